This design comes from an exercise in tuning for small area on the open sky130 flow, not from production work. RTL that was checked went through simulation tests only; none was proved equivalent to the original. Runs are listed by start time; runs that overlapped did not see each other's results, and the first one shown may already differ from the original design. Not every run is shown, and edits may drop behaviour that the tests do not exercise. The RTL of runs 1, 2, 4, 5 and 15 was laid out without a check of its function. Power is estimated from default activity; no workload was simulated.

$ cat flow/design.v
`timescale 1ns / 1ps
module  uart_rx (
    input wire          clk,
    input wire          rst,
    input wire          din,
    output reg [7:0]    data_out,
    output reg          valid
);
parameter START_BIT  = 3'b000;
parameter RX_BITS   = 3'b001;
parameter STOP_BIT   = 3'b010;
reg [2:0]   state;
reg [9:0]   etu_cnt;
reg [2:0]   bit_index;
wire etu_full, etu_half;
assign etu_full = (etu_cnt == (100_000_000/115200));
assign etu_half = (etu_cnt == ((100_000_000/115200)/2));
always  @ (posedge clk)
begin
  if (rst)
    begin
      state <= START_BIT;
      etu_cnt <= 10'd0;
      bit_index <= 3'd0;
      data_out <= 8'd0;
      valid <= 1'b0;
    end
  else
    begin
      valid <= 1'b0;
      etu_cnt <= (etu_cnt + 1'b1);
      state <= state;
      data_out <= data_out;
    case(state)
      START_BIT:
        begin
           if(din == 1'b0)
           begin
             if(etu_half)
              begin
               state <= RX_BITS;
               etu_cnt <= 10'd0;
               data_out <= 8'd0;
              end
             end
               else
                etu_cnt <= 10'd0;
              end
     RX_BITS:
       if(etu_full)
       begin
         etu_cnt <= 0;
         data_out[bit_index] <= din;
         if (bit_index < 7)
           begin
             bit_index <= bit_index + 1;
             state <= RX_BITS;
           end
         else
           begin
             bit_index <= 0;
             state<= STOP_BIT;
           end
         end
     STOP_BIT:
      if(etu_full)
       begin
        etu_cnt <= 10'd0;
        state <= START_BIT;
        valid <= din;
      end
    default:
         $display ("UART RX: Invalid state 0x%X", state);
    endcase
  end
end
endmodule
`timescale 1ns / 1ps
module  uart_tx (
  input wire       clk,
  input wire       rst,
  output reg       dout,
  input wire [7:0] data_in,
  input wire       en,
  output reg       rdy
);
parameter UART_START  = 3'b000;
parameter UART_DATA   = 3'b001;
parameter UART_STOP   = 3'b010;
parameter UART_IDLE   = 3'b011;
reg [2:0] state;
reg [9:0] etu_cnt;
reg [2:0] bit_index;
wire etu_full;
assign etu_full = (etu_cnt == (100_000_000/115200));
always  @ (posedge clk)
  if (rst)
    begin
      state <= UART_START;
      dout <= 1'b1;
      rdy <= 1'b1;
      etu_cnt <= 10'd0;
      bit_index <= 3'd0;
    end
  else
    begin
      etu_cnt <= (etu_cnt + 1'b1);
      dout <= dout;
      rdy <= rdy;
      state <= state;
      case(state)
        UART_START:
          begin
            if(en)
              begin
                dout <= 1'b0;
                state <= UART_DATA;
                etu_cnt <= 9'd0;
                rdy <= 1'b0;
              end
            end
        UART_DATA:
          if(etu_full)
            begin
              dout  <= data_in[bit_index];
              etu_cnt <= 0;    
              if (bit_index < 7)
                begin
                  bit_index <= bit_index + 1;
                  state <= UART_DATA;
                end
              else
                begin
                  bit_index <= 0;
                  state <= UART_STOP;
                end
            end
       UART_STOP:
        if(etu_full)
          begin
            etu_cnt <= 9'd0;
            dout <= 1'b1;
            state <= UART_IDLE;
          end
       UART_IDLE:
        if(etu_full)
          begin
            rdy <= 1'b1;
            state <= UART_START;
          end
       default:
        $display ("UART TX: Invalid state 0x%X", state);
     endcase
   end
endmodule
module uint32_receiver(
    input clk,
   input reset,
   input enable,
   input [7:0] uart_data,
   input uart_valid,
   output reg [31:0] data,
   output reg data_valid
   );
parameter STATE_IDLE = 4'd0;
parameter STATE_RECEIVING = 4'd1;
reg [3:0] state;
reg [3:0] received_bytes;
always @(posedge clk)
begin
   if(reset)
   begin
       received_bytes <= 4'd0;
       state <= STATE_IDLE;
       data <= 32'd0;
       data_valid <= 1'b0;
   end
   else
   begin
      received_bytes <= received_bytes;
      state <= state;
      data_valid <= 1'b0;
      data <= data;
       case(state)
           STATE_IDLE:
           begin
               if(enable)
               begin
                   received_bytes <= 4'd0;
                   data_valid <= 4'd0;
                   state <= STATE_RECEIVING;
               end
           end
           STATE_RECEIVING:
           begin
               if(uart_valid)
               begin
                   data <= {data[23:0], uart_data};
                   received_bytes <= received_bytes + 1;
                   if(received_bytes == 3)
                   begin
                       state <= STATE_IDLE;
                       data_valid <= 1'b1;
                   end
               end
           end
       endcase        
   end
end
endmodule
`timescale 1ns / 1ps
module pwm(
 input clk,
 input rst,
 input [7:0] duty,
 input  signal,
 output reg state
 );
 reg [7:0] counter;
 always @ (posedge clk)
  begin
    state <= 1'b0;
    if(rst)
      begin
        counter <= 8'd0;
      end
    else if(counter == duty)
      begin
        state <= signal;
        counter <= 8'd0;
      end
    else
      begin
        counter <= counter + 1;
      end
  end
endmodule
`timescale 1ns / 1ps
module glitch(
  input clk,
  input rst,
  input enable,
  input wire [31:0] glitch_delay,
  input wire [31:0] glitch_width,
  input wire [31:0] glitch_count,
  input wire [31:0] glitch_gap,
  input wire [31:0] glitch_max,
  input wire [31:0] reset_target,
  output reg glitched,
  input wire vstart,
  output reg vout,
  output wire finished,
  output wire reset_out
    );
parameter DELAY = 3'b000;
parameter GLITCH = 3'b001;
parameter GAP = 3'b010;
  reg [31:0] width_cnt;
  reg [31:0] cnt;
  reg [31:0] cycles;
  reg [31:0] reset_cnt;
  reg [2:0] state;
  assign finished = (glitch_max && cycles == glitch_max);
  assign reset_out = !enable || !reset_target || state != DELAY || (enable && reset_target && state == DELAY && reset_cnt == reset_target);
  always @(posedge clk)
  begin
    if(!enable)
      begin
         state <= DELAY;
         if(!glitched)
           begin
             vout <= vstart;
           end
         width_cnt <= 32'd0;
         cnt <= 32'd0;
      end
    if(rst)
      begin
        state <= DELAY;
        vout <= vstart;
        width_cnt <= 32'd0;
        cnt <= 32'd0;
        glitched <= 1'b0;
        cycles <= 32'b0;
        reset_cnt <= 32'b0;
      end
    if(enable)
    begin
      glitched <= 1'b1;
      case(state)
        DELAY:
          begin
            vout <= 1'b1;
            if(reset_target && reset_cnt < reset_target)
              begin
                reset_cnt <= reset_cnt + 32'b1;
              end
            if(width_cnt == glitch_delay)
              begin
                state <= GLITCH;
                vout <= 1'b0;
                width_cnt <= 32'd0;
                reset_cnt <= 32'd0;
              end
            else
              begin
                width_cnt <= width_cnt + 32'b1;
              end
          end
        GLITCH:
          begin
              if(width_cnt == glitch_width - 1 || glitch_width == 0)
                begin
                  width_cnt <= 32'd0;             
                  state <= GAP;
                  vout <= 1'b1;
                  cnt <= cnt + 32'b1;
                  if(cnt == glitch_count - 1)
                    begin
                      cnt <= 32'd0;
                      state <= DELAY;
                      vout <= 1'b1;
                      cycles <= cycles + 32'b1;
                    end
              end
            else
              begin
                width_cnt <= width_cnt + 32'b1;
              end
          end
        GAP:
          begin
            if(width_cnt == glitch_gap - 1 || glitch_gap == 0)
              begin
                width_cnt <= 32'd0;
                state <= GLITCH;
                vout <= 1'b0;
            end
          else
            begin
              width_cnt <= width_cnt + 32'b1;
            end
          end
        default:
          begin
          end
      endcase
    end
  end
endmodule
`timescale 1ns / 1ps
module cmd(
  input clk,
  input din,
  input trigger_in,
  input rst,
  input finished,
  input glitched,
  input glitch_out,
  input gpio_in1,
  input gpio_in2,
  output reg gpio_out,
  output wire dout,
  output reg [1:0] force_state,
  output reg [31:0] glitch_delay,
  output reg [31:0] glitch_width,
  output reg [31:0] glitch_count,
  output reg [31:0] glitch_gap,
  output reg [31:0] glitch_max,
  output reg armed,
  output reg reset_glitcher,
  output reg vstart,
  output reg invert_trigger,
  output reg [31:0] reset_target
  );
reg fpga_rst;
parameter AUTO = 2'd2;
parameter CMD_RST_GLITCHER = 8'd65;
parameter CMD_FORCE_GLITCH_OUT_STATE = 8'd66;
parameter CMD_FLAG_STATUS = 8'd68;
parameter CMD_GLITCH_DELAY = 8'd69;
parameter CMD_GLITCH_WIDTH = 8'd70;
parameter CMD_GLITCH_COUNT = 8'd71;
parameter CMD_ARM = 8'd72;
parameter CMD_GLITCH_GAP = 8'd73;
parameter CMD_RST = 8'd74;
parameter CMD_VSTART = 8'd75;
parameter CMD_GLITCH_MAX = 8'd76;
parameter CMD_BUILDTIME = 8'd77;
parameter CMD_INVERT = 8'd78;
parameter CMD_RESET_TARGET = 8'd79;
parameter CMD_GPIO_OUT = 8'd80;
parameter BUILDTIME_WORD = 32'h20200914;
parameter IDLE = 5'b00000;
parameter ACK_4BYTE_CMD = 5'b00001;
parameter GLITCH_WIDTH = 5'b00011;
parameter GLITCH_DELAY_LENGTH = 5'b00100;
parameter GLITCH_COUNT = 5'b01000;
parameter ARM = 5'b01001;
parameter GLITCH_GAP = 5'b01100;
parameter FORCE_GLITCH_OUT_STATE = 5'b01110;
parameter RST_GLITCHER = 5'b10000;
parameter GPIO_OUT = 5'b10001;
parameter RST = 5'b10010;
parameter VSTART = 5'b10100;
parameter GLITCH_MAX = 5'b10110;
parameter BUILDTIME = 5'b11000;
parameter FLAG_STATUS = 5'b11010;
parameter INVERT = 5'b11100;
parameter RESET_TARGET = 5'b11110;
reg [4:0] state;
wire bit_out;
wire [7:0] rx_data;
wire rx_valid;
uart_rx rxi (
  .clk(clk),
  .rst(rst),
  .din(din),
  .data_out(rx_data),
  .valid(rx_valid)
  );
reg  tx_en;
reg [7:0] tx_data;
wire tx_rdy;
wire [8:0] flags; 
assign flags[0]= armed;        
assign flags[1]= glitched;     
assign flags[2]= finished;     
assign flags[3]= glitch_out;   
assign flags[4]= trigger_in;   
assign flags[5] = gpio_in1;  
assign flags[6] = gpio_out;  
assign flags[7] = gpio_in2;  
uart_tx txi (
  .clk(clk),
  .rst(rst),
  .dout(dout),
  .data_in(tx_data),
  .en(tx_en),
  .rdy(tx_rdy)
  );
reg u32_rec_enable;
wire u32_rec_valid;
wire [31:0] u32_rec_data;
uint32_receiver u32_rec(
  .clk(clk),
  .reset(rst),
  .uart_data(rx_data),
  .uart_valid(rx_valid),
  .data(u32_rec_data),
  .data_valid(u32_rec_valid),
  .enable(u32_rec_enable)
);
wire [31:0] buildtime;     
reg [2:0] count;
always @(posedge clk)
  begin
    if(rst)
      begin
        state <= IDLE;
        force_state <= AUTO;
        glitch_delay <= 32'd0;
        glitch_width <= 32'd0;
        glitch_count <= 32'd0;
        glitch_gap <= 32'd0;
        glitch_max <= 32'd0;
        reset_target <= 32'd0;
        armed <= 1'b0;
        reset_glitcher <= 1'b0;
        vstart <= 1'b0;
        invert_trigger <= 1'b0;
        gpio_out <= 1'b0;
        fpga_rst <= 1'b0;
        tx_en <= 1'b0;
        tx_data <= 8'd0;
        u32_rec_enable <= 1'b0;
        count <= 3'd0;
      end
    else if(reset_glitcher)
      begin
        reset_glitcher <= 0;
      end
  else
  begin
    u32_rec_enable <= 1'b0;
    glitch_delay <= glitch_delay;
    glitch_count <= glitch_count;
    glitch_width <= glitch_width;
    glitch_max <= glitch_max;
    glitch_gap <= glitch_gap;
    state <= state;
    if(state == BUILDTIME || state == ACK_4BYTE_CMD)
      begin
        tx_en <= 1'b1;
      end
    else
      begin
        tx_en <= 1'b0;
      end
    case(state)
      IDLE:
        begin
          if(rx_valid)
            begin
              case(rx_data)
                CMD_FORCE_GLITCH_OUT_STATE:
                  begin
                    tx_data <= rx_data;
                    tx_en <= 1'b1; 
                    state <= FORCE_GLITCH_OUT_STATE;
                  end
                CMD_RST_GLITCHER:
                  begin
                    tx_data <= rx_data;
                    tx_en <= 1'b1; 
                    state <= RST_GLITCHER;
                  end
                CMD_RST:
                  begin
                    tx_data <= rx_data;
                    tx_en <= 1'b1; 
                    state <= RST;
                  end
                CMD_FLAG_STATUS:
                  begin
                    tx_en <= 1'b1;
                    state <= FLAG_STATUS;
                  end
                CMD_GLITCH_DELAY:
                  begin
                    tx_data <= rx_data;
                    tx_en <= 1'b1;
                    u32_rec_enable <= 1'b1;
                    state <= GLITCH_DELAY_LENGTH;
                  end
                CMD_GLITCH_WIDTH:
                  begin
                    tx_data <= rx_data;
                    tx_en <= 1'b1;
                    u32_rec_enable <= 1'b1;
                    state <= GLITCH_WIDTH;
                  end
                CMD_GLITCH_COUNT:
                  begin
                    tx_data <= rx_data;
                    tx_en <= 1'b1;
                    u32_rec_enable <= 1'b1;
                    state <= GLITCH_COUNT;
                  end
                CMD_GLITCH_GAP:
                  begin
                    tx_data <= rx_data;
                    tx_en <= 1'b1;
                    u32_rec_enable <= 1'b1;
                    state <= GLITCH_GAP;
                  end
                CMD_GLITCH_MAX:
                  begin
                    tx_data <= rx_data;
                    tx_en <= 1'b1;
                    u32_rec_enable <= 1'b1;
                    state <= GLITCH_MAX;
                  end
                CMD_RESET_TARGET:
                  begin
                    tx_data <= rx_data;
                    tx_en <= 1'b1;
                    u32_rec_enable <= 1'b1;
                    state <= RESET_TARGET;
                  end
                CMD_ARM:
                  begin
                    tx_data <= rx_data;
                    tx_en <= 1'b1;    
                    state <= ARM;
                  end
                CMD_VSTART:  
                  begin
                    tx_data <= rx_data;
                    tx_en <= 1'b1;    
                    state <= VSTART;
                  end
                CMD_INVERT:  
                  begin
                    tx_data <= rx_data;
                    tx_en <= 1'b1;    
                    state <= INVERT;
                  end
                  CMD_GPIO_OUT:  
                    begin
                      tx_data <= rx_data;
                      tx_en <= 1'b1;    
                      state <= GPIO_OUT;
                     end
                CMD_BUILDTIME:
                  begin
                    tx_en <= 1'b1;    
                    state <= BUILDTIME;
                  end
              endcase     
            end
        end
     FORCE_GLITCH_OUT_STATE:
      begin
        if(rx_valid)
          begin
            force_state <= rx_data;
            tx_data <= rx_data;
            tx_en <= 1'b1;  
            state <= IDLE;
          end
        end
     RST_GLITCHER:
      begin
        if(rx_valid)
          begin
            reset_glitcher <= rx_data != 32'b0;
            tx_data <= rx_data;
            tx_en <= 1'b1;
            state <= IDLE;
          end
      end
     RST:
      begin
        if(rx_valid)
          begin
            fpga_rst <= rx_data != 32'b0;
            tx_data <= rx_data;
            tx_en <= 1'b1;
          end
      end
      GLITCH_DELAY_LENGTH:
        begin
          if(u32_rec_valid)
            begin
              glitch_delay <= u32_rec_data;
              state <= ACK_4BYTE_CMD;
              count <= count -1;
            end
        end
      RESET_TARGET:
        begin
          if(u32_rec_valid)
            begin
              reset_target <= u32_rec_data;
              state <= ACK_4BYTE_CMD;
              count <= count -1;
            end
        end
      ACK_4BYTE_CMD:
        begin
          if(tx_rdy)
            begin
              tx_data <= u32_rec_data[(count *8 ) +:8]; 
              count <= count +1;
              if(count == 3)
                begin
                  state <= IDLE;
                  count <= 0;
               end
             end   
         end       
      GLITCH_WIDTH:
        begin
          if(u32_rec_valid)
            begin
              glitch_width <= u32_rec_data;
              state <= ACK_4BYTE_CMD;
              count <= count -1;
            end
        end
      GLITCH_COUNT:
       begin
        if(u32_rec_valid)
          begin
            glitch_count <= u32_rec_data;
            state <= ACK_4BYTE_CMD;
            count <= count -1;
          end
       end
      GLITCH_GAP:
        begin
          if(u32_rec_valid)
            begin
              glitch_gap <= u32_rec_data;
              state <= ACK_4BYTE_CMD;
              count <= count -1;
            end
        end
      GLITCH_MAX:
        begin
          if(u32_rec_valid)
            begin
              glitch_max <= u32_rec_data;
              state <= ACK_4BYTE_CMD;
              count <= count -1;
            end
        end
      ARM:
        begin
         if(rx_valid)
           begin
             armed <= rx_data != 8'b0;
             tx_data <= rx_data;
             tx_en <= 1'b1;    
             state <= IDLE;
           end
       end
      VSTART:
        begin
          if(rx_valid)
            begin
              vstart <= rx_data != 8'b0;
              tx_data <= rx_data;
              tx_en <= 1'b1;    
              state <= IDLE;
            end
        end
      INVERT:
        begin
          if(rx_valid)
            begin
              invert_trigger <= rx_data != 8'b0;
              tx_data <= rx_data;
              tx_en <= 1'b1;    
              state <= IDLE;
            end
        end
      GPIO_OUT:
        begin
         if(rx_valid)
           begin
            gpio_out <= rx_data != 8'b0;
            tx_data <= rx_data;
            tx_en <= 1'b1;    
            state <= IDLE;
           end
         end
      FLAG_STATUS:
        begin
          if(tx_rdy)
            begin
             tx_data <= flags;
             state <= IDLE;
            end
        end
      BUILDTIME:
        begin
          if(tx_rdy)
            begin
              tx_data <= buildtime[(count *8 ) +:8]; 
                count <= count +1;
                if(count == 3)
                  begin
                    state <= IDLE;
                    count <= 0;
                  end  
              end
          end
    endcase
   end
 end
    assign buildtime = BUILDTIME_WORD;
 endmodule
`timescale 1ns / 1ps
module top(
  input clk,
  input rst,
  input ftdi_rx,
  input trigger_in,
  input gpio_in1,
  input gpio_in2,
  output gpio_out,
  output ftdi_tx,
  output led0_g,
  output led0_r,
  output led0_b,
  output led2_g,
  output led2_r,
  output led2_b,
  output led_blink,
  output led5_debug,
  output led6_debug,
  output debug_io0_14_p30,
  output led_glitch_out,
  output wire glitch_out,
  output invert_glitch_out,
  output wire reset_out
    );
parameter AUTO = 2'd2;
wire bit_out;
wire active;
wire [31:0] glitch_delay;
wire [31:0] glitch_width;
wire [31:0] glitch_count;
wire [31:0] glitch_gap;
wire [31:0] glitch_max;
wire [31:0] reset_target;
wire armed;
wire glitched;
wire finished;
wire vstart;  
wire invert_trigger;
wire [1:0] force_state;
wire reset_glitcher;
reg [31:0] counter;
cmd cmd_inst
(
  .clk(clk),
  .rst(rst),
  .din(ftdi_rx),
  .dout(bit_out),
  .trigger_in(trigger_in),
  .glitch_delay(glitch_delay),
  .glitch_width(glitch_width),
  .glitch_count(glitch_count),
  .glitch_gap(glitch_gap),
  .glitch_max(glitch_max),
  .armed(armed),
  .finished(finished),
  .glitched(glitched),
  .glitch_out(glitch_out),
  .force_state(force_state),
  .reset_glitcher(reset_glitcher),
  .vstart(vstart),
  .invert_trigger(invert_trigger),
  .reset_target(reset_target),
  .gpio_in1(gpio_in1),
  .gpio_in2(gpio_in2),
  .gpio_out(gpio_out)
  );   
  assign ftdi_tx =  bit_out;
wire glitch;
wire trigger;
assign trigger = invert_trigger ^ trigger_in;
assign glitch_out = force_state != AUTO ? force_state : glitch;
assign invert_glitch_out = !glitch_out;
wire enable =  (force_state == AUTO && (((armed && !finished) && trigger) || (glitch_max && glitched && !finished)));
 glitch glitchi
 (
  .clk(clk),
  .rst(rst || reset_glitcher),
  .enable(enable),
  .vout(glitch),
  .glitch_delay(glitch_delay),
  .glitch_width(glitch_width),
  .glitch_count(glitch_count),
  .glitch_gap(glitch_gap),
  .glitch_max(glitch_max),
  .glitched(glitched),
  .vstart(vstart),
  .finished(finished),
  .reset_target(reset_target),
  .reset_out(reset_out)
 );
   pwm pwm_led0_r (
    .clk(clk),
    .rst(rst),
    .duty(64),
    .signal(finished),
    .state(led0_r)
   );
   pwm pwm_led0_g (
    .clk(clk),
    .rst(rst),
    .duty(16),
    .signal(glitched && !finished),
    .state(led0_g)
   );
   pwm pwm_led0_b (
    .clk(clk),
    .rst(rst),
    .duty(64),
    .signal(!glitched && armed),
    .state(led0_b)
   );
   pwm pwm_led2_r (
    .clk(clk),
    .rst(rst),
    .duty(32),
    .signal(trigger_in),
    .state(led2_r)
   );
   pwm pwm_led2_g (
    .clk(clk),
    .rst(rst),
    .duty(4),
    .signal(trigger_in),
    .state(led2_g)
   );
   pwm pwm_led2_b (
    .clk(clk),
    .rst(rst),
    .duty(48),
    .signal(trigger_in),
    .state(led2_b)
   );
  assign debug_io0_14_p30 = glitch_out;
  assign led5_debug = reset_out;
  assign led6_debug = reset_target;
  assign led_blink = counter[22];
  assign led_glitch_out = glitch_out;
  always @(posedge clk)
  begin
    if(rst)
      counter <= 32'd0;
    else
      counter <= counter + 1;
  end
endmodule
$ cat flow/run.sh
#!/bin/bash
# synth_recipe.tcl (not shown) runs the flow's synth.tcl, then flattens the netlist and writes it again
# the make line also repeats each setting of config.mk as NAME=value (left out here)
make -C /OpenROAD-flow-scripts/flow DESIGN_CONFIG=/design/flow/config.mk WORK_HOME=/design/flow/orfs CLKGATE_MAP_FILE= SYNTH_SCRIPT=/design/flow/synth_recipe.tcl finish
$ cat flow/constraint.sdc
create_clock -name core_clock -period 10.0 [get_ports {clk}]
set_input_delay 2.0000 -clock core_clock [delete_from_list [all_inputs] [get_ports {clk}]]
set_output_delay 2.0000 -clock core_clock [all_outputs]
set_load 0.01 [all_outputs]
$ cat flow/config.mk
export PLATFORM = sky130hd
export DESIGN_NAME = top
export DESIGN_NICKNAME = top
export VERILOG_FILES = /design/flow/design.v
export SDC_FILE = /design/flow/constraint.sdc
export NUM_CORES = 4
export LEC_CHECK = 0
export CAP_MARGIN = 20
export CORE_MARGIN = 2
export CORE_UTILIZATION = 40
export SLEW_MARGIN = 20
==> out/qor_table.md, run 1 <==
| Group | Metric | Reported |
| --- | --- | --- |
| worst setup path | Critical Path Start Type | primary input |
| timing | Number of slew-limit violations in the final report | 0 |
| timing | Slew headroom | 26.7% |
| global route | Global-route wire length before repair | 125 mm |
| floorplanning | Total Die Area | 71,700 um2 |
| worst setup path | Required time reported for the critical path endpoint | 8.00 ns |
| power and ir drop | Worst IR drop on VDD | 0.142 mV |
| routing | Initial DRT Pass Iterations | 5 |
| layout | Ratio of cells with drive above 1 in the final layout | 5.16% |
| global route | Sum of overflow across all layers after global routing | 0 |
| floorplanning | I/O pin cnt | 22 |
| clock network | Buffer cell driving the clock tree root | clkbuf_16 |
| clock network | Clock-pin transition on the worst setup and hold timing paths | 0.06 ns |
| routing | Detailed-route via count | 24,755 |
| global route | Antenna violations before repair | 1 |
| global route | Pin count of the biggest net entering global routing | 209 |
| layout | Area grow syn2layout | 8.89% |
| worst setup path | Highest cell delay on the worst timing path | 0.64 ns |
| synth | Count of unique library cells instantiated by Yosys | 90 |
| synth | Synth Cell Area | 27,800 um2 |
| synth | Dominant synthesized flop cell | dfxtp_1 |
| layout | Most common library cell in the layout ignoring fill and taps | nand2_1 |
| synth | Biggest area consumer among synthesized cells | dfxtp_1 |
| clock network | Clk Latency, worst-skew pair | 0.64 ns |
| worst setup path | CP bufs+invs | 2 |
| clock network | H-Tree Level Count | 2 |
| layout | Fin nets | 3,553 |
| placed design | RD Place Congestion | 0.910 |
| synth | Top post-synthesis cells by area | dfxtp_1 36%, nand2_1 8.8%, a21oi_1 6.6% |
| floorplanning | Number of cell rows | 96 |
| outcome | Status | timing/DRC/antenna clean |
| placed design | Count of input and output buffers | 21 |
| worst setup path | Critical path capture point type | output port |
| floorplanning | Area of the core | 68,700 um2 |
| floorplanning | Die W | 268 um |
| synth | Synthesized net count | 3,702 |
| worst setup path | Cell type with the highest occurrence count on the critical path | clkdlybuf4s50_1 |
| layout | Commonest cells after routing, fill and taps aside | 652 x nand2_1, 506 x dfxtp_1, 366 x a21oi_1, 222 x nor2_1, 152 x xor2_1 |
| timing | Final setup violation count | 0 |
| timing | Actual transition at the worst max-transition pin | 1.10 ns |
| clock network | Post-CTS resize count | 0 |
| worst setup path | Critical-path maximum fanout | 9 |
| global route | Global Route Usage Sum | 21.8% |
| synth | Post-synth ARST share | 0% |
| clock network | # Post-CTS Setup Buffers | 0 |
| synth | Total number of yosys warnings | 13 |
| timing | Peak clock frequency supported by timing | 145 MHz |
| routing | Initial DRC count | 2,043 |
| timing | Final worst-path cycle share | 69.0% |
| clock network | Post-cts hold buffer count | 0 |
| min path | Hold Path Class | reg -> reg |
| synth | Synth Instances | 3,621 |
| synth | Share of Yosys cell area claimed by the top area cell type | 36.4% |
| timing | Final sum of negative setup slack | 0 ns |
| synth | Post-synth EDFFs | 0 |
| clock network | Total clock buffers created by CTS | 54 |
| routing | Post-DRT Antenna Nets | 0 |
| routing | Overall routed net length | 79.0 mm |
| layout | Final antenna diode count | 0 |
| worst setup path | Critical Path, Cell by Cell | clkdlybuf4s50_1 > xor2_1 > nand2_1 > o21ai_0 > nand4b_1 > nand2b_1 > or4_1 > clkdlybuf4s50_1 |
| routing | Routed length per instance | 17.8 um |
| floorplanning | Die boundary height | 268 um |
| timing | Hold Vio Cnt, Final | 0 |
| timing | Setup clock skew after layout | 0.0272 ns |
| layout | Post-layout util | 44.1% |
| clock network | Sink Count | 506 |
| run | Maximum Capacitance Violations | 0 |
| timing | Tmin final | 6.90 ns |
| synth | Synthesized area divided by synthesized cell count | 7.68 um2 |
| worst setup path | Data arrival, critical path | 4.90 ns |
| placed design | Detailed Place HPWL | 53.4 mm |
| worst setup path | Cell at the slowest stage of the critical path | clkdlybuf4s50_1 |
| routing | Total DRC errors in the routed layout | 0 |
| worst setup path | Critical path class | in -> out |
| timing | Setup repair after global routing missed its margin | no |
| global route | Vias in the first global route | 22,282 |
| routing | Via density per instance | 5.58 |
| synth | Portion of the post-synthesis area used by sequential elements | 36.4% |
| floorplanning | Effective utilization at floorplan | 40.5% |
| power and ir drop | Total power divided by cell area | 145 nW/um2 |
| worst setup path | Kind of cell adding the most delay to the critical path | simple AND/OR/NAND/NOR gates |
| synth | Number of register bits inferred by synthesis | 506 |
| clock network | Largest buffer count on any clock path | 3 |
| power and ir drop | Leakage power | 11.4 nW |
| layout | Fillers | 7,023 |
| clock network | CTS tree | built |
## sequential cells by signal, indices dropped and copies added, names as in the netlist, 10 cells and up, named ones only
register,cells
cmd_inst.glitch_count,32
cmd_inst.glitch_delay,32
cmd_inst.glitch_gap,32
cmd_inst.glitch_max,32
cmd_inst.glitch_width,32
cmd_inst.reset_target,32
cmd_inst.u32_rec.data,32
glitchi.cnt,32
glitchi.cycles,32
glitchi.reset_cnt,32
glitchi.width_cnt,32
counter,23
cmd_inst.rxi.etu_cnt,10
cmd_inst.txi.etu_cnt,10
## kinds of logic after synthesis
| kind of cell | Yosys count | share of synthesized area, % |
|---|---|---|
| simple gates | 1587 | 27.8 |
| compound gates | 748 | 16.1 |
| flops | 506 | 36.4 |
| buf+inv | 368 | 5.20 |
| xor+xnor | 298 | 9.44 |
| fa+ha+maj | 75 | 3.37 |
| mux | 39 | 1.66 |
## per-stage QoR
step / cells / setup slack [ns] / power [mW] / instance area, um2 / hold slack [ns]
floorplan: 3621 / 4.54 / 2.32 / 27800 / 0.398
global placement: 4346 / 3.15 / 2.38 / 28500 / 0.428
detailed placement: 4346 / 3.12 / 2.38 / 28500 / 0.431
CTS: 4439 / 3.11 / 4.44 / 30300 / 0.444
global route: 4440 / 3.04 / 4.55 / 30300 / 0.471
finish: 4440 / 3.10 / 4.39 / 30300 / 0.444
## power by group
group | switching [mW] | internal [mW] | leakage (nW)
Clock | 0.859 | 1.19 | 0.886
Combinational | 0.146 | 0.0914 | 6.43
Sequential | 0.0559 | 2.04 | 4.08
Total | 1.06 | 3.33 | 11.4
## final cells by class
| cell class | count | area, um2 | share of cell area (%) |
|---|---|---|---|
| multi-input combinational | 2747 | 16300 | 53.8 |
| sequential | 506 | 10100 | 33.4 |
| clock buffer | 78 | 1570 | 5.19 |
| tap | 931 | 1160 | 3.85 |
| timing repair buffer | 55 | 490 | 1.62 |
| inverter | 108 | 405 | 1.34 |
| clock inverter | 15 | 239 | 0.789 |
## layer usage
layer	wire length [um]	vias up	track usage, %
met2	35400	680	34.3
li1	-	12258	-
met5	0	-	0
met3	4980	141	3.35
met1	36100	11676	30.3
met4	2600	0	7.66
## synth_stat cells (7+ instances only)
cell type	instances
nand2_1	653
dfxtp_1	506
a21oi_1	367
clkbuf_1	233
nor2_1	224
xor2_1	152
xnor2_1	145
nand3_1	143
o21ai_0	122
inv_1	107
nor3_1	84
and3_1	76
ha_1	75
nor4_1	73
nand4_1	69
a21o_1	66
nor3b_1	36
a31oi_1	35
or3_1	35
nand2b_1	28
mux2i_1	26
nor2b_1	25
and2_1	24
or4_1	23
or2_2	18
nor4b_1	17
o211ai_1	14
o21bai_1	14
and4_1	13
a211oi_1	12
a211o_1	11
a22oi_1	9
nand3b_1	9
nand4b_1	9
o22ai_1	9
buf_2	8
mux2_2	8
o31ai_1	8
a2111oi_0	7
buf_1	7
## worst reg2reg max path: cells and delay by family (launching register included)
family	cells	cell delay [ns]
simple gates	7	2.88
compound gates	3	0.73
flops	1	0.39
buf+inv	2	0.38
fa+ha+maj	1	0.26
## worst paths after layout
kind,startpoint,to,slack (ns),depth (start not counted)
min reg2reg,counter[0]$_SDFF_PP0_,counter[0]$_SDFF_PP0_,0.44,1
max,trigger_in,led5_debug,3.10,8
max reg2reg,cmd_inst.glitch_width[0]$_SDFFE_PP0P_,glitchi.cycles[2]$_DFF_P_,5.26,13
min,counter[0]$_SDFF_PP0_,counter[0]$_SDFF_PP0_,0.44,1
==> run 2, diff against run 1 <==
--- a/flow/config.mk
+++ b/flow/config.mk
@@ -5,6 +5,7 @@
 export SDC_FILE = /design/flow/constraint.sdc
 export NUM_CORES = 4
 export LEC_CHECK = 0
+export ABC_AREA = 1
 export CAP_MARGIN = 20
 export CORE_MARGIN = 2
 export CORE_UTILIZATION = 40
==> run 2 against run 1 <==
Net effect:
- sequential share of layout area down 4.0 points
- largest cell class unchanged
- critical path depth up 2
- still clean on timing, DRC and antenna
- register-to-register slack better by 0.57 ns
- core utilization up 0.15 points
- via count up 27%
- wire length up 31%
- global-route usage up 2.9 points
- maximum frequency up 7.1%
- highest routed layer unchanged
- hold slack worse by 0.0033 ns
- first-iteration DRC count up 56%
- largest power group is now clock
- synthesized cell count up 36%
==> out/qor_table.md, run 2 <==
| Group | Metric | Reported | Change |
| --- | --- | --- | --- |
| min path | Worst hold path stage count | 1 | unchanged |
| timing | Final sum of negative setup slack | 0 ns | unchanged |
| placed design | Detailed Place HPWL | 72.5 mm | +36% |
| synth | Synthesized area divided by synthesized cell count | 6.40 um2 | -17% |
| layout | Most common library cell in the layout ignoring fill and taps | nand2_1 |  |
| synth | Dominant synthesized flop cell | dfxtp_1 |  |
| global route | Vias in the first global route | 28,235 | +27% |
| clock network | H-Tree Level Count | 2 | unchanged |
| worst setup path | Critical Path, Cell by Cell | clkdlybuf4s50_1 > a21oi_1 > o21ai_0 > nand2_1 > nand3_1 > nor2_4 > nand2_1 > inv_1 > nand3_1 > clkdlybuf4s50_1 |  |
| timing | Worst hold slack after final layout | 0.440 ns | -0.00335 ns |
| power and ir drop | Worst IR drop on VDD | 0.154 mV | +8.3% |
| routing | Overall routed net length | 103 mm | +31% |
| layout | Non-filler instance count after layout | 5,908 | +33% |
| worst setup path | Reg2Reg Depth | 21 | +8 |
| timing | Peak clock frequency supported by timing | 155 MHz | +7.1% |
| power and ir drop | Leakage power | 15.2 nW | +33% |
| synth | Synth Instances | 4,921 | +36% |
| synth | Synth Cell Area | 31,500 um2 | +13% |
| synth | Count of unique library cells instantiated by Yosys | 58 | -36% |
| floorplanning | Total Die Area | 81,000 um2 | +13% |
| routing | Routed length per instance | 17.5 um | -1.9% |
| power and ir drop | Design Power | 4.60 mW | +4.8% |
| synth | Biggest area consumer among synthesized cells | dfxtp_1 |  |
| synth | Number of register bits inferred by synthesis | 506 | unchanged |
| timing | Tmin final | 6.44 ns | -0.457 ns |
| placed design | Inst Count DP | 5,803 | +34% |
| timing | Slew headroom | 25.6% | -1.1 points |
| clock network | Post-cts hold buffer count | 0 | unchanged |
| routing | Initial DRT Pass Iterations | 5 | unchanged |
| worst setup path | Critical Path Start Type | primary input |  |
| worst setup path | Highest cell delay on the worst timing path | 0.52 ns | -0.12 ns |
| routing | Via density per instance | 5.32 | -4.7% |
| worst setup path | Critical path class | in -> out |  |
| power and ir drop | Switching power | 1.19 mW | +12% |
| timing | Final setup violation count | 0 | unchanged |
| min path | Worst min-delay path endpoint | pwm_led0_b.counter[0]$_SDFF_PP0_ |  |
| min path | Hold path start | pwm_led0_b.counter[0]$_SDFF_PP0_ |  |
| floorplanning | Die boundary height | 285 um | +6.3% |
| placed design | Count of input and output buffers | 21 | unchanged |
| timing | Worst path setup slack after routing | 3.56 ns | +0.457 ns |
| clock network | Clk Latency, worst-skew pair | 0.65 ns | about the same |
| synth | Post-synth ARST share | 0% | unchanged |
| floorplanning | Number of cell rows | 102 | +6.3% |
| floorplanning | Area of the core | 77,700 um2 | +13% |
| floorplanning | Effective utilization at floorplan | 40.5% | about the same |
| run | Maximum Capacitance Violations | 0 | unchanged |
| timing | Final worst-path cycle share | 64.4% | -4.6 points |
| layout | Ratio of cells with drive above 1 in the final layout | 4.77% | -0.39 points |
| synth | Total number of yosys warnings | 13 | unchanged |
| timing | Hold Vio Cnt, Final | 0 | unchanged |
| synth | Most frequently used cell type in the post-synthesis netlist | nand2_1 |  |
| global route | Antenna violations before repair | 2 | +1 |
| floorplanning | I/O pin cnt | 22 | unchanged |
| worst setup path | Reg2Reg Launch Point | cmd_inst.glitch_count[0]$_SDFFE_PP0P_ |  |
| routing | Total DRC errors in the routed layout | 0 | unchanged |
| routing | Initial DRC count | 3,191 | +56% |
| routing | Post-DRT Antenna Nets | 0 | unchanged |
| floorplanning | Die W | 285 um | +6.3% |
| clock network | # Post-CTS Setup Buffers | 0 | unchanged |
| global route | Global Route Usage Sum | 24.7% | +2.9 points |
| worst setup path | Register-to-register path setup slack | 5.83 ns | +0.57 ns |
| global route | Pin count of the biggest net entering global routing | 106 | -49% |
| layout | Area grow syn2layout | 9.17% |  |
| power and ir drop | Fraction of power spent switching nets | 25.9% | +1.7 points |
| timing | Actual transition at the worst max-transition pin | 1.11 ns | +0.0151 ns |
| layout | Commonest cells after routing, fill and taps aside | 1,019 x nand2_1, 743 x nor2_1, 575 x inv_1, 506 x dfxtp_1, 368 x o21ai_0 |  |
| synth | Post-synth EDFFs | 0 | unchanged |
| worst setup path | Data arrival, critical path | 4.44 ns | -0.46 ns |
| power and ir drop | Part of the total power dissipated in combinational logic | 7.1% | +1.7 points |
| timing | Setup repair after global routing missed its margin | no |  |
| clock network | Sink Count | 506 | unchanged |
| placed design | Post-place setup slack | 3.58 ns | +0.460 ns |
| worst setup path | Required time reported for the critical path endpoint | 8.00 ns | about the same |
| power and ir drop | Sequential fraction of design power | 45.6% | -2.2 points |
| routing | Detailed-route via count | 31,405 | +27% |
| timing | Setup clock skew after layout | 0.0489 ns | +0.0218 ns |
| clock network | CTS tree | built |  |
| clock network | Largest buffer count on any clock path | 3 | unchanged |
| min path | Hold Path Class | reg -> reg |  |
| global route | Global-route wire length before repair | 160 mm | +28% |
| worst setup path | Critical Path Start | trigger_in |  |
| synth | Portion of the post-synthesis area used by sequential elements | 32.2% | -4.2 points |
| placed design | RD Place Congestion | 0.953 | +4.7% |
| clock network | Post-CTS resize count | 0 | unchanged |
| layout | Fin nets | 4,904 | +38% |
| power and ir drop | Clock network power share | 47.2% | +0.4 points |
| synth | Synthesized net count | 5,002 | +35% |
| power and ir drop | Total power divided by cell area | 134 nW/um2 | -7.7% |
| clock network | Clock-pin transition on the worst setup and hold timing paths | 0.06 ns | about the same |
| global route | Sum of overflow across all layers after global routing | 0 | unchanged |
| synth | Share of Yosys cell area claimed by the top area cell type | 32.2% | -4.2 points |
| worst setup path | Critical path capture point type | output port |  |
| synth | Top post-synthesis cells by area | dfxtp_1 32%, nand2_1 12%, nor2_1 8.9% |  |
| power and ir drop | Pint | 3.41 mW | +2.4% |
| worst setup path | Capture instance of the worst register-to-register path | glitchi.cycles[21]$_DFF_P_ |  |
| timing | Number of slew-limit violations in the final report | 0 | unchanged |
| worst setup path | Cell at the slowest stage of the critical path | clkdlybuf4s50_1 |  |
| outcome | Status | timing/DRC/antenna clean |  |
| clock network | Buffer cell driving the clock tree root | clkbuf_16 |  |
| synth | Synth cell count leaders | 1,020 x nand2_1, 747 x nor2_1, 577 x inv_1, 506 x dfxtp_1, 368 x o21ai_0 |  |
| worst setup path | Critical-path maximum fanout | 14 | +5 |
| clock network | Total clock buffers created by CTS | 57 | +5.6% |
[run 2: changes by cell type after synthesis, moves of 73 or more]
cell and delta:
o21ai_0 +246, clkbuf_1 -83, xnor2_1 -76, and3_1 -73
inv_1 +470, nand4_1 +136, nand2_1 +367, a21oi_1 -106
nand3_1 +158, nor2_1 +523
[run 2: worst max path at each step]
stage / endpoint / slack [ns] / depth (start not counted)
floorplan: reset_out / 4.72 / 10
global placement: reset_out / 3.58 / 10
detailed placement: reset_out / 3.58 / 10
CTS: reset_out / 3.56 / 10
global route: led5_debug / 3.39 / 10
finish: reset_out / 3.56 / 10
[run 2: cell families (layout without fill, tap and decap cells)]
family	Yosys count	in the layout	synth area share (%)
AO/OA/AOI/OAI	733	733	12.4
XOR/XNOR	264	264	7.41
adder cells (fa/ha/maj)	75	75	2.98
buffers and inverters	809	755	9.92
flip-flops	506	506	32.2
other	0	1	0
AND/OR/NAND/NOR	2534	2534	35.1
[run 2: routing by layer]
| metal | wire length, um | vias to the layer above | track usage, % |
|---|---|---|---|
| met5 | 0 | - | 0 |
| met4 | 3540 | 0 | 8.96 |
| met3 | 7600 | 195 | 3.61 |
| met2 | 45000 | 1088 | 38.6 |
| met1 | 47100 | 14353 | 34.4 |
| li1 | - | 15769 | - |
[run 2: worst max-delay path: cells and delay by family]
kind,cells,cell delay [ns]
simple gates,5,0.88
compound gates,2,0.30
buf+inv,3,1.26
[run 2: cell type report]
type / count / area, um2
antenna: 1 / 2.50
clock buffer: 75 / 1620
clock inverter: 28 / 318
fill: 8179 / 43300
inverter: 599 / 2250
multi-input combinational: 3606 / 18300
sequential: 506 / 10100
tap: 1040 / 1300
timing repair buffer: 53 / 465
[run 2: power groups by stage]
stage                     sequential [mW]  combinational, mW  clock [mW]
after floorplan                      2.13              0.242           0
after global placement               2.14              0.322           0
after detailed placement             2.14              0.324           0
after CTS                            2.10              0.325        2.21
after global routing                 2.10              0.383        2.30
final                                2.10              0.328        2.17
[run 2: metrics by stage]
step / instance area (um2) / utilization [%]
4_1_cts: 34300 / 44.2
6_report: 34400 / 44.2
3_5_place_dp: 32400 / 41.7
2_1_floorplan: 31500 / -
5_1_grt: 34400 / 44.2
3_3_place_gp: 32400 / 41.7
==> run 3, diff against run 2 <==
==> flow/design.v (replaced) <==
module uart_rx (
    input  wire       clk,
    input  wire       rst,
    input  wire       din,
    output reg  [7:0] data_out,
    output reg        valid
);
reg [3:0] ph;
reg [9:0] etu;
wire [9:0] etu_nx = {etu[8:0], ~(etu[9] ^ etu[6])};
wire etu_half = ~etu[0] & etu[1] & ~etu[2] & ~etu[5] & ~etu[6] & ~etu[7] & ~etu[9];
wire etu_full = ~etu[0] & ~etu[1] & etu[3] & ~etu[4] & ~etu[5] & etu[6] & etu[7] & ~etu[8] & etu[9];
wire start = (ph == 4'b0001);
always @(posedge clk) begin
  if (rst) begin
    ph <= 4'b0001;
    etu <= 10'd0;
    valid <= 1'b0;
  end else begin
    valid <= 1'b0;
    etu <= etu_nx;
    if (start) begin
      if (din)
        etu <= 10'd0;
      else if (etu_half) begin
        ph <= 4'b1000;
        etu <= 10'd0;
      end
    end else if (etu_full) begin
      etu <= 10'd0;
      if (ph[3]) begin
        data_out <= {din, data_out[7:1]};
        ph <= ph + 4'd1;
      end else begin
        ph <= 4'b0001;
        valid <= din;
      end
    end
  end
end
endmodule
module uart_tx (
  input  wire       clk,
  input  wire       rst,
  output reg        dout,
  input  wire [7:0] data_in,
  input  wire       en,
  output wire       rdy
);
reg [3:0] ph;
reg [9:0] etu;
wire [9:0] etu_nx = {etu[8:0], ~(etu[9] ^ etu[6])};
wire etu_full = ~etu[0] & ~etu[1] & etu[3] & ~etu[4] & ~etu[5] & etu[6] & etu[7] & ~etu[8] & etu[9];
assign rdy = (ph == 4'b0010);
always @(posedge clk) begin
  if (rst) begin
    ph <= 4'b0010;
    dout <= 1'b1;
    etu <= 10'd0;
  end else begin
    etu <= etu_nx;
    if (rdy) begin
      etu <= 10'd0;
      if (en) begin
        dout <= 1'b0;
        ph <= 4'b1000;
      end
    end else if (etu_full) begin
      etu <= 10'd0;
      dout <= ph[3] ? data_in[ph[2:0]] : 1'b1;
      ph <= ph + 4'd1;
    end
  end
end
endmodule
module uint32_receiver(
  input             clk,
  input             shift,
  input      [7:0]  uart_data,
  output reg [23:0] data
);
always @(posedge clk)
  if (shift)
    data <= {data[15:0], uart_data};
endmodule
module pwm #(parameter W = 3, parameter [W-1:0] TERM = 4) (
  input  clk,
  input  rst,
  output term
);
reg [W-1:0] counter;
assign term = &(counter | ~TERM);
always @(posedge clk)
  if (rst || term)
    counter <= {W{1'b0}};
  else
    counter <= counter + 1'b1;
endmodule
module glitch(
  input clk,
  input rst,
  input enable,
  input wire [31:0] glitch_delay,
  input wire [31:0] glitch_width,
  input wire [31:0] glitch_count,
  input wire [31:0] glitch_gap,
  input wire [31:0] glitch_max,
  input wire [31:0] reset_target,
  output reg glitched,
  input wire vstart,
  output reg vout,
  output wire finished,
  output wire reset_out
    );
reg [31:0] width_cnt;
reg [31:0] cnt;
reg [31:0] cycles;
reg [31:0] reset_cnt;
reg [1:0] state;    
wire s_delay = !state[0] && !state[1];
wire s_glitch = state[0];
wire s_gap = state[1];
wire [31:0] width_nx = width_cnt + 32'd1;
wire [31:0] cnt_nx = cnt + 32'd1;
wire delay_done = width_cnt == glitch_delay;
wire width_done = width_nx == glitch_width || glitch_width == 32'd0;
wire gap_done = width_nx == glitch_gap || glitch_gap == 32'd0;
wire count_done = cnt_nx == glitch_count;
wire target_nz = reset_target != 32'd0;
wire target_eq = reset_cnt == reset_target;
wire target_lt = reset_cnt < reset_target;
assign finished = glitch_max != 32'd0 && cycles == glitch_max;
assign reset_out = !enable || !target_nz || !s_delay || target_eq;
wire phase_done = s_glitch ? width_done : s_gap ? gap_done : delay_done;
wire pulse_end = enable && s_glitch && width_done;       
wire train_end = pulse_end && count_done;                
wire rst_inc = enable && s_delay && !delay_done && target_lt;
wire rst_clr = (enable && s_delay && delay_done) || (rst && !rst_inc);
wire cnt_clr = !enable || train_end || (rst && !pulse_end);
always @(posedge clk)
  begin
    width_cnt <= (enable && !phase_done) ? width_nx : 32'd0;
    cnt <= cnt_clr ? 32'd0 : pulse_end ? cnt_nx : cnt;
    cycles <= (rst && !train_end) ? 32'd0 : cycles + {31'd0, train_end};
    reset_cnt <= rst_clr ? 32'd0 : reset_cnt + {31'd0, rst_inc};
    glitched <= enable || (glitched && !rst);
    if (enable)
      begin
        if (s_glitch)
          state <= width_done ? (count_done ? 2'd0 : 2'd2) : (rst ? 2'd0 : 2'd1);
        else if (s_gap)
          state <= gap_done ? 2'd1 : (rst ? 2'd0 : 2'd2);
        else
          state <= {1'b0, delay_done};
      end
    else
      state <= 2'd0;
    if (enable)
      begin
        if (s_glitch)
          vout <= width_done ? 1'b1 : rst ? vstart : vout;
        else if (s_gap)
          vout <= gap_done ? 1'b0 : rst ? vstart : vout;
        else
          vout <= !delay_done;
      end
    else if (rst || !glitched)
      vout <= vstart;
  end
endmodule
module cmd(
  input clk,
  input din,
  input trigger_in,
  input rst,
  input finished,
  input glitched,
  input glitch_out,
  input gpio_in1,
  input gpio_in2,
  output reg gpio_out,
  output wire dout,
  output reg [1:0] force_state,
  output reg [31:0] glitch_delay,
  output reg [31:0] glitch_width,
  output reg [31:0] glitch_count,
  output reg [31:0] glitch_gap,
  output reg [31:0] glitch_max,
  output reg armed,
  output reg reset_glitcher,
  output reg vstart,
  output reg invert_trigger,
  output reg [31:0] reset_target
  );
localparam [3:0] N_GPIO = 4'h0, N_RSTG = 4'h1, N_FORCE = 4'h2, N_ACK = 4'h3,
                 N_FLAG = 4'h4, N_DELAY = 4'h5, N_WIDTH = 4'h6, N_COUNT = 4'h7,
                 N_ARM = 4'h8, N_GAP = 4'h9, N_RST = 4'hA, N_VSTART = 4'hB,
                 N_MAX = 4'hC, N_BUILD = 4'hD, N_INVERT = 4'hE, N_RTGT = 4'hF;
reg busy;
reg [3:0] nib;
reg [1:0] count;
reg tx_en;
reg [7:0] tx_data;
reg u32_valid;
wire [7:0] rx_data;
wire rx_valid;
wire tx_rdy;
uart_rx rxi (
  .clk(clk),
  .rst(rst),
  .din(din),
  .data_out(rx_data),
  .valid(rx_valid)
  );
uart_tx txi (
  .clk(clk),
  .rst(rst),
  .dout(dout),
  .data_in(tx_data),
  .en(tx_en),
  .rdy(tx_rdy)
  );
wire is_four = (nib == N_DELAY) || (nib == N_WIDTH) || (nib == N_COUNT) ||
               (nib == N_GAP) || (nib == N_MAX) || (nib == N_RTGT);
wire is_reply = (nib == N_ACK) || (nib == N_BUILD);
wire [23:0] u32_hi;
uint32_receiver u32_rec(
  .clk(clk),
  .shift(busy && is_four && rx_valid && count != 2'd3),
  .uart_data(rx_data),
  .data(u32_hi)
);
wire [31:0] u32_data = {u32_hi, rx_data};
wire is_cmd = (rx_data[7:4] == 4'h4 && rx_data[3:0] != 4'h0 && rx_data[3:0] != 4'h3) ||
              rx_data == 8'h50;
wire [7:0] flags = {gpio_in2, gpio_out, gpio_in1, trigger_in, glitch_out, finished, glitched, armed};
reg [7:0] reply_byte;
always @(*)
  if (nib[3])    
    case (count)
      2'd0: reply_byte = 8'h14;
      2'd1: reply_byte = 8'h09;
      default: reply_byte = 8'h20;
    endcase
  else
    case (count)
      2'd0: reply_byte = u32_data[7:0];
      2'd1: reply_byte = u32_data[15:8];
      2'd2: reply_byte = u32_data[23:16];
      default: reply_byte = u32_data[31:24];
    endcase
wire [31:0] wdata = rst ? 32'd0 : u32_data;
always @(posedge clk) begin
  if (rst || (u32_valid && nib == N_DELAY)) glitch_delay <= wdata;
  if (rst || (u32_valid && nib == N_WIDTH)) glitch_width <= wdata;
  if (rst || (u32_valid && nib == N_COUNT)) glitch_count <= wdata;
  if (rst || (u32_valid && nib == N_GAP))   glitch_gap <= wdata;
  if (rst || (u32_valid && nib == N_MAX))   glitch_max <= wdata;
  if (rst || (u32_valid && nib == N_RTGT))  reset_target <= wdata;
end
wire rx_nz = rx_data != 8'd0;
always @(posedge clk)
  begin
    if (rst)
      begin
        busy <= 1'b0;
        count <= 2'd0;
        tx_en <= 1'b0;
        u32_valid <= 1'b0;
        force_state <= 2'd2;
        armed <= 1'b0;
        reset_glitcher <= 1'b0;
        vstart <= 1'b0;
        invert_trigger <= 1'b0;
        gpio_out <= 1'b0;
      end
    else if (reset_glitcher)
      reset_glitcher <= 1'b0;
    else
      begin
        u32_valid <= 1'b0;
        tx_en <= busy && is_reply;
        if (!busy)
          begin
            if (rx_valid && is_cmd)
              begin
                busy <= 1'b1;
                nib <= rx_data[3:0];
                tx_en <= 1'b1;
                if (rx_data != 8'd68 && rx_data != 8'd77)
                  tx_data <= rx_data;
              end
          end
        else if (is_four)
          begin
            if (rx_valid)
              begin
                count <= count + 2'd1;
                if (count == 2'd3)
                  u32_valid <= 1'b1;
              end
            if (u32_valid)
              nib <= N_ACK;
          end
        else if (is_reply)
          begin
            if (tx_rdy && tx_en)
              begin
                tx_data <= reply_byte;
                count <= count + 2'd1;
                if (count == 2'd3)
                  busy <= 1'b0;
              end
          end
        else if (nib == N_FLAG)
          begin
            if (tx_rdy)
              begin
                tx_data <= flags;
                busy <= 1'b0;
              end
          end
        else if (rx_valid)    
          begin
            tx_data <= rx_data;
            tx_en <= 1'b1;
            if (nib != N_RST)
              busy <= 1'b0;
            case (nib)
              N_FORCE:  force_state <= rx_data[1:0];
              N_RSTG:   reset_glitcher <= rx_nz;
              N_ARM:    armed <= rx_nz;
              N_VSTART: vstart <= rx_nz;
              N_INVERT: invert_trigger <= rx_nz;
              N_GPIO:   gpio_out <= rx_nz;
              default: ;
            endcase
          end
      end
  end
endmodule
module top(
  input clk,
  input rst,
  input ftdi_rx,
  input trigger_in,
  input gpio_in1,
  input gpio_in2,
  output gpio_out,
  output ftdi_tx,
  output led0_g,
  output led0_r,
  output led0_b,
  output led2_g,
  output led2_r,
  output led2_b,
  output led_blink,
  output led5_debug,
  output led6_debug,
  output debug_io0_14_p30,
  output led_glitch_out,
  output wire glitch_out,
  output invert_glitch_out,
  output wire reset_out
    );
wire [31:0] glitch_delay;
wire [31:0] glitch_width;
wire [31:0] glitch_count;
wire [31:0] glitch_gap;
wire [31:0] glitch_max;
wire [31:0] reset_target;
wire armed;
wire glitched;
wire finished;
wire vstart;
wire invert_trigger;
wire [1:0] force_state;
wire reset_glitcher;
wire glitch;
cmd cmd_inst
(
  .clk(clk),
  .rst(rst),
  .din(ftdi_rx),
  .dout(ftdi_tx),
  .trigger_in(trigger_in),
  .glitch_delay(glitch_delay),
  .glitch_width(glitch_width),
  .glitch_count(glitch_count),
  .glitch_gap(glitch_gap),
  .glitch_max(glitch_max),
  .armed(armed),
  .finished(finished),
  .glitched(glitched),
  .glitch_out(glitch_out),
  .force_state(force_state),
  .reset_glitcher(reset_glitcher),
  .vstart(vstart),
  .invert_trigger(invert_trigger),
  .reset_target(reset_target),
  .gpio_in1(gpio_in1),
  .gpio_in2(gpio_in2),
  .gpio_out(gpio_out)
  );
wire automatic_out = force_state == 2'd2;
wire trigger = invert_trigger ^ trigger_in;
assign glitch_out = automatic_out ? glitch : force_state[0];
assign invert_glitch_out = !glitch_out;
wire enable = automatic_out && !finished &&
              ((armed && trigger) || (glitch_max != 32'd0 && glitched));
glitch glitchi
(
  .clk(clk),
  .rst(rst || reset_glitcher),
  .enable(enable),
  .vout(glitch),
  .glitch_delay(glitch_delay),
  .glitch_width(glitch_width),
  .glitch_count(glitch_count),
  .glitch_gap(glitch_gap),
  .glitch_max(glitch_max),
  .glitched(glitched),
  .vstart(vstart),
  .finished(finished),
  .reset_target(reset_target),
  .reset_out(reset_out)
);
wire t5, t13, t17, t33, t49;
pwm #(.W(3), .TERM(3'd4))   p5  (.clk(clk), .rst(rst), .term(t5));
pwm #(.W(4), .TERM(4'd12))  p13 (.clk(clk), .rst(rst), .term(t13));
pwm #(.W(5), .TERM(5'd16))  p17 (.clk(clk), .rst(rst), .term(t17));
pwm #(.W(6), .TERM(6'd32))  p33 (.clk(clk), .rst(rst), .term(t33));
pwm #(.W(6), .TERM(6'd48))  p49 (.clk(clk), .rst(rst), .term(t49));
wire t65 = t5 && t13;
reg r_led0_r, r_led0_g, r_led0_b, r_led2_r, r_led2_g, r_led2_b;
always @(posedge clk) begin
  r_led0_r <= !rst && t65 && finished;
  r_led0_g <= !rst && t17 && glitched && !finished;
  r_led0_b <= !rst && t65 && !glitched && armed;
  r_led2_r <= !rst && t33 && trigger_in;
  r_led2_g <= !rst && t5 && trigger_in;
  r_led2_b <= !rst && t49 && trigger_in;
end
assign led0_r = r_led0_r;
assign led0_g = r_led0_g;
assign led0_b = r_led0_b;
assign led2_r = r_led2_r;
assign led2_g = r_led2_g;
assign led2_b = r_led2_b;
assign debug_io0_14_p30 = glitch_out;
assign led5_debug = reset_out;
assign led6_debug = reset_target[0];
assign led_glitch_out = glitch_out;
reg [21:0] hb;
reg blink;
wire hb_low_zero = hb[20:0] == 21'd0;
wire hb_last = hb[21] && hb_low_zero;
always @(posedge clk) begin
  if (rst) begin
    hb <= 22'd0;
    blink <= 1'b0;
  end else begin
    hb <= {hb[20:0], hb[21] ^ hb[20] ^ hb_low_zero};
    blink <= blink ^ hb_last;
  end
end
assign led_blink = blink;
endmodule
--- a/flow/config.mk
+++ b/flow/config.mk
@@ -5,7 +5,6 @@
 export SDC_FILE = /design/flow/constraint.sdc
 export NUM_CORES = 4
 export LEC_CHECK = 0
-export ABC_AREA = 1
 export CAP_MARGIN = 20
 export CORE_MARGIN = 2
 export CORE_UTILIZATION = 40
==> run 3 against run 2 <==
Net effect:
- worst setup slack lost 0.28 ns
- sequential power rose by 3%
- cell count down 51%
- combinational power up 8.8%
- maximum frequency shrank 4.1%
- global-route usage down 3.6 points
- first-iteration DRC count is 48% lower
- critical path depth decreased by 2
- core utilization increased by 1.0 points
- via count decreased by 48%
- non-clock buffer count down 1
- clock skew shrank 0.0033 ns
- largest cell class is now sequential cells
==> out/qor_table.md, run 3 <==
| Group | Metric | Reported | Change |
| --- | --- | --- | --- |
| clock network | Sink Count | 463 | -8.5% |
| global route | Global-route wire length before repair | 92.4 mm | -42% |
| worst setup path | Register-to-register path setup slack | 3.80 ns | -2.03 ns |
| placed design | Count of input and output buffers | 21 | unchanged |
| floorplanning | Area of the core | 55,100 um2 | -29% |
| timing | Final setup violation count | 0 | unchanged |
| global route | Vias in the first global route | 15,706 | -44% |
| routing | Detail Route met3 WL | 4.55 mm | -40% |
| synth | Synthesized area divided by synthesized cell count | 10.5 um2 | +65% |
| layout | Fin nets | 2,167 | -56% |
| run | Maximum Capacitance Violations | 0 | unchanged |
| worst setup path | Data arrival, critical path | 4.72 ns | +0.28 ns |
| routing | Overall routed net length | 60.4 mm | -41% |
| outcome | Status | timing/DRC/antenna clean |  |
| routing | Via density per instance | 5.64 | +6.1% |
| synth | Synth cell count leaders | 237 x edfxtp_1, 226 x dfxtp_1, 220 x nor2_1, 141 x xor2_1, 115 x xnor2_1 |  |
| routing | Post-DRT Antenna Nets | 0 | unchanged |
| synth | Portion of the post-synthesis area used by sequential elements | 52.3% | +20 points |
| worst setup path | Critical path class | in -> out |  |
| clock network | Clk Latency, worst-skew pair | 0.61 ns | -0.04 ns |
| worst setup path | Reg2Reg Depth | 18 | -14% |
| power and ir drop | Total power divided by cell area | 175 nW/um2 | +31% |
| synth | Count of unique library cells instantiated by Yosys | 91 | +57% |
| global route | Sum of overflow across all layers after global routing | 0 | unchanged |
| clock network | Buffer cell driving the clock tree root | clkbuf_16 |  |
| synth | Dominant synthesized flop cell | edfxtp_1 |  |
| placed design | Post-place setup slack | 3.25 ns | -0.328 ns |
| timing | Setup repair after global routing missed its margin | no |  |
| routing | Detailed-route via count | 16,360 | -48% |
| worst setup path | Critical Path Start Type | primary input |  |
| layout | Fillers | 5,191 | -37% |
| timing | Number of slew-limit violations in the final report | 0 | unchanged |
| timing | Slew headroom | 26.9% | +1.3 points |
| timing | Final sum of negative setup slack | 0 ns | unchanged |
| placed design | Detailed Place HPWL | 43.3 mm | -40% |
| timing | Worst path setup slack after routing | 3.28 ns | -0.277 ns |
| clock network | Post-CTS resize count | 0 | unchanged |
| floorplanning | Total Die Area | 57,600 um2 | -29% |
| placed design | RD Place Congestion | 0.983 | +3.2% |
| clock network | Clock-pin transition on the worst setup and hold timing paths | 0.06 ns | about the same |
| worst setup path | Critical Path Start | trigger_in |  |
| timing | Tmin final | 6.72 ns | +0.277 ns |
| synth | Number of register bits inferred by synthesis | 463 | -8.5% |
| synth | Total number of yosys warnings | 11 | -2 |
| synth | Top post-synthesis cells by area | edfxtp_1 32%, dfxtp_1 20%, xor2_1 5.5% |  |
| floorplanning | Die boundary height | 240 um | -16% |
| layout | Ratio of cells with drive above 1 in the final layout | 6.88% | +2.1 points |
| global route | Pin count of the biggest net entering global routing | 61 | -42% |
| worst setup path | Critical Path End | reset_out |  |
| floorplanning | Die W | 240 um | -16% |
| synth | Post-synth EDFFs | 237 | +237 |
| timing | Setup clock skew after layout | 0.0456 ns | -0.00331 ns |
| clock network | H-Tree Level Count | 2 | unchanged |
| floorplanning | Effective utilization at floorplan | 40.4% | -0.10 points |
| routing | Total DRC errors in the routed layout | 0 | unchanged |
| clock network | Total clock buffers created by CTS | 50 | -12% |
| clock network | # Post-CTS Setup Buffers | 0 | unchanged |
| clock network | Largest buffer count on any clock path | 3 | unchanged |
| worst setup path | Required time reported for the critical path endpoint | 8.00 ns | about the same |
| synth | Synthesized net count | 2,169 | -57% |
| clock network | CTS tree | built |  |
| routing | Routed wire length on met2 | 27.3 mm | -39% |
| power and ir drop | Leakage power | 9.11 nW | -40% |
| routing | Initial DRC count | 1,659 | -48% |
| layout | Commonest cells after routing, fill and taps aside | 237 x edfxtp_1, 226 x dfxtp_1, 220 x nor2_1, 141 x xor2_1, 115 x xnor2_1 |  |
| routing | Routed length per instance | 20.8 um | +19% |
| floorplanning | I/O pin cnt | 22 | unchanged |
| worst setup path | Critical-path maximum fanout | 10 | -4 |
| global route | Antenna violations before repair | 11 | +9 |
| synth | Post-synth ARST share | 0% | unchanged |
| synth | Synth Instances | 2,113 | -57% |
| min path | Hold path start | p5.counter[0]$_SDFF_PP0_ |  |
| floorplanning | Number of cell rows | 86 | -16% |
| routing | Top layer in use | met4 |  |
| routing | Wire length the detailed router placed on met1 | 26.7 mm | -43% |
| worst setup path | Capture instance of the worst register-to-register path | glitchi.cycles[31]$_SDFF_PP0_ |  |
| synth | Share of Yosys cell area claimed by the top area cell type | 32.0% | -0.20 points |
| worst setup path | Critical path capture point type | output port |  |
| synth | Most frequently used cell type in the post-synthesis netlist | edfxtp_1 |  |
| routing | Initial DRT Pass Iterations | 7 | +2 |
| timing | Peak clock frequency supported by timing | 149 MHz | -4.1% |
| worst setup path | Reg2Reg Launch Point | glitchi.width_cnt[8]$_SDFF_PN0_ |  |
| power and ir drop | Worst IR drop on VDD | 0.120 mV | -22% |
| synth | Biggest area consumer among synthesized cells | edfxtp_1 |  |
| layout | Most common library cell in the layout ignoring fill and taps | edfxtp_1 |  |
| global route | Global Route Usage Sum | 21.0% | -3.6 points |
| timing | Final worst-path cycle share | 67.2% | +2.8 points |
| timing | Hold Vio Cnt, Final | 0 | unchanged |
| synth | Synth Cell Area | 22,300 um2 | -29% |
| timing | Actual transition at the worst max-transition pin | 1.09 ns | -0.0182 ns |
| power and ir drop | Design Power | 4.37 mW | -4.9% |
| clock network | Post-cts hold buffer count | 0 | unchanged |
| layout | Area grow syn2layout | 11.9% |  |
| min path | Hold Path Class | reg -> reg |  |
run 3: cell types whose count changed in the layout (fill, tap and decap cells not counted), sizes merged, moves of 69 or more:
cell,before,now
nand2,1031,87
nor2,775,220
inv,591,92
o21ai,384,62
dfxtp,506,226
edfxtp,0,237
nand3,306,84
a21oi,265,57
nand4,206,60
nor2b,1,70
run 3: area by class of cell:
cell class / instances / area, um2 / area share, %
timing repair buffer: 52 / 440 / 1.77
multi-input combinational: 1453 / 9890 / 39.7
tap: 748 / 936 / 3.76
antenna: 1 / 2.50 / 0.0100
inverter: 91 / 342 / 1.37
clock inverter: 20 / 215 / 0.864
sequential: 463 / 11600 / 46.7
clock buffer: 73 / 1450 / 5.81
run 3: worst max-delay path, stage by stage:
cell             delay, ns
clkdlybuf4s50_1       0.61
xor2_1                0.18
nand2_1               0.07
o21ai_0               0.07
and4b_1               0.51
nor3b_1               0.52
nand2_1               0.21
clkdlybuf4s50_1       0.53
run 3: worst min path at each step:
stage | endpoint | slack [ns] | cells past startpoint
final | p5.counter[0]$_SDFF_PP0_ | 0.43 | 1
after global routing | p5.counter[0]$_SDFF_PP0_ | 0.45 | 1
after CTS | p5.counter[0]$_SDFF_PP0_ | 0.43 | 1
after detailed placement | p5.counter[0]$_SDFF_PP0_ | 0.43 | 1
after global placement | p5.counter[0]$_SDFF_PP0_ | 0.41 | 1
after floorplan | p5.counter[0]$_SDFF_PP0_ | 0.40 | 1
run 3: metrics by stage:
step | utilization (%) | hold slack, ns | area [um2] | std cells
4_1_cts | 45.2 | 0.434 | 24900 | 2900
3_3_place_gp | 42.2 | 0.412 | 23200 | 2807
6_report | 45.2 | 0.429 | 24900 | 2901
3_5_place_dp | 42.2 | 0.425 | 23200 | 2807
2_1_floorplan | - | 0.404 | 22300 | 2113
5_1_grt | 45.2 | 0.453 | 24900 | 2900
run 3: routing by layer:
metal	up-vias	GRT usage [%]
met4	0	7.81
met5	-	0
met2	630	32.9
met1	7964	29.4
li1	7662	-
met3	104	3.41
run 3: power breakdown:
| group | leakage (nW) | internal [mW] | switching [mW] |
|---|---|---|---|
| logic | 4.10 | 0.156 | 0.201 |
| clock network | 0.808 | 1.09 | 0.768 |
| registers | 4.20 | 2.07 | 0.0916 |
| total | 9.11 | 3.31 | 1.06 |
run 3: logic make-up (layout without fill, tap and decap cells):
kind of cell    after synthesis  count (layout)  share of synthesized area, %
simple gates                814             814                          19.4
flops                       463             463                          52.3
compound gates              300             300                          9.40
xor+xnor                    271             271                          11.6
buf+inv                     197             236                          3.55
fa+ha+maj                    50              50                          2.81
mux                          18              18                         0.938
other cells                   0               1                             0
==> run 4, diff against run 3 <==
--- a/flow/design.v
+++ b/flow/design.v
@@ -120,8 +120,19 @@
 wire s_delay = !state[0] && !state[1];
 wire s_glitch = state[0];
 wire s_gap = state[1];
-wire [31:0] width_nx = width_cnt + 32'd1;
-wire [31:0] cnt_nx = cnt + 32'd1;
+function [31:0] inc32(input [31:0] x, input ci);
+  integer i;
+  reg c;
+  begin
+    c = ci;
+    for (i = 0; i < 32; i = i + 1) begin
+      inc32[i] = x[i] ^ c;
+      c = x[i] & c;
+    end
+  end
+endfunction
+wire [31:0] width_nx = inc32(width_cnt, 1'b1);
+wire [31:0] cnt_nx = inc32(cnt, 1'b1);
 wire delay_done = width_cnt == glitch_delay;
 wire width_done = width_nx == glitch_width || glitch_width == 32'd0;
 wire gap_done = width_nx == glitch_gap || glitch_gap == 32'd0;
@@ -141,8 +152,8 @@
   begin
     width_cnt <= (enable && !phase_done) ? width_nx : 32'd0;
     cnt <= cnt_clr ? 32'd0 : pulse_end ? cnt_nx : cnt;
-    cycles <= (rst && !train_end) ? 32'd0 : cycles + {31'd0, train_end};
-    reset_cnt <= rst_clr ? 32'd0 : reset_cnt + {31'd0, rst_inc};
+    cycles <= (rst && !train_end) ? 32'd0 : inc32(cycles, train_end);
+    reset_cnt <= rst_clr ? 32'd0 : inc32(reset_cnt, rst_inc);
     glitched <= enable || (glitched && !rst);
     if (enable)
       begin
==> run 4 against run 3 <==
Net effect:
- now fails the layout checks on setup timing
- total power fell by 2.2%
- global-route usage fell by 1.9 points
- cell count fell by 17%
- register-to-register slack got worse by 4.7 ns
- synthesized cell count fell by 22%
==> out/qor_table.md, run 4 <==
| Group | Metric | Reported | Change |
| --- | --- | --- | --- |
| outcome | Status | complete, but fails checks |  |
| outcome | Reasons for failing layout checks | setup timing |  |
| layout | Final antenna diode count | 0 | -1 |
| worst setup path | Critical path capture point type | flop |  |
| clock network | Clock-pin transition on the worst setup and hold timing paths | 0.06 ns | about the same |
| routing | Post-DRT Antenna Nets | 0 | unchanged |
| synth | Portion of the post-synthesis area used by sequential elements | 57.9% | +5.6 points |
| synth | Top post-synthesis cells by area | edfxtp_1 35%, dfxtp_1 22%, ha_1 10% |  |
| synth | Post-synth EDFFs | 237 | unchanged |
| global route | Global Route Usage Sum | 19.1% | -1.9 points |
| worst setup path | Cell type with the highest occurrence count on the critical path | ha_4 |  |
| synth | Synthesized area divided by synthesized cell count | 12.2 um2 | +16% |
| floorplanning | Number of cell rows | 82 | -4.7% |
| worst setup path | Critical path class | reg -> reg |  |
| timing | Setup clock skew after layout | 0.0152 ns | -0.0304 ns |
| layout | Non-filler instance count after layout | 2,421 | -17% |
| synth | Dominant synthesized flop cell | edfxtp_1 |  |
| synth | Most frequently used cell type in the post-synthesis netlist | edfxtp_1 |  |
| worst setup path | Required time reported for the critical path endpoint | 10.47 ns | +2.47 ns |
| routing | Initial DRT Pass Iterations | 8 | +1 |
| floorplanning | Die boundary height | 228 um | -4.9% |
| routing | Initial DRC count | 1,141 | -31% |
| routing | Detailed-route via count | 12,675 | -23% |
| synth | Number of register bits inferred by synthesis | 463 | unchanged |
| timing | Peak clock frequency supported by timing | 91.9 MHz | -38% |
| global route | Sum of overflow across all layers after global routing | 0 | unchanged |
| worst setup path | Data arrival, critical path | 11.35 ns | +6.63 ns |
| timing | Worst path setup slack after routing | -0.879 ns | -4.16 ns |
| worst setup path | Critical-path maximum fanout | 2 | -8 |
| synth | Total number of yosys warnings | 11 | unchanged |
| routing | Via density per instance | 5.24 | -7.2% |
| clock network | Largest buffer count on any clock path | 3 | unchanged |
| timing | Number of slew-limit violations in the final report | 0 | unchanged |
| worst setup path | Cell at the slowest stage of the critical path | dfxtp_4 |  |
| power and ir drop | Worst IR drop on VDD | 0.104 mV | -14% |
| synth | Post-synth ARST share | 0% | unchanged |
| timing | Final setup violation count | 7 | +7 |
| synth | Synth cell count leaders | 237 x edfxtp_1, 226 x dfxtp_1, 166 x ha_1, 137 x nor2_1, 95 x xnor2_1 |  |
| clock network | Sink Count | 463 | unchanged |
| worst setup path | Critical Path Start Type | flop |  |
| floorplanning | Area of the core | 49,900 um2 | -9.5% |
| floorplanning | I/O pin cnt | 22 | unchanged |
| timing | Final worst-path cycle share | 109% | +42 points |
| routing | Total DRC errors in the routed layout | 0 | unchanged |
| clock network | Clk Latency, worst-skew pair | 0.58 ns | -0.03 ns |
| timing | Final sum of negative setup slack | -3.23 ns | -3.23 ns |
| power and ir drop | Leakage power | 9.27 nW | +1.7% |
| placed design | Count of input and output buffers | 21 | unchanged |
| timing | Worst hold slack after final layout | 0.430 ns | +0.00186 ns |
| synth | Biggest area consumer among synthesized cells | edfxtp_1 |  |
| clock network | H-Tree Level Count | 2 | unchanged |
| layout | Fin nets | 1,880 | -13% |
| power and ir drop | Total power divided by cell area | 178 nW/um2 | +1.2% |
| placed design | Inst Count DP | 2,328 | -17% |
| layout | Area grow syn2layout | 19.7% |  |
| floorplanning | Die W | 228 um | -4.9% |
| layout | Most common library cell in the layout ignoring fill and taps | edfxtp_1 |  |
| global route | Vias in the first global route | 12,614 | -20% |
| global route | Global-route wire length before repair | 75.5 mm | -18% |
| timing | Actual transition at the worst max-transition pin | 1.13 ns | +0.0379 ns |
| placed design | Detailed Place HPWL | 35.5 mm | -18% |
| timing | Tmin final | 10.88 ns | +4.16 ns |
| worst setup path | Highest cell delay on the worst timing path | 0.35 ns | -0.26 ns |
| clock network | CTS tree | built |  |
| run | Maximum Capacitance Violations | 0 | unchanged |
| routing | Routed length per instance | 20.5 um | -1.4% |
| synth | Share of Yosys cell area claimed by the top area cell type | 35.4% | +3.4 points |
| synth | Synth Cell Area | 20,100 um2 | -9.7% |
| clock network | Buffer cell driving the clock tree root | clkbuf_16 |  |
| routing | Overall routed net length | 49.7 mm | -18% |
| floorplanning | Total Die Area | 52,100 um2 | -9.5% |
| layout | Commonest cells after routing, fill and taps aside | 237 x edfxtp_1, 223 x dfxtp_1, 136 x nor2_1, 94 x xnor2_1, 90 x ha_4 |  |
| synth | Count of unique library cells instantiated by Yosys | 69 | -24% |
| global route | Antenna violations before repair | 4 | -7 |
| synth | Synthesized net count | 1,816 | -16% |
| min path | Hold Path Class | reg -> reg |  |
| placed design | RD Place Congestion | 0.869 | -12% |
| timing | Hold Vio Cnt, Final | 0 | unchanged |
| power and ir drop | Design Power | 4.27 mW | -2.2% |
| clock network | Post-cts hold buffer count | 0 | unchanged |
| floorplanning | Effective utilization at floorplan | 40.3% | -0.074 points |
| global route | Pin count of the biggest net entering global routing | 61 | unchanged |
| layout | Ratio of cells with drive above 1 in the final layout | 14.1% | +7.2 points |
| clock network | Total clock buffers created by CTS | 49 | -2.0% |
| timing | Setup repair after global routing missed its margin | yes |  |
| timing | Slew headroom | 24.4% | -2.5 points |
| synth | Synth Instances | 1,644 | -22% |
-- run 4: path summary, 6_finish.rpt --
kind / startpoint / to / slack [ns] / cells after the start
min reg2reg: cmd_inst.txi.etu[2]$_SDFF_PP0_ / cmd_inst.txi.etu[3]$_SDFF_PP0_ / 0.43 / 1
max reg2reg: glitchi.width_cnt[0]$_SDFF_PN0_ / glitchi.cycles[31]$_SDFF_PP0_ / -0.88 / 69
min: cmd_inst.txi.etu[2]$_SDFF_PP0_ / cmd_inst.txi.etu[3]$_SDFF_PP0_ / 0.43 / 1
max: glitchi.width_cnt[0]$_SDFF_PN0_ / glitchi.cycles[31]$_SDFF_PP0_ / -0.88 / 69
-- run 4: worst max-delay path, delay by kind of cell, from the launching register on --
family                   cells  cell delay [ns]
flip-flops                   1             0.35
adder cells (fa/ha/maj)     61             9.46
XOR/XNOR                     2             0.29
AO/OA/AOI/OAI                1             0.11
AND/OR/NAND/NOR              5             0.46
-- run 4: logic make-up (layout without fill, tap and decap cells) --
| logic type | Yosys count | in the layout | synth area share (%) |
|---|---|---|---|
| xor gates and xnor gates | 182 | 182 | 7.96 |
| AOI/OAI and AO/OA | 128 | 128 | 4.53 |
| muxes | 39 | 39 | 2.10 |
| and+or+nand+nor | 567 | 567 | 15.2 |
| buffers and inverters | 99 | 204 | 2.05 |
| adders and majority gates | 166 | 166 | 10.3 |
| DFF | 463 | 463 | 57.9 |
-- run 4: power breakdown --
| part | internal (mW) | leakage (nW) | total, mW | switching (mW) |
|---|---|---|---|---|
| Clock | 1.04 | 0.762 | 1.77 | 0.730 |
| Sequential | 2.07 | 4.17 | 2.13 | 0.0544 |
| Combinational | 0.171 | 4.33 | 0.380 | 0.209 |
| Total | 3.28 | 9.27 | 4.27 | 0.993 |
-- run 4: metal layers --
metal / up-vias / GRT usage (%) / share of wire (%) / routed length, um
li1: 6052 / - / - / -
met1: 6157 / 25.7 / 44 / 22100
met2: 374 / 31.2 / 47 / 23200
met3: 92 / 2.99 / 5.7 / 2830
met4: 0 / 7.27 / 3.4 / 1670
met5: - / 0 / 0 / 0
-- run 4: what timing repair did --
item                       in CTS  in global routing
pin swaps                       4                 10
hold endpoints to repair        0                  0
resized for setup               4                  5
setup buffers                   0                  1
setup endpoints to repair       7                  8
-- run 4: stage by stage --
step | worst slack [ns] | utilization, % | cell area [um2]
final | -0.879 | 48.3 | 24100
after global routing | -1.11 | 48.3 | 24100
after CTS | -0.927 | 48.2 | 24000
after detailed placement | -0.947 | 45.0 | 22400
after global placement | -0.837 | 44.9 | 22400
after floorplan | -0.619 | - | 21200
-- run 4: layout make-up --
| class | count | area (um2) |
|---|---|---|
| clock buffer | 76 | 1430 |
| clock inverter | 16 | 134 |
| fill | 4436 | 25800 |
| inverter | 47 | 176 |
| multi-input combinational | 1082 | 9300 |
| sequential | 463 | 11600 |
| tap | 672 | 841 |
| timing repair buffer | 65 | 551 |
==> run 5, diff against run 4 <==
==> flow/config.mk (replaced) <==
export PLATFORM = sky130hd
export DESIGN_NAME = top
export DESIGN_NICKNAME = top
export VERILOG_FILES = /design/flow/design.v
export SDC_FILE = /design/flow/constraint.sdc
export NUM_CORES = 4
export LEC_CHECK = 0
export CAP_MARGIN = 0
export CORE_MARGIN = 2
export CORE_UTILIZATION = 60
export CTS_BUF_LIST = sky130_fd_sc_hd__clkbuf_4
export SLEW_MARGIN = 0
==> run 5 against run 4 <==
Net effect:
- the layout still fails its checks (setup timing)
- total power down 4.7%
- worst setup slack worse by 0.035 ns
- maximum frequency down 0.32%
- sequential power about the same
- core utilization up 23 points
- critical endpoint unchanged
- largest power group unchanged
==> out/qor_table.md, run 5 <==
| Group | Metric | Reported | Change |
| --- | --- | --- | --- |
| routing | Detailed-route via count | 13,158 | +3.8% |
| layout | Commonest cells after routing, fill and taps aside | 237 x edfxtp_1, 223 x dfxtp_1, 177 x clkbuf_4, 136 x nor2_1, 94 x xnor2_1 |  |
| floorplanning | Number of cell rows | 67 | -18% |
| worst setup path | Data arrival, critical path | 11.59 ns | +0.24 ns |
| synth | Count of unique library cells instantiated by Yosys | 69 | unchanged |
| timing | Setup clock skew after layout | 0.0670 ns | +0.0518 ns |
| layout | Fillers | 2,387 | -46% |
| clock network | Clock-pin transition on the worst setup and hold timing paths | 0.07 ns | about the same |
| timing | Actual transition at the worst max-transition pin | 1.20 ns | +0.0709 ns |
| synth | Post-synth EDFFs | 237 | unchanged |
| synth | Biggest area consumer among synthesized cells | edfxtp_1 |  |
| floorplanning | Die W | 187 um | -18% |
| power and ir drop | Worst IR drop on VDD | 0.126 mV | +21% |
| global route | Vias in the first global route | 13,285 | +5.3% |
| timing | Number of slew-limit violations in the final report | 0 | unchanged |
| synth | Top post-synthesis cells by area | edfxtp_1 35%, dfxtp_1 22%, ha_1 10% |  |
| clock network | Post-cts hold buffer count | 0 | unchanged |
| global route | Pin count of the biggest net entering global routing | 89 | +46% |
| timing | Hold Vio Cnt, Final | 0 | unchanged |
| layout | Ratio of cells with drive above 1 in the final layout | 18.9% | +4.7 points |
| synth | Dominant synthesized flop cell | edfxtp_1 |  |
| worst setup path | Cell at the slowest stage of the critical path | dfxtp_4 |  |
| timing | Worst path setup slack after routing | -0.915 ns | -0.0351 ns |
| power and ir drop | Total power divided by cell area | 172 nW/um2 | -3.0% |
| timing | Final setup violation count | 7 | unchanged |
| timing | Setup repair after global routing missed its margin | yes |  |
| global route | Antenna violations before repair | 2 | -2 |
| floorplanning | Effective utilization at floorplan | 60.4% | +20 points |
| layout | Sequential standard cell area | 11,600 um2 | unchanged |
| layout | Post-layout util | 71.1% | +23 points |
| synth | Post-synth ARST share | 0% | unchanged |
| placed design | Count of input and output buffers | 21 | unchanged |
| min path | Hold Path Class | reg -> reg |  |
| clock network | Largest buffer count on any clock path | 3 | unchanged |
| global route | Global Route Usage Sum | 28.5% | +9.3 points |
| routing | Initial DRT Pass Iterations | 5 | -3 |
| synth | Portion of the post-synthesis area used by sequential elements | 57.9% | unchanged |
| routing | Total DRC errors in the routed layout | 0 | unchanged |
| floorplanning | Die boundary height | 187 um | -18% |
| floorplanning | Area of the core | 33,300 um2 | -33% |
| worst setup path | Cell type with the highest occurrence count on the critical path | ha_4 |  |
| synth | Synth cell count leaders | 237 x edfxtp_1, 226 x dfxtp_1, 166 x ha_1, 137 x nor2_1, 95 x xnor2_1 |  |
| worst setup path | Required time reported for the critical path endpoint | 10.68 ns | +0.21 ns |
| layout | Area grow syn2layout | 17.7% |  |
| placed design | RD Place Congestion | 0.938 | +7.9% |
| synth | Synthesized area divided by synthesized cell count | 12.2 um2 | unchanged |
| synth | Synth Instances | 1,644 | unchanged |
| placed design | Detailed Place HPWL | 34.3 mm | -3.3% |
| power and ir drop | Design Power | 4.08 mW | -4.7% |
| worst setup path | Highest cell delay on the worst timing path | 0.35 ns | about the same |
| layout | Fin nets | 1,939 | +3.1% |
| floorplanning | I/O pin cnt | 22 | unchanged |
| synth | Synth Cell Area | 20,100 um2 | unchanged |
| synth | Synthesized net count | 1,816 | unchanged |
| synth | Share of Yosys cell area claimed by the top area cell type | 35.4% | unchanged |
| routing | Routed length per instance | 21.1 um | +2.6% |
| timing | Peak clock frequency supported by timing | 91.6 MHz | -0.32% |
| synth | Number of register bits inferred by synthesis | 463 | unchanged |
| routing | Via density per instance | 5.68 | +8.4% |
| outcome | Status | complete, but fails checks |  |
| synth | Most frequently used cell type in the post-synthesis netlist | edfxtp_1 |  |
| timing | Tmin final | 10.91 ns | +0.0351 ns |
| clock network | Total clock buffers created by CTS | 115 | +130% |
| power and ir drop | Leakage power | 9.36 nW | +1.0% |
| run | Maximum Capacitance Violations | 0 | unchanged |
| clock network | Buffer cell driving the clock tree root | clkbuf_4 |  |
| clock network | Clk Latency, worst-skew pair | 0.83 ns | +0.25 ns |
| outcome | Reasons for failing layout checks | setup timing |  |
| global route | Global-route wire length before repair | 75.2 mm | -0.29% |
| routing | Post-DRT Antenna Nets | 0 | unchanged |
| worst setup path | Critical Path Start Type | flop |  |
| clock network | Sink Count | 463 | unchanged |
| worst setup path | Critical path capture point type | flop |  |
| worst setup path | Critical path class | reg -> reg |  |
| routing | Initial DRC count | 978 | -14% |
| floorplanning | Total Die Area | 35,000 um2 | -33% |
| timing | Final worst-path cycle share | 109% | +0.35 points |
| clock network | CTS tree | built |  |
| clock network | H-Tree Level Count | 3 | +1 |
| synth | Total number of yosys warnings | 11 | unchanged |
| global route | Sum of overflow across all layers after global routing | 0 | unchanged |
| layout | Area used by multi-input combinational logic | 9280 um2 | -0.27% |
| timing | Slew headroom | 19.7% | -4.7 points |
| worst setup path | Critical-path maximum fanout | 2 | unchanged |
| layout | Most common library cell in the layout ignoring fill and taps | edfxtp_1 |  |
| routing | Overall routed net length | 48.8 mm | -1.8% |
run 5: cell counts after synthesis:
No cell type changed its count.
run 5: where the power goes:
group | leakage (nW) | internal, mW | switching, mW
Sequential | 4.17 | 2.07 | 0.0579
Combinational | 4.28 | 0.166 | 0.194
Clock | 0.906 | 0.833 | 0.752
run 5: logic make-up after synthesis:
| kind of cell | share of synthesized area [%] |
|---|---|
| DFF | 57.9 |
| muxes | 2.10 |
| AOI/OAI and AO/OA | 4.53 |
| xor gates and xnor gates | 7.96 |
| and+or+nand+nor | 15.2 |
| adders and majority gates | 10.3 |
| buffers and inverters | 2.05 |
run 5: final timing paths:
check                                        from                             to  depth (start not counted)  slack, ns
setup reg to reg  glitchi.width_cnt[0]$_SDFF_PN0_  glitchi.cycles[31]$_SDFF_PP0_                         69      -0.91
setup / recovery  glitchi.width_cnt[0]$_SDFF_PN0_  glitchi.cycles[31]$_SDFF_PP0_                         69      -0.91
hold reg to reg          p5.counter[0]$_SDFF_PP0_       p5.counter[0]$_SDFF_PP0_                          1       0.43
hold / removal           p5.counter[0]$_SDFF_PP0_       p5.counter[0]$_SDFF_PP0_                          1       0.43
run 5: worst max-delay path: cells and delay by family, from the launching register on:
family          cells  cell delay (ns)
simple gates        5             0.50
compound gates      1             0.08
fa+ha+maj          61             9.45
flops               1             0.35
xor+xnor            2             0.30
run 5: repair_timing:
item / CTS / global route
buffers inserted: 2 / 1
endpoints found under the setup margin: 7 / 8
resized for setup: 7 / 3
pin swaps: 6 / 9
run 5: cell type report:
type / count / share of cell area (%)
clock inverter: 39 / 0.772
multi-input combinational: 1082 / 39.2
antenna: 4 / 0.0423
tap: 448 / 2.37
timing repair buffer: 58 / 2.05
inverter: 47 / 0.745
sequential: 463 / 49.2
clock buffer: 177 / 5.61
run 5: metrics by stage:
step           instances  hold slack, ns  cell area, um2  setup TNS (ns)  worst slack [ns]
4_1_cts             2313           0.425           23600           -3.79            -0.962
3_3_place_gp        2095           0.409           22100           -3.10            -0.857
2_1_floorplan       1644           0.398           21200           -1.81            -0.619
3_5_place_dp        2095           0.412           22100           -4.04             -1.00
6_report            2318           0.427           23700           -3.46            -0.915
5_1_grt             2317           0.459           23700           -5.12             -1.15
run 5: layer usage:
metal	global-route usage [%]	wire (um)	vias up
met5	0	0	-
met4	12.7	1870	0
met3	5.89	3320	107
met2	46.4	23300	493
met1	37.0	20300	6309
li1	-	-	6249
==> run 6, diff against run 5 <==
--- a/flow/design.v
+++ b/flow/design.v
@@ -112,8 +112,8 @@
   output wire finished,
   output wire reset_out
     );
-reg [31:0] width_cnt;
-reg [31:0] cnt;
+reg [31:0] phase_cnt;
+reg [31:0] pulse_no;
 reg [31:0] cycles;
 reg [31:0] reset_cnt;
 reg [1:0] state;    
@@ -131,49 +131,59 @@
     end
   end
 endfunction
-wire [31:0] width_nx = inc32(width_cnt, 1'b1);
-wire [31:0] cnt_nx = inc32(cnt, 1'b1);
-wire delay_done = width_cnt == glitch_delay;
-wire width_done = width_nx == glitch_width || glitch_width == 32'd0;
-wire gap_done = width_nx == glitch_gap || glitch_gap == 32'd0;
-wire count_done = cnt_nx == glitch_count;
+wire [31:0] phase_nx = inc32(phase_cnt, !(rst && !s_delay));
+wire [31:0] phase_len = ({32{s_delay}} & glitch_delay) |
+                        ({32{s_glitch}} & glitch_width) |
+                        ({32{s_gap}} & glitch_gap);
+wire phase_hit = phase_cnt == phase_len;
+wire width_zero = glitch_width == 32'd0;
+wire gap_zero = glitch_gap == 32'd0;
+wire phase_done = phase_hit || (s_glitch && width_zero) || (s_gap && gap_zero);
+wire count_done = pulse_no == glitch_count;
 wire target_nz = reset_target != 32'd0;
-wire target_eq = reset_cnt == reset_target;
-wire target_lt = reset_cnt < reset_target;
+wire [31:0] rt_diff = reset_cnt ^ reset_target;
+wire target_eq = rt_diff == 32'd0;
+reg target_lt;
+integer k;
+always @(*) begin
+  target_lt = 1'b0;
+  for (k = 0; k < 32; k = k + 1)
+    target_lt = rt_diff[k] ? reset_target[k] : target_lt;
+end
 assign finished = glitch_max != 32'd0 && cycles == glitch_max;
 assign reset_out = !enable || !target_nz || !s_delay || target_eq;
-wire phase_done = s_glitch ? width_done : s_gap ? gap_done : delay_done;
-wire pulse_end = enable && s_glitch && width_done;       
+wire pulse_end = enable && s_glitch && phase_done;       
 wire train_end = pulse_end && count_done;                
-wire rst_inc = enable && s_delay && !delay_done && target_lt;
-wire rst_clr = (enable && s_delay && delay_done) || (rst && !rst_inc);
-wire cnt_clr = !enable || train_end || (rst && !pulse_end);
+wire rst_inc = enable && s_delay && !phase_done && target_lt;
+wire rst_clr = (enable && s_delay && phase_done) || (rst && !rst_inc);
+wire pulse_clr = !enable || train_end || (rst && !pulse_end);
 always @(posedge clk)
   begin
-    width_cnt <= (enable && !phase_done) ? width_nx : 32'd0;
-    cnt <= cnt_clr ? 32'd0 : pulse_end ? cnt_nx : cnt;
+    phase_cnt[31:1] <= (enable && !phase_done) ? phase_nx[31:1] : 31'd0;
+    phase_cnt[0] <= enable && (phase_done ? !train_end : phase_nx[0]);
+    pulse_no <= pulse_clr ? 32'd1 : inc32(pulse_no, pulse_end);
     cycles <= (rst && !train_end) ? 32'd0 : inc32(cycles, train_end);
     reset_cnt <= rst_clr ? 32'd0 : inc32(reset_cnt, rst_inc);
     glitched <= enable || (glitched && !rst);
     if (enable)
       begin
         if (s_glitch)
-          state <= width_done ? (count_done ? 2'd0 : 2'd2) : (rst ? 2'd0 : 2'd1);
+          state <= phase_done ? (count_done ? 2'd0 : 2'd2) : (rst ? 2'd0 : 2'd1);
         else if (s_gap)
-          state <= gap_done ? 2'd1 : (rst ? 2'd0 : 2'd2);
+          state <= phase_done ? 2'd1 : (rst ? 2'd0 : 2'd2);
         else
-          state <= {1'b0, delay_done};
+          state <= {1'b0, phase_done};
       end
     else
       state <= 2'd0;
     if (enable)
       begin
         if (s_glitch)
-          vout <= width_done ? 1'b1 : rst ? vstart : vout;
+          vout <= phase_done ? 1'b1 : rst ? vstart : vout;
         else if (s_gap)
-          vout <= gap_done ? 1'b0 : rst ? vstart : vout;
+          vout <= phase_done ? 1'b0 : rst ? vstart : vout;
         else
-          vout <= !delay_done;
+          vout <= !phase_done;
       end
     else if (rst || !glitched)
       vout <= vstart;
==> flow/config.mk (replaced) <==
export PLATFORM = sky130hd
export DESIGN_NAME = top
export DESIGN_NICKNAME = top
export VERILOG_FILES = /design/flow/design.v
export SDC_FILE = /design/flow/constraint.sdc
export NUM_CORES = 4
export LEC_CHECK = 0
export CAP_MARGIN = 20
export CORE_MARGIN = 2
export CORE_UTILIZATION = 55
export CTS_BUF_LIST = sky130_fd_sc_hd__clkbuf_4 sky130_fd_sc_hd__clkbuf_8
export CTS_CLUSTER_DIAMETER = 60
export CTS_CLUSTER_SIZE = 20
export SLEW_MARGIN = 20
==> run 6 against run 5 <==
Net effect:
- sequential cell count unchanged
- synthesized area down 2.5%
- hold slack better by 0.0044 ns
- wire length down 7.6%
- worst setup slack better by 1.6 ns
- synthesized cell count down 3.0%
- largest cell class unchanged
- clock skew down 0.041 ns
- the run now finishes clean
- largest power group unchanged
- sequential power about the same
==> out/qor_table.md, run 6 <==
| Group | Metric | Reported | Change |
| --- | --- | --- | --- |
| layout | Ratio of cells with drive above 1 in the final layout | 7.13% | -12 points |
| timing | Hold Vio Cnt, Final | 0 | unchanged |
| synth | Synth Cell Area | 19,600 um2 | -2.5% |
| clock network | CTS tree | built |  |
| timing | Setup repair after global routing missed its margin | no |  |
| routing | Post-DRT Antenna Nets | 0 | unchanged |
| global route | Antenna violations before repair | 2 | unchanged |
| clock network | Buffer cell driving the clock tree root | clkbuf_8 |  |
| clock network | Largest buffer count on any clock path | 3 | unchanged |
| power and ir drop | Leakage power | 8.57 nW | -8.4% |
| worst setup path | Capture instance of the worst register-to-register path | glitchi.reset_cnt[31]$_SDFF_PP0_ |  |
| layout | Layout Cell Area excl Fill | 21,100 um2 | -11% |
| worst setup path | Highest cell delay on the worst timing path | 0.49 ns | +0.14 ns |
| floorplanning | Number of cell rows | 69 | +3.0% |
| min path | Hold Path Class | reg -> reg |  |
| timing | Final worst-path cycle share | 93.0% | -16 points |
| clock network | # Post-CTS Setup Buffers | 0 | -2 |
| worst setup path | Critical Path Start Type | primary input |  |
| power and ir drop | Design Power | 3.43 mW | -16% |
| synth | Biggest area consumer among synthesized cells | edfxtp_1 |  |
| routing | Initial DRC count | 809 | -17% |
| layout | Commonest cells after routing, fill and taps aside | 237 x edfxtp_1, 224 x dfxtp_1, 137 x ha_1, 90 x and3_1 |  |
| timing | Number of slew-limit violations in the final report | 0 | unchanged |
| synth | Count of unique library cells instantiated by Yosys | 72 | +4.3% |
| routing | Routed length per instance | 21.5 um | +2.0% |
| outcome | Status | timing/DRC/antenna clean |  |
| timing | Slew headroom | 21.7% | +2.0 points |
| clock network | Total clock buffers created by CTS | 36 | -69% |
| min path | Hold path start | p5.counter[0]$_SDFF_PP0_ |  |
| clock network | Post-CTS resize count | 0 | -7 |
| worst setup path | Critical path class | in -> reg |  |
| layout | Area grow syn2layout | 7.77% |  |
| worst setup path | Cell type with the highest occurrence count on the critical path | ha_1 |  |
| timing | Tmin final | 9.30 ns | -1.61 ns |
| timing | Worst path setup slack after routing | 0.696 ns | +1.61 ns |
| synth | Portion of the post-synthesis area used by sequential elements | 59.4% | +1.5 points |
| layout | Post-layout util | 59.9% | -11 points |
| layout | Final antenna diode count | 0 | -4 |
| global route | Sum of overflow across all layers after global routing | 0 | unchanged |
| timing | Worst hold slack after final layout | 0.431 ns | +0.00435 ns |
| placed design | Placed Instance Area | 20,400 um2 | -7.7% |
| synth | Share of Yosys cell area claimed by the top area cell type | 36.3% | +0.91 points |
| run | Maximum Capacitance Violations | 0 | unchanged |
| worst setup path | Data arrival, critical path | 9.77 ns | -1.82 ns |
| clock network | Clock-pin transition on the worst setup and hold timing paths | 0.11 ns | +0.04 ns |
| power and ir drop | Worst IR drop on VDD | 0.137 mV | +9.3% |
| synth | Synthesized net count | 1,737 | -4.4% |
| timing | Final setup violation count | 0 | -7 |
| worst setup path | Cell at the slowest stage of the critical path | clkdlybuf4s50_1 |  |
| placed design | Detailed Place HPWL | 30.9 mm | -9.9% |
| layout | Fillers | 2,927 | +23% |
| placed design | Count of input and output buffers | 21 | unchanged |
| floorplanning | I/O pin cnt | 22 | unchanged |
| worst setup path | Required time reported for the critical path endpoint | 10.47 ns | -0.21 ns |
| clock network | Post-cts hold buffer count | 0 | unchanged |
| synth | Post-synth ARST share | 0% | unchanged |
| synth | Most frequently used cell type in the post-synthesis netlist | edfxtp_1 |  |
| worst setup path | Reg2Reg Launch Point | glitchi.state[1]$_SDFF_PN0_ |  |
| global route | Pin count of the biggest net entering global routing | 58 | -35% |
| synth | Number of register bits inferred by synthesis | 463 | unchanged |
| synth | Synth Instances | 1,594 | -3.0% |
| timing | Final sum of negative setup slack | 0 ns | +3.46 ns |
| layout | Non-filler instance count after layout | 2,101 | -9.4% |
| routing | Initial DRT Pass Iterations | 7 | +2 |
| floorplanning | Effective utilization at floorplan | 55.5% | -4.9 points |
| worst setup path | Critical-path maximum fanout | 9 | +7 |
| routing | Overall routed net length | 45.1 mm | -7.6% |
| clock network | H-Tree Level Count | 2 | -1 |
| global route | Global-route wire length before repair | 68.7 mm | -8.7% |
| placed design | Inst Count DP | 2,036 | -2.8% |
| floorplanning | Die boundary height | 193 um | +3.1% |
| global route | Global Route Usage Sum | 24.8% | -3.7 points |
| global route | Vias in the first global route | 12,018 | -9.5% |
| clock network | Sink Count | 463 | unchanged |
| layout | Fin nets | 1,757 | -9.4% |
| floorplanning | Die W | 193 um | +3.1% |
| power and ir drop | Total power divided by cell area | 162 nW/um2 | -5.9% |
| min path | Worst min-delay path endpoint | p5.counter[0]$_SDFF_PP0_ |  |
| routing | Total DRC errors in the routed layout | 0 | unchanged |
| placed design | Post-place setup slack | 0.0733 ns | +1.07 ns |
| synth | Synth cell count leaders | 237 x edfxtp_1, 226 x dfxtp_1, 137 x ha_1, 90 x and3_1, 76 x nor2b_1 |  |
| routing | Detailed-route via count | 12,279 | -6.7% |
| min path | Worst hold path stage count | 1 | unchanged |
| routing | Via density per instance | 5.84 | +3.0% |
| placed design | RD Place Congestion | 0.874 | -6.9% |
| floorplanning | Area of the core | 35,300 um2 | +6.1% |
| timing | Peak clock frequency supported by timing | 107 MHz | +17% |
| worst setup path | Register-to-register path setup slack | 0.74 ns | +1.65 ns |
| floorplanning | Total Die Area | 37,200 um2 | +6.2% |
| synth | Total number of yosys warnings | 11 | unchanged |
| synth | Synthesized area divided by synthesized cell count | 12.3 um2 | +0.55% |
| worst setup path | Critical path capture point type | flop |  |
| synth | Post-synth EDFFs | 237 | unchanged |
| synth | Dominant synthesized flop cell | edfxtp_1 |  |
| synth | Top post-synthesis cells by area | edfxtp_1 36%, dfxtp_1 23%, ha_1 8.7% |  |
| clock network | Clk Latency, worst-skew pair | 0.58 ns | -0.25 ns |
| timing | Setup clock skew after layout | 0.0264 ns | -0.0406 ns |
| timing | Actual transition at the worst max-transition pin | 1.17 ns | -0.0304 ns |
| worst setup path | Reg2Reg Depth | 41 | -41% |
| layout | Most common library cell in the layout ignoring fill and taps | edfxtp_1 |  |
## run 6: cell count changes after synthesis, sizes merged, moves of 29 or more
cell / before / now
xnor2: 96 / 52
mux2i: 34 / 4
a21oi: 34 / 64
and2: 86 / 53
nor2: 137 / 75
xor2: 86 / 43
nor3b: 7 / 39
ha: 166 / 137
and3: 2 / 90
## run 6: how the worst max path moves through the flow
stage / start / end
2_1_floorplan: trigger_in / glitchi.pulse_no[30]$_SDFF_PP0_
3_3_place_gp: trigger_in / glitchi.reset_cnt[31]$_SDFF_PP0_
3_5_place_dp: trigger_in / glitchi.reset_cnt[31]$_SDFF_PP0_
4_1_cts: glitchi.state[1]$_SDFF_PN0_ / glitchi.reset_cnt[31]$_SDFF_PP0_
5_1_grt: glitchi.state[1]$_SDFF_PN0_ / glitchi.reset_cnt[31]$_SDFF_PP0_
6_report: trigger_in / glitchi.reset_cnt[31]$_SDFF_PP0_
## run 6: cell families (layout without fill, tap and decap cells)
| logic type | after synthesis | in the layout | share of synthesized area, % |
|---|---|---|---|
| buf+inv | 108 | 154 | 2.35 |
| fa+ha+maj | 139 | 139 | 8.84 |
| simple gates | 582 | 582 | 17.6 |
| compound gates | 200 | 200 | 7.11 |
| flops | 463 | 463 | 59.4 |
| mux | 7 | 7 | 0.491 |
| xor+xnor | 95 | 95 | 4.24 |
## run 6: power breakdown
group	switching, mW	internal (mW)
logic	0.119	0.0915
clock network	0.668	0.427
registers	0.0503	2.07
total	0.837	2.59
## run 6: cell type report
class	instances	area (um2)	area share (%)
clock inverter	23	224	1.06
multi-input combinational	1023	7550	35.7
timing repair buffer	50	448	2.12
inverter	40	150	0.710
clock buffer	41	546	2.58
tap	461	577	2.73
sequential	463	11600	55.1
## run 6: worst max-delay path, delay by kind of cell
kind	cells	cell delay, ns
AO/OA/AOI/OAI	2	0.17
XOR/XNOR	2	0.28
buffers and inverters	2	0.70
adder cells (fa/ha/maj)	31	6.15
AND/OR/NAND/NOR	3	0.50
## run 6: layer usage
metal	part of all wire (%)	up-vias	track usage (%)
li1	-	5931	-
met1	45	5989	34.3
met2	46	286	39.9
met3	5.1	73	3.69
met4	3.5	0	8.81
met5	0	-	0
==> run 7, diff against run 6 <==
==> flow/config.mk (replaced) <==
export PLATFORM = sky130hd
export DESIGN_NAME = top
export DESIGN_NICKNAME = top
export VERILOG_FILES = /design/flow/design.v
export SDC_FILE = /design/flow/constraint.sdc
export NUM_CORES = 4
export LEC_CHECK = 0
export CAP_MARGIN = 20
export CORE_MARGIN = 2
export CORE_UTILIZATION = 40
export SLEW_MARGIN = 20
==> run 7 against run 6 <==
Net effect:
- non-clock buffer count decreased by 4
- global-route usage decreased by 6.2 points
- worst setup slack got worse by 0.11 ns
- via count increased by 1.8%
- cell count increased by 8.9%
- wire length increased by 2.2%
- critical path type is now reg -> reg
- largest cell class unchanged
- largest power group unchanged
- highest routed layer unchanged
==> out/qor_table.md, run 7 <==
| Group | Metric | Reported | Change |
| --- | --- | --- | --- |
| outcome | Status | timing/DRC/antenna clean |  |
| synth | Count of unique library cells instantiated by Yosys | 72 | unchanged |
| routing | Total DRC errors in the routed layout | 0 | unchanged |
| routing | Detailed-route via count | 12,500 | +1.8% |
| layout | Area grow syn2layout | 12.8% |  |
| layout | Fin nets | 1,767 | +0.57% |
| layout | Final antenna diode count | 0 | unchanged |
| synth | Number of register bits inferred by synthesis | 463 | unchanged |
| synth | Share of Yosys cell area claimed by the top area cell type | 36.3% | unchanged |
| clock network | # Post-CTS Setup Buffers | 0 | unchanged |
| global route | Global-route wire length before repair | 72.2 mm | +5.1% |
| synth | Biggest area consumer among synthesized cells | edfxtp_1 |  |
| clock network | Largest buffer count on any clock path | 3 | unchanged |
| timing | Final sum of negative setup slack | 0 ns | unchanged |
| timing | Actual transition at the worst max-transition pin | 1.14 ns | -0.0305 ns |
| synth | Synth Instances | 1,594 | unchanged |
| synth | Post-synth EDFFs | 237 | unchanged |
| power and ir drop | Worst IR drop on VDD | 0.108 mV | -21% |
| global route | Busiest grt layer | met2 |  |
| synth | Synth cell count leaders | 237 x edfxtp_1, 226 x dfxtp_1, 137 x ha_1, 90 x and3_1, 76 x nor2b_1 |  |
| worst setup path | Reg2Reg Depth | 41 | unchanged |
| clock network | Total clock buffers created by CTS | 50 | +39% |
| clock network | Post-cts hold buffer count | 0 | unchanged |
| synth | Top post-synthesis cells by area | edfxtp_1 36%, dfxtp_1 23%, ha_1 8.7% |  |
| worst setup path | Reg2Reg Launch Point | glitchi.state[0]$_SDFF_PN0_ |  |
| routing | Initial DRT Pass Iterations | 5 | -2 |
| worst setup path | Cell at the slowest stage of the critical path | dfxtp_2 |  |
| power and ir drop | Clock network power share | 43.5% | +12 points |
| worst setup path | Critical Path Start Type | flop |  |
| global route | Pin count of the biggest net entering global routing | 60 | +3.4% |
| synth | Synthesized net count | 1,737 | unchanged |
| power and ir drop | Design Power | 4.13 mW | +21% |
| worst setup path | Required time reported for the critical path endpoint | 10.48 ns | about the same |
| routing | Post-DRT Antenna Nets | 0 | unchanged |
| layout | Layout Cell Area excl Fill | 22,100 um2 | +4.7% |
| power and ir drop | Leakage power | 8.93 nW | +4.1% |
| global route | Met2 routing resource usage after global routing | 29.1% | -11 points |
| routing | Via density per instance | 5.46 | -6.5% |
| floorplanning | I/O pin cnt | 22 | unchanged |
| synth | Post-synth ARST share | 0% | unchanged |
| layout | Area used by multi-input combinational logic | 7550 um2 | about the same |
| floorplanning | Number of cell rows | 81 | +17% |
| global route | Sum of overflow across all layers after global routing | 0 | unchanged |
| layout | Fillers | 4,439 | +52% |
| layout | Non-filler instance count after layout | 2,288 | +8.9% |
| timing | Slew headroom | 23.7% | +2.0 points |
| timing | Peak clock frequency supported by timing | 106 MHz | -1.2% |
| global route | Global Route Usage Sum | 18.6% | -6.2 points |
| clock network | Post-CTS resize count | 0 | unchanged |
| min path | Hold Path Class | reg -> reg |  |
| floorplanning | Die boundary height | 225 um | +17% |
| layout | Sequential standard cell area | 11,600 um2 | unchanged |
| timing | Setup repair after global routing missed its margin | no |  |
| worst setup path | Highest cell delay on the worst timing path | 0.77 ns | +0.28 ns |
| power and ir drop | Total power divided by cell area | 187 nW/um2 | +15% |
| global route | GR Util met3 | 2.82% | -0.88 points |
| worst setup path | Critical Path Start | glitchi.state[0]$_SDFF_PN0_ |  |
| timing | Number of slew-limit violations in the final report | 0 | unchanged |
| placed design | Count of input and output buffers | 21 | unchanged |
| layout | Ratio of cells with drive above 1 in the final layout | 7.20% | +0.069 points |
| clock network | H-Tree Level Count | 2 | unchanged |
| clock network | Clk Latency, worst-skew pair | 0.59 ns | about the same |
| clock network | Sink Count | 463 | unchanged |
| synth | Most frequently used cell type in the post-synthesis netlist | edfxtp_1 |  |
| power and ir drop | Switching power | 0.900 mW | +7.5% |
| synth | Dominant synthesized flop cell | edfxtp_1 |  |
| global route | Met1 track utilization from global routing | 26.0% | -8.3 points |
| timing | Final worst-path cycle share | 94.2% | +1.1 points |
| floorplanning | Effective utilization at floorplan | 40.3% | -15 points |
| worst setup path | Critical path capture point type | flop |  |
| routing | Initial DRC count | 1,085 | +34% |
| placed design | Placed Instance Area | 20,500 um2 | +0.72% |
| global route | Vias in the first global route | 12,474 | +3.8% |
| timing | Hold Vio Cnt, Final | 0 | unchanged |
| clock network | CTS tree | built |  |
| synth | Total number of yosys warnings | 11 | unchanged |
| worst setup path | Critical Path End | glitchi.reset_cnt[31]$_SDFF_PP0_ |  |
| floorplanning | Area of the core | 48,600 um2 | +38% |
| power and ir drop | Part of the total power dissipated in combinational logic | 5.0% | -1.2 points |
| power and ir drop | Sequential fraction of design power | 51.4% | -10 points |
| floorplanning | Total Die Area | 50,800 um2 | +37% |
| synth | Portion of the post-synthesis area used by sequential elements | 59.4% | unchanged |
| timing | Setup clock skew after layout | 0.0190 ns | -0.00741 ns |
| layout | Commonest cells after routing, fill and taps aside | 237 x edfxtp_1, 224 x dfxtp_1, 137 x ha_1, 90 x and3_1 |  |
| clock network | Buffer cell driving the clock tree root | clkbuf_16 |  |
| worst setup path | Register-to-register path setup slack | 0.58 ns | -0.16 ns |
| synth | Synthesized area divided by synthesized cell count | 12.3 um2 | unchanged |
| run | Maximum Capacitance Violations | 0 | unchanged |
| worst setup path | Critical-path maximum fanout | 34 | +25 |
| global route | Antenna violations before repair | 1 | -1 |
| routing | Routed length per instance | 20.2 um | -6.2% |
| worst setup path | Critical path class | reg -> reg |  |
| timing | Final setup violation count | 0 | unchanged |
| synth | Synth Cell Area | 19,600 um2 | unchanged |
| placed design | Inst Count DP | 2,194 | +7.8% |
| timing | Tmin final | 9.42 ns | +0.112 ns |
| worst setup path | Capture instance of the worst register-to-register path | glitchi.reset_cnt[31]$_SDFF_PP0_ |  |
| placed design | Detailed Place HPWL | 31.6 mm | +2.2% |
| worst setup path | Data arrival, critical path | 9.89 ns | +0.12 ns |
| power and ir drop | Pint | 3.23 mW | +25% |
| clock network | Clock-pin transition on the worst setup and hold timing paths | 0.06 ns | -0.05 ns |
| layout | Most common library cell in the layout ignoring fill and taps | edfxtp_1 |  |
| worst setup path | Cell type with the highest occurrence count on the critical path | ha_1 |  |
| routing | Overall routed net length | 46.1 mm | +2.2% |
| floorplanning | Die W | 225 um | +17% |
| placed design | RD Place Congestion | 0.836 | -4.2% |
| power and ir drop | Fraction of power spent switching nets | 21.8% | -2.7 points |
-- run 7: cell types whose count changed in the layout (fill, tap and decap cells not counted), sizes merged --
cell	delta
buf	-3
clkbuf	+43
clkinv	-2
inv	-12
-- run 7: layout make-up --
class | instances | area share (%)
Tap cell | 622 | 3.52
Multi-Input combinational cell | 1023 | 34.1
Sequential cell | 463 | 52.6
Clock buffer | 85 | 6.95
Inverter | 40 | 0.679
Timing Repair Buffer | 46 | 1.79
Clock inverter | 9 | 0.328
-- run 7: how the worst min path moves through the flow --
| stage | from | endpoint | slack (ns) | cells after the start |
|---|---|---|---|---|
| 6_report | p5.counter[0]$_SDFF_PP0_ | p5.counter[0]$_SDFF_PP0_ | 0.42 | 1 |
| 5_1_grt | p5.counter[0]$_SDFF_PP0_ | p5.counter[0]$_SDFF_PP0_ | 0.46 | 1 |
| 4_1_cts | p5.counter[0]$_SDFF_PP0_ | p5.counter[0]$_SDFF_PP0_ | 0.42 | 1 |
| 3_5_place_dp | p5.counter[0]$_SDFF_PP0_ | p5.counter[0]$_SDFF_PP0_ | 0.42 | 1 |
| 3_3_place_gp | p5.counter[0]$_SDFF_PP0_ | p5.counter[0]$_SDFF_PP0_ | 0.41 | 1 |
| 2_1_floorplan | p5.counter[0]$_SDFF_PP0_ | p5.counter[0]$_SDFF_PP0_ | 0.40 | 1 |
-- run 7: metal layers --
metal | up-vias | share of wire (%)
li1 | 5975 | -
met3 | 78 | 5.6
met1 | 6098 | 46
met4 | 0 | 3.3
met5 | - | 0
met2 | 349 | 45
-- run 7: power groups by stage --
stage | combinational (mW) | clock [mW] | sequential [mW]
after floorplan | 0.149 | 0 | 2.15
after global placement | 0.199 | 0 | 2.16
after detailed placement | 0.206 | 0 | 2.17
after CTS | 0.208 | 1.85 | 2.12
after global routing | 0.239 | 1.92 | 2.13
final | 0.207 | 1.80 | 2.12
-- run 7: kinds of logic after synthesis --
kind of cell,count (synthesis),share of synthesized area (%)
AO/OA/AOI/OAI,200,7.11
XOR/XNOR,95,4.24
adder cells (fa/ha/maj),139,8.84
buffers and inverters,108,2.35
flip-flops,463,59.4
multiplexers,7,0.491
AND/OR/NAND/NOR,582,17.6
-- run 7: critical path, delay by kind of cell (launching register included) --
kind / cells / cell delay (ns)
AND/OR/NAND/NOR: 6 / 1.58
XOR/XNOR: 1 / 0.14
adder cells (fa/ha/maj): 31 / 6.04
flip-flops: 1 / 0.77
AO/OA/AOI/OAI: 2 / 0.37
buffers and inverters: 1 / 0.37
-- run 7: metrics by stage --
step                setup WS [ns]  util (%)  hold WS [ns]
floorplan                   0.677         -         0.398
global placement            0.160      42.1         0.407
detailed placement          0.118      42.1         0.415
CTS                         0.451      45.5         0.425
global route              0.00759      45.5         0.463
finish                      0.583      45.5         0.424
==> run 8, diff against run 7 <==
==> flow/config.mk (replaced) <==
export PLATFORM = sky130hd
export DESIGN_NAME = top
export DESIGN_NICKNAME = top
export VERILOG_FILES = /design/flow/design.v
export SDC_FILE = /design/flow/constraint.sdc
export NUM_CORES = 4
export LEC_CHECK = 0
export CAP_MARGIN = 10
export CORE_MARGIN = 2
export CORE_UTILIZATION = 65
export CTS_BUF_LIST = sky130_fd_sc_hd__clkbuf_8
export CTS_CLUSTER_DIAMETER = 50
export CTS_CLUSTER_SIZE = 16
export SLEW_MARGIN = 10
==> run 8 against run 7 <==
Net effect:
- critical path depth unchanged
- global-route usage up 9.3 points
- sequential cell count unchanged
- register-to-register slack lost 0.02 ns
- total power decreased by 17%
- largest power group unchanged
- non-clock buffer count fell by 2
- still clean
- critical endpoint unchanged
- sequential share of layout area rose by 2.8 points
- sequential power about the same
- via count is 0.45% lower
- first-iteration DRC count grew 10%
- core utilization increased by 25 points
- synthesized cell count stayed put
==> out/qor_table.md, run 8 <==
| Group | Metric | Reported | Change |
| --- | --- | --- | --- |
| outcome | Status | timing/DRC/antenna clean |  |
| clock network | Total clock buffers created by CTS | 39 | -22% |
| routing | Detailed-route via count | 12,444 | -0.45% |
| clock network | Post-cts hold buffer count | 0 | unchanged |
| timing | Peak clock frequency supported by timing | 106 MHz | -0.19% |
| placed design | Placed Instance Area | 20,200 um2 | -1.4% |
| routing | Post-DRT Antenna Nets | 0 | unchanged |
| global route | Vias in the first global route | 12,163 | -2.5% |
| power and ir drop | Leakage power | 8.60 nW | -3.7% |
| routing | Initial DRC count | 1,194 | +10% |
| clock network | CTS tree | built |  |
| worst setup path | Critical path class | reg -> reg |  |
| run | Maximum Capacitance Violations | 0 | unchanged |
| routing | Total DRC errors in the routed layout | 0 | unchanged |
| clock network | # Post-CTS Setup Buffers | 0 | unchanged |
| layout | Area grow syn2layout | 7.09% |  |
| clock network | Clk Latency, worst-skew pair | 0.58 ns | about the same |
| clock network | Sink Count | 463 | unchanged |
| clock network | Largest buffer count on any clock path | 3 | unchanged |
| worst setup path | Data arrival, critical path | 9.88 ns | about the same |
| clock network | Post-CTS resize count | 0 | unchanged |
| synth | Synth Instances | 1,594 | unchanged |
| global route | Sum of overflow across all layers after global routing | 0 | unchanged |
| synth | Synthesized net count | 1,737 | unchanged |
| timing | Hold Vio Cnt, Final | 0 | unchanged |
| global route | Global Route Usage Sum | 27.9% | +9.3 points |
| placed design | Inst Count DP | 1,960 | -11% |
| clock network | Buffer cell driving the clock tree root | clkbuf_8 |  |
| placed design | Post-place setup slack | 0.0754 ns | -0.0423 ns |
| placed design | Detailed Place HPWL | 29.8 mm | -5.8% |
| power and ir drop | Worst IR drop on VDD | 0.138 mV | +28% |
| timing | Setup clock skew after layout | 0.0337 ns | +0.0147 ns |
| synth | Top post-synthesis cells by area | edfxtp_1 36%, dfxtp_1 23%, ha_1 8.7% |  |
| floorplanning | Die boundary height | 178 um | -21% |
| timing | Number of slew-limit violations in the final report | 0 | unchanged |
| layout | Final antenna diode count | 0 | unchanged |
| floorplanning | Effective utilization at floorplan | 66.2% | +26 points |
| layout | Most common library cell in the layout ignoring fill and taps | edfxtp_1 |  |
| timing | Setup repair after global routing missed its margin | no |  |
| floorplanning | Die W | 178 um | -21% |
| layout | Fin nets | 1,754 | -0.74% |
| clock network | H-Tree Level Count | 2 | unchanged |
| synth | Count of unique library cells instantiated by Yosys | 72 | unchanged |
| timing | Slew headroom | 20.5% | -3.2 points |
| global route | Antenna violations before repair | 1 | unchanged |
| placed design | RD Place Congestion | 0.904 | +8.0% |
| worst setup path | Critical-path maximum fanout | 30 | -12% |
| floorplanning | I/O pin cnt | 22 | unchanged |
| timing | Final setup violation count | 0 | unchanged |
| placed design | Count of input and output buffers | 21 | unchanged |
| synth | Post-synth ARST share | 0% | unchanged |
| routing | Initial DRT Pass Iterations | 6 | +1 |
| floorplanning | Area of the core | 29,600 um2 | -39% |
| floorplanning | Total Die Area | 31,600 um2 | -38% |
| layout | Ratio of cells with drive above 1 in the final layout | 6.22% | -0.99 points |
| synth | Post-synth EDFFs | 237 | unchanged |
| timing | Final sum of negative setup slack | 0 ns | unchanged |
| synth | Most frequently used cell type in the post-synthesis netlist | edfxtp_1 |  |
| synth | Portion of the post-synthesis area used by sequential elements | 59.4% | unchanged |
| global route | Global-route wire length before repair | 66.8 mm | -7.4% |
| synth | Synth cell count leaders | 237 x edfxtp_1, 226 x dfxtp_1, 137 x ha_1, 90 x and3_1, 76 x nor2b_1 |  |
| power and ir drop | Total power divided by cell area | 163 nW/um2 | -13% |
| worst setup path | Critical Path Start Type | flop |  |
| worst setup path | Cell at the slowest stage of the critical path | dfxtp_2 |  |
| routing | Routed length per instance | 21.2 um | +5.3% |
| worst setup path | Cell type with the highest occurrence count on the critical path | ha_1 |  |
| floorplanning | Number of cell rows | 63 | -22% |
| timing | Tmin final | 9.43 ns | +0.0179 ns |
| synth | Synthesized area divided by synthesized cell count | 12.3 um2 | unchanged |
| min path | Hold Path Class | reg -> reg |  |
| timing | Final worst-path cycle share | 94.3% | +0.18 points |
| synth | Biggest area consumer among synthesized cells | edfxtp_1 |  |
| worst setup path | Critical path capture point type | flop |  |
| synth | Dominant synthesized flop cell | edfxtp_1 |  |
| layout | Layout Cell Area excl Fill | 21,000 um2 | -5.1% |
| layout | Non-filler instance count after layout | 2,031 | -11% |
| routing | Overall routed net length | 43.1 mm | -6.5% |
| worst setup path | Required time reported for the critical path endpoint | 10.45 ns | -0.03 ns |
| worst setup path | Highest cell delay on the worst timing path | 0.51 ns | -0.26 ns |
| synth | Synth Cell Area | 19,600 um2 | unchanged |
| synth | Share of Yosys cell area claimed by the top area cell type | 36.3% | unchanged |
| routing | Via density per instance | 6.13 | +12% |
| synth | Number of register bits inferred by synthesis | 463 | unchanged |
| synth | Total number of yosys warnings | 11 | unchanged |
| clock network | Clock-pin transition on the worst setup and hold timing paths | 0.10 ns | +0.04 ns |
| layout | Commonest cells after routing, fill and taps aside | 237 x edfxtp_1, 224 x dfxtp_1, 137 x ha_1, 90 x and3_1, 76 x nor2b_1 |  |
| timing | Worst path setup slack after routing | 0.566 ns | -0.0179 ns |
| layout | Fillers | 2,150 | -52% |
| timing | Actual transition at the worst max-transition pin | 1.19 ns | +0.0477 ns |
| global route | Pin count of the biggest net entering global routing | 56 | -6.7% |
run 8: layout make-up:
type / instances / area (um2) / area share [%]
sequential: 463 / 11600 / 55.4
timing repair buffer: 44 / 393 / 1.87
tap: 390 / 488 / 2.32
inverter: 40 / 150 / 0.715
clock inverter: 28 / 203 / 0.965
clock buffer: 43 / 592 / 2.82
multi-input combinational: 1023 / 7530 / 35.9
run 8: final timing paths:
| path | startpoint | to | slack [ns] | depth (start not counted) |
|---|---|---|---|---|
| worst max-delay path | glitchi.state[1]$_SDFF_PN0_ | glitchi.reset_cnt[31]$_SDFF_PP0_ | 0.57 | 41 |
| worst min-delay path | p5.counter[0]$_SDFF_PP0_ | p5.counter[0]$_SDFF_PP0_ | 0.44 | 1 |
| worst max register to register | glitchi.state[1]$_SDFF_PN0_ | glitchi.reset_cnt[31]$_SDFF_PP0_ | 0.57 | 41 |
| worst min register to register | p5.counter[0]$_SDFF_PP0_ | p5.counter[0]$_SDFF_PP0_ | 0.44 | 1 |
run 8: cell families after synthesis:
group,synth area share (%)
AO/OA/AOI/OAI,7.11
buffers and inverters,2.35
XOR/XNOR,4.24
AND/OR/NAND/NOR,17.6
flip-flops,59.4
adder cells (fa/ha/maj),8.84
multiplexers,0.491
run 8: report_power, final:
group          switching, mW  internal [mW]  total [mW]
clock                  0.628          0.465        1.09
combinational          0.114         0.0903       0.204
sequential            0.0508           2.07        2.12
total                  0.793           2.62        3.42
run 8: metal layers:
metal	share of wire, %	up-vias	track usage (%)
met4	2.8	0	8.37
met1	43	6037	38.6
li1	-	5925	-
met2	47	416	46.3
met5	0	-	0
met3	6.9	66	3.77
run 8: through the flow:
step / utilization (%) / hold slack, ns / power (mW)
global placement: 68.2 / 0.407 / 2.36
CTS: 70.9 / 0.440 / 3.44
detailed placement: 68.2 / 0.425 / 2.37
floorplan: - / 0.398 / 2.30
global route: 70.9 / 0.459 / 3.55
finish: 70.9 / 0.440 / 3.42
run 8: worst max-delay path: cells and delay by family (launching register included):
kind	cells	cell delay, ns
AOI/OAI and AO/OA	1	0.21
xor gates and xnor gates	1	0.14
adders and majority gates	31	6.15
buffers and inverters	1	0.29
DFF	1	0.51
and+or+nand+nor	7	2.05
==> run 9, diff against run 8 <==
--- a/flow/design.v
+++ b/flow/design.v
@@ -106,6 +106,10 @@
   input wire [31:0] glitch_gap,
   input wire [31:0] glitch_max,
   input wire [31:0] reset_target,
+  input wire width_zero,
+  input wire gap_zero,
+  input wire max_zero,
+  input wire target_zero,
   output reg glitched,
   input wire vstart,
   output reg vout,
@@ -136,11 +140,8 @@
                         ({32{s_glitch}} & glitch_width) |
                         ({32{s_gap}} & glitch_gap);
 wire phase_hit = phase_cnt == phase_len;
-wire width_zero = glitch_width == 32'd0;
-wire gap_zero = glitch_gap == 32'd0;
 wire phase_done = phase_hit || (s_glitch && width_zero) || (s_gap && gap_zero);
 wire count_done = pulse_no == glitch_count;
-wire target_nz = reset_target != 32'd0;
 wire [31:0] rt_diff = reset_cnt ^ reset_target;
 wire target_eq = rt_diff == 32'd0;
 reg target_lt;
@@ -150,8 +151,8 @@
   for (k = 0; k < 32; k = k + 1)
     target_lt = rt_diff[k] ? reset_target[k] : target_lt;
 end
-assign finished = glitch_max != 32'd0 && cycles == glitch_max;
-assign reset_out = !enable || !target_nz || !s_delay || target_eq;
+assign finished = !max_zero && cycles == glitch_max;
+assign reset_out = !enable || target_zero || !s_delay || target_eq;
 wire pulse_end = enable && s_glitch && phase_done;       
 wire train_end = pulse_end && count_done;                
 wire rst_inc = enable && s_delay && !phase_done && target_lt;
@@ -211,7 +212,11 @@
   output reg reset_glitcher,
   output reg vstart,
   output reg invert_trigger,
-  output reg [31:0] reset_target
+  output reg [31:0] reset_target,
+  output reg width_zero,
+  output reg gap_zero,
+  output reg max_zero,
+  output reg target_zero
   );
 localparam [3:0] N_GPIO = 4'h0, N_RSTG = 4'h1, N_FORCE = 4'h2, N_ACK = 4'h3,
                  N_FLAG = 4'h4, N_DELAY = 4'h5, N_WIDTH = 4'h6, N_COUNT = 4'h7,
@@ -271,6 +276,7 @@
       default: reply_byte = u32_data[31:24];
     endcase
 wire [31:0] wdata = rst ? 32'd0 : u32_data;
+wire wzero = rst || u32_data == 32'd0;
 always @(posedge clk) begin
   if (rst || (u32_valid && nib == N_DELAY)) glitch_delay <= wdata;
   if (rst || (u32_valid && nib == N_WIDTH)) glitch_width <= wdata;
@@ -278,6 +284,10 @@
   if (rst || (u32_valid && nib == N_GAP))   glitch_gap <= wdata;
   if (rst || (u32_valid && nib == N_MAX))   glitch_max <= wdata;
   if (rst || (u32_valid && nib == N_RTGT))  reset_target <= wdata;
+  if (rst || (u32_valid && nib == N_WIDTH)) width_zero <= wzero;
+  if (rst || (u32_valid && nib == N_GAP))   gap_zero <= wzero;
+  if (rst || (u32_valid && nib == N_MAX))   max_zero <= wzero;
+  if (rst || (u32_valid && nib == N_RTGT))  target_zero <= wzero;
 end
 wire rx_nz = rx_data != 8'd0;
 always @(posedge clk)
@@ -398,6 +408,7 @@
 wire [1:0] force_state;
 wire reset_glitcher;
 wire glitch;
+wire width_zero, gap_zero, max_zero, target_zero;
 cmd cmd_inst
 (
   .clk(clk),
@@ -421,14 +432,18 @@
   .reset_target(reset_target),
   .gpio_in1(gpio_in1),
   .gpio_in2(gpio_in2),
-  .gpio_out(gpio_out)
+  .gpio_out(gpio_out),
+  .width_zero(width_zero),
+  .gap_zero(gap_zero),
+  .max_zero(max_zero),
+  .target_zero(target_zero)
   );
 wire automatic_out = force_state == 2'd2;
 wire trigger = invert_trigger ^ trigger_in;
 assign glitch_out = automatic_out ? glitch : force_state[0];
 assign invert_glitch_out = !glitch_out;
 wire enable = automatic_out && !finished &&
-              ((armed && trigger) || (glitch_max != 32'd0 && glitched));
+              ((armed && trigger) || (!max_zero && glitched));
 glitch glitchi
 (
   .clk(clk),
@@ -444,7 +459,11 @@
   .vstart(vstart),
   .finished(finished),
   .reset_target(reset_target),
-  .reset_out(reset_out)
+  .reset_out(reset_out),
+  .width_zero(width_zero),
+  .gap_zero(gap_zero),
+  .max_zero(max_zero),
+  .target_zero(target_zero)
 );
 wire t5, t13, t17, t33, t49;
 pwm #(.W(3), .TERM(3'd4))   p5  (.clk(clk), .rst(rst), .term(t5));
--- a/flow/config.mk
+++ b/flow/config.mk
@@ -8,7 +8,7 @@
 export CAP_MARGIN = 10
 export CORE_MARGIN = 2
 export CORE_UTILIZATION = 65
-export CTS_BUF_LIST = sky130_fd_sc_hd__clkbuf_8
-export CTS_CLUSTER_DIAMETER = 50
-export CTS_CLUSTER_SIZE = 16
+export CTS_BUF_LIST = sky130_fd_sc_hd__clkbuf_16
+export CTS_CLUSTER_DIAMETER = 60
+export CTS_CLUSTER_SIZE = 30
 export SLEW_MARGIN = 10
==> run 9 against run 8 <==
Net effect:
- cell count fell by 2.2%
- worst setup slack improved by 0.058 ns
- sequential cell count rose by 4
- wire length fell by 2.6%
- highest routed layer unchanged
- cell area rose by 0.42%
- global-route usage barely moved
- non-clock buffer count fell by 1
==> out/qor_table.md, run 9 <==
| Group | Metric | Reported | Change |
| --- | --- | --- | --- |
| timing | Tmin final | 9.38 ns | -0.0581 ns |
| synth | Synth cell count leaders | 241 x edfxtp_1, 226 x dfxtp_1, 137 x ha_1, 79 x xor2_1, 77 x nand2_1 |  |
| power and ir drop | Part of the total power dissipated in combinational logic | 3.7% | -2.3 points |
| layout | Fin nets | 1,715 | -2.2% |
| placed design | Count of input and output buffers | 21 | unchanged |
| timing | Setup clock skew after layout | 0.0165 ns | -0.0172 ns |
| timing | Hold Vio Cnt, Final | 0 | unchanged |
| worst setup path | Critical path class | in -> reg |  |
| global route | Antenna violations before repair | 0 | -1 |
| clock network | Buffer cell driving the clock tree root | clkbuf_16 |  |
| timing | Final worst-path cycle share | 93.8% | -0.58 points |
| power and ir drop | Pint | 2.79 mW | +6.3% |
| power and ir drop | Leakage power | 8.72 nW | +1.3% |
| routing | Detailed-route via count | 12,016 | -3.4% |
| placed design | RD Place Congestion | 0.912 | +0.91% |
| global route | Pin count of the biggest net entering global routing | 66 | +18% |
| global route | Sum of overflow across all layers after global routing | 0 | unchanged |
| worst setup path | Required time reported for the critical path endpoint | 10.40 ns | -0.05 ns |
| timing | Setup repair after global routing missed its margin | no |  |
| synth | Count of unique library cells instantiated by Yosys | 64 | -11% |
| outcome | Status | timing/DRC/antenna clean |  |
| power and ir drop | Clock network power share | 38.4% | +6.4 points |
| synth | Post-synth EDFFs | 241 | +1.7% |
| layout | Sequential standard cell area | 11,800 um2 | +1.0% |
| power and ir drop | Fraction of power spent switching nets | 22.5% | -0.67 points |
| synth | Synthesized area divided by synthesized cell count | 12.4 um2 | +0.84% |
| power and ir drop | Total power divided by cell area | 171 nW/um2 | +5.0% |
| clock network | Largest buffer count on any clock path | 3 | unchanged |
| timing | Final sum of negative setup slack | 0 ns | unchanged |
| worst setup path | Critical Path Start Type | primary input |  |
| floorplanning | Number of cell rows | 63 | unchanged |
| worst setup path | Kind of cell adding the most delay to the critical path | adder cells |  |
| power and ir drop | Design Power | 3.60 mW | +5.4% |
| floorplanning | Die W | 177 um | -0.58% |
| synth | Share of Yosys cell area claimed by the top area cell type | 37.3% | +1.1 points |
| routing | Initial DRT Pass Iterations | 8 | +2 |
| power and ir drop | Worst IR drop on VDD | 0.152 mV | +10% |
| layout | Final antenna diode count | 0 | unchanged |
| clock network | Sink Count | 467 | +0.86% |
| clock network | Total clock buffers created by CTS | 34 | -13% |
| timing | Peak clock frequency supported by timing | 107 MHz | +0.62% |
| synth | Post-synth ARST share | 0% | unchanged |
| worst setup path | Critical-path maximum fanout | 2 | -93% |
| synth | Biggest area consumer among synthesized cells | edfxtp_1 |  |
| synth | Top post-synthesis cells by area | edfxtp_1 37%, dfxtp_1 23%, ha_1 8.8% |  |
| worst setup path | CP bufs+invs | 1 | unchanged |
| global route | Global Route Usage Sum | 27.9% | about the same |
| global route | Global-route wire length before repair | 66.2 mm | -0.90% |
| layout | Area grow syn2layout | 8.83% |  |
| layout | Commonest cells after routing, fill and taps aside | 241 x edfxtp_1, 226 x dfxtp_1, 137 x ha_1, 79 x xor2_1, 77 x nand2_1 |  |
| timing | Slew headroom | 19.5% | -1.1 points |
| worst setup path | Critical path capture point type | flop |  |
| layout | Layout Cell Area excl Fill | 21,100 um2 | +0.42% |
| placed design | Detailed Place HPWL | 28.3 mm | -4.8% |
| worst setup path | Data arrival, critical path | 9.78 ns | -0.10 ns |
| routing | Total DRC errors in the routed layout | 0 | unchanged |
| floorplanning | Effective utilization at floorplan | 65.7% | -0.44 points |
| placed design | Placed Instance Area | 20,000 um2 | -1.2% |
| layout | Fillers | 2,124 | -1.2% |
| routing | Overall routed net length | 42.0 mm | -2.6% |
| timing | Number of slew-limit violations in the final report | 0 | unchanged |
| floorplanning | Total Die Area | 31,200 um2 | -1.2% |
| layout | Most common library cell in the layout ignoring fill and taps | edfxtp_1 |  |
| synth | Dominant synthesized flop cell | edfxtp_1 |  |
| routing | Routed length per instance | 21.1 um | -0.42% |
| power and ir drop | Sequential fraction of design power | 57.8% | -4.2 points |
| clock network | # Post-CTS Setup Buffers | 0 | unchanged |
| worst setup path | Register-to-register path setup slack | 0.88 ns | +0.31 ns |
| routing | Via density per instance | 6.05 | -1.3% |
| layout | Ratio of cells with drive above 1 in the final layout | 6.45% | +0.23 points |
| worst setup path | Highest cell delay on the worst timing path | 0.46 ns | -0.05 ns |
| worst setup path | Cell at the slowest stage of the critical path | clkdlybuf4s50_1 |  |
| global route | Vias in the first global route | 11,811 | -2.9% |
| synth | Total number of yosys warnings | 11 | unchanged |
| floorplanning | Die boundary height | 177 um | -0.58% |
| clock network | Clk Latency, worst-skew pair | 0.53 ns | -0.05 ns |
| synth | Synthesized net count | 1,705 | -1.8% |
| layout | Area used by multi-input combinational logic | 7190 um2 | -4.6% |
| timing | Final setup violation count | 0 | unchanged |
| synth | Synth Instances | 1,562 | -2.0% |
| synth | Number of register bits inferred by synthesis | 467 | +0.86% |
| clock network | Post-CTS resize count | 0 | unchanged |
| timing | Actual transition at the worst max-transition pin | 1.21 ns | +0.0162 ns |
| min path | Hold Path Class | reg -> reg |  |
| floorplanning | Area of the core | 29,500 um2 | -0.53% |
| synth | Synth Cell Area | 19,400 um2 | -1.2% |
| clock network | Post-cts hold buffer count | 0 | unchanged |
| clock network | Clock-pin transition on the worst setup and hold timing paths | 0.08 ns | -0.02 ns |
| clock network | H-Tree Level Count | 2 | unchanged |
| run | Maximum Capacitance Violations | 0 | unchanged |
| routing | Initial DRC count | 1,176 | -1.5% |
| floorplanning | I/O pin cnt | 22 | unchanged |
| synth | Portion of the post-synthesis area used by sequential elements | 60.7% | +1.3 points |
| power and ir drop | Switching power | 0.811 mW | +2.4% |
| clock network | CTS tree | built |  |
| worst setup path | Cell type with the highest occurrence count on the critical path | ha_1 |  |
| routing | Post-DRT Antenna Nets | 0 | unchanged |
| synth | Most frequently used cell type in the post-synthesis netlist | edfxtp_1 |  |
## run 9: per-layer routing
layer	global-route usage, %	vias up	share of wire (%)
met3	3.74	84	6.4
met2	45.1	420	46
met4	10.8	0	3.8
li1	-	5706	-
met5	0	-	0
met1	38.8	5806	43
## run 9: cell families (layout without fill, tap and decap cells)
kind of cell	after synthesis	after routing	share of synthesized area [%]
compound gates	197	197	7.23
flops	467	467	60.7
xor+xnor	121	121	5.47
buf+inv	110	145	2.58
mux	7	7	0.497
simple gates	520	520	14.5
fa+ha+maj	140	140	9.00
## run 9: worst paths after layout
kind,start,to,cells past startpoint
max,trigger_in,glitchi.reset_cnt[31]$_SDFF_PP0_,39
min,p5.counter[0]$_SDFF_PP0_,p5.counter[0]$_SDFF_PP0_,1
max reg2reg,glitchi.state[1]$_SDFF_PN0_,glitchi.reset_cnt[31]$_SDFF_PP0_,41
min reg2reg,p5.counter[0]$_SDFF_PP0_,p5.counter[0]$_SDFF_PP0_,1
## run 9: power groups by stage
stage | registers, mW | clock network [mW] | logic, mW
finish | 2.08 | 1.38 | 0.135
detailed placement | 2.13 | 0 | 0.133
CTS | 2.08 | 1.41 | 0.134
floorplan | 2.12 | 0 | 0.0853
global route | 2.09 | 1.49 | 0.147
global placement | 2.13 | 0 | 0.132
## run 9: layout make-up
class | instances | share of cell area, %
clock buffer | 36 | 4.27
clock inverter | 25 | 1.06
inverter | 41 | 0.730
multi-input combinational | 985 | 34.1
sequential | 467 | 55.8
tap | 390 | 2.31
timing repair buffer | 43 | 1.77
## run 9: through the flow
step	hold slack [ns]	utilization (%)	setup slack, ns	cells
6_report	0.422	71.5	0.624	1987
5_1_grt	0.439	71.5	0.303	1987
4_1_cts	0.428	71.5	0.643	1987
3_5_place_dp	0.410	67.7	0.0989	1926
3_3_place_gp	0.410	67.7	0.285	1926
2_1_floorplan	0.398	-	1.05	1562
==> run 10, diff against run 9 <==
==> flow/flow/run.sh (new file) <==
#!/bin/bash
# The standard layout, except that synthesis maps the logic with the ABC
# script in flow/abc_map.script (an area-leaning mapping) in place of
# ORFS's abc_speed.script. Everything else, registers included, is as the
# standard synthesis makes it. Logs: synth.log and layout.log here, and
# ORFS's own logs under orfs/logs.
set -euo pipefail
WORK=$PWD
rm -rf "$WORK/alt_scripts"
cp -r "$FLOW_HOME/scripts" "$WORK/alt_scripts"
cp "$WORK/flow/abc_map.script" "$WORK/alt_scripts/abc_speed.script"
bash "$WORK/standard.sh" SCRIPTS_DIR="$WORK/alt_scripts" synth > "$WORK/synth.log" 2>&1
bash "$WORK/standard.sh" > "$WORK/layout.log" 2>&1
==> flow/flow/abc_map.script (new file) <==
strash
ifraig
scorr
dc2
dretime
strash
&get -n
&dch -f
&nf
&put
strash
&get -n
&dch -f
&nf
&put
==> flow/standard.sh (new file) <==
#!/bin/bash
# synth_recipe.tcl (not shown) runs the flow's synth.tcl, then flattens the netlist and writes it again
# the make line also repeats each setting of config.mk as NAME=value (left out here)
make -C /OpenROAD-flow-scripts/flow DESIGN_CONFIG=/design/flow/config.mk WORK_HOME=/design/flow/orfs CLKGATE_MAP_FILE= SYNTH_SCRIPT=/design/flow/synth_recipe.tcl "${@:-finish}"
--- a/flow/config.mk
+++ b/flow/config.mk
@@ -8,7 +8,7 @@
 export CAP_MARGIN = 10
 export CORE_MARGIN = 2
 export CORE_UTILIZATION = 65
-export CTS_BUF_LIST = sky130_fd_sc_hd__clkbuf_16
-export CTS_CLUSTER_DIAMETER = 60
-export CTS_CLUSTER_SIZE = 30
+export CTS_BUF_LIST = sky130_fd_sc_hd__clkbuf_8
+export CTS_CLUSTER_DIAMETER = 50
+export CTS_CLUSTER_SIZE = 16
 export SLEW_MARGIN = 10
removed: flow/run.sh
==> run 10 against run 9 <==
Net effect:
- core utilization grew 1.1 points
- hold slack gained 0.0098 ns
- cell area shrank 1.1%
- register-to-register slack lost 0.45 ns
- critical path depth grew 10
- synthesized cell count shrank 4.8%
- worst setup slack lost 0.19 ns
- sequential cell count is the same
- clock power shrank 14%
- largest power group unchanged
==> out/qor_table.md, run 10 <==
| Group | Metric | Reported | Change |
| --- | --- | --- | --- |
| floorplanning | Area of the core | 28,700 um2 | -2.6% |
| synth | Number of register bits inferred by synthesis | 467 | unchanged |
| synth | Synthesized area divided by synthesized cell count | 12.8 um2 | +2.8% |
| layout | Final antenna diode count | 0 | unchanged |
| synth | Total number of yosys warnings | 11 | unchanged |
| power and ir drop | Switching power | 0.751 mW | -7.5% |
| synth | Count of unique library cells instantiated by Yosys | 57 | -11% |
| timing | Slew headroom | 15.5% | -4.0 points |
| worst setup path | Critical-path maximum fanout | 2 | unchanged |
| worst setup path | Critical path class | reg -> reg |  |
| synth | Most frequently used cell type in the post-synthesis netlist | edfxtp_1 |  |
| global route | Sum of overflow across all layers after global routing | 0 | unchanged |
| worst setup path | Critical Path Start Type | flop |  |
| synth | Synth Cell Area | 19,000 um2 | -2.1% |
| power and ir drop | Leakage power | 8.31 nW | -4.7% |
| clock network | Largest buffer count on any clock path | 3 | unchanged |
| floorplanning | Die boundary height | 175 um | -1.1% |
| timing | Final worst-path cycle share | 95.7% | +1.9 points |
| layout | Sequential standard cell area | 11,800 um2 | about the same |
| global route | Global Route Usage Sum | 28.2% | +0.28 points |
| timing | Actual transition at the worst max-transition pin | 1.26 ns | +0.0592 ns |
| timing | Hold Vio Cnt, Final | 0 | unchanged |
| power and ir drop | Part of the total power dissipated in combinational logic | 3.8% | about the same |
| synth | Portion of the post-synthesis area used by sequential elements | 62.0% | +1.3 points |
| timing | Peak clock frequency supported by timing | 105 MHz | -2.0% |
| power and ir drop | Total power divided by cell area | 162 nW/um2 | -4.9% |
| clock network | Clk Latency, worst-skew pair | 0.59 ns | +0.06 ns |
| clock network | Sink Count | 467 | unchanged |
| synth | Biggest area consumer among synthesized cells | edfxtp_1 |  |
| timing | Tmin final | 9.57 ns | +0.190 ns |
| synth | Top post-synthesis cells by area | edfxtp_1 38%, dfxtp_1 24%, ha_1 9.0% |  |
| worst setup path | Highest cell delay on the worst timing path | 0.41 ns | -0.05 ns |
| timing | Final setup violation count | 0 | unchanged |
| worst setup path | Data arrival, critical path | 10.03 ns | +0.25 ns |
| placed design | RD Place Congestion | 0.907 | -0.56% |
| outcome | Status | timing/DRC/antenna clean |  |
| synth | Share of Yosys cell area claimed by the top area cell type | 38.2% | +0.82 points |
| layout | Layout Cell Area excl Fill | 20,900 um2 | -1.1% |
| power and ir drop | Clock network power share | 34.9% | -3.5 points |
| synth | Post-synth EDFFs | 241 | unchanged |
| routing | Initial DRT Pass Iterations | 8 | unchanged |
| synth | Synthesized net count | 1,630 | -4.4% |
| layout | Ratio of cells with drive above 1 in the final layout | 7.47% | +1.0 points |
| floorplanning | Die W | 175 um | -1.1% |
| global route | Global-route wire length before repair | 65.8 mm | -0.73% |
| routing | Via density per instance | 6.05 | about the same |
| global route | Antenna violations before repair | 0 | unchanged |
| clock network | Clock-pin transition on the worst setup and hold timing paths | 0.10 ns | +0.02 ns |
| power and ir drop | Worst IR drop on VDD | 0.150 mV | -1.5% |
| layout | Area used by multi-input combinational logic | 7080 um2 | -1.5% |
| clock network | CTS tree | built |  |
| synth | Dominant synthesized flop cell | edfxtp_1 |  |
| placed design | Placed Instance Area | 19,900 um2 | -0.41% |
| placed design | Count of input and output buffers | 21 | unchanged |
| routing | Total DRC errors in the routed layout | 0 | unchanged |
| power and ir drop | Pint | 2.64 mW | -5.6% |
| routing | Routed length per instance | 21.2 um | +0.26% |
| routing | Overall routed net length | 42.2 mm | +0.47% |
| floorplanning | Effective utilization at floorplan | 66.1% | +0.33 points |
| floorplanning | I/O pin cnt | 22 | unchanged |
| routing | Post-DRT Antenna Nets | 0 | unchanged |
| min path | Hold Path Class | reg -> reg |  |
| worst setup path | Critical path capture point type | flop |  |
| worst setup path | Cell type with the highest occurrence count on the critical path | ha_1 |  |
| layout | Area grow syn2layout | 9.96% |  |
| global route | Pin count of the biggest net entering global routing | 59 | -11% |
| floorplanning | Number of cell rows | 62 | -1.6% |
| layout | Most common library cell in the layout ignoring fill and taps | edfxtp_1 |  |
| worst setup path | Cell at the slowest stage of the critical path | edfxtp_1 |  |
| synth | Post-synth ARST share | 0% | unchanged |
| power and ir drop | Design Power | 3.39 mW | -6.0% |
| synth | Synth Instances | 1,487 | -4.8% |
| routing | Detailed-route via count | 12,038 | +0.18% |
| worst setup path | Required time reported for the critical path endpoint | 10.47 ns | +0.07 ns |
| power and ir drop | Sequential fraction of design power | 61.3% | +3.5 points |
| placed design | Detailed Place HPWL | 29.1 mm | +2.7% |
| clock network | Buffer cell driving the clock tree root | clkbuf_8 |  |
| synth | Synth cell count leaders | 241 x edfxtp_1, 226 x dfxtp_1, 137 x ha_1, 115 x nor2b_1, 71 x a21oi_1 |  |
| clock network | H-Tree Level Count | 2 | unchanged |
| run | Maximum Capacitance Violations | 0 | unchanged |
| floorplanning | Total Die Area | 30,600 um2 | -2.1% |
| global route | Vias in the first global route | 11,684 | -1.1% |
| layout | Fin nets | 1,718 | +0.17% |
| layout | Commonest cells after routing, fill and taps aside | 241 x edfxtp_1, 225 x dfxtp_1, 124 x ha_1, 114 x nor2b_1, 70 x a21oi_1 |  |
| clock network | Total clock buffers created by CTS | 41 | +21% |
| timing | Number of slew-limit violations in the final report | 0 | unchanged |
| timing | Setup clock skew after layout | 0.0308 ns | +0.0142 ns |
| routing | Initial DRC count | 1,295 | +10% |
| layout | Fillers | 2,061 | -3.0% |
| power and ir drop | Fraction of power spent switching nets | 22.2% | -0.36 points |
[run 10: changes by cell type in the layout (fill, tap and decap cells not counted), moves of 26 or more]
cell	before	now
inv_1	41	10
clkbuf_8	0	45
xor2_1	79	35
nor2b_1	71	114
and2_1	52	1
clkinv_1	1	54
and2_0	0	48
clkbuf_16	36	0
nor3b_1	9	35
[run 10: worst paths after layout]
| kind | from | to | slack, ns | cells past startpoint |
|---|---|---|---|---|
| worst max-delay path | cmd_inst.reset_target[1]$_DFFE_PP_ | glitchi.reset_cnt[30]$_SDFF_PP0_ | 0.43 | 49 |
| worst max register to register | cmd_inst.reset_target[1]$_DFFE_PP_ | glitchi.reset_cnt[30]$_SDFF_PP0_ | 0.43 | 49 |
| worst min-delay path | p5.counter[0]$_SDFF_PP0_ | p5.counter[0]$_SDFF_PP0_ | 0.43 | 1 |
| worst min register to register | p5.counter[0]$_SDFF_PP0_ | p5.counter[0]$_SDFF_PP0_ | 0.43 | 1 |
[run 10: what timing repair did]
| item | CTS | global route |
|---|---|---|
| resized for setup | 0 | 24 |
| hold buffers | 0 | 0 |
| setup endpoints to repair | 0 | 4 |
| setup buffers | 0 | 1 |
[run 10: area by class of cell]
| type | count | share of cell area (%) |
|---|---|---|
| timing repair buffer | 48 | 2.09 |
| tap | 384 | 2.30 |
| clock inverter | 30 | 1.33 |
| clock buffer | 45 | 2.97 |
| multi-input combinational | 964 | 33.9 |
| inverter | 53 | 0.954 |
| sequential | 467 | 56.4 |
[run 10: logic make-up after synthesis]
family                     after synthesis  synth area share, %
and+or+nand+nor                        502                 14.9
DFF                                    467                 62.0
AOI/OAI and AO/OA                      242                 8.83
adders and majority gates              137                 9.04
xor gates and xnor gates                79                 3.65
buffers and inverters                   56                 1.17
muxes                                    4                0.343
[run 10: power by group through the flow]
stage               Sequential [mW]  Combinational (mW)  Clock (mW)
global placement               2.12               0.125           0
detailed placement             2.12               0.127           0
floorplan                      2.11              0.0710           0
finish                         2.08               0.129        1.18
global route                   2.08               0.140        1.28
CTS                            2.08               0.128        1.21
[run 10: worst max-delay path: cells and delay by family (launching register included)]
kind	cells	cell delay [ns]
AO/OA/AOI/OAI	15	2.54
adder cells (fa/ha/maj)	31	6.00
flip-flops	1	0.41
AND/OR/NAND/NOR	3	0.50
[run 10: per-layer routing]
| layer | up-vias | global-route usage [%] | share of wire (%) |
|---|---|---|---|
| li1 | 5714 | - | - |
| met1 | 5764 | 39.4 | 42 |
| met2 | 465 | 44.0 | 45 |
| met3 | 95 | 5.22 | 8.2 |
| met4 | 0 | 11.7 | 4.7 |
| met5 | - | 0 | 0 |
[run 10: through the flow]
step	hold slack (ns)	instances	TNS (ns)	worst slack, ns	utilization [%]
5_1_grt	0.450	1991	-0.00375	-0.00375	72.6
3_3_place_gp	0.407	1915	0	0.0409	69.3
4_1_cts	0.433	1990	0	0.0987	72.4
6_report	0.432	1991	0	0.434	72.6
3_5_place_dp	0.410	1915	-0.310	-0.168	69.3
2_1_floorplan	0.398	1487	0	0.252	-
==> run 11, diff against run 10 <==
==> flow/run.sh (new file) <==
#!/bin/bash
# synth_recipe.tcl (not shown) runs the flow's synth.tcl, then flattens the netlist and writes it again
# the make line also repeats each setting of config.mk as NAME=value (left out here)
make -C /OpenROAD-flow-scripts/flow DESIGN_CONFIG=/design/flow/config.mk WORK_HOME=/design/flow/orfs CLKGATE_MAP_FILE= SYNTH_SCRIPT=/design/flow/synth_recipe.tcl finish
removed: flow/flow/run.sh
removed: flow/flow/abc_map.script
removed: flow/standard.sh
==> run 11 against run 10 <==
Net effect:
- worst setup slack better by 0.24 ns
- non-clock buffer count down 5
- total power down 0.68%
- cell count up 0.25%
- register-to-register slack better by 0.35 ns
- sequential cell count unchanged
- core utilization down 2.1 points
- global-route usage down 0.41 points
- clock skew up 0.0011 ns
- critical path type is now in -> reg
- critical endpoint is now glitchi.reset_cnt[31]$_SDFF_PP0_
- largest cell class unchanged
- highest routed layer unchanged
==> out/qor_table.md, run 11 <==
| Group | Metric | Reported | Change |
| --- | --- | --- | --- |
| synth | Share of Yosys cell area claimed by the top area cell type | 37.3% | -0.82 points |
| timing | Slew headroom | 20.7% | +5.2 points |
| timing | Final worst-path cycle share | 93.3% | -2.4 points |
| worst setup path | Cell at the slowest stage of the critical path | clkdlybuf4s50_1 |  |
| placed design | RD Place Congestion | 0.912 | +0.56% |
| synth | Count of unique library cells instantiated by Yosys | 64 | +12% |
| timing | Setup clock skew after layout | 0.0319 ns | +0.00114 ns |
| synth | Dominant synthesized flop cell | edfxtp_1 |  |
| worst setup path | Critical path capture point type | flop |  |
| synth | Synth Cell Area | 19,400 um2 | +2.2% |
| layout | Post-layout util | 70.6% | -2.1 points |
| timing | Hold Vio Cnt, Final | 0 | unchanged |
| worst setup path | Critical-path maximum fanout | 2 | unchanged |
| timing | Actual transition at the worst max-transition pin | 1.19 ns | -0.0781 ns |
| synth | Post-synth ARST share | 0% | unchanged |
| worst setup path | Highest cell delay on the worst timing path | 0.46 ns | +0.05 ns |
| synth | Combinational family with the most area after synthesis | simple AND/OR/NAND/NOR gates |  |
| layout | Ratio of cells with drive above 1 in the final layout | 6.41% | -1.1 points |
| run | Maximum Capacitance Violations | 0 | unchanged |
| routing | Total DRC errors in the routed layout | 0 | unchanged |
| clock network | Buffer cell driving the clock tree root | clkbuf_8 |  |
| floorplanning | Die W | 177 um | +1.1% |
| outcome | Status | timing/DRC/antenna clean |  |
| clock network | # Post-CTS Setup Buffers | 0 | unchanged |
| clock network | Clock-pin transition on the worst setup and hold timing paths | 0.09 ns | about the same |
| timing | Number of slew-limit violations in the final report | 0 | unchanged |
| floorplanning | I/O pin cnt | 22 | unchanged |
| layout | Final antenna diode count | 0 | unchanged |
| layout | Most common library cell in the layout ignoring fill and taps | edfxtp_1 |  |
| clock network | H-Tree Level Count | 2 | unchanged |
| synth | Area share of xor/xnor cells in the synthesized design | 5.47% | +1.8 points |
| routing | Initial DRT Pass Iterations | 6 | -2 |
| clock network | Clk Latency, worst-skew pair | 0.57 ns | -0.02 ns |
| worst setup path | Critical path class | in -> reg |  |
| synth | Synthesized area divided by synthesized cell count | 12.4 um2 | -2.7% |
| clock network | CTS tree | built |  |
| routing | Overall routed net length | 41.9 mm | -0.66% |
| clock network | Total clock buffers created by CTS | 40 | -2.4% |
| synth | Synth Instances | 1,562 | +5.0% |
| global route | Global Route Usage Sum | 27.8% | -0.41 points |
| worst setup path | Critical Path Start Type | primary input |  |
| clock network | Post-cts hold buffer count | 0 | unchanged |
| routing | Detailed-route via count | 11,995 | -0.36% |
| synth | Synthesized net count | 1,705 | +4.6% |
| power and ir drop | Worst IR drop on VDD | 0.119 mV | -20% |
| timing | Setup repair after global routing missed its margin | no |  |
| timing | Worst hold slack after final layout | 0.421 ns | -0.0101 ns |
| global route | Pin count of the biggest net entering global routing | 66 | +12% |
| timing | Final setup violation count | 0 | unchanged |
| floorplanning | Total Die Area | 31,200 um2 | +2.1% |
| floorplanning | Number of cell rows | 63 | +1.6% |
| synth | Area fraction in compound gates after synthesis | 7.23% | -1.6 points |
| synth | Total number of yosys warnings | 11 | unchanged |
| worst setup path | Required time reported for the critical path endpoint | 10.46 ns | about the same |
| synth | Number of register bits inferred by synthesis | 467 | unchanged |
| routing | Post-DRT Antenna Nets | 0 | unchanged |
| power and ir drop | Leakage power | 8.61 nW | +3.6% |
| layout | Fillers | 2,171 | +5.3% |
| routing | Routed length per instance | 21.0 um | -0.91% |
| synth | Top post-synthesis cells by area | edfxtp_1 37%, dfxtp_1 23%, ha_1 8.8% |  |
| global route | Global-route wire length before repair | 65.7 mm | -0.10% |
| timing | Peak clock frequency supported by timing | 107 MHz | +2.5% |
| synth | Post-synth EDFFs | 241 | unchanged |
| routing | Initial DRC count | 1,151 | -11% |
| worst setup path | Cell type with the highest occurrence count on the critical path | ha_1 |  |
| placed design | Post-place setup slack | 0.0989 ns | +0.267 ns |
| clock network | Post-CTS resize count | 0 | unchanged |
| synth | Biggest area consumer among synthesized cells | edfxtp_1 |  |
| synth | Mux share of post-synthesis cell area | 0.497% | +0.15 points |
| floorplanning | Effective utilization at floorplan | 65.7% | -0.33 points |
| timing | Final sum of negative setup slack | 0 ns | unchanged |
| layout | Area grow syn2layout | 7.39% |  |
| min path | Hold Path Class | reg -> reg |  |
| layout | Layout Cell Area excl Fill | 20,800 um2 | -0.20% |
| clock network | Sink Count | 467 | unchanged |
| floorplanning | Area of the core | 29,500 um2 | +2.7% |
| synth | Most frequently used cell type in the post-synthesis netlist | edfxtp_1 |  |
| global route | Vias in the first global route | 11,761 | +0.66% |
| layout | Commonest cells after routing, fill and taps aside | 241 x edfxtp_1, 226 x dfxtp_1, 137 x ha_1, 79 x xor2_1, 77 x nand2_1 |  |
| synth | Share of synthesized cell area in full adder, half adder and majority cells | 9.00% | -0.039 points |
| placed design | Placed Instance Area | 20,000 um2 | +0.41% |
| worst setup path | Data arrival, critical path | 9.79 ns | -0.24 ns |
| synth | Synth cell count leaders | 241 x edfxtp_1, 226 x dfxtp_1, 137 x ha_1, 79 x xor2_1, 77 x nand2_1 |  |
| layout | Fin nets | 1,721 | +0.17% |
| global route | Antenna violations before repair | 0 | unchanged |
| placed design | Detailed Place HPWL | 28.3 mm | -2.6% |
| placed design | Count of input and output buffers | 21 | unchanged |
| timing | Tmin final | 9.33 ns | -0.236 ns |
| synth | Portion of the post-synthesis area used by sequential elements | 60.7% | -1.3 points |
| routing | Via density per instance | 6.01 | -0.61% |
| timing | Worst path setup slack after routing | 0.670 ns | +0.236 ns |
| power and ir drop | Total power divided by cell area | 162 nW/um2 | -0.48% |
| clock network | Largest buffer count on any clock path | 3 | unchanged |
| floorplanning | Die boundary height | 177 um | +1.1% |
| synth | Area fraction in and, or, nand and nor cells after synthesis | 14.5% | -0.41 points |
| global route | Sum of overflow across all layers after global routing | 0 | unchanged |
## run 11: changes by cell type after synthesis, sizes merged, moves of 26 or more
| cell | before | now |
|---|---|---|
| clkbuf | 0 | 43 |
| clkinv | 53 | 0 |
| inv | 0 | 41 |
| nor2b | 115 | 71 |
| nor3 | 33 | 59 |
| nor3b | 36 | 9 |
| xor2 | 35 | 79 |
## run 11: through the flow
stage	total power, mW	instances
final	3.36	1996
after CTS	3.39	1996
after global placement	2.26	1926
after global routing	3.48	1996
after floorplan	2.21	1562
after detailed placement	2.26	1926
## run 11: area by class of cell
| cell class | count | area [um2] | share of cell area [%] |
|---|---|---|---|
| sequential | 467 | 11800 | 56.5 |
| multi-input combinational | 985 | 7190 | 34.5 |
| clock buffer | 41 | 564 | 2.71 |
| tap | 390 | 488 | 2.35 |
| timing repair buffer | 43 | 373 | 1.79 |
| clock inverter | 29 | 280 | 1.35 |
| inverter | 41 | 154 | 0.740 |
## run 11: critical path, delay by kind of cell
kind / cells / cell delay, ns
fa+ha+maj: 31 / 6.16
buf+inv: 1 / 0.46
compound gates: 2 / 0.37
simple gates: 3 / 0.48
xor+xnor: 2 / 0.30
## run 11: path summary, 6_finish.rpt
| kind | startpoint | end | slack, ns | cells past startpoint |
|---|---|---|---|---|
| worst min register to register | p5.counter[0]$_SDFF_PP0_ | p5.counter[0]$_SDFF_PP0_ | 0.42 | 1 |
| worst min-delay path | p5.counter[0]$_SDFF_PP0_ | p5.counter[0]$_SDFF_PP0_ | 0.42 | 1 |
| worst max-delay path | trigger_in | glitchi.reset_cnt[31]$_SDFF_PP0_ | 0.67 | 39 |
| worst max register to register | glitchi.state[1]$_SDFF_PN0_ | glitchi.reset_cnt[31]$_SDFF_PP0_ | 0.78 | 41 |
## run 11: logic make-up (layout without fill, tap and decap cells)
| logic type | count (synthesis) | in the layout |
|---|---|---|
| buffers and inverters | 110 | 154 |
| and+or+nand+nor | 520 | 520 |
| DFF | 467 | 467 |
| AOI/OAI and AO/OA | 197 | 197 |
| xor gates and xnor gates | 121 | 121 |
| muxes | 7 | 7 |
| adders and majority gates | 140 | 140 |
## run 11: report_power, final
part	switching, mW	internal [mW]	leakage, nW	total [mW]
logic	0.0910	0.0433	3.94	0.134
registers	0.0240	2.06	4.21	2.08
clock network	0.621	0.525	0.460	1.15
total	0.736	2.63	8.61	3.36
## run 11: per-layer routing
metal	up-vias	wire length [um]	track usage, %
li1	5702	-	-
met1	5818	18300	38.8
met2	392	19500	44.6
met3	83	2430	3.63
met4	0	1730	11.0
met5	-	0	0
==> run 12, diff against run 11 <==
--- a/flow/config.mk
+++ b/flow/config.mk
@@ -8,7 +8,7 @@
 export CAP_MARGIN = 10
 export CORE_MARGIN = 2
 export CORE_UTILIZATION = 65
-export CTS_BUF_LIST = sky130_fd_sc_hd__clkbuf_8
-export CTS_CLUSTER_DIAMETER = 50
-export CTS_CLUSTER_SIZE = 16
+export CTS_BUF_LIST = sky130_fd_sc_hd__clkbuf_4
+export CTS_CLUSTER_DIAMETER = 30
+export CTS_CLUSTER_SIZE = 8
 export SLEW_MARGIN = 10
==> run 12 against run 11 <==
Net effect:
- still clean on timing, DRC and antenna
- worst setup slack gained 0.16 ns
- sequential power is essentially flat
- die area stayed put
- largest cell class unchanged
- largest power group unchanged
- highest routed layer unchanged
==> out/qor_table.md, run 12 <==
| Group | Metric | Reported | Change |
| --- | --- | --- | --- |
| timing | Tmin final | 9.17 ns | -0.161 ns |
| global route | Global Route Usage Sum | 28.3% | +0.47 points |
| layout | Non-filler instance count after layout | 2,084 | +4.4% |
| worst setup path | Data arrival, critical path | 9.79 ns | about the same |
| global route | Pin count of the biggest net entering global routing | 66 | unchanged |
| placed design | Inst Count DP | 1,926 | unchanged |
| layout | Ratio of cells with drive above 1 in the final layout | 11.1% | +4.6 points |
| routing | Routed length per instance | 20.3 um | -3.2% |
| global route | Sum of overflow across all layers after global routing | 0 | unchanged |
| global route | Global-route wire length before repair | 66.6 mm | +1.5% |
| clock network | CTS tree | built |  |
| worst setup path | Critical-path maximum fanout | 2 | unchanged |
| run | Maximum Capacitance Violations | 0 | unchanged |
| synth | Total number of yosys warnings | 11 | unchanged |
| floorplanning | Area of the core | 29,500 um2 | unchanged |
| global route | Antenna violations before repair | 2 | +2 |
| timing | Actual transition at the worst max-transition pin | 1.25 ns | +0.0670 ns |
| routing | Post-DRT Antenna Nets | 0 | unchanged |
| layout | Layout Cell Area excl Fill | 21,400 um2 | +2.9% |
| layout | Sequential standard cell area | 11,800 um2 | unchanged |
| floorplanning | Die boundary height | 177 um | unchanged |
| floorplanning | I/O pin cnt | 22 | unchanged |
| worst setup path | Reg2Reg Depth | 41 | unchanged |
| timing | Final setup violation count | 0 | unchanged |
| clock network | # Post-CTS Setup Buffers | 0 | unchanged |
| routing | Initial DRT Pass Iterations | 7 | +1 |
| synth | Synth Cell Area | 19,400 um2 | unchanged |
| worst setup path | Capture instance of the worst register-to-register path | glitchi.reset_cnt[31]$_SDFF_PP0_ |  |
| clock network | Total clock buffers created by CTS | 85 | +110% |
| synth | Post-synth EDFFs | 241 | unchanged |
| routing | Initial DRC count | 1,127 | -2.1% |
| worst setup path | Critical Path End | glitchi.reset_cnt[31]$_SDFF_PP0_ |  |
| timing | Worst hold slack after final layout | 0.422 ns | +0.0000790 ns |
| global route | Vias in the first global route | 12,200 | +3.7% |
| routing | Via density per instance | 5.91 | -1.6% |
| worst setup path | Critical Path Start Type | primary input |  |
| routing | Overall routed net length | 42.4 mm | +1.1% |
| clock network | Clock-pin transition on the worst setup and hold timing paths | 0.08 ns | about the same |
| routing | Detailed-route via count | 12,323 | +2.7% |
| timing | Number of slew-limit violations in the final report | 0 | unchanged |
| synth | Dominant synthesized flop cell | edfxtp_1 |  |
| clock network | H-Tree Level Count | 3 | +1 |
| synth | Synthesized area divided by synthesized cell count | 12.4 um2 | unchanged |
| placed design | Count of input and output buffers | 21 | unchanged |
| synth | Portion of the post-synthesis area used by sequential elements | 60.7% | unchanged |
| power and ir drop | Leakage power | 8.96 nW | +4.1% |
| placed design | Post-place setup slack | 0.0989 ns | unchanged |
| placed design | Detailed Place HPWL | 28.3 mm | unchanged |
| outcome | Status | timing/DRC/antenna clean |  |
| worst setup path | Critical path capture point type | flop |  |
| placed design | Placed Instance Area | 20,000 um2 | unchanged |
| timing | Worst path setup slack after routing | 0.831 ns | +0.161 ns |
| floorplanning | Effective utilization at floorplan | 65.7% | unchanged |
| synth | Most frequently used cell type in the post-synthesis netlist | edfxtp_1 |  |
| worst setup path | Cell type with the highest occurrence count on the critical path | ha_1 |  |
| power and ir drop | Total power divided by cell area | 181 nW/um2 | +12% |
| power and ir drop | Design Power | 3.87 mW | +15% |
| clock network | Largest buffer count on any clock path | 3 | unchanged |
| timing | Peak clock frequency supported by timing | 109 MHz | +1.8% |
| worst setup path | Register-to-register path setup slack | 0.91 ns | +0.13 ns |
| worst setup path | Critical Path Start | trigger_in |  |
| layout | Area grow syn2layout | 10.6% |  |
| layout | Fillers | 2,135 | -1.7% |
| worst setup path | Reg2Reg Launch Point | glitchi.state[1]$_SDFF_PN0_ |  |
| synth | Post-synth ARST share | 0% | unchanged |
| synth | Synth cell count leaders | 241 x edfxtp_1, 226 x dfxtp_1, 137 x ha_1, 79 x xor2_1, 77 x nand2_1 |  |
| floorplanning | Number of cell rows | 63 | unchanged |
| timing | Setup clock skew after layout | 0.0631 ns | +0.0312 ns |
| layout | Fin nets | 1,766 | +2.6% |
| synth | Synth Instances | 1,562 | unchanged |
| floorplanning | Die W | 177 um | unchanged |
| min path | Hold Path Class | reg -> reg |  |
| synth | Number of register bits inferred by synthesis | 467 | unchanged |
| worst setup path | Critical path class | in -> reg |  |
| clock network | Clk Latency, worst-skew pair | 0.74 ns | +0.17 ns |
| routing | Total DRC errors in the routed layout | 0 | unchanged |
| layout | Most common library cell in the layout ignoring fill and taps | edfxtp_1 |  |
| timing | Hold Vio Cnt, Final | 0 | unchanged |
| clock network | Buffer cell driving the clock tree root | clkbuf_4 |  |
| clock network | Post-cts hold buffer count | 0 | unchanged |
| timing | Final sum of negative setup slack | 0 ns | unchanged |
| placed design | RD Place Congestion | 0.912 | unchanged |
| timing | Final worst-path cycle share | 91.7% | -1.6 points |
| layout | Area used by multi-input combinational logic | 7190 um2 | unchanged |
| synth | Count of unique library cells instantiated by Yosys | 64 | unchanged |
| timing | Setup repair after global routing missed its margin | no |  |
| synth | Biggest area consumer among synthesized cells | edfxtp_1 |  |
| power and ir drop | Worst IR drop on VDD | 0.140 mV | +17% |
| worst setup path | Cell at the slowest stage of the critical path | clkdlybuf4s50_1 |  |
| timing | Slew headroom | 16.2% | -4.5 points |
| layout | Post-layout util | 72.7% | +2.1 points |
| clock network | Sink Count | 467 | unchanged |
| worst setup path | Required time reported for the critical path endpoint | 10.62 ns | +0.16 ns |
| synth | Top post-synthesis cells by area | edfxtp_1 37%, dfxtp_1 23%, ha_1 8.8% |  |
| floorplanning | Total Die Area | 31,200 um2 | unchanged |
| synth | Share of Yosys cell area claimed by the top area cell type | 37.3% | unchanged |
| layout | Commonest cells after routing, fill and taps aside | 241 x edfxtp_1, 226 x dfxtp_1, 137 x ha_1, 111 x clkbuf_4, 79 x xor2_1 |  |
| worst setup path | Highest cell delay on the worst timing path | 0.45 ns | about the same |
| clock network | Post-CTS resize count | 0 | unchanged |
| synth | Synthesized net count | 1,705 | unchanged |
run 12: cell count changes in the layout (fill, tap and decap cells not counted), moves of 2 or more:
cell | before | now
inv_2 | 1 | 3
clkbuf_4 | 0 | 111
clkbuf_8 | 41 | 0
clkinv_1 | 3 | 13
clkinv_2 | 6 | 9
bufinv_16 | 5 | 16
diode_2 | 0 | 2
inv_1 | 48 | 40
run 12: worst min-delay path by stage:
stage,startpoint,endpoint,slack (ns),cells after the start
floorplan,p5.counter[0]$_SDFF_PP0_,p5.counter[0]$_SDFF_PP0_,0.40,1
CTS,p5.counter[0]$_SDFF_PP0_,p5.counter[0]$_SDFF_PP0_,0.43,1
finish,p5.counter[0]$_SDFF_PP0_,p5.counter[0]$_SDFF_PP0_,0.42,1
global placement,p5.counter[0]$_SDFF_PP0_,p5.counter[0]$_SDFF_PP0_,0.41,1
global route,p5.counter[0]$_SDFF_PP0_,p5.counter[0]$_SDFF_PP0_,0.44,1
detailed placement,p5.counter[0]$_SDFF_PP0_,p5.counter[0]$_SDFF_PP0_,0.41,1
run 12: cell families after synthesis:
family                   count (synthesis)  synth area share (%)
AND/OR/NAND/NOR                        520                  14.5
flip-flops                             467                  60.7
AO/OA/AOI/OAI                          197                  7.23
adder cells (fa/ha/maj)                140                  9.00
XOR/XNOR                               121                  5.47
buffers and inverters                  110                  2.58
multiplexers                             7                 0.497
run 12: worst max-delay path, delay by kind of cell:
kind	cells	cell delay, ns
buffers and inverters	1	0.45
adders and majority gates	31	6.20
and+or+nand+nor	3	0.47
AOI/OAI and AO/OA	2	0.37
xor gates and xnor gates	2	0.29
run 12: layout make-up:
type | count | share of cell area (%)
multi-input cells | 985 | 33.6
repair buffers | 43 | 1.74
well taps | 390 | 2.28
inverters | 41 | 0.718
diodes | 2 | 0.0234
clock buffers | 111 | 3.89
clock inverters | 45 | 2.89
flip-flops and latches | 467 | 54.9
run 12: where the power goes:
part,internal (mW),leakage [nW],switching [mW],total (mW)
clock,0.948,0.810,0.707,1.65
sequential,2.06,4.21,0.0239,2.08
combinational,0.0433,3.94,0.0909,0.134
total,3.05,8.96,0.822,3.87
run 12: routing by layer:
layer	wire, um	share of wire [%]	track usage, %
met1	18000	42	38.2
met5	0	0	0
met2	19500	46	44.7
met4	1820	4.3	13.4
met3	3040	7.2	5.22
==> run 13, diff against run 12 <==
==> flow/config.mk (replaced) <==
export PLATFORM = sky130hd
export DESIGN_NAME = top
export DESIGN_NICKNAME = top
export VERILOG_FILES = /design/flow/design.v
export SDC_FILE = /design/flow/constraint.sdc
export NUM_CORES = 4
export LEC_CHECK = 0
export CAP_MARGIN = 10
export CORE_MARGIN = 2
export CORE_UTILIZATION = 78
export CTS_BUF_LIST = sky130_fd_sc_hd__clkbuf_8
export CTS_CLUSTER_DIAMETER = 50
export CTS_CLUSTER_SIZE = 16
export SLEW_MARGIN = 10
==> run 13 against run 12 <==
Net effect:
- cell count fell by 7.6%
- still clean
- cell area is 4.0% lower
- first-iteration DRC count rose by 19%
==> out/qor_table.md, run 13 <==
| Group | Metric | Reported | Change |
| --- | --- | --- | --- |
| synth | Synthesized area divided by synthesized cell count | 12.4 um2 | unchanged |
| timing | Final setup violation count | 0 | unchanged |
| timing | Tmin final | 9.47 ns | +0.301 ns |
| power and ir drop | Part of the total power dissipated in combinational logic | 4.2% | +0.7 points |
| floorplanning | Die W | 162 um | -8.5% |
| synth | Number of register bits inferred by synthesis | 467 | unchanged |
| timing | Peak clock frequency supported by timing | 106 MHz | -3.2% |
| synth | Post-synth EDFFs | 241 | unchanged |
| clock network | H-Tree Level Count | 2 | -1 |
| clock network | # Post-CTS Setup Buffers | 0 | unchanged |
| min path | Hold Path Class | reg -> reg |  |
| placed design | Detailed Place HPWL | 28.9 mm | +2.0% |
| layout | Ratio of cells with drive above 1 in the final layout | 5.81% | -5.2 points |
| global route | Global-route wire length before repair | 66.2 mm | -0.65% |
| timing | Slew headroom | 22.6% | +6.4 points |
| synth | Synth Cell Area | 19,400 um2 | unchanged |
| clock network | Post-cts hold buffer count | 0 | unchanged |
| synth | Biggest area consumer among synthesized cells | edfxtp_1 |  |
| synth | Synthesized net count | 1,705 | unchanged |
| routing | Routed length per instance | 22.2 um | +9.0% |
| clock network | Sink Count | 467 | unchanged |
| timing | Final worst-path cycle share | 94.7% | +3.0 points |
| worst setup path | Capture instance of the worst register-to-register path | glitchi.cycles[31]$_SDFF_PP0_ |  |
| min path | Worst hold path stage count | 1 | unchanged |
| worst setup path | Reg2Reg Depth | 42 | +2.4% |
| floorplanning | I/O pin cnt | 22 | unchanged |
| synth | Top post-synthesis cells by area | edfxtp_1 37%, dfxtp_1 23%, ha_1 8.8% |  |
| power and ir drop | Worst IR drop on VDD | 0.136 mV | -2.6% |
| placed design | RD Place Congestion | 0.911 | about the same |
| worst setup path | Required time reported for the critical path endpoint | 10.46 ns | -0.16 ns |
| timing | Worst hold slack after final layout | 0.444 ns | +0.0222 ns |
| worst setup path | Critical Path End | glitchi.cycles[31]$_SDFF_PP0_ |  |
| timing | Setup clock skew after layout | 0.0344 ns | -0.0287 ns |
| floorplanning | Area of the core | 24,300 um2 | -18% |
| power and ir drop | Clock network power share | 31.2% | -12 points |
| global route | Vias in the first global route | 12,170 | -0.25% |
| synth | Post-synth ARST share | 0% | unchanged |
| clock network | Clock-pin transition on the worst setup and hold timing paths | 0.10 ns | +0.02 ns |
| routing | Detailed-route via count | 12,297 | -0.21% |
| floorplanning | Total Die Area | 26,100 um2 | -16% |
| clock network | Clk Latency, worst-skew pair | 0.57 ns | -0.17 ns |
| outcome | Status | timing/DRC/antenna clean |  |
| placed design | Count of input and output buffers | 21 | unchanged |
| worst setup path | Critical Path Start | trigger_in |  |
| routing | Post-DRT Antenna Nets | 0 | unchanged |
| worst setup path | Critical-path maximum fanout | 3 | +1 |
| power and ir drop | Switching power | 0.723 mW | -12% |
| power and ir drop | Design Power | 3.23 mW | -17% |
| worst setup path | Critical Path Start Type | primary input |  |
| synth | Synth cell count leaders | 241 x edfxtp_1, 226 x dfxtp_1, 137 x ha_1, 79 x xor2_1, 77 x nand2_1 |  |
| worst setup path | Cell at the slowest stage of the critical path | clkdlybuf4s50_1 |  |
| power and ir drop | Fraction of power spent switching nets | 22.4% | +1.2 points |
| run | Maximum Capacitance Violations | 0 | unchanged |
| synth | Count of unique library cells instantiated by Yosys | 64 | unchanged |
| routing | Via density per instance | 6.38 | +8.0% |
| timing | Hold Vio Cnt, Final | 0 | unchanged |
| worst setup path | Critical path capture point type | flop |  |
| worst setup path | Reg2Reg Launch Point | glitchi.state[1]$_SDFF_PN0_ |  |
| power and ir drop | Total power divided by cell area | 157 nW/um2 | -13% |
| clock network | Total clock buffers created by CTS | 38 | -55% |
| global route | Antenna violations before repair | 0 | -2 |
| power and ir drop | Pint | 2.50 mW | -18% |
| power and ir drop | Leakage power | 8.56 nW | -4.5% |
| timing | Number of slew-limit violations in the final report | 0 | unchanged |
| layout | Fin nets | 1,718 | -2.7% |
| layout | Most common library cell in the layout ignoring fill and taps | edfxtp_1 |  |
| floorplanning | Die boundary height | 162 um | -8.5% |
| routing | Initial DRT Pass Iterations | 6 | -1 |
| timing | Setup repair after global routing missed its margin | no |  |
| timing | Final sum of negative setup slack | 0 ns | unchanged |
| global route | Pin count of the biggest net entering global routing | 66 | unchanged |
| layout | Area grow syn2layout | 6.11% |  |
| layout | Commonest cells after routing, fill and taps aside | 241 x edfxtp_1, 226 x dfxtp_1, 137 x ha_1, 79 x xor2_1, 77 x nand2_1 |  |
| placed design | Inst Count DP | 1,859 | -3.5% |
| power and ir drop | Sequential fraction of design power | 64.6% | +11 points |
| synth | Synth Instances | 1,562 | unchanged |
| timing | Worst path setup slack after routing | 0.530 ns | -0.301 ns |
| synth | Most frequently used cell type in the post-synthesis netlist | edfxtp_1 |  |
| worst setup path | Register-to-register path setup slack | 0.54 ns | -0.37 ns |
| clock network | Largest buffer count on any clock path | 3 | unchanged |
| worst setup path | Data arrival, critical path | 9.93 ns | +0.14 ns |
| layout | Layout Cell Area excl Fill | 20,600 um2 | -4.0% |
| global route | Sum of overflow across all layers after global routing | 0 | unchanged |
| floorplanning | Effective utilization at floorplan | 79.7% | +14 points |
| clock network | Buffer cell driving the clock tree root | clkbuf_8 |  |
| synth | Total number of yosys warnings | 11 | unchanged |
| clock network | CTS tree | built |  |
| placed design | Post-place setup slack | 0.109 ns | +0.00963 ns |
| synth | Dominant synthesized flop cell | edfxtp_1 |  |
| worst setup path | Critical path class | in -> reg |  |
| worst setup path | Highest cell delay on the worst timing path | 0.46 ns | about the same |
| layout | Post-layout util | 84.6% | +12 points |
| worst setup path | Cell type with the highest occurrence count on the critical path | ha_1 |  |
| floorplanning | Number of cell rows | 57 | -9.5% |
| synth | Share of Yosys cell area claimed by the top area cell type | 37.3% | unchanged |
| layout | Non-filler instance count after layout | 1,926 | -7.6% |
| timing | Actual transition at the worst max-transition pin | 1.16 ns | -0.0956 ns |
| global route | Global Route Usage Sum | 33.0% | +4.7 points |
| placed design | Placed Instance Area | 19,900 um2 | -0.53% |
| layout | Final antenna diode count | 0 | -2 |
| synth | Portion of the post-synthesis area used by sequential elements | 60.7% | unchanged |
| clock network | Post-CTS resize count | 0 | unchanged |
| routing | Overall routed net length | 42.7 mm | +0.71% |
| routing | Initial DRC count | 1,336 | +19% |
| routing | Total DRC errors in the routed layout | 0 | unchanged |
-- run 13: power groups by stage --
stage	sequential, mW	combinational (mW)	clock [mW]
2_1_floorplan	2.12	0.0853	0
3_3_place_gp	2.12	0.128	0
3_5_place_dp	2.13	0.132	0
4_1_cts	2.08	0.133	1.02
5_1_grt	2.09	0.145	1.10
6_report	2.08	0.135	1.01
-- run 13: worst min path at each step --
| stage | from | end | slack (ns) |
|---|---|---|---|
| global route | p5.counter[0]$_SDFF_PP0_ | p5.counter[0]$_SDFF_PP0_ | 0.47 |
| detailed placement | p5.counter[0]$_SDFF_PP0_ | p5.counter[0]$_SDFF_PP0_ | 0.42 |
| global placement | p5.counter[0]$_SDFF_PP0_ | p5.counter[0]$_SDFF_PP0_ | 0.41 |
| CTS | p5.counter[0]$_SDFF_PP0_ | p5.counter[0]$_SDFF_PP0_ | 0.44 |
| finish | p5.counter[0]$_SDFF_PP0_ | p5.counter[0]$_SDFF_PP0_ | 0.44 |
| floorplan | p5.counter[0]$_SDFF_PP0_ | p5.counter[0]$_SDFF_PP0_ | 0.40 |
-- run 13: final cells by class --
type | instances | area, um2
clock buffer | 39 | 537
clock inverter | 28 | 171
fill | 1289 | 3760
inverter | 41 | 154
multi-input combinational | 985 | 7170
sequential | 467 | 11800
tap | 324 | 405
timing repair buffer | 42 | 365
-- run 13: cells by family (layout without fill, tap and decap cells) --
kind of cell,count (synthesis),count (layout),share of synthesized area [%]
AND/OR/NAND/NOR,520,520,14.5
buffers and inverters,110,150,2.58
adder cells (fa/ha/maj),140,140,9.00
multiplexers,7,7,0.497
flip-flops,467,467,60.7
AO/OA/AOI/OAI,197,197,7.23
XOR/XNOR,121,121,5.47
-- run 13: layer usage --
| metal | up-vias | wire [um] | GRT usage (%) |
|---|---|---|---|
| met2 | 574 | 20100 | 53.5 |
| li1 | 5692 | - | - |
| met4 | 0 | 2300 | 16.3 |
| met1 | 5911 | 16700 | 44.2 |
| met3 | 120 | 3590 | 5.01 |
| met5 | - | 0 | 0 |
-- run 13: critical path, delay by kind of cell --
kind	cells	cell delay [ns]
AOI/OAI and AO/OA	1	0.18
xor gates and xnor gates	2	0.30
and+or+nand+nor	3	0.31
buffers and inverters	3	0.69
adders and majority gates	31	6.43
==> run 14, diff against run 13 <==
--- a/flow/config.mk
+++ b/flow/config.mk
@@ -7,7 +7,7 @@
 export LEC_CHECK = 0
 export CAP_MARGIN = 10
 export CORE_MARGIN = 2
-export CORE_UTILIZATION = 78
+export CORE_UTILIZATION = 86
 export CTS_BUF_LIST = sky130_fd_sc_hd__clkbuf_8
 export CTS_CLUSTER_DIAMETER = 50
 export CTS_CLUSTER_SIZE = 16
==> run 14 against run 13 <==
Net effect:
- still clean on timing, DRC and antenna
- maximum frequency is 1.9% lower
- global-route usage is 9.3 points higher
- cell area is 0.43% lower
- combinational power is 4% higher
- worst setup slack worse by 0.18 ns
- core utilization is 8.7 points higher
- critical path depth stayed put
- die area is 9.1% lower
- wire length is 16% higher
- sequential share of layout area is 0.24 points higher
- count of clock-buffer cells in the layout stayed put
- clock power hardly changed
- largest cell class unchanged
==> out/qor_table.md, run 14 <==
| Group | Metric | Reported | Change |
| --- | --- | --- | --- |
| layout | Non-filler instance count after layout | 1,882 | -2.3% |
| routing | Via density per instance | 7.06 | +11% |
| synth | Post-synth ARST share | 0% | unchanged |
| routing | Routed length per instance | 26.4 um | +19% |
| layout | Area used by multi-input combinational logic | 7170 um2 | about the same |
| clock network | CTS tree | built |  |
| power and ir drop | Leakage power | 8.55 nW | -0.20% |
| clock network | Total clock buffers created by CTS | 37 | -2.6% |
| timing | Actual transition at the worst max-transition pin | 1.34 ns | +0.184 ns |
| routing | Initial DRT Pass Iterations | 7 | +1 |
| global route | Sum of overflow across all layers after global routing | 0 | unchanged |
| timing | Worst hold slack after final layout | 0.434 ns | -0.00972 ns |
| min path | Hold Path Class | reg -> reg |  |
| clock network | Largest buffer count on any clock path | 3 | unchanged |
| timing | Peak clock frequency supported by timing | 104 MHz | -1.9% |
| global route | Global Route Usage Sum | 42.3% | +9.3 points |
| routing | Total DRC errors in the routed layout | 0 | unchanged |
| placed design | Count of input and output buffers | 21 | unchanged |
| clock network | Buffer cell driving the clock tree root | clkbuf_8 |  |
| outcome | Status | timing/DRC/antenna clean |  |
| routing | Post-DRT Antenna Nets | 0 | unchanged |
| global route | Pin count of the biggest net entering global routing | 71 | +7.6% |
| synth | Synthesized area divided by synthesized cell count | 12.4 um2 | unchanged |
| worst setup path | Critical path capture point type | flop |  |
| worst setup path | Critical Path Start Type | primary input |  |
| floorplanning | Area of the core | 22,000 um2 | -9.7% |
| synth | Count of unique library cells instantiated by Yosys | 64 | unchanged |
| timing | Setup clock skew after layout | 0.0552 ns | +0.0208 ns |
| synth | Post-synth EDFFs | 241 | unchanged |
| layout | Fin nets | 1,714 | -0.23% |
| clock network | Sink Count | 467 | unchanged |
| timing | Number of slew-limit violations in the final report | 0 | unchanged |
| worst setup path | Critical path class | in -> reg |  |
| synth | Dominant synthesized flop cell | edfxtp_1 |  |
| floorplanning | Total Die Area | 23,700 um2 | -9.1% |
| worst setup path | Cell at the slowest stage of the critical path | clkdlybuf4s50_1 |  |
| timing | Setup repair after global routing missed its margin | no |  |
| timing | Tmin final | 9.65 ns | +0.182 ns |
| timing | Final setup violation count | 0 | unchanged |
| synth | Most frequently used cell type in the post-synthesis netlist | edfxtp_1 |  |
| placed design | RD Place Congestion | 0.931 | +2.2% |
| clock network | Clk Latency, worst-skew pair | 0.60 ns | +0.03 ns |
| power and ir drop | Total power divided by cell area | 158 nW/um2 | +0.95% |
| timing | Final worst-path cycle share | 96.5% | +1.8 points |
| layout | Area grow syn2layout | 5.66% |  |
| synth | Portion of the post-synthesis area used by sequential elements | 60.7% | unchanged |
| layout | Most common library cell in the layout ignoring fill and taps | edfxtp_1 |  |
| layout | Commonest cells after routing, fill and taps aside | 241 x edfxtp_1, 226 x dfxtp_1, 137 x ha_1, 79 x xor2_1, 77 x nand2_1 |  |
| synth | Synth cell count leaders | 241 x edfxtp_1, 226 x dfxtp_1, 137 x ha_1, 79 x xor2_1, 77 x nand2_1 |  |
| layout | Fillers | 704 | -45% |
| routing | Overall routed net length | 49.7 mm | +16% |
| worst setup path | Data arrival, critical path | 10.10 ns | +0.17 ns |
| floorplanning | Die boundary height | 154 um | -4.6% |
| placed design | Inst Count DP | 1,812 | -2.5% |
| synth | Synthesized net count | 1,705 | unchanged |
| synth | Number of register bits inferred by synthesis | 467 | unchanged |
| worst setup path | Highest cell delay on the worst timing path | 0.46 ns | about the same |
| timing | Slew headroom | 10.3% | -12 points |
| placed design | Post-place setup slack | -0.0303 ns | -0.139 ns |
| routing | Initial DRC count | 1,797 | +35% |
| clock network | # Post-CTS Setup Buffers | 0 | unchanged |
| global route | Antenna violations before repair | 0 | unchanged |
| clock network | Clock-pin transition on the worst setup and hold timing paths | 0.10 ns | about the same |
| layout | Ratio of cells with drive above 1 in the final layout | 5.50% | -0.30 points |
| worst setup path | Cell type with the highest occurrence count on the critical path | ha_1 |  |
| clock network | H-Tree Level Count | 2 | unchanged |
| floorplanning | I/O pin cnt | 22 | unchanged |
| routing | Detailed-route via count | 13,280 | +8.0% |
| synth | Synth Cell Area | 19,400 um2 | unchanged |
| floorplanning | Effective utilization at floorplan | 88.2% | +8.6 points |
| synth | Share of Yosys cell area claimed by the top area cell type | 37.3% | unchanged |
| worst setup path | CP bufs+invs | 3 | unchanged |
| synth | Biggest area consumer among synthesized cells | edfxtp_1 |  |
| synth | Synth Instances | 1,562 | unchanged |
| worst setup path | Kind of cell adding the most delay to the critical path | adder cells |  |
| run | Maximum Capacitance Violations | 0 | unchanged |
| worst setup path | Required time reported for the critical path endpoint | 10.45 ns | about the same |
| floorplanning | Die W | 154 um | -4.6% |
| timing | Final sum of negative setup slack | 0 ns | unchanged |
| synth | Total number of yosys warnings | 11 | unchanged |
| synth | Top post-synthesis cells by area | edfxtp_1 37%, dfxtp_1 23%, ha_1 8.8% |  |
| power and ir drop | Worst IR drop on VDD | 0.177 mV | +30% |
| floorplanning | Number of cell rows | 54 | -5.3% |
| clock network | Post-CTS resize count | 0 | unchanged |
| clock network | Post-cts hold buffer count | 0 | unchanged |
| worst setup path | Critical-path maximum fanout | 3 | unchanged |
| layout | Sequential standard cell area | 11,800 um2 | unchanged |
| global route | Global-route wire length before repair | 75.7 mm | +14% |
| timing | Hold Vio Cnt, Final | 0 | unchanged |
| placed design | Detailed Place HPWL | 30.7 mm | +6.2% |
| global route | Vias in the first global route | 13,581 | +12% |
| timing | Worst path setup slack after routing | 0.348 ns | -0.182 ns |
## run 14: logic make-up (layout without fill, tap and decap cells)
logic type                 after synthesis  after routing  synth area share [%]
AOI/OAI and AO/OA                      197            197                  7.23
xor gates and xnor gates               121            121                  5.47
adders and majority gates              140            140                  9.00
buffers and inverters                  110            147                  2.58
DFF                                    467            467                  60.7
muxes                                    7              7                 0.497
other                                    0              3                     0
and+or+nand+nor                        520            520                  14.5
## run 14: per-stage QoR
stage,utilization [%],power [mW],area (um2)
4_1_cts,93.2,3.23,20500
5_1_grt,93.2,3.31,20500
6_report,93.2,3.24,20500
3_3_place_gp,90.0,2.25,19800
2_1_floorplan,-,2.21,19400
3_5_place_dp,90.0,2.26,19800
## run 14: final timing paths
kind                          startpoint                               to  slack (ns)  cells after the start
min reg2reg     p5.counter[0]$_SDFF_PP0_         p5.counter[0]$_SDFF_PP0_        0.43                      1
max                           trigger_in  glitchi.pulse_no[31]$_SDFF_PP0_        0.35                     40
max reg2reg  glitchi.state[1]$_SDFF_PN0_    glitchi.cycles[31]$_SDFF_PP0_        0.45                     42
min             p5.counter[0]$_SDFF_PP0_         p5.counter[0]$_SDFF_PP0_        0.43                      1
## run 14: metal layers
metal  vias to the layer above  global-route usage [%]  wire [um]
li1                       5695                       -          -
met1                      6242                    51.7      17100
met2                      1087                    68.9      23400
met3                       256                    9.10       5670
met4                         0                    27.2       3550
met5                         -                       0          0
## run 14: worst register-to-register path, delay by kind of cell, from the launching register on
| family | cells | cell delay [ns] |
|---|---|---|
| and+or+nand+nor | 5 | 0.89 |
| AOI/OAI and AO/OA | 2 | 0.42 |
| adders and majority gates | 31 | 6.47 |
| buffers and inverters | 2 | 0.84 |
| xor gates and xnor gates | 2 | 0.47 |
| DFF | 1 | 0.35 |
## run 14: cell type report
cell class	instances	share of cell area [%]
Timing Repair Buffer	39	1.67
Multi-Input combinational cell	985	35.0
Clock inverter	28	0.764
Inverter	41	0.752
Clock buffer	39	2.62
Tap cell	280	1.71
Antenna cell	3	0.0367
Sequential cell	467	57.4
## run 14: report_power, final
group	switching [mW]	internal, mW
logic	0.0977	0.0431
registers	0.0289	2.06
clock network	0.617	0.398
total	0.744	2.50
==> run 15, diff against run 14 <==
--- a/flow/design.v
+++ b/flow/design.v
@@ -83,18 +83,19 @@
   if (shift)
     data <= {data[15:0], uart_data};
 endmodule
-module pwm #(parameter W = 3, parameter [W-1:0] TERM = 4) (
+module pwm #(parameter W = 3, parameter TA = 0, parameter TB = 2,
+             parameter [W-1:0] MASK = 3'b011, parameter [W-1:0] VALUE = 3'b011) (
   input  clk,
   input  rst,
   output term
 );
 reg [W-1:0] counter;
-assign term = &(counter | ~TERM);
+assign term = (counter & MASK) == VALUE;
 always @(posedge clk)
   if (rst || term)
     counter <= {W{1'b0}};
   else
-    counter <= counter + 1'b1;
+    counter <= {counter[W-2:0], ~(counter[TA] ^ counter[TB])};
 endmodule
 module glitch(
   input clk,
@@ -466,11 +467,11 @@
   .target_zero(target_zero)
 );
 wire t5, t13, t17, t33, t49;
-pwm #(.W(3), .TERM(3'd4))   p5  (.clk(clk), .rst(rst), .term(t5));
-pwm #(.W(4), .TERM(4'd12))  p13 (.clk(clk), .rst(rst), .term(t13));
-pwm #(.W(5), .TERM(5'd16))  p17 (.clk(clk), .rst(rst), .term(t17));
-pwm #(.W(6), .TERM(6'd32))  p33 (.clk(clk), .rst(rst), .term(t33));
-pwm #(.W(6), .TERM(6'd48))  p49 (.clk(clk), .rst(rst), .term(t49));
+pwm #(.W(3), .TA(0), .TB(2), .MASK(3'b011), .VALUE(3'd3))      p5  (.clk(clk), .rst(rst), .term(t5));
+pwm #(.W(4), .TA(0), .TB(3), .MASK(4'b1101), .VALUE(4'd14 & 4'b1101))  p13 (.clk(clk), .rst(rst), .term(t13));
+pwm #(.W(5), .TA(1), .TB(4), .MASK(5'b01101), .VALUE(5'd26 & 5'b01101)) p17 (.clk(clk), .rst(rst), .term(t17));
+pwm #(.W(6), .TA(0), .TB(5), .MASK(6'b001110), .VALUE(6'd14 & 6'b001110)) p33 (.clk(clk), .rst(rst), .term(t33));
+pwm #(.W(6), .TA(0), .TB(5), .MASK(6'b111001), .VALUE(6'd57 & 6'b111001)) p49 (.clk(clk), .rst(rst), .term(t49));
 wire t65 = t5 && t13;
 reg r_led0_r, r_led0_g, r_led0_b, r_led2_r, r_led2_g, r_led2_b;
 always @(posedge clk) begin
--- a/flow/config.mk
+++ b/flow/config.mk
@@ -7,7 +7,7 @@
 export LEC_CHECK = 0
 export CAP_MARGIN = 10
 export CORE_MARGIN = 2
-export CORE_UTILIZATION = 86
+export CORE_UTILIZATION = 78
 export CTS_BUF_LIST = sky130_fd_sc_hd__clkbuf_8
 export CTS_CLUSTER_DIAMETER = 50
 export CTS_CLUSTER_SIZE = 16
==> run 15 against run 14 <==
Net effect:
- still clean
- combinational power decreased by 8%
- worst setup slack better by 0.18 ns
- core utilization shrank 9.3 points
- non-clock buffer count increased by 2
- first-iteration DRC count is 20% lower
- sequential cell count stayed put
- synthesized cell count grew 3.2%
- count of clock-buffer cells in the layout grew 5
- critical path depth did not move
- die area rose by 12%
- synthesized area is 1.9% higher
- register-to-register slack better by 0.10 ns
==> out/qor_table.md, run 15 <==
| Group | Metric | Reported | Change |
| --- | --- | --- | --- |
| worst setup path | Cell at the slowest stage of the critical path | clkdlybuf4s50_1 |  |
| floorplanning | I/O pin cnt | 22 | unchanged |
| synth | Biggest area consumer among synthesized cells | edfxtp_1 |  |
| layout | Area grow syn2layout | 6.49% |  |
| routing | Post-DRT Antenna Nets | 0 | unchanged |
| layout | Non-filler instance count after layout | 1,983 | +5.4% |
| timing | Setup repair after global routing missed its margin | no |  |
| placed design | Detailed Place HPWL | 29.1 mm | -5.1% |
| min path | Hold Path Class | reg -> reg |  |
| placed design | Count of input and output buffers | 21 | unchanged |
| floorplanning | Die W | 163 um | +5.8% |
| synth | Synth cell count leaders | 241 x edfxtp_1, 226 x dfxtp_1, 132 x ha_1, 91 x nor2_1, 72 x nor2b_1 |  |
| timing | Worst path setup slack after routing | 0.525 ns | +0.177 ns |
| synth | Most frequently used cell type in the post-synthesis netlist | edfxtp_1 |  |
| timing | Actual transition at the worst max-transition pin | 1.20 ns | -0.145 ns |
| global route | Pin count of the biggest net entering global routing | 89 | +25% |
| timing | Final worst-path cycle share | 94.8% | -1.8 points |
| layout | Layout Cell Area excl Fill | 21,000 um2 | +2.7% |
| synth | Count of unique library cells instantiated by Yosys | 69 | +7.8% |
| global route | Global-route wire length before repair | 66.4 mm | -12% |
| timing | Slew headroom | 20.2% | +9.8 points |
| floorplanning | Total Die Area | 26,600 um2 | +12% |
| worst setup path | Data arrival, critical path | 9.91 ns | -0.19 ns |
| routing | Detailed-route via count | 12,810 | -3.5% |
| routing | Initial DRT Pass Iterations | 10 | +3 |
| timing | Setup clock skew after layout | 0.0359 ns | -0.0193 ns |
| clock network | Clk Latency, worst-skew pair | 0.58 ns | -0.02 ns |
| synth | Post-synth EDFFs | 241 | unchanged |
| synth | Synth Cell Area | 19,700 um2 | +1.9% |
| floorplanning | Number of cell rows | 58 | +7.4% |
| worst setup path | Required time reported for the critical path endpoint | 10.43 ns | -0.02 ns |
| layout | Post-layout util | 84.0% | -9.3 points |
| placed design | Post-place setup slack | -0.0109 ns | +0.0195 ns |
| synth | Top post-synthesis cells by area | edfxtp_1 37%, dfxtp_1 23%, ha_1 8.4% |  |
| layout | Ratio of cells with drive above 1 in the final layout | 6.90% | +1.4 points |
| global route | Antenna violations before repair | 0 | unchanged |
| timing | Final setup violation count | 0 | unchanged |
| floorplanning | Die boundary height | 163 um | +5.8% |
| worst setup path | Critical-path maximum fanout | 10 | +7 |
| routing | Overall routed net length | 42.4 mm | -15% |
| layout | Final antenna diode count | 0 | -3 |
| synth | Total number of yosys warnings | 11 | unchanged |
| clock network | Buffer cell driving the clock tree root | clkbuf_8 |  |
| placed design | Inst Count DP | 1,913 | +5.6% |
| synth | Number of register bits inferred by synthesis | 467 | unchanged |
| worst setup path | Highest cell delay on the worst timing path | 0.47 ns | about the same |
| power and ir drop | Total power divided by cell area | 156 nW/um2 | -1.7% |
| layout | Commonest cells after routing, fill and taps aside | 241 x edfxtp_1, 224 x dfxtp_1, 132 x ha_1, 91 x nor2_1, 86 x inv_1 |  |
| layout | Most common library cell in the layout ignoring fill and taps | edfxtp_1 |  |
| clock network | CTS tree | built |  |
| worst setup path | Critical path class | in -> reg |  |
| synth | Synthesized net count | 1,750 | +2.6% |
| global route | Sum of overflow across all layers after global routing | 0 | unchanged |
| synth | Synthesized area divided by synthesized cell count | 12.2 um2 | -1.3% |
| routing | Routed length per instance | 21.4 um | -19% |
| timing | Number of slew-limit violations in the final report | 0 | unchanged |
| global route | Vias in the first global route | 12,430 | -8.5% |
| worst setup path | CP bufs+invs | 2 | -1 |
| outcome | Status | timing/DRC/antenna clean |  |
| synth | Portion of the post-synthesis area used by sequential elements | 59.6% | -1.1 points |
| placed design | Placed Instance Area | 20,200 um2 | +2.4% |
| clock network | Sink Count | 467 | unchanged |
| clock network | H-Tree Level Count | 2 | unchanged |
| routing | Via density per instance | 6.46 | -8.5% |
| layout | Fin nets | 1,761 | +2.7% |
| timing | Peak clock frequency supported by timing | 106 MHz | +1.9% |
| worst setup path | Kind of cell adding the most delay to the critical path | adder cells |  |
| worst setup path | Cell type with the highest occurrence count on the critical path | ha_1 |  |
| synth | Share of Yosys cell area claimed by the top area cell type | 36.6% | -0.70 points |
| clock network | Total clock buffers created by CTS | 38 | +2.7% |
| routing | Initial DRC count | 1,444 | -20% |
| floorplanning | Effective utilization at floorplan | 78.9% | -9.4 points |
| timing | Hold Vio Cnt, Final | 0 | unchanged |
| timing | Tmin final | 9.48 ns | -0.177 ns |
| power and ir drop | Worst IR drop on VDD | 0.203 mV | +14% |
| power and ir drop | Leakage power | 8.52 nW | -0.29% |
| worst setup path | Critical Path Start Type | primary input |  |
| synth | Post-synth ARST share | 0% | unchanged |
| synth | Synth Instances | 1,612 | +3.2% |
| clock network | Clock-pin transition on the worst setup and hold timing paths | 0.09 ns | about the same |
| routing | Total DRC errors in the routed layout | 0 | unchanged |
| clock network | Largest buffer count on any clock path | 3 | unchanged |
| floorplanning | Area of the core | 25,000 um2 | +14% |
| worst setup path | Critical path capture point type | flop |  |
| placed design | RD Place Congestion | 0.915 | -1.8% |
| run | Maximum Capacitance Violations | 0 | unchanged |
| synth | Dominant synthesized flop cell | edfxtp_1 |  |
| global route | Global Route Usage Sum | 32.6% | -9.7 points |
==> run 15: changes by cell type after synthesis, sizes merged, moves of 30 or more <==
cell	change
a21boi	+62
a22o	-32
a22oi	+31
inv	+30
nor3	-41
or3b	+32
==> run 15: cell type report <==
| cell class | count | area, um2 |
|---|---|---|
| sequential | 467 | 11800 |
| multi-input combinational | 1004 | 7420 |
| clock inverter | 26 | 179 |
| clock buffer | 44 | 606 |
| fill | 1365 | 4010 |
| inverter | 71 | 267 |
| tap | 330 | 413 |
| timing repair buffer | 41 | 380 |
==> run 15: timing repair <==
item | 4_1_cts | 5_1_grt
endpoints found under the setup margin | 0 | 2
hold buffers | 0 | 0
gates resized for setup | 0 | 1
setup buffers | 0 | 0
==> run 15: metal layers <==
layer / share of wire, % / vias up / track usage (%)
li1: - / 5913 / -
met1: 39 / 6146 / 43.7
met2: 48 / 615 / 53.2
met3: 8.5 / 136 / 5.21
met4: 4.6 / 0 / 14.0
met5: 0 / - / 0
==> run 15: through the flow <==
| step | power [mW] | setup TNS (ns) | hold slack [ns] |
|---|---|---|---|
| finish | 3.27 | 0 | 0.454 |
| global route | 3.38 | 0 | 0.477 |
| CTS | 3.29 | 0 | 0.458 |
| detailed placement | 2.24 | -0.0109 | 0.423 |
| global placement | 2.24 | 0 | 0.411 |
| floorplan | 2.20 | 0 | 0.406 |
==> run 15: cells by family (layout without fill, tap and decap cells) <==
| kind of cell | count (synthesis) | after routing | synth area share [%] |
|---|---|---|---|
| fa+ha+maj | 136 | 136 | 8.57 |
| xor+xnor | 83 | 83 | 3.68 |
| flops | 467 | 467 | 59.6 |
| buf+inv | 141 | 182 | 3.08 |
| simple gates | 507 | 507 | 14.9 |
| mux | 8 | 8 | 0.564 |
| compound gates | 270 | 270 | 9.67 |
==> run 15: final timing paths <==
path / start / endpoint / slack (ns) / cells past startpoint
worst max-delay path: trigger_in / glitchi.pulse_no[30]$_SDFF_PP0_ / 0.52 / 40
worst min-delay path: cmd_inst.txi.etu[2]$_SDFF_PP0_ / cmd_inst.txi.etu[3]$_SDFF_PP0_ / 0.45 / 1
worst max register to register: glitchi.state[0]$_SDFF_PN0_ / glitchi.reset_cnt[30]$_SDFF_PP0_ / 0.55 / 40
worst min register to register: cmd_inst.txi.etu[2]$_SDFF_PP0_ / cmd_inst.txi.etu[3]$_SDFF_PP0_ / 0.45 / 1
==> run 15: report_power, final <==
group	internal, mW	leakage (nW)	total, mW	switching (mW)
Clock	0.466	0.461	1.07	0.607
Combinational	0.0416	3.81	0.130	0.0888
Sequential	2.05	4.25	2.07	0.0202
Total	2.56	8.52	3.27	0.716
==> run 16, diff against run 15 <==
--- a/flow/design.v
+++ b/flow/design.v
@@ -83,19 +83,18 @@
   if (shift)
     data <= {data[15:0], uart_data};
 endmodule
-module pwm #(parameter W = 3, parameter TA = 0, parameter TB = 2,
-             parameter [W-1:0] MASK = 3'b011, parameter [W-1:0] VALUE = 3'b011) (
+module pwm #(parameter W = 3, parameter [W-1:0] TERM = 4) (
   input  clk,
   input  rst,
   output term
 );
 reg [W-1:0] counter;
-assign term = (counter & MASK) == VALUE;
+assign term = &(counter | ~TERM);
 always @(posedge clk)
   if (rst || term)
     counter <= {W{1'b0}};
   else
-    counter <= {counter[W-2:0], ~(counter[TA] ^ counter[TB])};
+    counter <= counter + 1'b1;
 endmodule
 module glitch(
   input clk,
@@ -467,11 +466,11 @@
   .target_zero(target_zero)
 );
 wire t5, t13, t17, t33, t49;
-pwm #(.W(3), .TA(0), .TB(2), .MASK(3'b011), .VALUE(3'd3))      p5  (.clk(clk), .rst(rst), .term(t5));
-pwm #(.W(4), .TA(0), .TB(3), .MASK(4'b1101), .VALUE(4'd14 & 4'b1101))  p13 (.clk(clk), .rst(rst), .term(t13));
-pwm #(.W(5), .TA(1), .TB(4), .MASK(5'b01101), .VALUE(5'd26 & 5'b01101)) p17 (.clk(clk), .rst(rst), .term(t17));
-pwm #(.W(6), .TA(0), .TB(5), .MASK(6'b001110), .VALUE(6'd14 & 6'b001110)) p33 (.clk(clk), .rst(rst), .term(t33));
-pwm #(.W(6), .TA(0), .TB(5), .MASK(6'b111001), .VALUE(6'd57 & 6'b111001)) p49 (.clk(clk), .rst(rst), .term(t49));
+pwm #(.W(3), .TERM(3'd4))   p5  (.clk(clk), .rst(rst), .term(t5));
+pwm #(.W(4), .TERM(4'd12))  p13 (.clk(clk), .rst(rst), .term(t13));
+pwm #(.W(5), .TERM(5'd16))  p17 (.clk(clk), .rst(rst), .term(t17));
+pwm #(.W(6), .TERM(6'd32))  p33 (.clk(clk), .rst(rst), .term(t33));
+pwm #(.W(6), .TERM(6'd48))  p49 (.clk(clk), .rst(rst), .term(t49));
 wire t65 = t5 && t13;
 reg r_led0_r, r_led0_g, r_led0_b, r_led2_r, r_led2_g, r_led2_b;
 always @(posedge clk) begin
--- a/flow/config.mk
+++ b/flow/config.mk
@@ -8,7 +8,7 @@
 export CAP_MARGIN = 10
 export CORE_MARGIN = 2
 export CORE_UTILIZATION = 78
-export CTS_BUF_LIST = sky130_fd_sc_hd__clkbuf_8
-export CTS_CLUSTER_DIAMETER = 50
-export CTS_CLUSTER_SIZE = 16
+export CTS_BUF_LIST = sky130_fd_sc_hd__clkbuf_4 sky130_fd_sc_hd__clkbuf_8
+export CTS_CLUSTER_DIAMETER = 40
+export CTS_CLUSTER_SIZE = 14
 export SLEW_MARGIN = 10
==> run 16 against run 15 <==
Net effect:
- register-to-register slack got worse by 0.05 ns
- worst setup slack got worse by 0.024 ns
- wire length increased by 3.7%
- hold slack got worse by 0.011 ns
- die area decreased by 1.8%
- critical path depth increased by 2
- sequential cell count unchanged
- synthesized area decreased by 1.9%
- first-iteration DRC count increased by 17%
- synthesized cell count decreased by 3.1%
- highest routed layer unchanged
==> out/qor_table.md, run 16 <==
| Group | Metric | Reported | Change |
| --- | --- | --- | --- |
| layout | Post-layout util | 86.3% | +2.3 points |
| placed design | Placed Instance Area | 19,900 um2 | -1.9% |
| clock network | Clock-pin transition on the worst setup and hold timing paths | 0.08 ns | about the same |
| clock network | Largest buffer count on any clock path | 3 | unchanged |
| clock network | Sink Count | 467 | unchanged |
| placed design | Inst Count DP | 1,859 | -2.8% |
| timing | Tmin final | 9.50 ns | +0.0241 ns |
| routing | Total DRC errors in the routed layout | 0 | unchanged |
| worst setup path | Critical Path Start Type | flop |  |
| layout | Non-filler instance count after layout | 1,950 | -1.7% |
| floorplanning | Die boundary height | 162 um | -0.92% |
| clock network | Clk Latency, worst-skew pair | 0.61 ns | +0.03 ns |
| synth | Share of Yosys cell area claimed by the top area cell type | 37.3% | +0.70 points |
| layout | Commonest cells after routing, fill and taps aside | 241 x edfxtp_1, 226 x dfxtp_1, 137 x ha_1, 79 x xor2_1, 77 x nand2_1 |  |
| timing | Actual transition at the worst max-transition pin | 1.23 ns | +0.0353 ns |
| clock network | Post-cts hold buffer count | 0 | unchanged |
| run | Maximum Capacitance Violations | 0 | unchanged |
| synth | Synth Instances | 1,562 | -3.1% |
| routing | Via density per instance | 6.41 | -0.82% |
| routing | Routed length per instance | 22.6 um | +5.5% |
| timing | Final sum of negative setup slack | 0 ns | unchanged |
| layout | Ratio of cells with drive above 1 in the final layout | 8.18% | +1.3 points |
| worst setup path | Highest cell delay on the worst timing path | 0.78 ns | +0.31 ns |
| timing | Worst hold slack after final layout | 0.443 ns | -0.0110 ns |
| worst setup path | Cell type with the highest occurrence count on the critical path | ha_1 |  |
| synth | Number of register bits inferred by synthesis | 467 | unchanged |
| floorplanning | Number of cell rows | 57 | -1.7% |
| clock network | H-Tree Level Count | 2 | unchanged |
| clock network | Post-CTS resize count | 0 | unchanged |
| timing | Number of slew-limit violations in the final report | 0 | unchanged |
| global route | Global-route wire length before repair | 68.2 mm | +2.7% |
| synth | Synth Cell Area | 19,400 um2 | -1.9% |
| timing | Setup repair after global routing missed its margin | no |  |
| floorplanning | I/O pin cnt | 22 | unchanged |
| power and ir drop | Leakage power | 8.73 nW | +2.4% |
| routing | Post-DRT Antenna Nets | 0 | unchanged |
| min path | Hold Path Class | reg -> reg |  |
| power and ir drop | Design Power | 3.60 mW | +9.8% |
| synth | Synthesized area divided by synthesized cell count | 12.4 um2 | +1.3% |
| worst setup path | Critical path capture point type | flop |  |
| timing | Worst path setup slack after routing | 0.501 ns | -0.0241 ns |
| synth | Post-synth ARST share | 0% | unchanged |
| placed design | Post-place setup slack | 0.109 ns | +0.119 ns |
| clock network | Total clock buffers created by CTS | 49 | +29% |
| floorplanning | Die W | 162 um | -0.92% |
| placed design | Detailed Place HPWL | 28.9 mm | -0.76% |
| synth | Post-synth EDFFs | 241 | unchanged |
| synth | Total number of yosys warnings | 11 | unchanged |
| synth | Portion of the post-synthesis area used by sequential elements | 60.7% | +1.1 points |
| synth | Synthesized net count | 1,705 | -2.6% |
| global route | Antenna violations before repair | 0 | unchanged |
| routing | Initial DRC count | 1,696 | +17% |
| routing | Detailed-route via count | 12,493 | -2.5% |
| worst setup path | Required time reported for the critical path endpoint | 10.48 ns | +0.05 ns |
| worst setup path | Cell at the slowest stage of the critical path | dfxtp_1 |  |
| floorplanning | Area of the core | 24,300 um2 | -2.9% |
| synth | Dominant synthesized flop cell | edfxtp_1 |  |
| placed design | RD Place Congestion | 0.911 | -0.38% |
| timing | Final worst-path cycle share | 95.0% | +0.24 points |
| global route | Global Route Usage Sum | 34.1% | +1.6 points |
| global route | Vias in the first global route | 12,566 | +1.1% |
| worst setup path | Data arrival, critical path | 9.98 ns | +0.07 ns |
| clock network | Buffer cell driving the clock tree root | clkbuf_8 |  |
| floorplanning | Total Die Area | 26,100 um2 | -1.8% |
| synth | Top post-synthesis cells by area | edfxtp_1 37%, dfxtp_1 23%, ha_1 8.8% |  |
| synth | Count of unique library cells instantiated by Yosys | 64 | -7.2% |
| clock network | CTS tree | built |  |
| power and ir drop | Worst IR drop on VDD | 0.149 mV | -26% |
| synth | Most frequently used cell type in the post-synthesis netlist | edfxtp_1 |  |
| floorplanning | Effective utilization at floorplan | 79.7% | +0.81 points |
| routing | Overall routed net length | 44.0 mm | +3.7% |
| layout | Fin nets | 1,729 | -1.8% |
| worst setup path | Critical-path maximum fanout | 37 | +27 |
| clock network | # Post-CTS Setup Buffers | 0 | unchanged |
| timing | Setup clock skew after layout | 0.0398 ns | +0.00390 ns |
| timing | Peak clock frequency supported by timing | 105 MHz | -0.25% |
| layout | Area grow syn2layout | 8.34% |  |
| synth | Biggest area consumer among synthesized cells | edfxtp_1 |  |
| worst setup path | Critical path class | reg -> reg |  |
| routing | Initial DRT Pass Iterations | 6 | -4 |
| layout | Layout Cell Area excl Fill | 21,000 um2 | -0.16% |
| layout | Most common library cell in the layout ignoring fill and taps | edfxtp_1 |  |
| synth | Synth cell count leaders | 241 x edfxtp_1, 226 x dfxtp_1, 137 x ha_1, 79 x xor2_1, 77 x nand2_1 |  |
| timing | Slew headroom | 17.7% | -2.5 points |
| global route | Sum of overflow across all layers after global routing | 0 | unchanged |
| placed design | Count of input and output buffers | 21 | unchanged |
| timing | Hold Vio Cnt, Final | 0 | unchanged |
| timing | Final setup violation count | 0 | unchanged |
| outcome | Status | timing/DRC/antenna clean |  |
| global route | Pin count of the biggest net entering global routing | 66 | -26% |
| layout | Final antenna diode count | 0 | unchanged |
| power and ir drop | Total power divided by cell area | 171 nW/um2 | +10% |
-- run 16: path summary, 6_finish.rpt --
path	startpoint	to	slack, ns	cells past startpoint
min reg2reg	p5.counter[0]$_SDFF_PP0_	p5.counter[0]$_SDFF_PP0_	0.44	1
max	glitchi.state[1]$_SDFF_PN0_	glitchi.cycles[31]$_SDFF_PP0_	0.50	42
min	p5.counter[0]$_SDFF_PP0_	p5.counter[0]$_SDFF_PP0_	0.44	1
max reg2reg	glitchi.state[1]$_SDFF_PN0_	glitchi.cycles[31]$_SDFF_PP0_	0.50	42
-- run 16: logic make-up (layout without fill, tap and decap cells) --
family / Yosys count / after routing / synth area share (%)
AND/OR/NAND/NOR: 520 / 520 / 14.5
adder cells (fa/ha/maj): 140 / 140 / 9.00
AO/OA/AOI/OAI: 197 / 197 / 7.23
flip-flops: 467 / 467 / 60.7
buffers and inverters: 110 / 174 / 2.58
XOR/XNOR: 121 / 121 / 5.47
multiplexers: 7 / 7 / 0.497
-- run 16: area by class of cell --
cell class	count	area [um2]
well taps	324	405
repair buffers	42	365
clock inverters	27	322
inverters	41	154
multi-input cells	985	7170
flip-flops and latches	467	11800
fillers	1228	3330
clock buffers	64	818
-- run 16: power breakdown --
part | internal, mW | leakage [nW] | switching (mW)
Sequential | 2.06 | 4.21 | 0.0256
Combinational | 0.0433 | 3.93 | 0.0928
Clock | 0.688 | 0.586 | 0.688
Total | 2.79 | 8.73 | 0.807
-- run 16: per-layer routing --
| layer | up-vias | GRT usage [%] | routed length, um |
|---|---|---|---|
| met5 | - | 0 | 0 |
| met4 | 0 | 16.5 | 2380 |
| met3 | 141 | 5.78 | 3980 |
| met2 | 654 | 56.0 | 20600 |
| met1 | 5975 | 44.8 | 17000 |
| li1 | 5723 | - | - |
-- run 16: critical path: cells and delay by family, from the launching register on --
family                   cells  cell delay [ns]
buffers and inverters        2             0.77
adder cells (fa/ha/maj)     31             6.41
AND/OR/NAND/NOR              4             0.57
XOR/XNOR                     2             0.40
flip-flops                   1             0.78
AO/OA/AOI/OAI                3             0.45
==> run 17, diff against run 16 <==
--- a/flow/config.mk
+++ b/flow/config.mk
@@ -8,7 +8,8 @@
 export CAP_MARGIN = 10
 export CORE_MARGIN = 2
 export CORE_UTILIZATION = 78
-export CTS_BUF_LIST = sky130_fd_sc_hd__clkbuf_4 sky130_fd_sc_hd__clkbuf_8
-export CTS_CLUSTER_DIAMETER = 40
-export CTS_CLUSTER_SIZE = 14
+export CTS_BUF_LIST = sky130_fd_sc_hd__clkbuf_8
+export CTS_CLUSTER_DIAMETER = 50
+export CTS_CLUSTER_SIZE = 16
+export GPL_TIMING_DRIVEN = 0
 export SLEW_MARGIN = 10
==> run 17 against run 16 <==
Net effect:
- first-iteration DRC count fell by 0.47%
- critical path depth down 6
- clock skew shrank 0.0054 ns
- die area did not move
- synthesized area stayed put
- total power shrank 6.7%
- sequential cell count unchanged
- wire length is 4.6% higher
- sequential share of layout area down 0.23 points
- via count rose by 2.8%
- critical endpoint is now glitchi.phase_cnt[30]$_SDFF_PN0_
- largest cell class unchanged
- largest power group unchanged
- highest routed layer is now met5
==> out/qor_table.md, run 17 <==
| Group | Metric | Reported | Change |
| --- | --- | --- | --- |
| outcome | Status | timing/DRC/antenna clean |  |
| run | Maximum Capacitance Violations | 0 | unchanged |
| layout | Commonest cells after routing, fill and taps aside | 241 x edfxtp_1, 226 x dfxtp_1, 137 x ha_1, 79 x xor2_1, 76 x nand2_1 |  |
| timing | Actual transition at the worst max-transition pin | 1.33 ns | +0.0962 ns |
| routing | Initial DRC count | 1,688 | -0.47% |
| floorplanning | I/O pin cnt | 22 | unchanged |
| clock network | Clk Latency, worst-skew pair | 0.59 ns | -0.02 ns |
| clock network | Largest buffer count on any clock path | 3 | unchanged |
| synth | Synth cell count leaders | 241 x edfxtp_1, 226 x dfxtp_1, 137 x ha_1, 79 x xor2_1, 77 x nand2_1 |  |
| layout | Area grow syn2layout | 8.78% |  |
| worst setup path | Critical path capture point type | flop |  |
| timing | Setup repair after global routing missed its margin | no |  |
| power and ir drop | Total power divided by cell area | 159 nW/um2 | -7.1% |
| worst setup path | Cell type with the highest occurrence count on the critical path | ha_1 |  |
| routing | Overall routed net length | 46.1 mm | +4.6% |
| floorplanning | Number of cell rows | 57 | unchanged |
| layout | Fin nets | 1,776 | +2.7% |
| synth | Count of unique library cells instantiated by Yosys | 64 | unchanged |
| clock network | Clock-pin transition on the worst setup and hold timing paths | 0.10 ns | +0.02 ns |
| synth | Synth Instances | 1,562 | unchanged |
| floorplanning | Area of the core | 24,300 um2 | unchanged |
| routing | Total DRC errors in the routed layout | 0 | unchanged |
| routing | Detailed-route via count | 12,841 | +2.8% |
| timing | Slew headroom | 10.2% | -7.5 points |
| routing | Routed length per instance | 23.2 um | +2.6% |
| routing | Via density per instance | 6.46 | +0.82% |
| clock network | Post-cts hold buffer count | 0 | unchanged |
| placed design | RD Place Congestion | 0.930 | +2.1% |
| global route | Vias in the first global route | 13,053 | +3.9% |
| routing | Initial DRT Pass Iterations | 10 | +4 |
| floorplanning | Die W | 162 um | unchanged |
| worst setup path | Critical path class | in -> reg |  |
| global route | Global-route wire length before repair | 71.0 mm | +4.1% |
| clock network | Sink Count | 467 | unchanged |
| global route | Pin count of the biggest net entering global routing | 34 | -48% |
| timing | Final worst-path cycle share | 97.3% | +2.3 points |
| power and ir drop | Worst IR drop on VDD | 0.164 mV | +10% |
| min path | Hold Path Class | reg -> reg |  |
| timing | Setup clock skew after layout | 0.0344 ns | -0.00543 ns |
| global route | Antenna violations before repair | 2 | +2 |
| layout | Ratio of cells with drive above 1 in the final layout | 6.38% | -1.8 points |
| timing | Number of slew-limit violations in the final report | 0 | unchanged |
| synth | Area fraction in and, or, nand and nor cells after synthesis | 14.5% | unchanged |
| synth | Post-synth ARST share | 0% | unchanged |
| synth | Number of register bits inferred by synthesis | 467 | unchanged |
| synth | Synthesized area divided by synthesized cell count | 12.4 um2 | unchanged |
| timing | Tmin final | 9.73 ns | +0.232 ns |
| clock network | CTS tree | built |  |
| timing | Peak clock frequency supported by timing | 103 MHz | -2.4% |
| worst setup path | Critical-path maximum fanout | 10 | -73% |
| synth | Share of synthesized cell area in full adder, half adder and majority cells | 9.00% | unchanged |
| synth | Area share of xor/xnor cells in the synthesized design | 5.47% | unchanged |
| clock network | H-Tree Level Count | 2 | unchanged |
| synth | Most frequently used cell type in the post-synthesis netlist | edfxtp_1 |  |
| floorplanning | Effective utilization at floorplan | 79.7% | unchanged |
| clock network | Total clock buffers created by CTS | 38 | -22% |
| global route | Global Route Usage Sum | 36.0% | +1.9 points |
| synth | Synthesized net count | 1,705 | unchanged |
| floorplanning | Die boundary height | 162 um | unchanged |
| synth | Post-synth EDFFs | 241 | unchanged |
| routing | Post-DRT Antenna Nets | 0 | unchanged |
| synth | Synth Cell Area | 19,400 um2 | unchanged |
| clock network | Buffer cell driving the clock tree root | clkbuf_8 |  |
| floorplanning | Total Die Area | 26,100 um2 | unchanged |
| timing | Final setup violation count | 0 | unchanged |
| placed design | Inst Count DP | 1,916 | +3.1% |
| synth | Portion of the post-synthesis area used by sequential elements | 60.7% | unchanged |
| layout | Post-layout util | 86.7% | +0.35 points |
| placed design | Detailed Place HPWL | 31.5 mm | +9.1% |
| worst setup path | Highest cell delay on the worst timing path | 0.63 ns | -0.15 ns |
| layout | Non-filler instance count after layout | 1,988 | +1.9% |
| worst setup path | Required time reported for the critical path endpoint | 10.49 ns | about the same |
| worst setup path | Data arrival, critical path | 10.22 ns | +0.24 ns |
| worst setup path | Cell at the slowest stage of the critical path | clkbuf_1 |  |
| worst setup path | Critical Path Start Type | primary input |  |
| synth | Top post-synthesis cells by area | edfxtp_1 37%, dfxtp_1 23%, ha_1 8.8% |  |
| synth | Area fraction in compound gates after synthesis | 7.23% | unchanged |
| synth | Dominant synthesized flop cell | edfxtp_1 |  |
| timing | Hold Vio Cnt, Final | 0 | unchanged |
| synth | Total number of yosys warnings | 11 | unchanged |
| layout | Fillers | 1,200 | -2.3% |
| global route | Sum of overflow across all layers after global routing | 0 | unchanged |
| power and ir drop | Leakage power | 8.77 nW | +0.52% |
| synth | Share of Yosys cell area claimed by the top area cell type | 37.3% | unchanged |
| layout | Most common library cell in the layout ignoring fill and taps | edfxtp_1 |  |
| placed design | Count of input and output buffers | 21 | unchanged |
| synth | Combinational family with the most area after synthesis | simple AND/OR/NAND/NOR gates |  |
| synth | Biggest area consumer among synthesized cells | edfxtp_1 |  |
| synth | Mux share of post-synthesis cell area | 0.497% | unchanged |
[run 17: cell counts after synthesis]
No cell type changed its count.
[run 17: through the flow]
stage               instance area, um2  total power, mW  setup TNS, ns  hold slack, ns  setup slack (ns)
floorplan                        19400             2.21              0           0.398              1.05
global placement                 20000             2.26        -0.0230           0.409           -0.0144
detailed placement               20200             2.27         -0.781           0.417            -0.168
CTS                              21000             3.35              0           0.430             0.138
global route                     21100             3.44              0           0.450            0.0140
finish                           21100             3.36              0           0.434             0.268
[run 17: logic make-up after synthesis]
family          count (synthesis)
simple gates                  520
flops                         467
compound gates                197
fa+ha+maj                     140
xor+xnor                      121
buf+inv                       110
mux                             7
[run 17: timing repair]
item / 4_1_cts / 5_1_grt
setup endpoints to repair: 0 / 4
buffers inserted: 0 / 1
gates resized for setup: 0 / 6
[run 17: worst max-delay path, delay by kind of cell]
family | cells | cell delay [ns]
AO/OA/AOI/OAI | 1 | 0.12
buffers and inverters | 2 | 1.12
AND/OR/NAND/NOR | 2 | 0.49
adder cells (fa/ha/maj) | 31 | 6.50
[run 17: report_power, final]
part	internal (mW)	leakage, nW	total [mW]	switching (mW)
clock network	0.494	0.470	1.12	0.626
registers	2.06	4.21	2.08	0.0256
logic	0.0515	4.10	0.151	0.0998
[run 17: final timing paths]
| kind | from | end | slack (ns) | cells after the start |
|---|---|---|---|---|
| worst min-delay path | p5.counter[0]$_SDFF_PP0_ | p5.counter[0]$_SDFF_PP0_ | 0.43 | 1 |
| worst min register to register | p5.counter[0]$_SDFF_PP0_ | p5.counter[0]$_SDFF_PP0_ | 0.43 | 1 |
| worst max register to register | glitchi.state[0]$_SDFF_PN0_ | glitchi.cycles[31]$_SDFF_PP0_ | 0.37 | 44 |
| worst max-delay path | rst | glitchi.phase_cnt[30]$_SDFF_PN0_ | 0.27 | 36 |
[run 17: cell type report]
cell class	instances	area [um2]	share of cell area [%]
Antenna cell	2	5.00	0.0237
Buffer	69	349	1.66
Clock buffer	41	564	2.68
Clock inverter	28	238	1.13
Inverter	41	154	0.730
Multi-Input combinational cell	985	7200	34.2
Sequential cell	467	11800	55.8
Tap cell	324	405	1.92
Timing Repair Buffer	31	398	1.89
[run 17: per-layer routing]
metal | track usage, % | share of wire, % | up-vias
met4 | 18.3 | 5.6 | 2
li1 | - | - | 5827
met3 | 6.01 | 9.6 | 183
met2 | 59.0 | 47 | 705
met5 | 0 | 0.076 | -
met1 | 47.0 | 38 | 6124

port drivers added, routing unchanged:
The flow's constraints put no driver on any port. The routed layouts listed below were extracted and timed again, unchanged, in two steps.
Step 1 (the two cells are an assumption about what drives the block):
set clk [get_ports {clk}]
set_driving_cell -lib_cell sky130_fd_sc_hd__clkbuf_16 $clk
set_driving_cell -lib_cell sky130_fd_sc_hd__buf_2 [delete_from_list [all_inputs] $clk]
Step 2 adds t to the input delays and takes it off the output delays; t is the mean of the earliest and latest rising clock arrival at the registers after step 1. Input paths then give back, and output paths get back, about the clock's delay inside the block.
Slacks: ideal ports / drivers / drivers and shift; pairs: ideal ports / drivers.
run | t, ns | slack for setup (ns) | worst data-port slew with drivers (ns)
run 1 | 0.686 | 3.103 / 3.080 / 3.080 | 0.06
run 2 | 0.691 | 3.560 / 3.540 / 3.540 | 0.03
run 3 | 0.649 | 3.283 / 3.261 / 3.261 | 0.04
run 4 | 0.621 | -0.879 / -0.879 / -0.879 | 0.03
run 5 | 0.846 | -0.915 / -0.915 / -0.915 | 0.03
run 6 | 0.621 | 0.696 / 0.715 / 0.094 | 0.03
run 7 | 0.637 | 0.583 / 0.583 / 0.140 | 0.03
run 8 | 0.618 | 0.566 / 0.566 / 0.047 | 0.04
run 9 | 0.570 | 0.624 / 0.650 / 0.081 | 0.03
run 10 | 0.623 | 0.434 / 0.434 / 0.080 | 0.05
run 11 | 0.609 | 0.670 / 0.697 / 0.088 | 0.03
run 12 | 0.751 | 0.831 / 0.853 / 0.102 | 0.03
run 13 | 0.605 | 0.530 / 0.539 / -0.048 | 0.03
run 14 | 0.620 | 0.348 / 0.373 / -0.247 | 0.04
run 15 | 0.603 | 0.525 / 0.547 / -0.054 | 0.04
run 16 | 0.635 | 0.501 / 0.501 / -0.068 | 0.03
run 17 | 0.616 | 0.268 / 0.292 / -0.324 | 0.03
With both steps, setup timing fails in 5 of these runs, where it was met with ideal ports. The setup slack of run 12, which loses most, moves by +0.022 ns with the drivers and by -0.729 ns with both steps.
